Background: an optimization exercise with open tools, aiming at small area. Do not read the settings as production practice. RTL that was checked went through simulation tests only; none was proved equivalent to the original. Runs are listed by start time; runs that overlapped did not see each other's results, and the first one shown may already differ from the original design. Some runs may be left out. An edit can pass the tests and still lose a function that they never use. The RTL of run 1 was laid out without a check of its function. No activity file was given, so power comes from the tool's default toggle rates.

$ cat run.sh
#!/bin/bash
# synth_recipe.tcl (not shown) runs the flow's synth.tcl, then flattens the netlist and writes it again
# the make line also repeats each setting of config.mk as NAME=value (left out here)
make -C /OpenROAD-flow-scripts/flow DESIGN_CONFIG=/design/flow/config.mk WORK_HOME=/design/flow/orfs CLKGATE_MAP_FILE= SYNTH_SCRIPT=/design/flow/synth_recipe.tcl finish
$ cat config.mk
export PLATFORM = sky130hd
export DESIGN_NAME = neuron_layer
export DESIGN_NICKNAME = neuron_layer
export VERILOG_FILES = /design/flow/design.v
export SDC_FILE = /design/flow/constraint.sdc
export NUM_CORES = 4
export LEC_CHECK = 0
export CAP_MARGIN = 20
export CORE_MARGIN = 2
export CORE_UTILIZATION = 45
export PLACE_DENSITY = 0.6
export SLEW_MARGIN = 20
$ cat constraint.sdc
create_clock -name core_clock -period 7.0 [get_ports {clk}]
set_input_delay 1.4000 -clock core_clock [delete_from_list [all_inputs] [get_ports {clk}]]
set_output_delay 1.4000 -clock core_clock [all_outputs]
set_load 0.01 [all_outputs]
$ cat design.v
module neuron
#(
	SIZE = 8,
	ADDR_SIZE = 3
)
(
	input [SIZE-1:0] in,
	input [SIZE-1:0] set_weight,
	input [ADDR_SIZE-1:0] set_addr,
	input swr, sel, clk,
	output reg out
);
	reg [7:0] weight [SIZE-1:0];
	always @ (posedge clk)
		if (swr==1 && sel==1)
			weight[set_addr] <= set_weight;
	reg [7:0] mul [SIZE-1:0];
	reg [7:0] sum;
	integer i;
	always @ (posedge clk) begin
		if (swr==0)
			for (i=0; i<SIZE; i=i+1)
				mul[i] <= weight[i] * in[i];
			sum <= mul[0]+mul[1]+mul[2]+mul[3]+mul[4]+mul[5]+mul[6]+mul[7];
			if (sum > 8'b10000000)
				out <= 1'b1;
			else
				out <= 1'b0;
	end
endmodule
module neuron_layer
#(
	SIZE = 32
)
(
	input [SIZE-1:0] in,
	input [7:0] set_weight,
	input [4:0] set_addr,
	input [5:0] set_unit,
	input swr, clk,
	output out
);
	wire [SIZE-1:0] mid_out;
	genvar i;
	generate
		for (i=0; i<SIZE; i=i+1)
		begin : layer_generation
			neuron neuron_inst(
				.in (in[7:0]),
				.set_weight (set_weight),
				.set_addr (set_addr[2:0]),
				.swr (swr),
				.sel (set_unit == i),
				.clk (clk),
				.out (mid_out[i])
			);
		end
	endgenerate
	r_neuron r_neuron_inst(
		.in (mid_out),
		.set_weight ({24'b0, set_weight}),
		.set_addr (set_addr),
		.swr (swr),
		.sel (set_unit[5]),
		.clk (clk),
		.out (out)
	);
endmodule
module r_neuron
#(
	SIZE = 32,
	ADDR_SIZE = 5
)
(
	input [SIZE-1:0] in,
	input [SIZE-1:0] set_weight,
	input [ADDR_SIZE-1:0] set_addr,
	input swr, sel, clk,
	output reg out
);
	reg [7:0] weight [SIZE-1:0];
	always @ (posedge clk)
		if (swr==1 && sel==1)
			weight[set_addr] <= set_weight[7:0];
	reg [7:0] mul [SIZE-1:0];
	reg [7:0] sum;
	integer i;
	always @ (posedge clk) begin
		if (swr==0)
			for (i=0; i<SIZE; i=i+1)
				mul[i] <= weight[i] * in[i];
			sum <= mul[0]+mul[1]+mul[2]+mul[3]+mul[4]+mul[5]+mul[6]+mul[7]+mul[8]+mul[9]+mul[10]+mul[11]+mul[12]+mul[13]+mul[14]+mul[15]+mul[16]+mul[17]+mul[18]+mul[19]+mul[20]+mul[21]+mul[22]+mul[23]+mul[24]+mul[25]+mul[26]+mul[27]+mul[28]+mul[29]+mul[30]+mul[31];
			if (sum > 8'b10000000)
				out <= 1'b1;
			else
				out <= 1'b0;
	end
endmodule
==> flow_summary.ini, run 1 <==
[power_and_ir_drop]
power_leakage_nw = 86.54
peakVddDrop_mv = 2.295
p_per_area_nw_per_um2 = 399.5

[finish]
final_layout_size_suffix_gt1_frac = 0.06762
final_area_um2 = 233300
nets = 14525
area_growth_pct = 12.33
utilization = 0.5073

[cts]
cts_made_buffers = 518
htreeDepth = 6
hold_buffers = 0
postCtsSetupBuffers = 0
clk_latency_ps = 1030
ctsLongestPathBuffers = 4
cts.clk_slew.worst_paths_ps = 60
cts_sinks = 4905
cts_resized = 0
cts_tree = yes
cts-root-buf = clkbuf_16

[logic_synthesis]
ys_warn_count = 4
seq_area_frac_synth = 0.6949
syn_inst = 12361
synth_area_um2 = 207700
synth_nets = 14125
yosysUniqueCellTypes = 28
ys_seq_elements = 4905
syn_area_per_cell_um2 = 16.80

[setup_path]
rr_worst_depth = 21
critPathMaxFanout = 2
crit_path_max_incr_delay_ps = 540
crit_path_end_kind = flip-flop
path_cells = inv_1 > fa_1 > inv_1 > fa_1 > fa_1 > inv_1 > fa_1 > fa_1 > inv_1 > fa_1 > inv_1 > fa_1 > inv_1 > fa_1 > ha_1 > a21o_1 > a21oi_1 > o21bai_1 > a21oi_1 > xnor3_1 > xnor2_1
rr_startpoint = r_neuron_inst.mul[4][2]
cp-start-kind = flip-flop
path_class = reg2reg
crit_arrival_ps = 7200
cp.required_ps = 7850
crit_start = r_neuron_inst.mul[4][2]
crit_slowest_cell = fa_1
reg2reg_to = r_neuron_inst.sum[7]
cpMostUsedCell = fa_1
rrSetupSlack_ps = 650

[die]
die_w_um = 683.4
fp.dieH_um = 683.4
initial_core_util = 0.4517
core.rowCount = 249
core_um2 = 459800
dieArea_um2 = 467000
io_pins = 54

[min_path]
hold_depth = 1
holdCritPathClass = reg2reg
holdPathEnd = layer_generation[1].neuron_inst.out
min_from = layer_generation[1].neuron_inst.sum[7]

[place]
dp_hpwl_mm = 254.4
gp_congestion = 0.7999
portBuffers = 29
place_area_um2 = 216000

[routing]
wl_per_cell_um = 21.54
wirelength_mm = 417.0
drtAntennaViolNets = 0
via_per_inst = 4.785
drt_first_iter_violations = 7692
via_count = 92643
drt_pass1_iterations = 5
drcViolationCount = 0

[outcome]
outcome = finished clean

[timing]
slew_violations = 0
setup_tns_ps = 0
min_period_over_period = 0.9073
final-setup-viol-count = 0
fin_skew_ps = 52.67
finalCriticalPeriod_ps = 6351
clock.fmax_mhz = 157.5
hold_violations = 0
tightestPinTransition_ps = 1352
maxSlewHeadroom = 0.09848
rsz0062_at_grt = no

[global_route]
grtUsageTotal = 0.1807
grt_pass1_vias = 101709
grt_pass1_wl_mm = 636.0
grt_overflow_total = 0
antenna_found_initial = 37
grt_max_degree = 190

[flow_run]
maxCapViolations = 0
==> kinds of logic after synthesis <==
| group | synth area share |
|---|---|
| AO/OA/AOI/OAI | 0.007121 |
| AND/OR/NAND/NOR | 0.07821 |
| flip-flops | 0.6949 |
| XOR/XNOR | 0.02571 |
| adder cells (fa/ha/maj) | 0.1548 |
| buffers and inverters | 0.03928 |
==> final cells by class <==
type | count | area (µm²)
Timing Repair Buffer | 134 | 1528
Sequential cell | 4905 | 144300
Tap cell | 6149 | 7694
Clock buffer | 679 | 14320
Clock inverter | 272 | 2885
Antenna cell | 19 | 47.55
Fill cell | 37561 | 226600
Inverter | 1919 | 7207
Multi-Input combinational cell | 5283 | 55290
==> metal layers <==
metal  track usage  up-vias  wire length, µm
met4       0.04002        2             8474
met1        0.2553    48381           184000
met3       0.02381      543            20290
li1              -    41784                -
met2        0.3017     1933           204300
met5             0        -               13
==> through the flow <==
step	total power (W)	worst slack, ps	std cells	hold slack (ps)
floorplan	0.06039	-30310	12361	429.5
global placement	0.06605	-285.5	18387	437.3
detailed placement	0.06662	659.8	18389	446.4
CTS	0.09427	606.9	19340	442.0
global route	0.09863	383.1	19343	447.7
finish	0.09321	648.9	19360	443.5
==> flip-flops by register name, indices dropped and copies added (netlist names) <==
| register | count |
|---|---|
| layer_generation.neuron_inst.mul | 2048 |
| layer_generation.neuron_inst.weight | 2048 |
| layer_generation.neuron_inst.sum | 256 |
| r_neuron_inst.mul | 256 |
| r_neuron_inst.weight | 256 |
| layer_generation.neuron_inst.out | 32 |
| r_neuron_inst.sum | 8 |
| r_neuron_inst.out | 1 |
==> cell usage after synthesis <==
cell type / count / area share
buf_2: 2 / 0.000048
nor3_1: 34 / 0.00082
nand2_1: 30 / 0.00054
clkbuf_1: 239 / 0.0043
a21o_1: 65 / 0.0023
xnor2_1: 566 / 0.024
nand4_1: 1 / 0.000030
nor4_1: 33 / 0.00099
a21boi_0: 33 / 0.0012
nor2b_1: 10 / 0.00030
nand2b_1: 2 / 0.000060
xnor3_1: 1 / 0.00011
or3_1: 3 / 0.000090
dfxtp_1: 297 / 0.029
or3b_2: 2 / 0.000084
nor3_2: 1 / 0.000048
nand3_1: 13 / 0.00031
fa_1: 1431 / 0.14
ha_1: 280 / 0.017
and2_1: 2304 / 0.069
buf_1: 13 / 0.00023
a21oi_1: 99 / 0.0024
o21bai_1: 33 / 0.0012
edfxtp_1: 4608 / 0.67
nand3b_1: 5 / 0.00018
xor2_1: 41 / 0.0017
inv_1: 1919 / 0.035
nor2_1: 296 / 0.0053
==> report_power, final <==
group	switching (W)	leakage [nW]	internal [W]
Clock	0.0113	8.32	0.0162
Sequential	0.000822	46.9	0.0344
Combinational	0.0161	31.3	0.0144
==> placed cells by master (no fill, tap or decap), types with 82 or more instances in the layout <==
master and count:
edfxtp_1 4608, clkbuf_1 116, ha_1 280, fa_1 1431
and2_1 2304, nor2_1 294, inv_1 1918, a21oi_1 99
clkbuf_16 545, dfxtp_1 297, xnor2_1 566, clkinv_1 82
==> critical path, delay by kind of cell, from the launching register on <==
family / cells / cell delay (ps)
buffers and inverters: 6 / 350
flip-flops: 1 / 320
XOR/XNOR: 2 / 550
AO/OA/AOI/OAI: 4 / 650
adder cells (fa/ha/maj): 9 / 4310
==> worst max path at each step <==
stage                                                                to  slack [ps]  cells after the start
final                                              r_neuron_inst.sum[7]         650                     21
after floorplan           layer_generation[13].neuron_inst.weight[0][0]      -30310                      5
after global placement     layer_generation[2].neuron_inst.weight[0][4]        -290                      6
after detailed placement                           r_neuron_inst.sum[7]         660                     19
after CTS                                          r_neuron_inst.sum[7]         610                     21
after global routing                               r_neuron_inst.sum[7]         380                     21
==> run 2, diff against run 1 <==
==> design.v (replaced) <==
module csa8 (
  input [63:0] p,
  output h
);
  wire t1 = p[0] ^ p[8] ^ p[16];
  wire t2 = (p[0] & p[8]) | (p[0] & p[16]) | (p[8] & p[16]);
  wire t3 = p[24] ^ p[32] ^ p[40];
  wire t4 = (p[24] & p[32]) | (p[24] & p[40]) | (p[32] & p[40]);
  wire t5 = p[48] ^ p[56] ^ t1;
  wire t6 = (p[48] & p[56]) | (p[48] & t1) | (p[56] & t1);
  wire t7 = t3 ^ t5;
  wire t8 = t3 & t5;
  wire t9 = p[1] ^ p[9] ^ p[17];
  wire t10 = (p[1] & p[9]) | (p[1] & p[17]) | (p[9] & p[17]);
  wire t11 = p[25] ^ p[33] ^ p[41];
  wire t12 = (p[25] & p[33]) | (p[25] & p[41]) | (p[33] & p[41]);
  wire t13 = p[49] ^ p[57] ^ t2;
  wire t14 = (p[49] & p[57]) | (p[49] & t2) | (p[57] & t2);
  wire t15 = t4 ^ t9 ^ t11;
  wire t16 = (t4 & t9) | (t4 & t11) | (t9 & t11);
  wire t17 = t6 ^ t13 ^ t15;
  wire t18 = (t6 & t13) | (t6 & t15) | (t13 & t15);
  wire t19 = t8 ^ t17;
  wire t20 = t8 & t17;
  wire t21 = p[2] ^ p[10] ^ p[18];
  wire t22 = (p[2] & p[10]) | (p[2] & p[18]) | (p[10] & p[18]);
  wire t23 = p[26] ^ p[34] ^ p[42];
  wire t24 = (p[26] & p[34]) | (p[26] & p[42]) | (p[34] & p[42]);
  wire t25 = p[50] ^ p[58] ^ t10;
  wire t26 = (p[50] & p[58]) | (p[50] & t10) | (p[58] & t10);
  wire t27 = t12 ^ t21 ^ t23;
  wire t28 = (t12 & t21) | (t12 & t23) | (t21 & t23);
  wire t29 = t14 ^ t16 ^ t25;
  wire t30 = (t14 & t16) | (t14 & t25) | (t16 & t25);
  wire t31 = t27 ^ t18 ^ t29;
  wire t32 = (t27 & t18) | (t27 & t29) | (t18 & t29);
  wire t33 = t20 ^ t31;
  wire t34 = t20 & t31;
  wire t35 = p[3] ^ p[11] ^ p[19];
  wire t36 = (p[3] & p[11]) | (p[3] & p[19]) | (p[11] & p[19]);
  wire t37 = p[27] ^ p[35] ^ p[43];
  wire t38 = (p[27] & p[35]) | (p[27] & p[43]) | (p[35] & p[43]);
  wire t39 = p[51] ^ p[59] ^ t22;
  wire t40 = (p[51] & p[59]) | (p[51] & t22) | (p[59] & t22);
  wire t41 = t24 ^ t35 ^ t37;
  wire t42 = (t24 & t35) | (t24 & t37) | (t35 & t37);
  wire t43 = t26 ^ t28 ^ t39;
  wire t44 = (t26 & t28) | (t26 & t39) | (t28 & t39);
  wire t45 = t41 ^ t30 ^ t43;
  wire t46 = (t41 & t30) | (t41 & t43) | (t30 & t43);
  wire t47 = t32 ^ t45 ^ t34;
  wire t48 = (t32 & t45) | (t32 & t34) | (t45 & t34);
  wire t49 = p[4] ^ p[12] ^ p[20];
  wire t50 = (p[4] & p[12]) | (p[4] & p[20]) | (p[12] & p[20]);
  wire t51 = p[28] ^ p[36] ^ p[44];
  wire t52 = (p[28] & p[36]) | (p[28] & p[44]) | (p[36] & p[44]);
  wire t53 = p[52] ^ p[60] ^ t36;
  wire t54 = (p[52] & p[60]) | (p[52] & t36) | (p[60] & t36);
  wire t55 = t38 ^ t49 ^ t51;
  wire t56 = (t38 & t49) | (t38 & t51) | (t49 & t51);
  wire t57 = t40 ^ t42 ^ t53;
  wire t58 = (t40 & t42) | (t40 & t53) | (t42 & t53);
  wire t59 = t55 ^ t44 ^ t57;
  wire t60 = (t55 & t44) | (t55 & t57) | (t44 & t57);
  wire t61 = t46 ^ t59 ^ t48;
  wire t62 = (t46 & t59) | (t46 & t48) | (t59 & t48);
  wire t63 = p[5] ^ p[13] ^ p[21];
  wire t64 = (p[5] & p[13]) | (p[5] & p[21]) | (p[13] & p[21]);
  wire t65 = p[29] ^ p[37] ^ p[45];
  wire t66 = (p[29] & p[37]) | (p[29] & p[45]) | (p[37] & p[45]);
  wire t67 = p[53] ^ p[61] ^ t50;
  wire t68 = (p[53] & p[61]) | (p[53] & t50) | (p[61] & t50);
  wire t69 = t52 ^ t63 ^ t65;
  wire t70 = (t52 & t63) | (t52 & t65) | (t63 & t65);
  wire t71 = t54 ^ t56 ^ t67;
  wire t72 = (t54 & t56) | (t54 & t67) | (t56 & t67);
  wire t73 = t69 ^ t58 ^ t71;
  wire t74 = (t69 & t58) | (t69 & t71) | (t58 & t71);
  wire t75 = t60 ^ t73 ^ t62;
  wire t76 = (t60 & t73) | (t60 & t62) | (t73 & t62);
  wire t77 = p[6] ^ p[14] ^ p[22];
  wire t78 = (p[6] & p[14]) | (p[6] & p[22]) | (p[14] & p[22]);
  wire t79 = p[30] ^ p[38] ^ p[46];
  wire t80 = (p[30] & p[38]) | (p[30] & p[46]) | (p[38] & p[46]);
  wire t81 = p[54] ^ p[62] ^ t64;
  wire t82 = (p[54] & p[62]) | (p[54] & t64) | (p[62] & t64);
  wire t83 = t66 ^ t77 ^ t79;
  wire t84 = (t66 & t77) | (t66 & t79) | (t77 & t79);
  wire t85 = t68 ^ t70 ^ t81;
  wire t86 = (t68 & t70) | (t68 & t81) | (t70 & t81);
  wire t87 = t83 ^ t72 ^ t85;
  wire t88 = (t83 & t72) | (t83 & t85) | (t72 & t85);
  wire t89 = t74 ^ t87 ^ t76;
  wire t90 = (t74 & t87) | (t74 & t76) | (t87 & t76);
  wire t91 = p[7] ^ p[15];
  wire t92 = p[23] ^ p[31];
  wire t93 = p[39] ^ p[47];
  wire t94 = p[55] ^ p[63];
  wire t95 = t91 ^ t92;
  wire t96 = t93 ^ t94;
  wire t97 = t78 ^ t80;
  wire t98 = t95 ^ t96;
  wire t99 = t97 ^ t98;
  wire t100 = t82 ^ t84;
  wire t101 = t99 ^ t100;
  wire t102 = t86 ^ t101;
  wire t103 = t102 ^ t88;
  wire t104 = t103 ^ t90;
  wire [7:0] s = {t104, t89, t75, t61, t47, t33, t19, t7};
  assign h = s[7] & (|s[6:0]);
endmodule
module csa32 (
  input [255:0] p,
  output h
);
  wire t1 = p[0] ^ p[8] ^ p[16];
  wire t2 = (p[0] & p[8]) | (p[0] & p[16]) | (p[8] & p[16]);
  wire t3 = p[24] ^ p[32] ^ p[40];
  wire t4 = (p[24] & p[32]) | (p[24] & p[40]) | (p[32] & p[40]);
  wire t5 = p[48] ^ p[56] ^ p[64];
  wire t6 = (p[48] & p[56]) | (p[48] & p[64]) | (p[56] & p[64]);
  wire t7 = p[72] ^ p[80] ^ p[88];
  wire t8 = (p[72] & p[80]) | (p[72] & p[88]) | (p[80] & p[88]);
  wire t9 = p[96] ^ p[104] ^ p[112];
  wire t10 = (p[96] & p[104]) | (p[96] & p[112]) | (p[104] & p[112]);
  wire t11 = p[120] ^ p[128] ^ p[136];
  wire t12 = (p[120] & p[128]) | (p[120] & p[136]) | (p[128] & p[136]);
  wire t13 = p[144] ^ p[152] ^ p[160];
  wire t14 = (p[144] & p[152]) | (p[144] & p[160]) | (p[152] & p[160]);
  wire t15 = p[168] ^ p[176] ^ p[184];
  wire t16 = (p[168] & p[176]) | (p[168] & p[184]) | (p[176] & p[184]);
  wire t17 = p[192] ^ p[200] ^ p[208];
  wire t18 = (p[192] & p[200]) | (p[192] & p[208]) | (p[200] & p[208]);
  wire t19 = p[216] ^ p[224] ^ p[232];
  wire t20 = (p[216] & p[224]) | (p[216] & p[232]) | (p[224] & p[232]);
  wire t21 = p[240] ^ p[248] ^ t1;
  wire t22 = (p[240] & p[248]) | (p[240] & t1) | (p[248] & t1);
  wire t23 = t3 ^ t5 ^ t7;
  wire t24 = (t3 & t5) | (t3 & t7) | (t5 & t7);
  wire t25 = t9 ^ t11 ^ t13;
  wire t26 = (t9 & t11) | (t9 & t13) | (t11 & t13);
  wire t27 = t15 ^ t17 ^ t19;
  wire t28 = (t15 & t17) | (t15 & t19) | (t17 & t19);
  wire t29 = t21 ^ t23 ^ t25;
  wire t30 = (t21 & t23) | (t21 & t25) | (t23 & t25);
  wire t31 = t27 ^ t29;
  wire t32 = t27 & t29;
  wire t33 = p[1] ^ p[9] ^ p[17];
  wire t34 = (p[1] & p[9]) | (p[1] & p[17]) | (p[9] & p[17]);
  wire t35 = p[25] ^ p[33] ^ p[41];
  wire t36 = (p[25] & p[33]) | (p[25] & p[41]) | (p[33] & p[41]);
  wire t37 = p[49] ^ p[57] ^ p[65];
  wire t38 = (p[49] & p[57]) | (p[49] & p[65]) | (p[57] & p[65]);
  wire t39 = p[73] ^ p[81] ^ p[89];
  wire t40 = (p[73] & p[81]) | (p[73] & p[89]) | (p[81] & p[89]);
  wire t41 = p[97] ^ p[105] ^ p[113];
  wire t42 = (p[97] & p[105]) | (p[97] & p[113]) | (p[105] & p[113]);
  wire t43 = p[121] ^ p[129] ^ p[137];
  wire t44 = (p[121] & p[129]) | (p[121] & p[137]) | (p[129] & p[137]);
  wire t45 = p[145] ^ p[153] ^ p[161];
  wire t46 = (p[145] & p[153]) | (p[145] & p[161]) | (p[153] & p[161]);
  wire t47 = p[169] ^ p[177] ^ p[185];
  wire t48 = (p[169] & p[177]) | (p[169] & p[185]) | (p[177] & p[185]);
  wire t49 = p[193] ^ p[201] ^ p[209];
  wire t50 = (p[193] & p[201]) | (p[193] & p[209]) | (p[201] & p[209]);
  wire t51 = p[217] ^ p[225] ^ p[233];
  wire t52 = (p[217] & p[225]) | (p[217] & p[233]) | (p[225] & p[233]);
  wire t53 = p[241] ^ p[249] ^ t2;
  wire t54 = (p[241] & p[249]) | (p[241] & t2) | (p[249] & t2);
  wire t55 = t4 ^ t6 ^ t8;
  wire t56 = (t4 & t6) | (t4 & t8) | (t6 & t8);
  wire t57 = t10 ^ t12 ^ t14;
  wire t58 = (t10 & t12) | (t10 & t14) | (t12 & t14);
  wire t59 = t16 ^ t18 ^ t20;
  wire t60 = (t16 & t18) | (t16 & t20) | (t18 & t20);
  wire t61 = t33 ^ t35 ^ t37;
  wire t62 = (t33 & t35) | (t33 & t37) | (t35 & t37);
  wire t63 = t39 ^ t41 ^ t43;
  wire t64 = (t39 & t41) | (t39 & t43) | (t41 & t43);
  wire t65 = t45 ^ t47 ^ t49;
  wire t66 = (t45 & t47) | (t45 & t49) | (t47 & t49);
  wire t67 = t51 ^ t22 ^ t24;
  wire t68 = (t51 & t22) | (t51 & t24) | (t22 & t24);
  wire t69 = t26 ^ t28 ^ t53;
  wire t70 = (t26 & t28) | (t26 & t53) | (t28 & t53);
  wire t71 = t55 ^ t57 ^ t59;
  wire t72 = (t55 & t57) | (t55 & t59) | (t57 & t59);
  wire t73 = t61 ^ t63 ^ t65;
  wire t74 = (t61 & t63) | (t61 & t65) | (t63 & t65);
  wire t75 = t30 ^ t67 ^ t69;
  wire t76 = (t30 & t67) | (t30 & t69) | (t67 & t69);
  wire t77 = t71 ^ t73 ^ t32;
  wire t78 = (t71 & t73) | (t71 & t32) | (t73 & t32);
  wire t79 = t75 ^ t77;
  wire t80 = t75 & t77;
  wire t81 = p[2] ^ p[10] ^ p[18];
  wire t82 = (p[2] & p[10]) | (p[2] & p[18]) | (p[10] & p[18]);
  wire t83 = p[26] ^ p[34] ^ p[42];
  wire t84 = (p[26] & p[34]) | (p[26] & p[42]) | (p[34] & p[42]);
  wire t85 = p[50] ^ p[58] ^ p[66];
  wire t86 = (p[50] & p[58]) | (p[50] & p[66]) | (p[58] & p[66]);
  wire t87 = p[74] ^ p[82] ^ p[90];
  wire t88 = (p[74] & p[82]) | (p[74] & p[90]) | (p[82] & p[90]);
  wire t89 = p[98] ^ p[106] ^ p[114];
  wire t90 = (p[98] & p[106]) | (p[98] & p[114]) | (p[106] & p[114]);
  wire t91 = p[122] ^ p[130] ^ p[138];
  wire t92 = (p[122] & p[130]) | (p[122] & p[138]) | (p[130] & p[138]);
  wire t93 = p[146] ^ p[154] ^ p[162];
  wire t94 = (p[146] & p[154]) | (p[146] & p[162]) | (p[154] & p[162]);
  wire t95 = p[170] ^ p[178] ^ p[186];
  wire t96 = (p[170] & p[178]) | (p[170] & p[186]) | (p[178] & p[186]);
  wire t97 = p[194] ^ p[202] ^ p[210];
  wire t98 = (p[194] & p[202]) | (p[194] & p[210]) | (p[202] & p[210]);
  wire t99 = p[218] ^ p[226] ^ p[234];
  wire t100 = (p[218] & p[226]) | (p[218] & p[234]) | (p[226] & p[234]);
  wire t101 = p[242] ^ p[250] ^ t34;
  wire t102 = (p[242] & p[250]) | (p[242] & t34) | (p[250] & t34);
  wire t103 = t36 ^ t38 ^ t40;
  wire t104 = (t36 & t38) | (t36 & t40) | (t38 & t40);
  wire t105 = t42 ^ t44 ^ t46;
  wire t106 = (t42 & t44) | (t42 & t46) | (t44 & t46);
  wire t107 = t48 ^ t50 ^ t52;
  wire t108 = (t48 & t50) | (t48 & t52) | (t50 & t52);
  wire t109 = t81 ^ t83 ^ t85;
  wire t110 = (t81 & t83) | (t81 & t85) | (t83 & t85);
  wire t111 = t87 ^ t89 ^ t91;
  wire t112 = (t87 & t89) | (t87 & t91) | (t89 & t91);
  wire t113 = t93 ^ t95 ^ t97;
  wire t114 = (t93 & t95) | (t93 & t97) | (t95 & t97);
  wire t115 = t99 ^ t54 ^ t56;
  wire t116 = (t99 & t54) | (t99 & t56) | (t54 & t56);
  wire t117 = t58 ^ t60 ^ t62;
  wire t118 = (t58 & t60) | (t58 & t62) | (t60 & t62);
  wire t119 = t64 ^ t66 ^ t101;
  wire t120 = (t64 & t66) | (t64 & t101) | (t66 & t101);
  wire t121 = t103 ^ t105 ^ t107;
  wire t122 = (t103 & t105) | (t103 & t107) | (t105 & t107);
  wire t123 = t109 ^ t111 ^ t113;
  wire t124 = (t109 & t111) | (t109 & t113) | (t111 & t113);
  wire t125 = t68 ^ t70 ^ t72;
  wire t126 = (t68 & t70) | (t68 & t72) | (t70 & t72);
  wire t127 = t74 ^ t115 ^ t117;
  wire t128 = (t74 & t115) | (t74 & t117) | (t115 & t117);
  wire t129 = t119 ^ t121 ^ t123;
  wire t130 = (t119 & t121) | (t119 & t123) | (t121 & t123);
  wire t131 = t76 ^ t125 ^ t127;
  wire t132 = (t76 & t125) | (t76 & t127) | (t125 & t127);
  wire t133 = t129 ^ t78 ^ t80;
  wire t134 = (t129 & t78) | (t129 & t80) | (t78 & t80);
  wire t135 = t131 ^ t133;
  wire t136 = t131 & t133;
  wire t137 = p[3] ^ p[11] ^ p[19];
  wire t138 = (p[3] & p[11]) | (p[3] & p[19]) | (p[11] & p[19]);
  wire t139 = p[27] ^ p[35] ^ p[43];
  wire t140 = (p[27] & p[35]) | (p[27] & p[43]) | (p[35] & p[43]);
  wire t141 = p[51] ^ p[59] ^ p[67];
  wire t142 = (p[51] & p[59]) | (p[51] & p[67]) | (p[59] & p[67]);
  wire t143 = p[75] ^ p[83] ^ p[91];
  wire t144 = (p[75] & p[83]) | (p[75] & p[91]) | (p[83] & p[91]);
  wire t145 = p[99] ^ p[107] ^ p[115];
  wire t146 = (p[99] & p[107]) | (p[99] & p[115]) | (p[107] & p[115]);
  wire t147 = p[123] ^ p[131] ^ p[139];
  wire t148 = (p[123] & p[131]) | (p[123] & p[139]) | (p[131] & p[139]);
  wire t149 = p[147] ^ p[155] ^ p[163];
  wire t150 = (p[147] & p[155]) | (p[147] & p[163]) | (p[155] & p[163]);
  wire t151 = p[171] ^ p[179] ^ p[187];
  wire t152 = (p[171] & p[179]) | (p[171] & p[187]) | (p[179] & p[187]);
  wire t153 = p[195] ^ p[203] ^ p[211];
  wire t154 = (p[195] & p[203]) | (p[195] & p[211]) | (p[203] & p[211]);
  wire t155 = p[219] ^ p[227] ^ p[235];
  wire t156 = (p[219] & p[227]) | (p[219] & p[235]) | (p[227] & p[235]);
  wire t157 = p[243] ^ p[251] ^ t82;
  wire t158 = (p[243] & p[251]) | (p[243] & t82) | (p[251] & t82);
  wire t159 = t84 ^ t86 ^ t88;
  wire t160 = (t84 & t86) | (t84 & t88) | (t86 & t88);
  wire t161 = t90 ^ t92 ^ t94;
  wire t162 = (t90 & t92) | (t90 & t94) | (t92 & t94);
  wire t163 = t96 ^ t98 ^ t100;
  wire t164 = (t96 & t98) | (t96 & t100) | (t98 & t100);
  wire t165 = t137 ^ t139 ^ t141;
  wire t166 = (t137 & t139) | (t137 & t141) | (t139 & t141);
  wire t167 = t143 ^ t145 ^ t147;
  wire t168 = (t143 & t145) | (t143 & t147) | (t145 & t147);
  wire t169 = t149 ^ t151 ^ t153;
  wire t170 = (t149 & t151) | (t149 & t153) | (t151 & t153);
  wire t171 = t155 ^ t102 ^ t104;
  wire t172 = (t155 & t102) | (t155 & t104) | (t102 & t104);
  wire t173 = t106 ^ t108 ^ t110;
  wire t174 = (t106 & t108) | (t106 & t110) | (t108 & t110);
  wire t175 = t112 ^ t114 ^ t157;
  wire t176 = (t112 & t114) | (t112 & t157) | (t114 & t157);
  wire t177 = t159 ^ t161 ^ t163;
  wire t178 = (t159 & t161) | (t159 & t163) | (t161 & t163);
  wire t179 = t165 ^ t167 ^ t169;
  wire t180 = (t165 & t167) | (t165 & t169) | (t167 & t169);
  wire t181 = t116 ^ t118 ^ t120;
  wire t182 = (t116 & t118) | (t116 & t120) | (t118 & t120);
  wire t183 = t122 ^ t124 ^ t171;
  wire t184 = (t122 & t124) | (t122 & t171) | (t124 & t171);
  wire t185 = t173 ^ t175 ^ t177;
  wire t186 = (t173 & t175) | (t173 & t177) | (t175 & t177);
  wire t187 = t179 ^ t126 ^ t128;
  wire t188 = (t179 & t126) | (t179 & t128) | (t126 & t128);
  wire t189 = t130 ^ t181 ^ t183;
  wire t190 = (t130 & t181) | (t130 & t183) | (t181 & t183);
  wire t191 = t185 ^ t132 ^ t187;
  wire t192 = (t185 & t132) | (t185 & t187) | (t132 & t187);
  wire t193 = t189 ^ t134 ^ t191;
  wire t194 = (t189 & t134) | (t189 & t191) | (t134 & t191);
  wire t195 = t136 ^ t193;
  wire t196 = t136 & t193;
  wire t197 = p[4] ^ p[12] ^ p[20];
  wire t198 = (p[4] & p[12]) | (p[4] & p[20]) | (p[12] & p[20]);
  wire t199 = p[28] ^ p[36] ^ p[44];
  wire t200 = (p[28] & p[36]) | (p[28] & p[44]) | (p[36] & p[44]);
  wire t201 = p[52] ^ p[60] ^ p[68];
  wire t202 = (p[52] & p[60]) | (p[52] & p[68]) | (p[60] & p[68]);
  wire t203 = p[76] ^ p[84] ^ p[92];
  wire t204 = (p[76] & p[84]) | (p[76] & p[92]) | (p[84] & p[92]);
  wire t205 = p[100] ^ p[108] ^ p[116];
  wire t206 = (p[100] & p[108]) | (p[100] & p[116]) | (p[108] & p[116]);
  wire t207 = p[124] ^ p[132] ^ p[140];
  wire t208 = (p[124] & p[132]) | (p[124] & p[140]) | (p[132] & p[140]);
  wire t209 = p[148] ^ p[156] ^ p[164];
  wire t210 = (p[148] & p[156]) | (p[148] & p[164]) | (p[156] & p[164]);
  wire t211 = p[172] ^ p[180] ^ p[188];
  wire t212 = (p[172] & p[180]) | (p[172] & p[188]) | (p[180] & p[188]);
  wire t213 = p[196] ^ p[204] ^ p[212];
  wire t214 = (p[196] & p[204]) | (p[196] & p[212]) | (p[204] & p[212]);
  wire t215 = p[220] ^ p[228] ^ p[236];
  wire t216 = (p[220] & p[228]) | (p[220] & p[236]) | (p[228] & p[236]);
  wire t217 = p[244] ^ p[252] ^ t138;
  wire t218 = (p[244] & p[252]) | (p[244] & t138) | (p[252] & t138);
  wire t219 = t140 ^ t142 ^ t144;
  wire t220 = (t140 & t142) | (t140 & t144) | (t142 & t144);
  wire t221 = t146 ^ t148 ^ t150;
  wire t222 = (t146 & t148) | (t146 & t150) | (t148 & t150);
  wire t223 = t152 ^ t154 ^ t156;
  wire t224 = (t152 & t154) | (t152 & t156) | (t154 & t156);
  wire t225 = t197 ^ t199 ^ t201;
  wire t226 = (t197 & t199) | (t197 & t201) | (t199 & t201);
  wire t227 = t203 ^ t205 ^ t207;
  wire t228 = (t203 & t205) | (t203 & t207) | (t205 & t207);
  wire t229 = t209 ^ t211 ^ t213;
  wire t230 = (t209 & t211) | (t209 & t213) | (t211 & t213);
  wire t231 = t215 ^ t158 ^ t160;
  wire t232 = (t215 & t158) | (t215 & t160) | (t158 & t160);
  wire t233 = t162 ^ t164 ^ t166;
  wire t234 = (t162 & t164) | (t162 & t166) | (t164 & t166);
  wire t235 = t168 ^ t170 ^ t217;
  wire t236 = (t168 & t170) | (t168 & t217) | (t170 & t217);
  wire t237 = t219 ^ t221 ^ t223;
  wire t238 = (t219 & t221) | (t219 & t223) | (t221 & t223);
  wire t239 = t225 ^ t227 ^ t229;
  wire t240 = (t225 & t227) | (t225 & t229) | (t227 & t229);
  wire t241 = t172 ^ t174 ^ t176;
  wire t242 = (t172 & t174) | (t172 & t176) | (t174 & t176);
  wire t243 = t178 ^ t180 ^ t231;
  wire t244 = (t178 & t180) | (t178 & t231) | (t180 & t231);
  wire t245 = t233 ^ t235 ^ t237;
  wire t246 = (t233 & t235) | (t233 & t237) | (t235 & t237);
  wire t247 = t239 ^ t182 ^ t184;
  wire t248 = (t239 & t182) | (t239 & t184) | (t182 & t184);
  wire t249 = t186 ^ t241 ^ t243;
  wire t250 = (t186 & t241) | (t186 & t243) | (t241 & t243);
  wire t251 = t245 ^ t188 ^ t190;
  wire t252 = (t245 & t188) | (t245 & t190) | (t188 & t190);
  wire t253 = t247 ^ t249 ^ t192;
  wire t254 = (t247 & t249) | (t247 & t192) | (t249 & t192);
  wire t255 = t251 ^ t194 ^ t253;
  wire t256 = (t251 & t194) | (t251 & t253) | (t194 & t253);
  wire t257 = t196 ^ t255;
  wire t258 = t196 & t255;
  wire t259 = p[5] ^ p[13] ^ p[21];
  wire t260 = (p[5] & p[13]) | (p[5] & p[21]) | (p[13] & p[21]);
  wire t261 = p[29] ^ p[37] ^ p[45];
  wire t262 = (p[29] & p[37]) | (p[29] & p[45]) | (p[37] & p[45]);
  wire t263 = p[53] ^ p[61] ^ p[69];
  wire t264 = (p[53] & p[61]) | (p[53] & p[69]) | (p[61] & p[69]);
  wire t265 = p[77] ^ p[85] ^ p[93];
  wire t266 = (p[77] & p[85]) | (p[77] & p[93]) | (p[85] & p[93]);
  wire t267 = p[101] ^ p[109] ^ p[117];
  wire t268 = (p[101] & p[109]) | (p[101] & p[117]) | (p[109] & p[117]);
  wire t269 = p[125] ^ p[133] ^ p[141];
  wire t270 = (p[125] & p[133]) | (p[125] & p[141]) | (p[133] & p[141]);
  wire t271 = p[149] ^ p[157] ^ p[165];
  wire t272 = (p[149] & p[157]) | (p[149] & p[165]) | (p[157] & p[165]);
  wire t273 = p[173] ^ p[181] ^ p[189];
  wire t274 = (p[173] & p[181]) | (p[173] & p[189]) | (p[181] & p[189]);
  wire t275 = p[197] ^ p[205] ^ p[213];
  wire t276 = (p[197] & p[205]) | (p[197] & p[213]) | (p[205] & p[213]);
  wire t277 = p[221] ^ p[229] ^ p[237];
  wire t278 = (p[221] & p[229]) | (p[221] & p[237]) | (p[229] & p[237]);
  wire t279 = p[245] ^ p[253] ^ t198;
  wire t280 = (p[245] & p[253]) | (p[245] & t198) | (p[253] & t198);
  wire t281 = t200 ^ t202 ^ t204;
  wire t282 = (t200 & t202) | (t200 & t204) | (t202 & t204);
  wire t283 = t206 ^ t208 ^ t210;
  wire t284 = (t206 & t208) | (t206 & t210) | (t208 & t210);
  wire t285 = t212 ^ t214 ^ t216;
  wire t286 = (t212 & t214) | (t212 & t216) | (t214 & t216);
  wire t287 = t259 ^ t261 ^ t263;
  wire t288 = (t259 & t261) | (t259 & t263) | (t261 & t263);
  wire t289 = t265 ^ t267 ^ t269;
  wire t290 = (t265 & t267) | (t265 & t269) | (t267 & t269);
  wire t291 = t271 ^ t273 ^ t275;
  wire t292 = (t271 & t273) | (t271 & t275) | (t273 & t275);
  wire t293 = t277 ^ t218 ^ t220;
  wire t294 = (t277 & t218) | (t277 & t220) | (t218 & t220);
  wire t295 = t222 ^ t224 ^ t226;
  wire t296 = (t222 & t224) | (t222 & t226) | (t224 & t226);
  wire t297 = t228 ^ t230 ^ t279;
  wire t298 = (t228 & t230) | (t228 & t279) | (t230 & t279);
  wire t299 = t281 ^ t283 ^ t285;
  wire t300 = (t281 & t283) | (t281 & t285) | (t283 & t285);
  wire t301 = t287 ^ t289 ^ t291;
  wire t302 = (t287 & t289) | (t287 & t291) | (t289 & t291);
  wire t303 = t232 ^ t234 ^ t236;
  wire t304 = (t232 & t234) | (t232 & t236) | (t234 & t236);
  wire t305 = t238 ^ t240 ^ t293;
  wire t306 = (t238 & t240) | (t238 & t293) | (t240 & t293);
  wire t307 = t295 ^ t297 ^ t299;
  wire t308 = (t295 & t297) | (t295 & t299) | (t297 & t299);
  wire t309 = t301 ^ t242 ^ t244;
  wire t310 = (t301 & t242) | (t301 & t244) | (t242 & t244);
  wire t311 = t246 ^ t303 ^ t305;
  wire t312 = (t246 & t303) | (t246 & t305) | (t303 & t305);
  wire t313 = t307 ^ t248 ^ t250;
  wire t314 = (t307 & t248) | (t307 & t250) | (t248 & t250);
  wire t315 = t309 ^ t311 ^ t252;
  wire t316 = (t309 & t311) | (t309 & t252) | (t311 & t252);
  wire t317 = t313 ^ t254 ^ t315;
  wire t318 = (t313 & t254) | (t313 & t315) | (t254 & t315);
  wire t319 = t256 ^ t317 ^ t258;
  wire t320 = (t256 & t317) | (t256 & t258) | (t317 & t258);
  wire t321 = p[6] ^ p[14] ^ p[22];
  wire t322 = (p[6] & p[14]) | (p[6] & p[22]) | (p[14] & p[22]);
  wire t323 = p[30] ^ p[38] ^ p[46];
  wire t324 = (p[30] & p[38]) | (p[30] & p[46]) | (p[38] & p[46]);
  wire t325 = p[54] ^ p[62] ^ p[70];
  wire t326 = (p[54] & p[62]) | (p[54] & p[70]) | (p[62] & p[70]);
  wire t327 = p[78] ^ p[86] ^ p[94];
  wire t328 = (p[78] & p[86]) | (p[78] & p[94]) | (p[86] & p[94]);
  wire t329 = p[102] ^ p[110] ^ p[118];
  wire t330 = (p[102] & p[110]) | (p[102] & p[118]) | (p[110] & p[118]);
  wire t331 = p[126] ^ p[134] ^ p[142];
  wire t332 = (p[126] & p[134]) | (p[126] & p[142]) | (p[134] & p[142]);
  wire t333 = p[150] ^ p[158] ^ p[166];
  wire t334 = (p[150] & p[158]) | (p[150] & p[166]) | (p[158] & p[166]);
  wire t335 = p[174] ^ p[182] ^ p[190];
  wire t336 = (p[174] & p[182]) | (p[174] & p[190]) | (p[182] & p[190]);
  wire t337 = p[198] ^ p[206] ^ p[214];
  wire t338 = (p[198] & p[206]) | (p[198] & p[214]) | (p[206] & p[214]);
  wire t339 = p[222] ^ p[230] ^ p[238];
  wire t340 = (p[222] & p[230]) | (p[222] & p[238]) | (p[230] & p[238]);
  wire t341 = p[246] ^ p[254] ^ t260;
  wire t342 = (p[246] & p[254]) | (p[246] & t260) | (p[254] & t260);
  wire t343 = t262 ^ t264 ^ t266;
  wire t344 = (t262 & t264) | (t262 & t266) | (t264 & t266);
  wire t345 = t268 ^ t270 ^ t272;
  wire t346 = (t268 & t270) | (t268 & t272) | (t270 & t272);
  wire t347 = t274 ^ t276 ^ t278;
  wire t348 = (t274 & t276) | (t274 & t278) | (t276 & t278);
  wire t349 = t321 ^ t323 ^ t325;
  wire t350 = (t321 & t323) | (t321 & t325) | (t323 & t325);
  wire t351 = t327 ^ t329 ^ t331;
  wire t352 = (t327 & t329) | (t327 & t331) | (t329 & t331);
  wire t353 = t333 ^ t335 ^ t337;
  wire t354 = (t333 & t335) | (t333 & t337) | (t335 & t337);
  wire t355 = t339 ^ t280 ^ t282;
  wire t356 = (t339 & t280) | (t339 & t282) | (t280 & t282);
  wire t357 = t284 ^ t286 ^ t288;
  wire t358 = (t284 & t286) | (t284 & t288) | (t286 & t288);
  wire t359 = t290 ^ t292 ^ t341;
  wire t360 = (t290 & t292) | (t290 & t341) | (t292 & t341);
  wire t361 = t343 ^ t345 ^ t347;
  wire t362 = (t343 & t345) | (t343 & t347) | (t345 & t347);
  wire t363 = t349 ^ t351 ^ t353;
  wire t364 = (t349 & t351) | (t349 & t353) | (t351 & t353);
  wire t365 = t294 ^ t296 ^ t298;
  wire t366 = (t294 & t296) | (t294 & t298) | (t296 & t298);
  wire t367 = t300 ^ t302 ^ t355;
  wire t368 = (t300 & t302) | (t300 & t355) | (t302 & t355);
  wire t369 = t357 ^ t359 ^ t361;
  wire t370 = (t357 & t359) | (t357 & t361) | (t359 & t361);
  wire t371 = t363 ^ t304 ^ t306;
  wire t372 = (t363 & t304) | (t363 & t306) | (t304 & t306);
  wire t373 = t308 ^ t365 ^ t367;
  wire t374 = (t308 & t365) | (t308 & t367) | (t365 & t367);
  wire t375 = t369 ^ t310 ^ t312;
  wire t376 = (t369 & t310) | (t369 & t312) | (t310 & t312);
  wire t377 = t371 ^ t373 ^ t314;
  wire t378 = (t371 & t373) | (t371 & t314) | (t373 & t314);
  wire t379 = t375 ^ t316 ^ t377;
  wire t380 = (t375 & t316) | (t375 & t377) | (t316 & t377);
  wire t381 = t318 ^ t379 ^ t320;
  wire t382 = (t318 & t379) | (t318 & t320) | (t379 & t320);
  wire t383 = p[7] ^ p[15];
  wire t384 = p[23] ^ p[31];
  wire t385 = p[39] ^ p[47];
  wire t386 = p[55] ^ p[63];
  wire t387 = p[71] ^ p[79];
  wire t388 = p[87] ^ p[95];
  wire t389 = p[103] ^ p[111];
  wire t390 = p[119] ^ p[127];
  wire t391 = p[135] ^ p[143];
  wire t392 = p[151] ^ p[159];
  wire t393 = p[167] ^ p[175];
  wire t394 = p[183] ^ p[191];
  wire t395 = p[199] ^ p[207];
  wire t396 = p[215] ^ p[223];
  wire t397 = p[231] ^ p[239];
  wire t398 = p[247] ^ p[255];
  wire t399 = t383 ^ t384;
  wire t400 = t385 ^ t386;
  wire t401 = t387 ^ t388;
  wire t402 = t389 ^ t390;
  wire t403 = t391 ^ t392;
  wire t404 = t393 ^ t394;
  wire t405 = t395 ^ t396;
  wire t406 = t397 ^ t398;
  wire t407 = t322 ^ t324;
  wire t408 = t326 ^ t328;
  wire t409 = t330 ^ t332;
  wire t410 = t334 ^ t336;
  wire t411 = t338 ^ t340;
  wire t412 = t399 ^ t400;
  wire t413 = t401 ^ t402;
  wire t414 = t403 ^ t404;
  wire t415 = t405 ^ t406;
  wire t416 = t407 ^ t408;
  wire t417 = t409 ^ t410;
  wire t418 = t411 ^ t412;
  wire t419 = t413 ^ t414;
  wire t420 = t415 ^ t342;
  wire t421 = t344 ^ t346;
  wire t422 = t348 ^ t350;
  wire t423 = t352 ^ t354;
  wire t424 = t416 ^ t417;
  wire t425 = t418 ^ t419;
  wire t426 = t420 ^ t421;
  wire t427 = t422 ^ t423;
  wire t428 = t424 ^ t425;
  wire t429 = t356 ^ t358;
  wire t430 = t360 ^ t362;
  wire t431 = t364 ^ t426;
  wire t432 = t427 ^ t428;
  wire t433 = t429 ^ t430;
  wire t434 = t431 ^ t432;
  wire t435 = t366 ^ t368;
  wire t436 = t370 ^ t433;
  wire t437 = t434 ^ t435;
  wire t438 = t436 ^ t372;
  wire t439 = t374 ^ t437;
  wire t440 = t438 ^ t439;
  wire t441 = t376 ^ t440;
  wire t442 = t441 ^ t378;
  wire t443 = t442 ^ t380;
  wire t444 = t443 ^ t382;
  wire [7:0] s = {t444, t381, t319, t257, t195, t135, t79, t31};
  assign h = s[7] & (|s[6:0]);
endmodule
module neuron_layer
#(
	parameter SIZE = 32
)
(
	input [SIZE-1:0] in,
	input [7:0] set_weight,
	input [4:0] set_addr,
	input [5:0] set_unit,
	input swr, clk,
	output out
);
	reg [7:0] in_n;           
	reg [31:0] h_n;           
	reg [3:0] od;             
	always @ (posedge clk) in_n <= ~in[7:0];
	wire [7:0] wd_n = ~set_weight;
	wire [7:0] asel;
	genvar i;
	generate
		for (i = 0; i < 8; i = i + 1) begin : addr_dec
			assign asel[i] = (set_addr[2:0] == i);
		end
	endgenerate
	wire [31:0] h;
	generate
		for (i = 0; i < 32; i = i + 1) begin : layer_generation
			wire usel = swr & (set_unit == i);
			neuron neuron_inst (
				.clk (clk),
				.in_n (in_n),
				.wd_n (wd_n),
				.we (asel & {8{usel}}),
				.h (h[i])
			);
		end
	endgenerate
	always @ (posedge clk) h_n <= ~h;
	wire o;
	r_neuron r_neuron_inst (
		.clk (clk),
		.in_n (h_n),
		.wd_n (wd_n),
		.set_addr (set_addr),
		.sel (swr & set_unit[5]),
		.h (o)
	);
	always @ (posedge clk) od <= {od[2:0], o};
	assign out = od[3];
endmodule
module neuron (
	input clk,
	input [7:0] in_n,
	input [7:0] wd_n,
	input [7:0] we,
	output h
);
	reg [63:0] w_n;
	wire [63:0] p;
	genvar i;
	generate
		for (i = 0; i < 8; i = i + 1) begin : weights
			always @ (posedge clk)
				if (we[i])
					w_n[i*8 +: 8] <= wd_n;
			assign p[i*8 +: 8] = ~(w_n[i*8 +: 8] | {8{in_n[i]}});
		end
	endgenerate
	csa8 sum (.p (p), .h (h));
endmodule
module r_neuron (
	input clk,
	input [31:0] in_n,
	input [7:0] wd_n,
	input [4:0] set_addr,
	input sel,
	output h
);
	reg [255:0] w_n;
	wire [255:0] p;
	genvar i;
	generate
		for (i = 0; i < 32; i = i + 1) begin : weights
			always @ (posedge clk)
				if (sel && set_addr == i)
					w_n[i*8 +: 8] <= wd_n;
			assign p[i*8 +: 8] = ~(w_n[i*8 +: 8] | {8{in_n[i]}});
		end
	endgenerate
	csa32 sum (.p (p), .h (h));
endmodule
==> run 2 against run 1 <==
Effect of this change:
- largest power group is now combinational cells
- sequential cell count shrank 2557
- final area shrank 41%
- via count shrank 32%
- clock power shrank 49%
- still clean
- highest routed layer unchanged
==> flow_summary.ini, run 2 <==
[timing]
timing.final.ws_setup_ps = 196.4
slew_violations = 0
final-setup-viol-count = 0
clock.fmax_mhz = 147.0
maxSlewHeadroom = 0.09536
tightestPinTransition_ps = 1357
finalCriticalPeriod_ps = 6804
min_period_over_period = 0.9719
rsz0062_at_grt = yes
hold_violations = 0
fin_skew_ps = 54.66

[power_and_ir_drop]
p_per_area_nw_per_um2 = 383.7
power_leakage_nw = 51.42
peakVddDrop_mv = 2.313
fin_total_pwr_w = 0.05320

[logic_synthesis]
ys_warn_count = 3
yosysUniqueCellTypes = 32
synth_ff_type = edfxtp_1
synth_top_family_by_area = adder cells
synth.most_common_cell = edfxtp_1
synthXorXnorAreaFrac = 0.03631
synth_common_cells = 2304 x edfxtp_1, 1945 x nor2_1, 1529 x fa_1
syn_inst = 8509
synth_nets = 10193
yosys.area_share.simple = 0.09732
seq_area_frac_synth = 0.5668
synth_area_um2 = 123600
synth_compound_gate_area_share = 0.002267
synth_largest_area_cell = edfxtp_1
ys_top_cells_by_area = edfxtp_1 56%, fa_1 25%, nor2_1 5.9%
synth-edff-count = 2304
ys_seq_elements = 2348
synthMuxAreaShare = 0
synthAdderAreaFrac = 0.2580
syn_area_per_cell_um2 = 14.53
synthArstFlopShare = 0
synth.top_cell.area_share = 0.5597

[routing]
via_count = 62943
via_per_inst = 5.007
wl_met1_mm = 120.0
wl_met3_mm = 13.45
wl_met2_mm = 138.7
drtAntennaViolNets = 0
wl_per_cell_um = 22.05
drt_first_iter_violations = 5032
wirelength_mm = 277.2
drt_pass1_iterations = 5
routed.top_layer = met5
drcViolationCount = 0

[finish]
largest_reg_flops = 2048
layout_common_cells = 2304 x edfxtp_1, 1945 x nor2_1, 1528 x fa_1, 1019 x inv_1, 657 x or2_2
top_regs = layer_generation.neuron_inst.w_n (2048), r_neuron_inst.w_n (256), h_n (32)
final_area_um2 = 138600
top_register = layer_generation.neuron_inst.w_n
nets = 10469
area_growth_pct = 12.16
layoutNonFillerInstCount = 12571
final_common_cell = edfxtp_1
final_layout_size_suffix_gt1_frac = 0.1485

[die]
die_w_um = 528.1
core.rowCount = 192
io_pins = 54
core_um2 = 273400
fp.dieH_um = 528.1
dieArea_um2 = 278900
initial_core_util = 0.4521

[place]
dp_hpwl_mm = 184.1
gp_congestion = 0.8546
place_area_um2 = 129800
portBuffers = 29
placed_cells = 12093
pre_cts_slack_ps = 61.85

[setup_path]
path_cells = or2_2 > fa_1 > inv_1 > fa_1 > fa_2 > fa_1 > fa_1 > inv_1 > fa_1 > fa_1 > fa_1 > inv_1 > ha_1 > fa_1 > inv_1 > fa_1 > xor2_1 > xnor2_1 > xnor2_1 > xnor2_1 > xnor2_2 > xnor3_1 > a21oi_2
crit_start = r_neuron_inst.w_n[25]
crit_path_max_incr_delay_ps = 610
reg2reg_to = od[0]
crit_arrival_ps = 7640
cp-start-kind = flip-flop
crit_path_end_kind = flip-flop
rrSetupSlack_ps = 200
cp-endpoint = od[0]
crit_slowest_cell = fa_1
path_class = reg2reg
cpMostUsedCell = fa_1
cp.required_ps = 7840
rr_startpoint = r_neuron_inst.w_n[25]
rr_worst_depth = 23
critPathMaxFanout = 1

[cts]
ctsLongestPathBuffers = 4
clk_latency_ps = 930
cts_sinks = 2348
hold_buffers = 0
cts.clk_slew.worst_paths_ps = 70
cts_made_buffers = 277
htreeDepth = 5
cts-root-buf = clkbuf_16
cts_tree = yes

[global_route]
grt_pass1_vias = 69516
grtUsageTotal = 0.2054
grt_overflow_total = 0
grt_max_degree = 150
antenna_found_initial = 16
grt_pass1_wl_mm = 426.0

[outcome]
outcome = finished clean

[flow_run]
maxCapViolations = 0

[min_path]
holdCritPathClass = reg2reg
-- run 2: cells by family after synthesis --
logic type / Yosys count
simple gates: 2697
flops: 2348
fa+ha+maj: 1631
buf+inv: 1291
xor+xnor: 510
compound gates: 32
-- run 2: timing repair --
action / in CTS / in global routing
resized for setup: 0 / 2
setup endpoints to repair: 0 / 6
endpoints found under the hold margin: 0 / 0
buffers inserted: 0 / 2
-- run 2: how the worst min path moves through the flow --
stage           from    end  slack [ps]  depth (start not counted)
6_report       od[2]  od[3]         330                          0
5_1_grt        od[2]  od[3]         340                          0
4_1_cts        od[2]  od[3]         330                          0
3_5_place_dp   od[2]  od[3]         320                          0
3_3_place_gp   od[2]  od[3]         320                          0
2_1_floorplan  od[0]  od[1]         310                          0
-- run 2: worst max-delay path: cells and delay by family, from the launching register on --
kind            cells  cell delay [ps]
compound gates      1              100
xor+xnor            6             1170
fa+ha+maj          11             4610
buf+inv             4              250
flops               1              340
simple gates        1              290
-- run 2: final cells by class --
type | count | area, µm²
fillers | 22767 | 134700
flip-flops and latches | 2348 | 70100
multi-input cells | 4870 | 48790
clock buffers | 337 | 7397
well taps | 3589 | 4491
inverters | 1027 | 3915
repair buffers | 261 | 2570
clock inverters | 134 | 1376
diodes | 5 | 12.51
-- run 2: where the power goes --
group          switching, W  total [W]  internal, W
clock network       0.00559     0.0141      0.00848
logic                0.0128     0.0234       0.0106
registers          0.000122     0.0157       0.0156
total                0.0185     0.0532       0.0347
-- run 2: per-stage QoR --
step	util	setup TNS (ps)	hold WS [ps]
after floorplan	-	0	309.6
after global placement	0.4748	0	316.5
after detailed placement	0.4748	0	318.4
after CTS	0.5069	0	331.7
after global routing	0.5071	-74.54	344.7
final	0.5071	0	327.9
-- run 2: layer usage --
metal	global-route usage	vias up
met5	0	-
met4	0.04419	4
met3	0.02758	328
met2	0.3471	1288
met1	0.2849	33561
li1	-	27762
==> run 3, diff against run 2 <==
==> design.v (replaced) <==
module fa (input a, b, c, output s, co);
  assign s = a ^ b ^ c;
  assign co = (a & b) | (a & c) | (b & c);
endmodule
module xr (input a, b, output y);
  assign y = a ^ b;
endmodule
module ha (input a, b, output s, co);
  assign s = a ^ b;
  assign co = a & b;
endmodule
module csa8 (
  input [63:0] p,
  output h
);
  wire t1, t2;
  fa ft1 (.a(p[0]), .b(p[8]), .c(p[16]), .s(t1), .co(t2));
  wire t3, t4;
  fa ft3 (.a(p[24]), .b(p[32]), .c(p[40]), .s(t3), .co(t4));
  wire t5, t6;
  fa ft5 (.a(p[48]), .b(p[56]), .c(t1), .s(t5), .co(t6));
  wire t7, t8;
  ha ht7 (.a(t3), .b(t5), .s(t7), .co(t8));
  wire t9, t10;
  fa ft9 (.a(p[1]), .b(p[9]), .c(p[17]), .s(t9), .co(t10));
  wire t11, t12;
  fa ft11 (.a(p[25]), .b(p[33]), .c(p[41]), .s(t11), .co(t12));
  wire t13, t14;
  fa ft13 (.a(p[49]), .b(p[57]), .c(t2), .s(t13), .co(t14));
  wire t15, t16;
  fa ft15 (.a(t4), .b(t9), .c(t11), .s(t15), .co(t16));
  wire t17, t18;
  fa ft17 (.a(t6), .b(t13), .c(t15), .s(t17), .co(t18));
  wire t19, t20;
  ha ht19 (.a(t8), .b(t17), .s(t19), .co(t20));
  wire t21, t22;
  fa ft21 (.a(p[2]), .b(p[10]), .c(p[18]), .s(t21), .co(t22));
  wire t23, t24;
  fa ft23 (.a(p[26]), .b(p[34]), .c(p[42]), .s(t23), .co(t24));
  wire t25, t26;
  fa ft25 (.a(p[50]), .b(p[58]), .c(t10), .s(t25), .co(t26));
  wire t27, t28;
  fa ft27 (.a(t12), .b(t21), .c(t23), .s(t27), .co(t28));
  wire t29, t30;
  fa ft29 (.a(t14), .b(t16), .c(t25), .s(t29), .co(t30));
  wire t31, t32;
  fa ft31 (.a(t27), .b(t18), .c(t29), .s(t31), .co(t32));
  wire t33, t34;
  ha ht33 (.a(t20), .b(t31), .s(t33), .co(t34));
  wire t35, t36;
  fa ft35 (.a(p[3]), .b(p[11]), .c(p[19]), .s(t35), .co(t36));
  wire t37, t38;
  fa ft37 (.a(p[27]), .b(p[35]), .c(p[43]), .s(t37), .co(t38));
  wire t39, t40;
  fa ft39 (.a(p[51]), .b(p[59]), .c(t22), .s(t39), .co(t40));
  wire t41, t42;
  fa ft41 (.a(t24), .b(t35), .c(t37), .s(t41), .co(t42));
  wire t43, t44;
  fa ft43 (.a(t26), .b(t28), .c(t39), .s(t43), .co(t44));
  wire t45, t46;
  fa ft45 (.a(t41), .b(t30), .c(t43), .s(t45), .co(t46));
  wire t47, t48;
  fa ft47 (.a(t32), .b(t45), .c(t34), .s(t47), .co(t48));
  wire t49, t50;
  fa ft49 (.a(p[4]), .b(p[12]), .c(p[20]), .s(t49), .co(t50));
  wire t51, t52;
  fa ft51 (.a(p[28]), .b(p[36]), .c(p[44]), .s(t51), .co(t52));
  wire t53, t54;
  fa ft53 (.a(p[52]), .b(p[60]), .c(t36), .s(t53), .co(t54));
  wire t55, t56;
  fa ft55 (.a(t38), .b(t49), .c(t51), .s(t55), .co(t56));
  wire t57, t58;
  fa ft57 (.a(t40), .b(t42), .c(t53), .s(t57), .co(t58));
  wire t59, t60;
  fa ft59 (.a(t55), .b(t44), .c(t57), .s(t59), .co(t60));
  wire t61, t62;
  fa ft61 (.a(t46), .b(t59), .c(t48), .s(t61), .co(t62));
  wire t63, t64;
  fa ft63 (.a(p[5]), .b(p[13]), .c(p[21]), .s(t63), .co(t64));
  wire t65, t66;
  fa ft65 (.a(p[29]), .b(p[37]), .c(p[45]), .s(t65), .co(t66));
  wire t67, t68;
  fa ft67 (.a(p[53]), .b(p[61]), .c(t50), .s(t67), .co(t68));
  wire t69, t70;
  fa ft69 (.a(t52), .b(t63), .c(t65), .s(t69), .co(t70));
  wire t71, t72;
  fa ft71 (.a(t54), .b(t56), .c(t67), .s(t71), .co(t72));
  wire t73, t74;
  fa ft73 (.a(t69), .b(t58), .c(t71), .s(t73), .co(t74));
  wire t75, t76;
  fa ft75 (.a(t60), .b(t73), .c(t62), .s(t75), .co(t76));
  wire t77, t78;
  fa ft77 (.a(p[6]), .b(p[14]), .c(p[22]), .s(t77), .co(t78));
  wire t79, t80;
  fa ft79 (.a(p[30]), .b(p[38]), .c(p[46]), .s(t79), .co(t80));
  wire t81, t82;
  fa ft81 (.a(p[54]), .b(p[62]), .c(t64), .s(t81), .co(t82));
  wire t83, t84;
  fa ft83 (.a(t66), .b(t77), .c(t79), .s(t83), .co(t84));
  wire t85, t86;
  fa ft85 (.a(t68), .b(t70), .c(t81), .s(t85), .co(t86));
  wire t87, t88;
  fa ft87 (.a(t83), .b(t72), .c(t85), .s(t87), .co(t88));
  wire t89, t90;
  fa ft89 (.a(t74), .b(t87), .c(t76), .s(t89), .co(t90));
  wire t91;
  xr xt91 (.a(p[7]), .b(p[15]), .y(t91));
  wire t92;
  xr xt92 (.a(p[23]), .b(p[31]), .y(t92));
  wire t93;
  xr xt93 (.a(p[39]), .b(p[47]), .y(t93));
  wire t94;
  xr xt94 (.a(p[55]), .b(p[63]), .y(t94));
  wire t95;
  xr xt95 (.a(t91), .b(t92), .y(t95));
  wire t96;
  xr xt96 (.a(t93), .b(t94), .y(t96));
  wire t97;
  xr xt97 (.a(t78), .b(t80), .y(t97));
  wire t98;
  xr xt98 (.a(t95), .b(t96), .y(t98));
  wire t99;
  xr xt99 (.a(t97), .b(t98), .y(t99));
  wire t100;
  xr xt100 (.a(t82), .b(t84), .y(t100));
  wire t101;
  xr xt101 (.a(t99), .b(t100), .y(t101));
  wire t102;
  xr xt102 (.a(t86), .b(t101), .y(t102));
  wire t103;
  xr xt103 (.a(t102), .b(t88), .y(t103));
  wire t104;
  xr xt104 (.a(t103), .b(t90), .y(t104));
  wire [7:0] s = {t104, t89, t75, t61, t47, t33, t19, t7};
  assign h = s[7] & (|s[6:0]);
endmodule
module csa32 (
  input [255:0] p,
  output h
);
  wire t1, t2;
  fa ft1 (.a(p[0]), .b(p[8]), .c(p[16]), .s(t1), .co(t2));
  wire t3, t4;
  fa ft3 (.a(p[24]), .b(p[32]), .c(p[40]), .s(t3), .co(t4));
  wire t5, t6;
  fa ft5 (.a(p[48]), .b(p[56]), .c(p[64]), .s(t5), .co(t6));
  wire t7, t8;
  fa ft7 (.a(p[72]), .b(p[80]), .c(p[88]), .s(t7), .co(t8));
  wire t9, t10;
  fa ft9 (.a(p[96]), .b(p[104]), .c(p[112]), .s(t9), .co(t10));
  wire t11, t12;
  fa ft11 (.a(p[120]), .b(p[128]), .c(p[136]), .s(t11), .co(t12));
  wire t13, t14;
  fa ft13 (.a(p[144]), .b(p[152]), .c(p[160]), .s(t13), .co(t14));
  wire t15, t16;
  fa ft15 (.a(p[168]), .b(p[176]), .c(p[184]), .s(t15), .co(t16));
  wire t17, t18;
  fa ft17 (.a(p[192]), .b(p[200]), .c(p[208]), .s(t17), .co(t18));
  wire t19, t20;
  fa ft19 (.a(p[216]), .b(p[224]), .c(p[232]), .s(t19), .co(t20));
  wire t21, t22;
  fa ft21 (.a(p[240]), .b(p[248]), .c(t1), .s(t21), .co(t22));
  wire t23, t24;
  fa ft23 (.a(t3), .b(t5), .c(t7), .s(t23), .co(t24));
  wire t25, t26;
  fa ft25 (.a(t9), .b(t11), .c(t13), .s(t25), .co(t26));
  wire t27, t28;
  fa ft27 (.a(t15), .b(t17), .c(t19), .s(t27), .co(t28));
  wire t29, t30;
  fa ft29 (.a(t21), .b(t23), .c(t25), .s(t29), .co(t30));
  wire t31, t32;
  ha ht31 (.a(t27), .b(t29), .s(t31), .co(t32));
  wire t33, t34;
  fa ft33 (.a(p[1]), .b(p[9]), .c(p[17]), .s(t33), .co(t34));
  wire t35, t36;
  fa ft35 (.a(p[25]), .b(p[33]), .c(p[41]), .s(t35), .co(t36));
  wire t37, t38;
  fa ft37 (.a(p[49]), .b(p[57]), .c(p[65]), .s(t37), .co(t38));
  wire t39, t40;
  fa ft39 (.a(p[73]), .b(p[81]), .c(p[89]), .s(t39), .co(t40));
  wire t41, t42;
  fa ft41 (.a(p[97]), .b(p[105]), .c(p[113]), .s(t41), .co(t42));
  wire t43, t44;
  fa ft43 (.a(p[121]), .b(p[129]), .c(p[137]), .s(t43), .co(t44));
  wire t45, t46;
  fa ft45 (.a(p[145]), .b(p[153]), .c(p[161]), .s(t45), .co(t46));
  wire t47, t48;
  fa ft47 (.a(p[169]), .b(p[177]), .c(p[185]), .s(t47), .co(t48));
  wire t49, t50;
  fa ft49 (.a(p[193]), .b(p[201]), .c(p[209]), .s(t49), .co(t50));
  wire t51, t52;
  fa ft51 (.a(p[217]), .b(p[225]), .c(p[233]), .s(t51), .co(t52));
  wire t53, t54;
  fa ft53 (.a(p[241]), .b(p[249]), .c(t2), .s(t53), .co(t54));
  wire t55, t56;
  fa ft55 (.a(t4), .b(t6), .c(t8), .s(t55), .co(t56));
  wire t57, t58;
  fa ft57 (.a(t10), .b(t12), .c(t14), .s(t57), .co(t58));
  wire t59, t60;
  fa ft59 (.a(t16), .b(t18), .c(t20), .s(t59), .co(t60));
  wire t61, t62;
  fa ft61 (.a(t33), .b(t35), .c(t37), .s(t61), .co(t62));
  wire t63, t64;
  fa ft63 (.a(t39), .b(t41), .c(t43), .s(t63), .co(t64));
  wire t65, t66;
  fa ft65 (.a(t45), .b(t47), .c(t49), .s(t65), .co(t66));
  wire t67, t68;
  fa ft67 (.a(t51), .b(t22), .c(t24), .s(t67), .co(t68));
  wire t69, t70;
  fa ft69 (.a(t26), .b(t28), .c(t53), .s(t69), .co(t70));
  wire t71, t72;
  fa ft71 (.a(t55), .b(t57), .c(t59), .s(t71), .co(t72));
  wire t73, t74;
  fa ft73 (.a(t61), .b(t63), .c(t65), .s(t73), .co(t74));
  wire t75, t76;
  fa ft75 (.a(t30), .b(t67), .c(t69), .s(t75), .co(t76));
  wire t77, t78;
  fa ft77 (.a(t71), .b(t73), .c(t32), .s(t77), .co(t78));
  wire t79, t80;
  ha ht79 (.a(t75), .b(t77), .s(t79), .co(t80));
  wire t81, t82;
  fa ft81 (.a(p[2]), .b(p[10]), .c(p[18]), .s(t81), .co(t82));
  wire t83, t84;
  fa ft83 (.a(p[26]), .b(p[34]), .c(p[42]), .s(t83), .co(t84));
  wire t85, t86;
  fa ft85 (.a(p[50]), .b(p[58]), .c(p[66]), .s(t85), .co(t86));
  wire t87, t88;
  fa ft87 (.a(p[74]), .b(p[82]), .c(p[90]), .s(t87), .co(t88));
  wire t89, t90;
  fa ft89 (.a(p[98]), .b(p[106]), .c(p[114]), .s(t89), .co(t90));
  wire t91, t92;
  fa ft91 (.a(p[122]), .b(p[130]), .c(p[138]), .s(t91), .co(t92));
  wire t93, t94;
  fa ft93 (.a(p[146]), .b(p[154]), .c(p[162]), .s(t93), .co(t94));
  wire t95, t96;
  fa ft95 (.a(p[170]), .b(p[178]), .c(p[186]), .s(t95), .co(t96));
  wire t97, t98;
  fa ft97 (.a(p[194]), .b(p[202]), .c(p[210]), .s(t97), .co(t98));
  wire t99, t100;
  fa ft99 (.a(p[218]), .b(p[226]), .c(p[234]), .s(t99), .co(t100));
  wire t101, t102;
  fa ft101 (.a(p[242]), .b(p[250]), .c(t34), .s(t101), .co(t102));
  wire t103, t104;
  fa ft103 (.a(t36), .b(t38), .c(t40), .s(t103), .co(t104));
  wire t105, t106;
  fa ft105 (.a(t42), .b(t44), .c(t46), .s(t105), .co(t106));
  wire t107, t108;
  fa ft107 (.a(t48), .b(t50), .c(t52), .s(t107), .co(t108));
  wire t109, t110;
  fa ft109 (.a(t81), .b(t83), .c(t85), .s(t109), .co(t110));
  wire t111, t112;
  fa ft111 (.a(t87), .b(t89), .c(t91), .s(t111), .co(t112));
  wire t113, t114;
  fa ft113 (.a(t93), .b(t95), .c(t97), .s(t113), .co(t114));
  wire t115, t116;
  fa ft115 (.a(t99), .b(t54), .c(t56), .s(t115), .co(t116));
  wire t117, t118;
  fa ft117 (.a(t58), .b(t60), .c(t62), .s(t117), .co(t118));
  wire t119, t120;
  fa ft119 (.a(t64), .b(t66), .c(t101), .s(t119), .co(t120));
  wire t121, t122;
  fa ft121 (.a(t103), .b(t105), .c(t107), .s(t121), .co(t122));
  wire t123, t124;
  fa ft123 (.a(t109), .b(t111), .c(t113), .s(t123), .co(t124));
  wire t125, t126;
  fa ft125 (.a(t68), .b(t70), .c(t72), .s(t125), .co(t126));
  wire t127, t128;
  fa ft127 (.a(t74), .b(t115), .c(t117), .s(t127), .co(t128));
  wire t129, t130;
  fa ft129 (.a(t119), .b(t121), .c(t123), .s(t129), .co(t130));
  wire t131, t132;
  fa ft131 (.a(t76), .b(t125), .c(t127), .s(t131), .co(t132));
  wire t133, t134;
  fa ft133 (.a(t129), .b(t78), .c(t80), .s(t133), .co(t134));
  wire t135, t136;
  ha ht135 (.a(t131), .b(t133), .s(t135), .co(t136));
  wire t137, t138;
  fa ft137 (.a(p[3]), .b(p[11]), .c(p[19]), .s(t137), .co(t138));
  wire t139, t140;
  fa ft139 (.a(p[27]), .b(p[35]), .c(p[43]), .s(t139), .co(t140));
  wire t141, t142;
  fa ft141 (.a(p[51]), .b(p[59]), .c(p[67]), .s(t141), .co(t142));
  wire t143, t144;
  fa ft143 (.a(p[75]), .b(p[83]), .c(p[91]), .s(t143), .co(t144));
  wire t145, t146;
  fa ft145 (.a(p[99]), .b(p[107]), .c(p[115]), .s(t145), .co(t146));
  wire t147, t148;
  fa ft147 (.a(p[123]), .b(p[131]), .c(p[139]), .s(t147), .co(t148));
  wire t149, t150;
  fa ft149 (.a(p[147]), .b(p[155]), .c(p[163]), .s(t149), .co(t150));
  wire t151, t152;
  fa ft151 (.a(p[171]), .b(p[179]), .c(p[187]), .s(t151), .co(t152));
  wire t153, t154;
  fa ft153 (.a(p[195]), .b(p[203]), .c(p[211]), .s(t153), .co(t154));
  wire t155, t156;
  fa ft155 (.a(p[219]), .b(p[227]), .c(p[235]), .s(t155), .co(t156));
  wire t157, t158;
  fa ft157 (.a(p[243]), .b(p[251]), .c(t82), .s(t157), .co(t158));
  wire t159, t160;
  fa ft159 (.a(t84), .b(t86), .c(t88), .s(t159), .co(t160));
  wire t161, t162;
  fa ft161 (.a(t90), .b(t92), .c(t94), .s(t161), .co(t162));
  wire t163, t164;
  fa ft163 (.a(t96), .b(t98), .c(t100), .s(t163), .co(t164));
  wire t165, t166;
  fa ft165 (.a(t137), .b(t139), .c(t141), .s(t165), .co(t166));
  wire t167, t168;
  fa ft167 (.a(t143), .b(t145), .c(t147), .s(t167), .co(t168));
  wire t169, t170;
  fa ft169 (.a(t149), .b(t151), .c(t153), .s(t169), .co(t170));
  wire t171, t172;
  fa ft171 (.a(t155), .b(t102), .c(t104), .s(t171), .co(t172));
  wire t173, t174;
  fa ft173 (.a(t106), .b(t108), .c(t110), .s(t173), .co(t174));
  wire t175, t176;
  fa ft175 (.a(t112), .b(t114), .c(t157), .s(t175), .co(t176));
  wire t177, t178;
  fa ft177 (.a(t159), .b(t161), .c(t163), .s(t177), .co(t178));
  wire t179, t180;
  fa ft179 (.a(t165), .b(t167), .c(t169), .s(t179), .co(t180));
  wire t181, t182;
  fa ft181 (.a(t116), .b(t118), .c(t120), .s(t181), .co(t182));
  wire t183, t184;
  fa ft183 (.a(t122), .b(t124), .c(t171), .s(t183), .co(t184));
  wire t185, t186;
  fa ft185 (.a(t173), .b(t175), .c(t177), .s(t185), .co(t186));
  wire t187, t188;
  fa ft187 (.a(t179), .b(t126), .c(t128), .s(t187), .co(t188));
  wire t189, t190;
  fa ft189 (.a(t130), .b(t181), .c(t183), .s(t189), .co(t190));
  wire t191, t192;
  fa ft191 (.a(t185), .b(t132), .c(t187), .s(t191), .co(t192));
  wire t193, t194;
  fa ft193 (.a(t189), .b(t134), .c(t191), .s(t193), .co(t194));
  wire t195, t196;
  ha ht195 (.a(t136), .b(t193), .s(t195), .co(t196));
  wire t197, t198;
  fa ft197 (.a(p[4]), .b(p[12]), .c(p[20]), .s(t197), .co(t198));
  wire t199, t200;
  fa ft199 (.a(p[28]), .b(p[36]), .c(p[44]), .s(t199), .co(t200));
  wire t201, t202;
  fa ft201 (.a(p[52]), .b(p[60]), .c(p[68]), .s(t201), .co(t202));
  wire t203, t204;
  fa ft203 (.a(p[76]), .b(p[84]), .c(p[92]), .s(t203), .co(t204));
  wire t205, t206;
  fa ft205 (.a(p[100]), .b(p[108]), .c(p[116]), .s(t205), .co(t206));
  wire t207, t208;
  fa ft207 (.a(p[124]), .b(p[132]), .c(p[140]), .s(t207), .co(t208));
  wire t209, t210;
  fa ft209 (.a(p[148]), .b(p[156]), .c(p[164]), .s(t209), .co(t210));
  wire t211, t212;
  fa ft211 (.a(p[172]), .b(p[180]), .c(p[188]), .s(t211), .co(t212));
  wire t213, t214;
  fa ft213 (.a(p[196]), .b(p[204]), .c(p[212]), .s(t213), .co(t214));
  wire t215, t216;
  fa ft215 (.a(p[220]), .b(p[228]), .c(p[236]), .s(t215), .co(t216));
  wire t217, t218;
  fa ft217 (.a(p[244]), .b(p[252]), .c(t138), .s(t217), .co(t218));
  wire t219, t220;
  fa ft219 (.a(t140), .b(t142), .c(t144), .s(t219), .co(t220));
  wire t221, t222;
  fa ft221 (.a(t146), .b(t148), .c(t150), .s(t221), .co(t222));
  wire t223, t224;
  fa ft223 (.a(t152), .b(t154), .c(t156), .s(t223), .co(t224));
  wire t225, t226;
  fa ft225 (.a(t197), .b(t199), .c(t201), .s(t225), .co(t226));
  wire t227, t228;
  fa ft227 (.a(t203), .b(t205), .c(t207), .s(t227), .co(t228));
  wire t229, t230;
  fa ft229 (.a(t209), .b(t211), .c(t213), .s(t229), .co(t230));
  wire t231, t232;
  fa ft231 (.a(t215), .b(t158), .c(t160), .s(t231), .co(t232));
  wire t233, t234;
  fa ft233 (.a(t162), .b(t164), .c(t166), .s(t233), .co(t234));
  wire t235, t236;
  fa ft235 (.a(t168), .b(t170), .c(t217), .s(t235), .co(t236));
  wire t237, t238;
  fa ft237 (.a(t219), .b(t221), .c(t223), .s(t237), .co(t238));
  wire t239, t240;
  fa ft239 (.a(t225), .b(t227), .c(t229), .s(t239), .co(t240));
  wire t241, t242;
  fa ft241 (.a(t172), .b(t174), .c(t176), .s(t241), .co(t242));
  wire t243, t244;
  fa ft243 (.a(t178), .b(t180), .c(t231), .s(t243), .co(t244));
  wire t245, t246;
  fa ft245 (.a(t233), .b(t235), .c(t237), .s(t245), .co(t246));
  wire t247, t248;
  fa ft247 (.a(t239), .b(t182), .c(t184), .s(t247), .co(t248));
  wire t249, t250;
  fa ft249 (.a(t186), .b(t241), .c(t243), .s(t249), .co(t250));
  wire t251, t252;
  fa ft251 (.a(t245), .b(t188), .c(t190), .s(t251), .co(t252));
  wire t253, t254;
  fa ft253 (.a(t247), .b(t249), .c(t192), .s(t253), .co(t254));
  wire t255, t256;
  fa ft255 (.a(t251), .b(t194), .c(t253), .s(t255), .co(t256));
  wire t257, t258;
  ha ht257 (.a(t196), .b(t255), .s(t257), .co(t258));
  wire t259, t260;
  fa ft259 (.a(p[5]), .b(p[13]), .c(p[21]), .s(t259), .co(t260));
  wire t261, t262;
  fa ft261 (.a(p[29]), .b(p[37]), .c(p[45]), .s(t261), .co(t262));
  wire t263, t264;
  fa ft263 (.a(p[53]), .b(p[61]), .c(p[69]), .s(t263), .co(t264));
  wire t265, t266;
  fa ft265 (.a(p[77]), .b(p[85]), .c(p[93]), .s(t265), .co(t266));
  wire t267, t268;
  fa ft267 (.a(p[101]), .b(p[109]), .c(p[117]), .s(t267), .co(t268));
  wire t269, t270;
  fa ft269 (.a(p[125]), .b(p[133]), .c(p[141]), .s(t269), .co(t270));
  wire t271, t272;
  fa ft271 (.a(p[149]), .b(p[157]), .c(p[165]), .s(t271), .co(t272));
  wire t273, t274;
  fa ft273 (.a(p[173]), .b(p[181]), .c(p[189]), .s(t273), .co(t274));
  wire t275, t276;
  fa ft275 (.a(p[197]), .b(p[205]), .c(p[213]), .s(t275), .co(t276));
  wire t277, t278;
  fa ft277 (.a(p[221]), .b(p[229]), .c(p[237]), .s(t277), .co(t278));
  wire t279, t280;
  fa ft279 (.a(p[245]), .b(p[253]), .c(t198), .s(t279), .co(t280));
  wire t281, t282;
  fa ft281 (.a(t200), .b(t202), .c(t204), .s(t281), .co(t282));
  wire t283, t284;
  fa ft283 (.a(t206), .b(t208), .c(t210), .s(t283), .co(t284));
  wire t285, t286;
  fa ft285 (.a(t212), .b(t214), .c(t216), .s(t285), .co(t286));
  wire t287, t288;
  fa ft287 (.a(t259), .b(t261), .c(t263), .s(t287), .co(t288));
  wire t289, t290;
  fa ft289 (.a(t265), .b(t267), .c(t269), .s(t289), .co(t290));
  wire t291, t292;
  fa ft291 (.a(t271), .b(t273), .c(t275), .s(t291), .co(t292));
  wire t293, t294;
  fa ft293 (.a(t277), .b(t218), .c(t220), .s(t293), .co(t294));
  wire t295, t296;
  fa ft295 (.a(t222), .b(t224), .c(t226), .s(t295), .co(t296));
  wire t297, t298;
  fa ft297 (.a(t228), .b(t230), .c(t279), .s(t297), .co(t298));
  wire t299, t300;
  fa ft299 (.a(t281), .b(t283), .c(t285), .s(t299), .co(t300));
  wire t301, t302;
  fa ft301 (.a(t287), .b(t289), .c(t291), .s(t301), .co(t302));
  wire t303, t304;
  fa ft303 (.a(t232), .b(t234), .c(t236), .s(t303), .co(t304));
  wire t305, t306;
  fa ft305 (.a(t238), .b(t240), .c(t293), .s(t305), .co(t306));
  wire t307, t308;
  fa ft307 (.a(t295), .b(t297), .c(t299), .s(t307), .co(t308));
  wire t309, t310;
  fa ft309 (.a(t301), .b(t242), .c(t244), .s(t309), .co(t310));
  wire t311, t312;
  fa ft311 (.a(t246), .b(t303), .c(t305), .s(t311), .co(t312));
  wire t313, t314;
  fa ft313 (.a(t307), .b(t248), .c(t250), .s(t313), .co(t314));
  wire t315, t316;
  fa ft315 (.a(t309), .b(t311), .c(t252), .s(t315), .co(t316));
  wire t317, t318;
  fa ft317 (.a(t313), .b(t254), .c(t315), .s(t317), .co(t318));
  wire t319, t320;
  fa ft319 (.a(t256), .b(t317), .c(t258), .s(t319), .co(t320));
  wire t321, t322;
  fa ft321 (.a(p[6]), .b(p[14]), .c(p[22]), .s(t321), .co(t322));
  wire t323, t324;
  fa ft323 (.a(p[30]), .b(p[38]), .c(p[46]), .s(t323), .co(t324));
  wire t325, t326;
  fa ft325 (.a(p[54]), .b(p[62]), .c(p[70]), .s(t325), .co(t326));
  wire t327, t328;
  fa ft327 (.a(p[78]), .b(p[86]), .c(p[94]), .s(t327), .co(t328));
  wire t329, t330;
  fa ft329 (.a(p[102]), .b(p[110]), .c(p[118]), .s(t329), .co(t330));
  wire t331, t332;
  fa ft331 (.a(p[126]), .b(p[134]), .c(p[142]), .s(t331), .co(t332));
  wire t333, t334;
  fa ft333 (.a(p[150]), .b(p[158]), .c(p[166]), .s(t333), .co(t334));
  wire t335, t336;
  fa ft335 (.a(p[174]), .b(p[182]), .c(p[190]), .s(t335), .co(t336));
  wire t337, t338;
  fa ft337 (.a(p[198]), .b(p[206]), .c(p[214]), .s(t337), .co(t338));
  wire t339, t340;
  fa ft339 (.a(p[222]), .b(p[230]), .c(p[238]), .s(t339), .co(t340));
  wire t341, t342;
  fa ft341 (.a(p[246]), .b(p[254]), .c(t260), .s(t341), .co(t342));
  wire t343, t344;
  fa ft343 (.a(t262), .b(t264), .c(t266), .s(t343), .co(t344));
  wire t345, t346;
  fa ft345 (.a(t268), .b(t270), .c(t272), .s(t345), .co(t346));
  wire t347, t348;
  fa ft347 (.a(t274), .b(t276), .c(t278), .s(t347), .co(t348));
  wire t349, t350;
  fa ft349 (.a(t321), .b(t323), .c(t325), .s(t349), .co(t350));
  wire t351, t352;
  fa ft351 (.a(t327), .b(t329), .c(t331), .s(t351), .co(t352));
  wire t353, t354;
  fa ft353 (.a(t333), .b(t335), .c(t337), .s(t353), .co(t354));
  wire t355, t356;
  fa ft355 (.a(t339), .b(t280), .c(t282), .s(t355), .co(t356));
  wire t357, t358;
  fa ft357 (.a(t284), .b(t286), .c(t288), .s(t357), .co(t358));
  wire t359, t360;
  fa ft359 (.a(t290), .b(t292), .c(t341), .s(t359), .co(t360));
  wire t361, t362;
  fa ft361 (.a(t343), .b(t345), .c(t347), .s(t361), .co(t362));
  wire t363, t364;
  fa ft363 (.a(t349), .b(t351), .c(t353), .s(t363), .co(t364));
  wire t365, t366;
  fa ft365 (.a(t294), .b(t296), .c(t298), .s(t365), .co(t366));
  wire t367, t368;
  fa ft367 (.a(t300), .b(t302), .c(t355), .s(t367), .co(t368));
  wire t369, t370;
  fa ft369 (.a(t357), .b(t359), .c(t361), .s(t369), .co(t370));
  wire t371, t372;
  fa ft371 (.a(t363), .b(t304), .c(t306), .s(t371), .co(t372));
  wire t373, t374;
  fa ft373 (.a(t308), .b(t365), .c(t367), .s(t373), .co(t374));
  wire t375, t376;
  fa ft375 (.a(t369), .b(t310), .c(t312), .s(t375), .co(t376));
  wire t377, t378;
  fa ft377 (.a(t371), .b(t373), .c(t314), .s(t377), .co(t378));
  wire t379, t380;
  fa ft379 (.a(t375), .b(t316), .c(t377), .s(t379), .co(t380));
  wire t381, t382;
  fa ft381 (.a(t318), .b(t379), .c(t320), .s(t381), .co(t382));
  wire t383;
  xr xt383 (.a(p[7]), .b(p[15]), .y(t383));
  wire t384;
  xr xt384 (.a(p[23]), .b(p[31]), .y(t384));
  wire t385;
  xr xt385 (.a(p[39]), .b(p[47]), .y(t385));
  wire t386;
  xr xt386 (.a(p[55]), .b(p[63]), .y(t386));
  wire t387;
  xr xt387 (.a(p[71]), .b(p[79]), .y(t387));
  wire t388;
  xr xt388 (.a(p[87]), .b(p[95]), .y(t388));
  wire t389;
  xr xt389 (.a(p[103]), .b(p[111]), .y(t389));
  wire t390;
  xr xt390 (.a(p[119]), .b(p[127]), .y(t390));
  wire t391;
  xr xt391 (.a(p[135]), .b(p[143]), .y(t391));
  wire t392;
  xr xt392 (.a(p[151]), .b(p[159]), .y(t392));
  wire t393;
  xr xt393 (.a(p[167]), .b(p[175]), .y(t393));
  wire t394;
  xr xt394 (.a(p[183]), .b(p[191]), .y(t394));
  wire t395;
  xr xt395 (.a(p[199]), .b(p[207]), .y(t395));
  wire t396;
  xr xt396 (.a(p[215]), .b(p[223]), .y(t396));
  wire t397;
  xr xt397 (.a(p[231]), .b(p[239]), .y(t397));
  wire t398;
  xr xt398 (.a(p[247]), .b(p[255]), .y(t398));
  wire t399;
  xr xt399 (.a(t383), .b(t384), .y(t399));
  wire t400;
  xr xt400 (.a(t385), .b(t386), .y(t400));
  wire t401;
  xr xt401 (.a(t387), .b(t388), .y(t401));
  wire t402;
  xr xt402 (.a(t389), .b(t390), .y(t402));
  wire t403;
  xr xt403 (.a(t391), .b(t392), .y(t403));
  wire t404;
  xr xt404 (.a(t393), .b(t394), .y(t404));
  wire t405;
  xr xt405 (.a(t395), .b(t396), .y(t405));
  wire t406;
  xr xt406 (.a(t397), .b(t398), .y(t406));
  wire t407;
  xr xt407 (.a(t322), .b(t324), .y(t407));
  wire t408;
  xr xt408 (.a(t326), .b(t328), .y(t408));
  wire t409;
  xr xt409 (.a(t330), .b(t332), .y(t409));
  wire t410;
  xr xt410 (.a(t334), .b(t336), .y(t410));
  wire t411;
  xr xt411 (.a(t338), .b(t340), .y(t411));
  wire t412;
  xr xt412 (.a(t399), .b(t400), .y(t412));
  wire t413;
  xr xt413 (.a(t401), .b(t402), .y(t413));
  wire t414;
  xr xt414 (.a(t403), .b(t404), .y(t414));
  wire t415;
  xr xt415 (.a(t405), .b(t406), .y(t415));
  wire t416;
  xr xt416 (.a(t407), .b(t408), .y(t416));
  wire t417;
  xr xt417 (.a(t409), .b(t410), .y(t417));
  wire t418;
  xr xt418 (.a(t411), .b(t412), .y(t418));
  wire t419;
  xr xt419 (.a(t413), .b(t414), .y(t419));
  wire t420;
  xr xt420 (.a(t415), .b(t342), .y(t420));
  wire t421;
  xr xt421 (.a(t344), .b(t346), .y(t421));
  wire t422;
  xr xt422 (.a(t348), .b(t350), .y(t422));
  wire t423;
  xr xt423 (.a(t352), .b(t354), .y(t423));
  wire t424;
  xr xt424 (.a(t416), .b(t417), .y(t424));
  wire t425;
  xr xt425 (.a(t418), .b(t419), .y(t425));
  wire t426;
  xr xt426 (.a(t420), .b(t421), .y(t426));
  wire t427;
  xr xt427 (.a(t422), .b(t423), .y(t427));
  wire t428;
  xr xt428 (.a(t424), .b(t425), .y(t428));
  wire t429;
  xr xt429 (.a(t356), .b(t358), .y(t429));
  wire t430;
  xr xt430 (.a(t360), .b(t362), .y(t430));
  wire t431;
  xr xt431 (.a(t364), .b(t426), .y(t431));
  wire t432;
  xr xt432 (.a(t427), .b(t428), .y(t432));
  wire t433;
  xr xt433 (.a(t429), .b(t430), .y(t433));
  wire t434;
  xr xt434 (.a(t431), .b(t432), .y(t434));
  wire t435;
  xr xt435 (.a(t366), .b(t368), .y(t435));
  wire t436;
  xr xt436 (.a(t370), .b(t433), .y(t436));
  wire t437;
  xr xt437 (.a(t434), .b(t435), .y(t437));
  wire t438;
  xr xt438 (.a(t436), .b(t372), .y(t438));
  wire t439;
  xr xt439 (.a(t374), .b(t437), .y(t439));
  wire t440;
  xr xt440 (.a(t438), .b(t439), .y(t440));
  wire t441;
  xr xt441 (.a(t376), .b(t440), .y(t441));
  wire t442;
  xr xt442 (.a(t441), .b(t378), .y(t442));
  wire t443;
  xr xt443 (.a(t442), .b(t380), .y(t443));
  wire t444;
  xr xt444 (.a(t443), .b(t382), .y(t444));
  wire [7:0] s = {t444, t381, t319, t257, t195, t135, t79, t31};
  assign h = s[7] & (|s[6:0]);
endmodule
module neuron_layer
#(
	parameter SIZE = 32
)
(
	input [SIZE-1:0] in,
	input [7:0] set_weight,
	input [4:0] set_addr,
	input [5:0] set_unit,
	input swr, clk,
	output out
);
	reg [7:0] in_n;           
	reg [31:0] h_n;           
	reg [3:0] od;             
	always @ (posedge clk) in_n <= ~in[7:0];
	wire [7:0] wd_n = ~set_weight;
	wire [7:0] asel_n;
	wire [31:0] usel_n;
	wire hsel = swr & ~set_unit[5];
	genvar i;
	generate
		for (i = 0; i < 8; i = i + 1) begin : addr_dec
			assign asel_n[i] = ~(set_addr[2:0] == i);
		end
		for (i = 0; i < 32; i = i + 1) begin : unit_dec
			assign usel_n[i] = ~(hsel & (set_unit[4:0] == i));
		end
	endgenerate
	wire [31:0] h;
	generate
		for (i = 0; i < 32; i = i + 1) begin : layer_generation
			neuron neuron_inst (
				.clk (clk),
				.in_n (in_n),
				.wd_n (wd_n),
				.asel_n (asel_n),
				.usel_n (usel_n[i]),
				.h (h[i])
			);
		end
	endgenerate
	always @ (posedge clk) h_n <= ~h;
	wire o;
	r_neuron r_neuron_inst (
		.clk (clk),
		.in_n (h_n),
		.wd_n (wd_n),
		.set_addr (set_addr),
		.sel (swr & set_unit[5]),
		.h (o)
	);
	always @ (posedge clk) od <= {od[2:0], o};
	assign out = od[3];
endmodule
module neuron (
	input clk,
	input [7:0] in_n,
	input [7:0] wd_n,
	input [7:0] asel_n,
	input usel_n,
	output h
);
	reg [63:0] w_n;
	wire [63:0] p;
	wire [7:0] we = ~(asel_n | {8{usel_n}});
	genvar i;
	generate
		for (i = 0; i < 8; i = i + 1) begin : weights
			always @ (posedge clk)
				if (we[i])
					w_n[i*8 +: 8] <= wd_n;
			assign p[i*8 +: 8] = ~(w_n[i*8 +: 8] | {8{in_n[i]}});
		end
	endgenerate
	csa8 sum (.p (p), .h (h));
endmodule
module r_neuron (
	input clk,
	input [31:0] in_n,
	input [7:0] wd_n,
	input [4:0] set_addr,
	input sel,
	output h
);
	reg [255:0] w_n;
	wire [255:0] p;
	genvar i;
	generate
		for (i = 0; i < 32; i = i + 1) begin : weights
			always @ (posedge clk)
				if (sel && set_addr == i)
					w_n[i*8 +: 8] <= wd_n;
			assign p[i*8 +: 8] = ~(w_n[i*8 +: 8] | {8{in_n[i]}});
		end
	endgenerate
	csa32 sum (.p (p), .h (h));
endmodule
--- a/config.mk
+++ b/config.mk
@@ -10,3 +10,4 @@
 export CORE_UTILIZATION = 45
 export PLACE_DENSITY = 0.6
 export SLEW_MARGIN = 20
+export SYNTH_HIERARCHICAL = 1
==> run 3 against run 2 <==
Effect of this change:
- clock power down 4%
- via count down 6.4%
- worst hold slack worse by 0.92 ps
- setup slack better by 760 ps
- first-iteration DRC count down 17%
- count of clock-buffer cells in the layout up 12
- synthesized cell count down 10%
- sequential share of layout area up 2.4 points
- sequential cell count unchanged
==> flow_summary.ini, run 3 <==
[logic_synthesis]
syn_inst = 7629
yosysUniqueCellTypes = 37
synth_nets = 9313
seq_area_frac_synth = 0.5786
ys_warn_count = 9
syn_area_per_cell_um2 = 15.87
synth.most_common_cell = nor2_1
synth_largest_area_cell = edfxtp_1
synth_ff_type = edfxtp_1
ys_top_cells_by_area = edfxtp_1 57%, fa_1 25%, nor2_1 8.0%
synth_common_cells = 2593 x nor2_1, 2304 x edfxtp_1, 1530 x fa_1
synth_area_um2 = 121100
synth.top_cell.area_share = 0.5714
synth-edff-count = 2304
ys_seq_elements = 2348
synthArstFlopShare = 0

[outcome]
outcome = finished clean

[min_path]
holdCritPathClass = reg2reg

[cts]
postCtsSetupBuffers = 0
hold_buffers = 0
clk_latency_ps = 930
ctsLongestPathBuffers = 4
cts_sinks = 2348
cts_resized = 0
cts_tree = yes
htreeDepth = 5
cts-root-buf = clkbuf_16
cts.clk_slew.worst_paths_ps = 60
cts_made_buffers = 275

[setup_path]
rrSetupSlack_ps = 960
cp-start-kind = flip-flop
crit_arrival_ps = 6840
rr_worst_depth = 14
rr_startpoint = h_n[0]
cp-endpoint = od[0]
path_class = reg2reg
reg2reg_to = od[0]
cp.required_ps = 7790
crit_path_end_kind = flip-flop
crit_start = h_n[0]
critPathMaxFanout = 8

[finish]
multi_input_area_um2 = 47430
nets = 9412
final_common_cell = nor2_1
layout_common_cells = 2593 x nor2_1, 2304 x edfxtp_1, 1530 x fa_1, 510 x xor2_1, 285 x clkbuf_16
area_growth_pct = 9.229
top_regs = layer_generation.neuron_inst.w_n (2048), r_neuron_inst.w_n (256), h_n (32)
final_layout_size_suffix_gt1_frac = 0.06705
seq_area_um2 = 70100
largest_reg_flops = 2048
top_register = layer_generation.neuron_inst.w_n
fill_cells = 22371
layoutNonFillerInstCount = 11459

[power_and_ir_drop]
intPower_w = 0.03246
swShare = 0.3343
fin_total_pwr_w = 0.04876
power_leakage_nw = 48.83
peakVddDrop_mv = 2.156
clkPwrFrac = 0.278
seqPwrFrac = 0.327
combPwrFrac = 0.395
p_per_area_nw_per_um2 = 368.7
p_sw_w = 0.01630

[global_route]
grt_overflow_total = 0
grt_pass1_vias = 66171
antenna_found_initial = 13
grt_pass1_wl_mm = 402.9
grtUsageTotal = 0.1974
grt_max_degree = 174

[die]
die_w_um = 522.7
fp.dieH_um = 522.7
initial_core_util = 0.4520
io_pins = 54
dieArea_um2 = 273200
core.rowCount = 190
core_um2 = 267900

[routing]
via_per_inst = 5.140
drt_first_iter_violations = 4198
drcViolationCount = 0
via_count = 58896
drt_pass1_iterations = 7
wl_per_cell_um = 22.73
wirelength_mm = 260.4
drtAntennaViolNets = 0

[timing]
tightestPinTransition_ps = 1114
setup_tns_ps = 0
clock.fmax_mhz = 165.4
fin_skew_ps = 41.70
maxSlewHeadroom = 0.2572
slew_violations = 0
min_period_over_period = 0.8635
rsz0062_at_grt = no
finalCriticalPeriod_ps = 6044
hold_violations = 0
final-setup-viol-count = 0

[flow_run]
maxCapViolations = 0

[place]
portBuffers = 29
placed_cells = 11003
gp_congestion = 0.8457
dp_hpwl_mm = 169.3
[run 3: cell count changes after synthesis, moves of 33 or more]
cell      previous run  this run
xor2_1             138       510
a21boi_1             0        33
clkbuf_1           236        35
nor4_2               0        33
xnor2_1            370         0
buf_6                1       291
nor2_1            1945      2593
inv_1             1027        48
or2_2              657         0
[run 3: worst min path at each step]
stage,start,slack [ps],end,cells past startpoint
after floorplan,od[0],310,od[1],0
after global placement,od[1],320,od[2],0
after global routing,od[1],350,od[2],0
after CTS,od[2],330,od[3],0
final,od[2],330,od[3],0
after detailed placement,od[2],310,od[3],0
[run 3: worst max-delay path, stage by stage (launching register included)]
cell      delay [ps]
dfxtp_1          500
nor2_1           120
fa_1             580
fa_1             550
fa_1             480
fa_1             500
fa_1             400
fa_1             480
fa_1             410
fa_1             480
ha_1             230
fa_1             410
fa_1             450
nor4_2           250
a21boi_1          90
[run 3: cell type report]
type | count | share of cell area
repair buffers | 152 | 0.01258
clock buffers | 349 | 0.05589
clock inverters | 104 | 0.007464
well taps | 3552 | 0.03360
multi-input cells | 4903 | 0.3586
inverters | 48 | 0.001816
flip-flops and latches | 2348 | 0.5300
diodes | 3 | 0.00005676
[run 3: logic make-up (layout without fill, tap and decap cells)]
group           after synthesis  after routing  synth area share
simple gates               2729           2729           0.08912
flops                      2348           2348            0.5786
fa+ha+maj                  1631           1631            0.2634
xor+xnor                    510            510           0.03689
buf+inv                     378            653           0.02990
compound gates               33             33          0.002046
other cells                   0              3                 0
[run 3: routing by layer]
metal  global-route usage  wire length (µm)
met3              0.03211             14210
met2               0.3290            128500
met5                    0                55
met1               0.2734            112400
met4              0.04628              5193
[run 3: modules after synthesis (local to each module, per instance), excerpt]
module	area [µm²]	flops+latches
csa32	25.02	0
csa8	25.02	0
fa	20.02	0
ha	12.51	0
neuron	2293	64
r_neuron	8999	256
xr	8.758	0
[run 3: power by group through the flow]
stage	sequential (W)	clock (W)	combinational, W
2_1_floorplan	0.0160	0	0.0150
3_3_place_gp	0.0162	0	0.0189
3_5_place_dp	0.0162	0	0.0195
4_1_cts	0.0159	0.0139	0.0195
5_1_grt	0.0159	0.0144	0.0213
6_report	0.0159	0.0136	0.0193
[run 3: stage by stage]
step	instance area (µm²)	setup WS, ps	hold slack [ps]	utilization
after floorplan	121100	1272	309.6	-
after global placement	123900	1022	318.1	0.4624
after detailed placement	123900	940.4	315.0	0.4624
after CTS	132300	920.4	328.9	0.4936
after global routing	132300	703.3	348.9	0.4936
final	132300	955.8	327.0	0.4937
==> run 4, diff against run 3 <==
--- a/config.mk
+++ b/config.mk
@@ -7,7 +7,10 @@
 export LEC_CHECK = 0
 export CAP_MARGIN = 20
 export CORE_MARGIN = 2
-export CORE_UTILIZATION = 45
-export PLACE_DENSITY = 0.6
+export CORE_UTILIZATION = 65
+export CTS_BUF_LIST = sky130_fd_sc_hd__clkbuf_8
+export CTS_CLUSTER_DIAMETER = 60
+export CTS_CLUSTER_SIZE = 16
+export PLACE_DENSITY = 0.75
 export SLEW_MARGIN = 20
 export SYNTH_HIERARCHICAL = 1
==> run 4 against run 3 <==
Effect of this change:
- routed wire length shrank 7.3%
- critical path type unchanged
- via count increased by 0.21%
- register-to-register slack worse by 120 ps
- power shrank 12%
==> flow_summary.ini, run 4 <==
[outcome]
outcome = finished clean

[place]
portBuffers = 29
placed_cells = 9946
gp_congestion = 0.8404
dp_hpwl_mm = 162.9

[logic_synthesis]
synth_top_family_by_area = adder cells
yosys.area_share.simple = 0.08912
synth_nets = 9313
synth_ff_type = edfxtp_1
synth_common_cells = 2593 x nor2_1, 2304 x edfxtp_1, 1530 x fa_1
yosysUniqueCellTypes = 37
synth_area_um2 = 121100
syn_area_per_cell_um2 = 15.87
synthAdderAreaFrac = 0.2634
syn_inst = 7629
ys_top_cells_by_area = edfxtp_1 57%, fa_1 25%, nor2_1 8.0%
synthArstFlopShare = 0
synth_largest_area_cell = edfxtp_1
synthXorXnorAreaFrac = 0.03689
synth.most_common_cell = nor2_1
synth-edff-count = 2304
synth.top_cell.area_share = 0.5714
synth_compound_gate_area_share = 0.002046
ys_seq_elements = 2348
seq_area_frac_synth = 0.5786
ys_warn_count = 9
synthMuxAreaShare = 0

[routing]
drtAntennaViolNets = 0
drt_first_iter_violations = 4854
via_count = 59019
wirelength_mm = 241.4
drcViolationCount = 0
drt_pass1_iterations = 5
via_per_inst = 5.747
wl_per_cell_um = 23.51

[cts]
cts-root-buf = clkbuf_8
postCtsSetupBuffers = 0
cts_made_buffers = 185
cts_tree = yes
hold_buffers = 0
ctsLongestPathBuffers = 3
cts_sinks = 2348
cts.clk_slew.worst_paths_ps = 100
htreeDepth = 4
cts_resized = 0
clk_latency_ps = 1000

[power_and_ir_drop]
power_leakage_nw = 46.81
fin_total_pwr_w = 0.04296
peakVddDrop_mv = 2.714
p_per_area_nw_per_um2 = 339.9

[timing]
slew_violations = 0
fin_skew_ps = 51.12
hold_violations = 0
rsz0062_at_grt = no
finalCriticalPeriod_ps = 6161
min_period_over_period = 0.8801
tightestPinTransition_ps = 1068
final-setup-viol-count = 0
setup_tns_ps = 0
clock.fmax_mhz = 162.3
maxSlewHeadroom = 0.2879

[finish]
nets = 9337
largest_reg_flops = 2048
top_register = layer_generation.neuron_inst.w_n
layout_common_cells = 2593 x nor2_1, 2304 x edfxtp_1, 1530 x fa_1, 510 x xor2_1, 192 x clkbuf_8
layoutNonFillerInstCount = 10269
top_regs = layer_generation.neuron_inst.w_n (2048), r_neuron_inst.w_n (256), h_n (32)
final_common_cell = nor2_1
utilization = 0.6823
area_growth_pct = 4.375
final_layout_size_suffix_gt1_frac = 0.05944

[global_route]
grt_overflow_total = 0
grt_max_degree = 160
grtUsageTotal = 0.2657
antenna_found_initial = 7
grt_pass1_vias = 65153
grt_pass1_wl_mm = 378.9

[setup_path]
crit_path_max_incr_delay_ps = 800
cpMostUsedCell = fa_1
cp.required_ps = 7740
cp-start-kind = flip-flop
path_cells = buf_12 > nor2_1 > fa_1 > fa_1 > fa_1 > fa_1 > ha_1 > fa_1 > fa_1 > fa_1 > fa_1 > xor2_1 > a21boi_1 > inv_1
crit_path_end_kind = flip-flop
critPathMaxFanout = 26
crit_slowest_cell = dfxtp_4
crit_arrival_ps = 6900
path_class = reg2reg

[die]
core.rowCount = 158
io_pins = 54
initial_core_util = 0.6537
dieArea_um2 = 189800
fp.dieH_um = 435.6
core_um2 = 185200
die_w_um = 435.6

[flow_run]
maxCapViolations = 0

[min_path]
holdCritPathClass = reg2reg
-- run 4: per-stage QoR --
stage | area (µm²) | hold WS, ps | setup WS (ps)
floorplan | 121100 | 309.6 | 1272
global placement | 122600 | 318.0 | 1022
detailed placement | 122600 | 315.7 | 935.2
CTS | 126300 | 337.7 | 910.5
global route | 126400 | 342.0 | 735.9
finish | 126400 | 335.2 | 839.4
-- run 4: worst paths after layout --
path / start / to / slack (ps) / cells after the start
worst max register to register: in_n[4] / h_n[3] / 840 / 14
worst max-delay path: in_n[4] / h_n[3] / 840 / 14
worst min register to register: od[1] / od[2] / 340 / 0
worst min-delay path: od[1] / od[2] / 340 / 0
-- run 4: cells by family after synthesis --
| group | count (synthesis) |
|---|---|
| buffers and inverters | 378 |
| XOR/XNOR | 510 |
| AND/OR/NAND/NOR | 2729 |
| adder cells (fa/ha/maj) | 1631 |
| flip-flops | 2348 |
| AO/OA/AOI/OAI | 33 |
-- run 4: cell type report --
class / count / area (µm²)
Sequential cell: 2348 / 70100
Inverter: 48 / 240.2
Antenna cell: 16 / 40.04
Clock buffer: 192 / 2643
Tap cell: 2480 / 3103
Multi-Input combinational cell: 4903 / 47430
Timing Repair Buffer: 167 / 1727
Fill cell: 12198 / 58850
Clock inverter: 115 / 1106
-- run 4: critical path: cells and delay by family, from the launching register on --
kind,cells,cell delay [ps]
xor gates and xnor gates,1,160
DFF,1,800
adders and majority gates,9,3620
buffers and inverters,2,670
AOI/OAI and AO/OA,1,500
and+or+nand+nor,1,90
-- run 4: power by group --
| part | total, W | switching, W | internal, W | leakage, nW |
|---|---|---|---|---|
| sequential | 0.0159 | 0.000325 | 0.0156 | 21.1 |
| combinational | 0.0192 | 0.0106 | 0.00865 | 23.7 |
| clock | 0.00784 | 0.00456 | 0.00327 | 2.01 |
-- run 4: modules after synthesis, one instance, submodules excluded --
module / area, µm² / cells inside / times used / flops+latches
ha: 12.51 / 1 / 101 / 0
neuron_layer: 1513 / 158 / 1 / 44
neuron: 2293 / 145 / 32 / 64
csa32: 25.02 / 3 / 1 / 0
csa8: 25.02 / 3 / 32 / 0
r_neuron: 8999 / 591 / 1 / 256
fa: 20.02 / 1 / 1530 / 0
xr: 8.758 / 1 / 510 / 0
-- run 4: layer usage --
metal / global-route usage / wire length, µm
met5: 0 / 0
met4: 0.07784 / 7253
met3: 0.03756 / 14690
met2: 0.4428 / 122800
met1: 0.3726 / 96650
==> run 5, diff against run 4 <==
--- a/config.mk
+++ b/config.mk
@@ -5,12 +5,12 @@
 export SDC_FILE = /design/flow/constraint.sdc
 export NUM_CORES = 4
 export LEC_CHECK = 0
-export CAP_MARGIN = 20
+export CAP_MARGIN = 5
 export CORE_MARGIN = 2
 export CORE_UTILIZATION = 65
 export CTS_BUF_LIST = sky130_fd_sc_hd__clkbuf_8
 export CTS_CLUSTER_DIAMETER = 60
 export CTS_CLUSTER_SIZE = 16
 export PLACE_DENSITY = 0.75
-export SLEW_MARGIN = 20
+export SLEW_MARGIN = 5
 export SYNTH_HIERARCHICAL = 1
==> run 5 against run 4 <==
Effect of this change:
- still clean
- sequential cell count did not move
- die area did not move
- register-to-register slack barely moved
- routed wire length did not move
- combinational power barely moved
- clock skew did not move
- critical endpoint unchanged
- highest routed layer unchanged
==> flow_summary.ini, run 5 <==
[outcome]
outcome = finished clean

[die]
initial_core_util = 0.6537
core.rowCount = 158
die_w_um = 435.6
io_pins = 54
dieArea_um2 = 189800
core_um2 = 185200
fp.dieH_um = 435.6

[logic_synthesis]
synthArstFlopShare = 0
ys_seq_elements = 2348
synth_largest_area_cell = edfxtp_1
synth.most_common_cell = nor2_1
syn_area_per_cell_um2 = 15.87
synth_ff_type = edfxtp_1
ys_top_cells_by_area = edfxtp_1 57%, fa_1 25%, nor2_1 8.0%
ys_warn_count = 9
synth-edff-count = 2304
yosysUniqueCellTypes = 37
seq_area_frac_synth = 0.5786
syn_inst = 7629
synth_nets = 9313
synth_common_cells = 2593 x nor2_1, 2304 x edfxtp_1, 1530 x fa_1
synth_area_um2 = 121100
synth.top_cell.area_share = 0.5714

[routing]
drcViolationCount = 0
drt_first_iter_violations = 4854
via_per_inst = 5.747
wirelength_mm = 241.4
wl_per_cell_um = 23.51
drt_pass1_iterations = 5
drtAntennaViolNets = 0
via_count = 59019

[min_path]
holdCritPathClass = reg2reg

[cts]
postCtsSetupBuffers = 0
cts_made_buffers = 185
ctsLongestPathBuffers = 3
cts_resized = 0
cts_tree = yes
hold_buffers = 0
cts_sinks = 2348
cts.clk_slew.worst_paths_ps = 100
clk_latency_ps = 1000
htreeDepth = 4
cts-root-buf = clkbuf_8

[timing]
hold_violations = 0
maxSlewHeadroom = 0.2879
min_period_over_period = 0.8801
rsz0062_at_grt = no
fin_skew_ps = 51.12
tightestPinTransition_ps = 1068
timing.final.ws_setup_ps = 839.4
setup_tns_ps = 0
finalCriticalPeriod_ps = 6161
clock.fmax_mhz = 162.3
final-setup-viol-count = 0
slew_violations = 0

[setup_path]
cp-start-kind = flip-flop
cp.required_ps = 7740
crit_arrival_ps = 6900
critPathMaxFanout = 26
crit_path_end_kind = flip-flop
path_class = reg2reg

[finish]
nets = 9337
top_register = layer_generation.neuron_inst.w_n
fill_cells = 12198
area_growth_pct = 4.375
top_regs = layer_generation.neuron_inst.w_n (2048), r_neuron_inst.w_n (256), h_n (32)
layoutNonFillerInstCount = 10269
final_area_um2 = 126400
multi_input_area_um2 = 47430
layout_common_cells = 2593 x nor2_1, 2304 x edfxtp_1, 1530 x fa_1, 510 x xor2_1, 192 x clkbuf_8
final_layout_size_suffix_gt1_frac = 0.05944
seq_area_um2 = 70100
utilization = 0.6823
final_common_cell = nor2_1
largest_reg_flops = 2048

[place]
dp_hpwl_mm = 162.9
portBuffers = 29
placed_cells = 9946
place_area_um2 = 122600
gp_congestion = 0.8404
pre_cts_slack_ps = 935.2

[power_and_ir_drop]
peakVddDrop_mv = 2.714
power_leakage_nw = 46.81
p_per_area_nw_per_um2 = 339.9

[global_route]
grt_max_degree = 160
grt_overflow_total = 0
grt_pass1_vias = 65153
antenna_found_initial = 7
grt_pass1_wl_mm = 378.9
grtUsageTotal = 0.2657

[flow_run]
maxCapViolations = 0
## run 5: stage by stage
step | total power [W] | hold WS [ps]
after floorplan | 0.03103 | 309.6
after global placement | 0.03482 | 318.0
after detailed placement | 0.03560 | 315.7
after CTS | 0.04325 | 337.7
after global routing | 0.04531 | 342.0
final | 0.04296 | 335.2
## run 5: critical path, cell delays in order, from the launching register on
cell and delay (ps):
dfxtp_4 800, buf_12 270, nor2_1 90, fa_1 500, fa_1 410, fa_1 550
fa_1 420, ha_1 200, fa_1 380, fa_1 390, fa_1 390, fa_1 380
xor2_1 160, a21boi_1 500, inv_1 400
## run 5: metal layers
layer / vias up / GRT usage / part of all wire
li1: 25386 / - / -
met1: 31502 / 0.3726 / 0.40
met2: 1775 / 0.4428 / 0.51
met3: 356 / 0.03756 / 0.061
met4: 0 / 0.07784 / 0.030
met5: - / 0 / 0
## run 5: final cells by class
class	instances	share of cell area
diodes	16	0.0003168
clock buffers	192	0.02091
clock inverters	115	0.008752
inverters	48	0.001901
multi-input cells	4903	0.3753
flip-flops and latches	2348	0.5546
well taps	2480	0.02455
repair buffers	167	0.01366
## run 5: path summary, 6_finish.rpt
| kind | slack, ps | cells past startpoint | start | to |
|---|---|---|---|---|
| worst max register to register | 840 | 14 | in_n[4] | h_n[3] |
| worst min register to register | 340 | 0 | od[1] | od[2] |
| worst min-delay path | 340 | 0 | od[1] | od[2] |
| worst max-delay path | 840 | 14 | in_n[4] | h_n[3] |
## run 5: cell families (layout without fill, tap and decap cells)
group | count (synthesis) | count (layout) | synth area share
AO/OA/AOI/OAI | 33 | 33 | 0.002046
adder cells (fa/ha/maj) | 1631 | 1631 | 0.2634
other | 0 | 16 | 0
flip-flops | 2348 | 2348 | 0.5786
XOR/XNOR | 510 | 510 | 0.03689
AND/OR/NAND/NOR | 2729 | 2729 | 0.08912
buffers and inverters | 378 | 522 | 0.02990
## run 5: Yosys stat by module, one instance, submodules excluded
module / flip-flops and latches / times used / cell area (µm²) / cells inside
csa32: 0 / 1 / 25.02 / 3
csa8: 0 / 32 / 25.02 / 3
fa: 0 / 1530 / 20.02 / 1
ha: 0 / 101 / 12.51 / 1
neuron: 64 / 32 / 2293 / 145
neuron_layer: 44 / 1 / 1513 / 158
r_neuron: 256 / 1 / 8999 / 591
xr: 0 / 510 / 8.758 / 1
## run 5: where the power goes
group / leakage, nW / total, W / switching [W] / internal [W]
Clock: 2.01 / 0.00784 / 0.00456 / 0.00327
Sequential: 21.1 / 0.0159 / 0.000325 / 0.0156
Combinational: 23.7 / 0.0192 / 0.0106 / 0.00865
==> run 6, diff against run 5 <==
--- a/design.v
+++ b/design.v
@@ -659,71 +659,150 @@
 	input swr, clk,
 	output out
 );
-	reg [7:0] in_n;           
-	reg [31:0] h_n;           
-	reg [3:0] od;             
-	always @ (posedge clk) in_n <= ~in[7:0];
-	wire [7:0] wd_n = ~set_weight;
-	wire [7:0] asel_n;
-	wire [31:0] usel_n;
-	wire hsel = swr & ~set_unit[5];
-	genvar i;
+	reg [1:0] ph;
+	wire [1:0] ph_next = ph + 2'd1;
+	always @ (posedge clk) ph <= ph_next;
+	reg [7:0] in_d1, in_d2, in_r_n;
+	reg [7:0] rot;
+	integer k, r;
+	always @ (*)
+		for (r = 0; r < 2; r = r + 1)
+			for (k = 0; k < 4; k = k + 1)
+				rot[4*r + k] = in_d2[4*r + ((k - ph_next) & 3)];
+	always @ (posedge clk) begin
+		in_d1 <= in[7:0];
+		in_d2 <= in_d1;
+		in_r_n <= ~rot;
+	end
+	reg [2:0] q_v;                  
+	reg [4:0] q_u [1:3];
+	reg [2:0] q_a [1:3];
+	reg [7:0] q_w [1:3];
+	wire [3:0] v;
+	wire [4:0] u [0:3];
+	wire [2:0] a [0:3];
+	wire [31:0] wq_n;               
+	assign v[0] = swr & ~set_unit[5];
+	assign u[0] = set_unit[4:0];
+	assign a[0] = set_addr[2:0];
+	assign wq_n[7:0] = ~set_weight;
+	genvar i, j, d;
 	generate
-		for (i = 0; i < 8; i = i + 1) begin : addr_dec
-			assign asel_n[i] = ~(set_addr[2:0] == i);
+		for (d = 1; d < 4; d = d + 1) begin : stage
+			assign v[d] = q_v[d-1];
+			assign u[d] = q_u[d];
+			assign a[d] = q_a[d];
+			assign wq_n[8*d +: 8] = ~q_w[d];
 		end
-		for (i = 0; i < 32; i = i + 1) begin : unit_dec
-			assign usel_n[i] = ~(hsel & (set_unit[4:0] == i));
+	endgenerate
+	always @ (posedge clk) begin
+		q_v <= {q_v[1:0], v[0]};
+		q_u[1] <= u[0]; q_u[2] <= q_u[1]; q_u[3] <= q_u[2];
+		q_a[1] <= a[0]; q_a[2] <= q_a[1]; q_a[3] <= q_a[2];
+		q_w[1] <= set_weight; q_w[2] <= q_w[1]; q_w[3] <= q_w[2];
+	end
+	wire [3:0] land;
+	generate
+		for (d = 0; d < 4; d = d + 1) begin : landing
+			wire [3:0] newer;
+			for (j = 0; j < 4; j = j + 1) begin : cmp
+				if (j < d)
+					assign newer[j] = v[j] & (u[j] == u[d]) & (a[j] == a[d]);
+				else
+					assign newer[j] = 1'b0;
+			end
+			assign land[d] = v[d] & (a[d][1:0] == ~ph) & ~|newer;
+		end
+	endgenerate
+	wire [7:0] lo_dec [0:3];
+	wire [7:0] hi_dec [0:3];
+	generate
+		for (d = 0; d < 4; d = d + 1) begin : dec
+			for (j = 0; j < 8; j = j + 1) begin : l
+				assign lo_dec[d][j] = land[d] & (a[d][2] == j[2]) & (u[d][1:0] == j[1:0]);
+				assign hi_dec[d][j] = (u[d][4:2] == j);
+			end
 		end
 	endgenerate
 	wire [31:0] h;
 	generate
 		for (i = 0; i < 32; i = i + 1) begin : layer_generation
+			wire [7:0] sel;         
+			for (d = 0; d < 4; d = d + 1) begin : s
+				assign sel[d]     = lo_dec[d][{1'b0, i[1:0]}] & hi_dec[d][i[4:2]];
+				assign sel[4 + d] = lo_dec[d][{1'b1, i[1:0]}] & hi_dec[d][i[4:2]];
+			end
 			neuron neuron_inst (
 				.clk (clk),
-				.in_n (in_n),
-				.wd_n (wd_n),
-				.asel_n (asel_n),
-				.usel_n (usel_n[i]),
+				.in_n (in_r_n),
+				.wq_n (wq_n),
+				.sel (sel),
 				.h (h[i])
 			);
 		end
 	endgenerate
+	reg [31:0] h_n;
 	always @ (posedge clk) h_n <= ~h;
 	wire o;
 	r_neuron r_neuron_inst (
 		.clk (clk),
 		.in_n (h_n),
-		.wd_n (wd_n),
+		.wd_n (~set_weight),
 		.set_addr (set_addr),
 		.sel (swr & set_unit[5]),
 		.h (o)
 	);
-	always @ (posedge clk) od <= {od[2:0], o};
-	assign out = od[3];
+	reg o_r, out_r;
+	always @ (posedge clk) begin
+		o_r <= o;
+		out_r <= o_r;
+	end
+	assign out = out_r;
 endmodule
 module neuron (
 	input clk,
-	input [7:0] in_n,
-	input [7:0] wd_n,
-	input [7:0] asel_n,
-	input usel_n,
+	input [7:0] in_n,        
+	input [31:0] wq_n,       
+	input [7:0] sel,         
 	output h
 );
-	reg [63:0] w_n;
+	reg [63:0] w_n;          
 	wire [63:0] p;
-	wire [7:0] we = ~(asel_n | {8{usel_n}});
-	genvar i;
+	genvar r, k;
 	generate
-		for (i = 0; i < 8; i = i + 1) begin : weights
-			always @ (posedge clk)
-				if (we[i])
-					w_n[i*8 +: 8] <= wd_n;
-			assign p[i*8 +: 8] = ~(w_n[i*8 +: 8] | {8{in_n[i]}});
+		for (r = 0; r < 2; r = r + 1) begin : ring
+			wire [3:0] s = sel[4*r +: 4];
+			wire hold = ~|s;
+			wire [7:0] nw;
+			for (k = 0; k < 8; k = k + 1) begin : b
+				rbit rb (
+					.s0 (s[0]), .x0 (wq_n[k]),
+					.s1 (s[1]), .x1 (wq_n[8 + k]),
+					.s2 (s[2]), .x2 (wq_n[16 + k]),
+					.s3 (s[3]), .x3 (wq_n[24 + k]),
+					.hold (hold), .y (w_n[8*(4*r+3) + k]),
+					.d (nw[k])
+				);
+			end
+			always @ (posedge clk) begin
+				w_n[8*(4*r) +: 8] <= nw;
+				w_n[8*(4*r+1) +: 8] <= w_n[8*(4*r) +: 8];
+				w_n[8*(4*r+2) +: 8] <= w_n[8*(4*r+1) +: 8];
+				w_n[8*(4*r+3) +: 8] <= w_n[8*(4*r+2) +: 8];
+			end
+		end
+		for (k = 0; k < 8; k = k + 1) begin : prod
+			assign p[8*k +: 8] = ~(w_n[8*k +: 8] | {8{in_n[k]}});
 		end
 	endgenerate
 	csa8 sum (.p (p), .h (h));
 endmodule
+module rbit (
+	input s0, x0, s1, x1, s2, x2, s3, x3, hold, y,
+	output d
+);
+	assign d = ~(~((s0 & x0) | (s1 & x1)) & ~((s2 & x2) | (s3 & x3) | (hold & y)));
+endmodule
 module r_neuron (
 	input clk,
 	input [31:0] in_n,
--- a/config.mk
+++ b/config.mk
@@ -5,12 +5,12 @@
 export SDC_FILE = /design/flow/constraint.sdc
 export NUM_CORES = 4
 export LEC_CHECK = 0
-export CAP_MARGIN = 5
+export CAP_MARGIN = 20
 export CORE_MARGIN = 2
 export CORE_UTILIZATION = 65
 export CTS_BUF_LIST = sky130_fd_sc_hd__clkbuf_8
 export CTS_CLUSTER_DIAMETER = 60
 export CTS_CLUSTER_SIZE = 16
 export PLACE_DENSITY = 0.75
-export SLEW_MARGIN = 5
+export SLEW_MARGIN = 20
 export SYNTH_HIERARCHICAL = 1
==> run 6 against run 5 <==
Effect of this change:
- sequential share of layout area decreased by 14 points
- core utilization rose by 2.0 points
- sequential power is 6% lower
- clock power about the same
- synthesized area shrank 6.1%
- power rose by 17%
- non-clock buffer count increased by 176
- maximum frequency down 0.50%
- global-route usage increased by 14 points
- register-to-register slack worse by 30 ps
- critical path type unchanged
- critical endpoint is now h_n[5]
- largest power group unchanged
==> flow_summary.ini, run 6 <==
[global_route]
met2_usage = 0.6066
grtUsageTotal = 0.4041
grt_pass1_wl_mm = 535.4
top_usage_layer = met2
grt_pass1_vias = 85826
grtUsageMet1 = 0.5113
antenna_found_initial = 18
grt_overflow_total = 0
globalRouteMet3Util = 0.1294
grt_max_degree = 97

[place]
gp_congestion = 0.9829
portBuffers = 29
dp_hpwl_mm = 234.7

[setup_path]
path_cells = buf_12 > nor2_1 > fa_1 > fa_1 > fa_1 > fa_1 > ha_1 > fa_1 > fa_1 > fa_1 > fa_1 > xor2_1 > a21boi_1 > inv_1
crit_path_end_kind = flip-flop
reg2reg_to = h_n[5]
crit_path_max_incr_delay_ps = 690
rrSetupSlack_ps = 810
rr_startpoint = in_r_n[1]
crit_slowest_cell = dfxtp_4
cp.required_ps = 7880
path_class = reg2reg
rr_worst_depth = 14
critPathMaxFanout = 63
cp-start-kind = flip-flop
cpMostUsedCell = fa_1
crit_arrival_ps = 7070

[cts]
cts_resized = 0
postCtsSetupBuffers = 0
cts-root-buf = clkbuf_8
cts_made_buffers = 185
cts_tree = yes
ctsLongestPathBuffers = 3
htreeDepth = 4
cts.clk_slew.worst_paths_ps = 100
cts_sinks = 2415
hold_buffers = 0
clk_latency_ps = 1030

[timing]
final-setup-viol-count = 0
clock.fmax_mhz = 161.5
finalCriticalPeriod_ps = 6191
maxSlewHeadroom = 0.1402
min_period_over_period = 0.8845
hold_violations = 0
setup_tns_ps = 0
tightestPinTransition_ps = 1288
slew_violations = 0
fin_skew_ps = 52.46
rsz0062_at_grt = no

[routing]
via_count = 81538
drcViolationCount = 0
drt_first_iter_violations = 13486
via_per_inst = 6.716
wirelength_mm = 358.7
wl_per_cell_um = 29.55
drt_pass1_iterations = 14
drtAntennaViolNets = 0

[outcome]
outcome = finished clean

[min_path]
holdPathEnd = layer_generation[19].neuron_inst.w_n[28]
min_from = layer_generation[19].neuron_inst.w_n[20]
hold_depth = 0
holdCritPathClass = reg2reg

[finish]
final_layout_size_suffix_gt1_frac = 0.08162
top_regs = layer_generation.neuron_inst.w_n (2048), r_neuron_inst.w_n (256), h_n (32)
nets = 11384
final_common_cell = nor2_1
largest_reg_flops = 2048
top_register = layer_generation.neuron_inst.w_n
utilization = 0.7021
layout_common_cells = 2493 x nor2_1, 2151 x dfxtp_1, 1530 x fa_1, 538 x xor2_1, 529 x nand2_1
area_growth_pct = 7.340

[die]
die_w_um = 422.2
core.rowCount = 153
fp.dieH_um = 422.2
core_um2 = 173800
dieArea_um2 = 178300
initial_core_util = 0.6541
io_pins = 54

[logic_synthesis]
synth_nets = 11232
synth_ff_type = dfxtp_1
yosysUniqueCellTypes = 39
synth_common_cells = 2495 x nor2_1, 2159 x dfxtp_1, 1530 x fa_1
synth.top_cell.area_share = 0.3802
ys_warn_count = 12
synthArstFlopShare = 0
ys_seq_elements = 2415
seq_area_frac_synth = 0.4478
syn_area_per_cell_um2 = 11.91
synth-edff-count = 256
syn_inst = 9548
synth.most_common_cell = nor2_1
ys_top_cells_by_area = dfxtp_1 38%, fa_1 27%, nor2_1 8.2%
synth_area_um2 = 113700
synth_largest_area_cell = dfxtp_1

[power_and_ir_drop]
power_leakage_nw = 48.56
p_per_area_nw_per_um2 = 413.4
peakVddDrop_mv = 2.488

[flow_run]
maxCapViolations = 0
[run 6: worst max-delay path by stage]
stage,from,to,cells past startpoint
2_1_floorplan,h_n[0],o_r,15
3_3_place_gp,in_r_n[3],h_n[12],15
3_5_place_dp,h_n[0],o_r,14
4_1_cts,h_n[6],o_r,14
5_1_grt,in_r_n[3],h_n[24],13
6_report,in_r_n[1],h_n[5],14
[run 6: where the power goes]
part | total [W] | switching, W | internal [W]
logic | 0.0276 | 0.0157 | 0.0119
clock network | 0.00785 | 0.00475 | 0.00310
registers | 0.0150 | 0.000523 | 0.0145
[run 6: logic make-up (layout without fill, tap and decap cells)]
| family | Yosys count | in the layout | synth area share |
|---|---|---|---|
| flip-flops | 2415 | 2415 | 0.4478 |
| AO/OA/AOI/OAI | 1058 | 1058 | 0.08121 |
| multiplexers | 8 | 8 | 0.001585 |
| adder cells (fa/ha/maj) | 1631 | 1631 | 0.2805 |
| AND/OR/NAND/NOR | 3417 | 3417 | 0.1269 |
| other | 0 | 14 | 0 |
| buffers and inverters | 452 | 706 | 0.01831 |
| XOR/XNOR | 567 | 567 | 0.04368 |
[run 6: area by class of cell]
cell class                 instances  area (µm²)
clock buffer                     199        2739
timing repair buffer             343        3050
tap                             2325        2909
clock inverter                    90       828.3
fill                           12360       51780
sequential                      2415       50940
multi-input combinational       6681       61200
inverter                          74       336.6
antenna                           14       35.03
[run 6: layer usage]
layer / up-vias / wire [µm]
met5: - / 10
met4: 2 / 27430
met3: 1624 / 50870
met2: 6179 / 157500
met1: 40748 / 122900
li1: 32985 / -
[run 6: modules after synthesis, one instance, submodules excluded, excerpt]
| module | area [µm²] | flip-flops and latches | times used |
|---|---|---|---|
| csa32 | 25.02 | 0 | 1 |
| fa | 20.02 | 0 | 1530 |
| ha | 12.51 | 0 | 101 |
| neuron | 1587 | 64 | 32 |
| neuron_layer | 5849 | 111 | 1 |
| r_neuron | 8999 | 256 | 1 |
| xr | 8.758 | 0 | 510 |
[run 6: critical path: cells and delay by family (launching register included)]
kind / cells / cell delay, ps
fa+ha+maj: 9 / 3700
flops: 1 / 690
compound gates: 1 / 680
buf+inv: 2 / 490
xor+xnor: 1 / 230
simple gates: 1 / 130
[run 6: per-stage QoR]
stage / hold slack [ps] / cells / setup WS [ps] / total power [W] / cell area [µm²]
3_3_place_gp: 310.5 / 11836 / 1029 / 0.04151 / 118400
6_report: 324.6 / 12141 / 808.7 / 0.05046 / 122000
3_5_place_dp: 312.1 / 11836 / 955.0 / 0.04252 / 118400
5_1_grt: 318.6 / 12134 / 686.5 / 0.05347 / 122000
2_1_floorplan: 309.6 / 9548 / 1272 / 0.03497 / 113700
4_1_cts: 328.2 / 12125 / 955.5 / 0.05010 / 122000
==> run 7, diff against run 6 <==
--- a/design.v
+++ b/design.v
@@ -660,46 +660,34 @@
 	output out
 );
 	reg [1:0] ph;
-	wire [1:0] ph_next = ph + 2'd1;
-	always @ (posedge clk) ph <= ph_next;
-	reg [7:0] in_d1, in_d2, in_r_n;
-	reg [7:0] rot;
-	integer k, r;
-	always @ (*)
-		for (r = 0; r < 2; r = r + 1)
-			for (k = 0; k < 4; k = k + 1)
-				rot[4*r + k] = in_d2[4*r + ((k - ph_next) & 3)];
+	always @ (posedge clk) ph <= ph + 2'd1;
+	reg [7:0] in_d1, in_d2, in_n;
 	always @ (posedge clk) begin
 		in_d1 <= in[7:0];
 		in_d2 <= in_d1;
-		in_r_n <= ~rot;
+		in_n <= ~in_d2;
 	end
-	reg [2:0] q_v;                  
-	reg [4:0] q_u [1:3];
-	reg [2:0] q_a [1:3];
-	reg [7:0] q_w [1:3];
+	reg [3:1] q_v;
+	reg [8:0] q_k [1:3];
+	reg [7:0] q_x [1:3];
 	wire [3:0] v;
-	wire [4:0] u [0:3];
-	wire [2:0] a [0:3];
-	wire [31:0] wq_n;               
-	assign v[0] = swr & ~set_unit[5];
-	assign u[0] = set_unit[4:0];
-	assign a[0] = set_addr[2:0];
-	assign wq_n[7:0] = ~set_weight;
-	genvar i, j, d;
+	wire [8:0] k [0:3];
+	wire [31:0] x;                  
+	assign v[0] = swr;
+	assign k[0] = set_unit[5] ? {4'b1000, set_addr} : {1'b0, set_unit[4:0], set_addr[2:0]};
+	assign x[7:0] = ~set_weight;
+	genvar g, a, d, j;
 	generate
 		for (d = 1; d < 4; d = d + 1) begin : stage
-			assign v[d] = q_v[d-1];
-			assign u[d] = q_u[d];
-			assign a[d] = q_a[d];
-			assign wq_n[8*d +: 8] = ~q_w[d];
+			assign v[d] = q_v[d];
+			assign k[d] = q_k[d];
+			assign x[8*d +: 8] = q_x[d];
 		end
 	endgenerate
 	always @ (posedge clk) begin
-		q_v <= {q_v[1:0], v[0]};
-		q_u[1] <= u[0]; q_u[2] <= q_u[1]; q_u[3] <= q_u[2];
-		q_a[1] <= a[0]; q_a[2] <= q_a[1]; q_a[3] <= q_a[2];
-		q_w[1] <= set_weight; q_w[2] <= q_w[1]; q_w[3] <= q_w[2];
+		q_v <= v[2:0];
+		q_k[1] <= k[0]; q_k[2] <= q_k[1]; q_k[3] <= q_k[2];
+		q_x[1] <= x[7:0]; q_x[2] <= q_x[1]; q_x[3] <= q_x[2];
 	end
 	wire [3:0] land;
 	generate
@@ -707,49 +695,52 @@
 			wire [3:0] newer;
 			for (j = 0; j < 4; j = j + 1) begin : cmp
 				if (j < d)
-					assign newer[j] = v[j] & (u[j] == u[d]) & (a[j] == a[d]);
+					assign newer[j] = v[j] & (k[j] == k[d]);
 				else
 					assign newer[j] = 1'b0;
 			end
-			assign land[d] = v[d] & (a[d][1:0] == ~ph) & ~|newer;
+			wire [1:0] pos = k[d][8] ? k[d][1:0] : k[d][4:3];
+			assign land[d] = v[d] & (pos == ~ph) & ~|newer;
 		end
 	endgenerate
-	wire [7:0] lo_dec [0:3];
-	wire [7:0] hi_dec [0:3];
+	wire [7:0] hg [0:3];            
+	wire [7:0] ha [0:3];            
+	wire [31:0] os;                 
 	generate
 		for (d = 0; d < 4; d = d + 1) begin : dec
 			for (j = 0; j < 8; j = j + 1) begin : l
-				assign lo_dec[d][j] = land[d] & (a[d][2] == j[2]) & (u[d][1:0] == j[1:0]);
-				assign hi_dec[d][j] = (u[d][4:2] == j);
+				assign hg[d][j] = land[d] & ~k[d][8] & (k[d][7:5] == j);
+				assign ha[d][j] = (k[d][2:0] == j);
+				assign os[4*j + d] = land[d] & k[d][8] & (k[d][4:2] == j);
 			end
 		end
 	endgenerate
 	wire [31:0] h;
 	generate
-		for (i = 0; i < 32; i = i + 1) begin : layer_generation
-			wire [7:0] sel;         
-			for (d = 0; d < 4; d = d + 1) begin : s
-				assign sel[d]     = lo_dec[d][{1'b0, i[1:0]}] & hi_dec[d][i[4:2]];
-				assign sel[4 + d] = lo_dec[d][{1'b1, i[1:0]}] & hi_dec[d][i[4:2]];
+		for (g = 0; g < 8; g = g + 1) begin : layer_generation
+			wire [31:0] hs;         
+			for (a = 0; a < 8; a = a + 1) begin : w
+				for (d = 0; d < 4; d = d + 1) begin : s
+					assign hs[4*a + d] = hg[d][g] & ha[d][a];
+				end
 			end
-			neuron neuron_inst (
+			hgroup group_inst (
 				.clk (clk),
-				.in_n (in_r_n),
-				.wq_n (wq_n),
-				.sel (sel),
-				.h (h[i])
+				.in_n (in_n),
+				.x (x),
+				.sel (hs),
+				.h (h[4*g +: 4])
 			);
 		end
 	endgenerate
-	reg [31:0] h_n;
+	reg [31:0] h_n;                 
 	always @ (posedge clk) h_n <= ~h;
 	wire o;
 	r_neuron r_neuron_inst (
 		.clk (clk),
 		.in_n (h_n),
-		.wd_n (~set_weight),
-		.set_addr (set_addr),
-		.sel (swr & set_unit[5]),
+		.x (x),
+		.sel (os),
 		.h (o)
 	);
 	reg o_r, out_r;
@@ -759,67 +750,96 @@
 	end
 	assign out = out_r;
 endmodule
+module rbit (
+	input s0, x0, s1, x1, s2, x2, s3, x3, hold, y,
+	output d
+);
+	assign d = ~(~((s0 & x0) | (s1 & x1)) & ~((s2 & x2) | (s3 & x3) | (hold & y)));
+endmodule
+module rbyte (
+	input [3:0] sel,                
+	input [31:0] x,
+	input [7:0] y,                  
+	output [7:0] d
+);
+	wire hold = ~|sel;
+	genvar b;
+	generate
+		for (b = 0; b < 8; b = b + 1) begin : bits
+			rbit rb (
+				.s0 (sel[0]), .x0 (x[b]),
+				.s1 (sel[1]), .x1 (x[8 + b]),
+				.s2 (sel[2]), .x2 (x[16 + b]),
+				.s3 (sel[3]), .x3 (x[24 + b]),
+				.hold (hold), .y (y[b]),
+				.d (d[b])
+			);
+		end
+	endgenerate
+endmodule
 module neuron (
-	input clk,
-	input [7:0] in_n,        
-	input [31:0] wq_n,       
-	input [7:0] sel,         
+	input [63:0] w_n,
+	input [7:0] in_n,
 	output h
 );
-	reg [63:0] w_n;          
 	wire [63:0] p;
-	genvar r, k;
+	genvar i;
 	generate
-		for (r = 0; r < 2; r = r + 1) begin : ring
-			wire [3:0] s = sel[4*r +: 4];
-			wire hold = ~|s;
-			wire [7:0] nw;
-			for (k = 0; k < 8; k = k + 1) begin : b
-				rbit rb (
-					.s0 (s[0]), .x0 (wq_n[k]),
-					.s1 (s[1]), .x1 (wq_n[8 + k]),
-					.s2 (s[2]), .x2 (wq_n[16 + k]),
-					.s3 (s[3]), .x3 (wq_n[24 + k]),
-					.hold (hold), .y (w_n[8*(4*r+3) + k]),
-					.d (nw[k])
-				);
-			end
-			always @ (posedge clk) begin
-				w_n[8*(4*r) +: 8] <= nw;
-				w_n[8*(4*r+1) +: 8] <= w_n[8*(4*r) +: 8];
-				w_n[8*(4*r+2) +: 8] <= w_n[8*(4*r+1) +: 8];
-				w_n[8*(4*r+3) +: 8] <= w_n[8*(4*r+2) +: 8];
-			end
-		end
-		for (k = 0; k < 8; k = k + 1) begin : prod
-			assign p[8*k +: 8] = ~(w_n[8*k +: 8] | {8{in_n[k]}});
+		for (i = 0; i < 8; i = i + 1) begin : prod
+			assign p[8*i +: 8] = ~(w_n[8*i +: 8] | {8{in_n[i]}});
 		end
 	endgenerate
 	csa8 sum (.p (p), .h (h));
 endmodule
-module rbit (
-	input s0, x0, s1, x1, s2, x2, s3, x3, hold, y,
-	output d
+module hgroup (
+	input clk,
+	input [7:0] in_n,
+	input [31:0] x,
+	input [31:0] sel,               
+	output [3:0] h
 );
-	assign d = ~(~((s0 & x0) | (s1 & x1)) & ~((s2 & x2) | (s3 & x3) | (hold & y)));
+	reg [63:0] w0_n, w1_n, w2_n, w3_n;
+	wire [63:0] nw;
+	genvar a;
+	generate
+		for (a = 0; a < 8; a = a + 1) begin : wr
+			rbyte rb (.sel (sel[4*a +: 4]), .x (x), .y (w3_n[8*a +: 8]), .d (nw[8*a +: 8]));
+		end
+	endgenerate
+	always @ (posedge clk) begin
+		w0_n <= nw;
+		w1_n <= w0_n;
+		w2_n <= w1_n;
+		w3_n <= w2_n;
+	end
+	neuron n0 (.w_n (w0_n), .in_n (in_n), .h (h[0]));
+	neuron n1 (.w_n (w1_n), .in_n (in_n), .h (h[1]));
+	neuron n2 (.w_n (w2_n), .in_n (in_n), .h (h[2]));
+	neuron n3 (.w_n (w3_n), .in_n (in_n), .h (h[3]));
 endmodule
 module r_neuron (
 	input clk,
-	input [31:0] in_n,
-	input [7:0] wd_n,
-	input [4:0] set_addr,
-	input sel,
+	input [31:0] in_n,              
+	input [31:0] x,
+	input [31:0] sel,               
 	output h
 );
-	reg [255:0] w_n;
+	reg [255:0] w_n;                
 	wire [255:0] p;
-	genvar i;
+	genvar g, q;
 	generate
-		for (i = 0; i < 32; i = i + 1) begin : weights
-			always @ (posedge clk)
-				if (sel && set_addr == i)
-					w_n[i*8 +: 8] <= wd_n;
-			assign p[i*8 +: 8] = ~(w_n[i*8 +: 8] | {8{in_n[i]}});
+		for (g = 0; g < 8; g = g + 1) begin : ring
+			wire [7:0] nw;
+			rbyte rb (.sel (sel[4*g +: 4]), .x (x), .y (w_n[8*(4*g+3) +: 8]), .d (nw));
+			always @ (posedge clk) begin
+				w_n[8*(4*g) +: 8] <= nw;
+				w_n[8*(4*g+1) +: 8] <= w_n[8*(4*g) +: 8];
+				w_n[8*(4*g+2) +: 8] <= w_n[8*(4*g+1) +: 8];
+				w_n[8*(4*g+3) +: 8] <= w_n[8*(4*g+2) +: 8];
+			end
+			for (q = 0; q < 4; q = q + 1) begin : prod
+				assign p[8*(4*g+q) +: 8] = ~(w_n[8*(4*g+q) +: 8] | {8{in_n[4*g + ((q + 3) % 4)]}});
+			end
 		end
 	endgenerate
 	csa32 sum (.p (p), .h (h));
==> run 7 against run 6 <==
Effect of this change:
- sequential cell count rose by 3
- clock skew grew 7.1 ps
- power grew 23%
- die area rose by 0.77%
- combinational power grew 41%
- largest cell class unchanged
- clock power is 2% lower
- first-iteration DRC count up 29%
- setup slack gained 34 ps
- synthesized area increased by 0.78%
- sequential power up 3%
- count of clock-buffer cells in the layout grew 2
==> flow_summary.ini, run 7 <==
[logic_synthesis]
synth_ff_type = dfxtp_1
synth.top_cell.area_share = 0.4225
syn_area_per_cell_um2 = 11.76
synth_common_cells = 2418 x dfxtp_1, 2379 x nor2_1, 1530 x fa_1
synthAdderAreaFrac = 0.2784
synthArstFlopShare = 0
ys_top_cells_by_area = dfxtp_1 42%, fa_1 27%, nor2_1 7.8%
ys_warn_count = 11
seq_area_frac_synth = 0.4225
synth_compound_gate_area_share = 0.09124
yosysUniqueCellTypes = 46
synth_area_um2 = 114600
synthMuxAreaShare = 0.0008736
synth_largest_area_cell = dfxtp_1
synth-edff-count = 0
ys_seq_elements = 2418
syn_inst = 9742
synth.most_common_cell = dfxtp_1
synth_top_family_by_area = adder cells
yosys.area_share.simple = 0.1298
synth_nets = 11426
synthXorXnorAreaFrac = 0.04311

[place]
gp_congestion = 1.026
dp_hpwl_mm = 275.8
portBuffers = 29

[timing]
final-setup-viol-count = 0
tightestPinTransition_ps = 1305
rsz0062_at_grt = no
finalCriticalPeriod_ps = 6157
setup_tns_ps = 0
fin_skew_ps = 59.58
hold_violations = 0
clock.fmax_mhz = 162.4
min_period_over_period = 0.8796
maxSlewHeadroom = 0.1278
slew_violations = 0

[cts]
cts_tree = yes
cts_resized = 0
htreeDepth = 4
hold_buffers = 0
cts-root-buf = clkbuf_8
ctsLongestPathBuffers = 3
clk_latency_ps = 1050
postCtsSetupBuffers = 0
cts_sinks = 2418
cts_made_buffers = 190
cts.clk_slew.worst_paths_ps = 100

[finish]
utilization = 0.6950
area_growth_pct = 6.600
final_common_cell = dfxtp_1
layout_common_cells = 2385 x dfxtp_1, 2376 x nor2_1, 1530 x fa_1, 626 x nand2_1, 577 x a222oi_1
fill_cells = 12877
nets = 11666
final_layout_size_suffix_gt1_frac = 0.09564

[setup_path]
path_cells = nor2_1 > fa_1 > fa_1 > fa_1 > fa_1 > ha_1 > fa_1 > fa_1 > fa_1 > fa_1 > xor2_1 > a21boi_1 > inv_1
crit_buf_inv = 1
path_class = reg2reg
path_delay_family = adder cells
reg2reg_to = h_n[18]
crit_path_max_incr_delay_ps = 820
rr_startpoint = in_n[2]
rr_worst_depth = 13
cp.required_ps = 7800
critPathMaxFanout = 23
cpMostUsedCell = fa_1
crit_path_end_kind = flip-flop
crit_arrival_ps = 6960
cp-start-kind = flip-flop
crit_slowest_cell = a21boi_1
rrSetupSlack_ps = 840

[die]
fp.dieH_um = 423.8
die_w_um = 423.8
io_pins = 54
core.rowCount = 154
initial_core_util = 0.6520
dieArea_um2 = 179600
core_um2 = 175700

[global_route]
grt_overflow_total = 0
top_usage_layer = met2
grtUsageTotal = 0.4396
grt_max_degree = 86
grtUsageMet1 = 0.5574
antenna_found_initial = 17
met2_usage = 0.6283
grt_pass1_wl_mm = 571.8
globalRouteMet3Util = 0.1740
grt_pass1_vias = 87398

[min_path]
hold_depth = 0
min_from = in_d1[2]
holdPathEnd = in_d2[2]
holdCritPathClass = reg2reg

[power_and_ir_drop]
p_per_area_nw_per_um2 = 506.8
peakVddDrop_mv = 3.610
power_leakage_nw = 48.71

[routing]
wl_per_cell_um = 31.79
drtAntennaViolNets = 0
via_count = 84854
drt_first_iter_violations = 17411
drcViolationCount = 0
wirelength_mm = 394.9
via_per_inst = 6.830
drt_pass1_iterations = 17

[outcome]
outcome = finished clean

[flow_run]
maxCapViolations = 0
## run 7: power by group
group	total [W]	switching, W	internal (W)
Sequential	0.0154	0.000799	0.0146
Clock	0.00772	0.00483	0.00289
Combinational	0.0388	0.0219	0.0169
## run 7: metrics by stage
stage	power [W]	hold slack, ps	cell area (µm²)	std cells	worst slack [ps]
final	0.06190	304.6	122100	12423	842.5
after global placement	0.05329	313.2	118500	12125	970.9
after detailed placement	0.05425	313.9	118500	12126	910.7
after global routing	0.06548	321.3	122100	12418	708.3
after CTS	0.06169	323.3	122000	12405	929.6
after floorplan	0.04405	309.6	114600	9742	1383
## run 7: metal layers
layer / up-vias / routed length, µm
met4: 12 / 32150
met2: 7373 / 165000
met3: 1985 / 63020
met5: - / 84
li1: 33921 / -
met1: 41563 / 134600
## run 7: final cells by class
class	count	area, µm²	share of cell area
timing repair buffer	431	3575	0.02927
sequential	2418	48530	0.3973
clock inverter	78	688.2	0.005634
antenna	14	35.03	0.0002868
multi-input combinational	6879	63370	0.5189
clock buffer	201	2766	0.02265
inverter	62	244.0	0.001998
tap	2340	2928	0.02397
## run 7: worst max-delay path by stage
stage            start  endpoint  slack [ps]  cells after the start
2_1_floorplan   h_n[0]       o_r        1380                     15
3_3_place_gp   h_n[15]       o_r         970                     14
3_5_place_dp   h_n[15]       o_r         910                     14
4_1_cts        h_n[15]       o_r         930                     14
5_1_grt        h_n[15]       o_r         710                     14
6_report       in_n[2]   h_n[18]         840                     13
## run 7: kinds of logic (layout without fill, tap and decap cells)
group	after synthesis	count (layout)
DFF	2418	2418
and+or+nand+nor	3474	3474
adders and majority gates	1631	1631
buffers and inverters	445	772
other	0	14
xor gates and xnor gates	564	564
muxes	10	10
AOI/OAI and AO/OA	1200	1200
## run 7: modules after synthesis (local to each module, per instance)
| module | times used | flops+latches | cells | area, µm² |
|---|---|---|---|---|
| xr | 510 | 0 | 1 | 8.758 |
| hgroup | 8 | 256 | 256 | 5125 |
| neuron_layer | 1 | 114 | 806 | 6221 |
| fa | 1530 | 0 | 1 | 20.02 |
| r_neuron | 1 | 256 | 544 | 6446 |
| rbit | 576 | 0 | 3 | 21.27 |
| ha | 101 | 0 | 1 | 12.51 |
| csa8 | 32 | 0 | 3 | 25.02 |
| neuron | 32 | 0 | 72 | 330.3 |
| rbyte | 72 | 0 | 1 | 12.51 |
| csa32 | 1 | 0 | 3 | 25.02 |
==> run 8, diff against run 7 <==
==> design.v: back to that of run 6 <==
--- a/config.mk
+++ b/config.mk
@@ -7,10 +7,10 @@
 export LEC_CHECK = 0
 export CAP_MARGIN = 20
 export CORE_MARGIN = 2
-export CORE_UTILIZATION = 65
+export CORE_UTILIZATION = 72
 export CTS_BUF_LIST = sky130_fd_sc_hd__clkbuf_8
 export CTS_CLUSTER_DIAMETER = 60
 export CTS_CLUSTER_SIZE = 16
-export PLACE_DENSITY = 0.75
+export PLACE_DENSITY = 0.82
 export SLEW_MARGIN = 20
 export SYNTH_HIERARCHICAL = 1
==> run 8 against run 7 <==
Effect of this change:
- still clean
- die area down 10%
- first-iteration DRC count decreased by 13%
- count of clock-buffer cells in the layout fell by 10
==> flow_summary.ini, run 8 <==
[setup_path]
rr_worst_depth = 14
cp-start-kind = flip-flop
crit_path_end_kind = flip-flop
path_class = reg2reg
reg2reg_to = h_n[21]
cp.required_ps = 7830
crit_arrival_ps = 6930
rrSetupSlack_ps = 900
crit_start = in_r_n[1]
cp-endpoint = h_n[21]
rr_startpoint = in_r_n[1]
critPathMaxFanout = 37

[routing]
via_count = 82676
wirelength_mm = 356.0
drt_pass1_iterations = 13
drt_first_iter_violations = 15095
drtAntennaViolNets = 0
wl_per_cell_um = 30.13
via_per_inst = 6.997
drcViolationCount = 0

[logic_synthesis]
syn_inst = 9548
synthArstFlopShare = 0
synth_common_cells = 2495 x nor2_1, 2159 x dfxtp_1, 1530 x fa_1
ys_warn_count = 12
yosysUniqueCellTypes = 39
seq_area_frac_synth = 0.4478
synth-edff-count = 256
synth_ff_type = dfxtp_1
ys_top_cells_by_area = dfxtp_1 38%, fa_1 27%, nor2_1 8.2%
ys_seq_elements = 2415
synth_largest_area_cell = dfxtp_1
syn_area_per_cell_um2 = 11.91
synth.top_cell.area_share = 0.3802
synth_area_um2 = 113700
synth.most_common_cell = nor2_1
synth_nets = 11232

[power_and_ir_drop]
combPwrFrac = 0.550
intPower_w = 0.02916
power_leakage_nw = 48.17
swShare = 0.4139
p_per_area_nw_per_um2 = 410.4
p_sw_w = 0.02059
clkPwrFrac = 0.148
peakVddDrop_mv = 3.614
seqPwrFrac = 0.302

[finish]
utilization = 0.7743
fill_cells = 9593
nets = 11340
top_regs = layer_generation.neuron_inst.w_n (2048), r_neuron_inst.w_n (256), h_n (32)
top_register = layer_generation.neuron_inst.w_n
multi_input_area_um2 = 61380
final_area_um2 = 121200
layout_common_cells = 2492 x nor2_1, 2151 x dfxtp_1, 1530 x fa_1, 538 x xor2_1, 528 x nand2_1
largest_reg_flops = 2048
final_common_cell = nor2_1
area_growth_pct = 6.637
final_layout_size_suffix_gt1_frac = 0.07695
layoutNonFillerInstCount = 11816
seq_area_um2 = 50940

[global_route]
grt_overflow_total = 0
antenna_found_initial = 25
grt_pass1_wl_mm = 531.3
grtUsageTotal = 0.4462
grt_pass1_vias = 87383
grt_max_degree = 68

[timing]
whs_ps = 311.3
hold_violations = 0
clock.fmax_mhz = 163.9
final-setup-viol-count = 0
rsz0062_at_grt = no
slew_violations = 0
fin_skew_ps = 49.69
tightestPinTransition_ps = 1349
maxSlewHeadroom = 0.1006
finalCriticalPeriod_ps = 6100
setup_tns_ps = 0
min_period_over_period = 0.8715

[cts]
hold_buffers = 0
cts_made_buffers = 178
cts_resized = 0
htreeDepth = 4
cts_tree = yes
cts.clk_slew.worst_paths_ps = 110
cts_sinks = 2415
postCtsSetupBuffers = 0
cts-root-buf = clkbuf_8
clk_latency_ps = 1010
ctsLongestPathBuffers = 3

[die]
core.rowCount = 145
core_um2 = 156600
dieArea_um2 = 161100
io_pins = 54
initial_core_util = 0.7262
fp.dieH_um = 401.4
die_w_um = 401.4

[place]
dp_hpwl_mm = 232.9
place_area_um2 = 117900
placed_cells = 11531
gp_congestion = 0.9951
portBuffers = 29

[outcome]
outcome = finished clean

[min_path]
holdCritPathClass = reg2reg

[flow_run]
maxCapViolations = 0
-- run 8: layout make-up --
type                            instances  share of cell area
Clock inverter                         66            0.004180
Inverter                               74            0.002704
Timing Repair Buffer                  306             0.02322
Clock buffer                          191             0.02168
Tap cell                             2058             0.02124
Antenna cell                           25           0.0005160
Multi-Input combinational cell       6681              0.5063
Sequential cell                      2415              0.4202
-- run 8: power groups by stage --
| stage | Clock [W] | Sequential, W | Combinational [W] |
|---|---|---|---|
| floorplan | 0 | 0.0150 | 0.0200 |
| global placement | 0 | 0.0153 | 0.0261 |
| detailed placement | 0 | 0.0153 | 0.0271 |
| CTS | 0.00733 | 0.0150 | 0.0272 |
| global route | 0.00781 | 0.0151 | 0.0298 |
| finish | 0.00735 | 0.0150 | 0.0274 |
-- run 8: Yosys stat by module, one instance, submodules excluded --
| module | cell area (µm²) | flip-flops and latches | times used | cells |
|---|---|---|---|---|
| r_neuron | 8999 | 256 | 1 | 591 |
| neuron_layer | 5849 | 111 | 1 | 765 |
| neuron | 1587 | 64 | 32 | 138 |
| csa32 | 25.02 | 0 | 1 | 3 |
| csa8 | 25.02 | 0 | 32 | 3 |
| rbit | 21.27 | 0 | 512 | 3 |
| fa | 20.02 | 0 | 1530 | 1 |
| ha | 12.51 | 0 | 101 | 1 |
| xr | 8.758 | 0 | 510 | 1 |
-- run 8: logic make-up after synthesis --
kind of cell,share of synthesized area
simple gates,0.1269
flops,0.4478
fa+ha+maj,0.2805
compound gates,0.08121
xor+xnor,0.04368
buf+inv,0.01831
mux,0.001585
-- run 8: worst max-delay path: stages, from the launching register on --
cell and delay [ps]:
dfxtp_4 820, buf_12 340, nor2_1 120, fa_1 490
fa_1 450, fa_1 550, fa_1 440, ha_1 220
fa_1 380, fa_1 400, fa_1 410, fa_1 380
xor2_1 210, a21boi_1 400, inv_1 270
-- run 8: stage by stage --
| step | worst slack (ps) | total power (W) |
|---|---|---|
| after floorplan | 1272 | 0.03497 |
| after global placement | 1050 | 0.04137 |
| after detailed placement | 987.2 | 0.04245 |
| after CTS | 962.8 | 0.04952 |
| after global routing | 710.2 | 0.05273 |
| final | 899.7 | 0.04975 |
-- run 8: how the worst min path moves through the flow --
stage,start,to,slack (ps),cells past startpoint
2_1_floorplan,in_d1[0],in_d2[0],310,0
3_3_place_gp,in_d1[7],in_d2[7],310,0
3_5_place_dp,in_d1[0],in_d2[0],310,0
4_1_cts,layer_generation[26].neuron_inst.w_n[51],layer_generation[26].neuron_inst.w_n[59],320,0
5_1_grt,layer_generation[26].neuron_inst.w_n[20],layer_generation[26].neuron_inst.w_n[28],330,0
6_report,layer_generation[26].neuron_inst.w_n[20],layer_generation[26].neuron_inst.w_n[28],310,0
-- run 8: layer usage --
metal  GRT usage  up-vias  wire, µm
li1            -    32871         -
met1      0.5391    40618    115000
met2      0.6537     6947    153000
met3      0.1714     2215     54300
met4      0.3294       25     33270
met5     0.01041        -       339

-- static timing again, ports no longer ideal --
How much do the figures lean on ideal ports? The routed layouts below were timed once more, with nothing changed but the port constraints.
Step 1 sets driving cells, clkbuf_16 on the clock port and buf_2 on the other inputs (assumed; they add their load-dependent delay and slew).
Step 2 also shifts input and output timing later by t, the mid clock arrival at the registers, as if the neighbouring blocks saw the same clock.
a / b / c = ideal ports / drivers / drivers and shift; a / b = the first two.
| run | t, ns | slack for setup (ns) | worst hold slack (ns) | worst register clock-pin slew, ns |
|---|---|---|---|---|
| run 1 | 1.116 | 0.649 / 0.649 / 0.649 | 0.443 / 0.443 / 0.443 | 0.07 / 0.07 |
| run 2 | 1.000 | 0.196 / 0.196 / 0.196 | 0.328 / 0.328 / 0.328 | 0.07 / 0.07 |
| run 3 | 0.998 | 0.956 / 0.956 / 0.956 | 0.327 / 0.327 / 0.327 | 0.06 / 0.06 |
| run 4 | 1.046 | 0.839 / 0.839 / 0.839 | 0.335 / 0.335 / 0.335 | 0.11 / 0.11 |
| run 5 | 1.046 | 0.839 / 0.839 / 0.839 | 0.335 / 0.335 / 0.335 | 0.11 / 0.11 |
| run 6 | 1.083 | 0.809 / 0.809 / 0.809 | 0.325 / 0.325 / 0.325 | 0.11 / 0.11 |
| run 7 | 1.113 | 0.843 / 0.843 / 0.835 | 0.305 / 0.305 / 0.305 | 0.11 / 0.11 |
| run 8 | 1.071 | 0.900 / 0.900 / 0.900 | 0.311 / 0.311 / 0.311 | 0.11 / 0.11 |
After both steps setup and hold are still met in every run listed. For run 7, which loses most, drivers alone change the setup slack by 0.000 ns; drivers and shift together by -0.008 ns.
